Source: an optimization exercise on an open RTL-to-GDS flow (aim: a short achievable clock period and few clock cycles). Production flows keep margins and buffers that such runs may drop. Function was checked by simulation only, so behaviour that the tests miss may differ from the original. The runs stand in the order in which they began. Some may have run side by side, so a run need not build on the results above it, and the first need not be the original design. The series may have gaps, and a smaller design here may also do less where the tests do not look. Power and IR drop assume default switching activity.

`design.v`:
```
    typedef enum bit [6:0] {
        lui_opcode   = 7'b0110111,  
        auipc_opcode = 7'b0010111,  
        jal_opcode   = 7'b1101111,  
        jalr_opcode  = 7'b1100111,  
        br_opcode    = 7'b1100011,  
        load_opcode  = 7'b0000011,  
        store_opcode = 7'b0100011,  
        imm_opcode   = 7'b0010011,  
        reg_opcode   = 7'b0110011,   
        csr_opcode   = 7'b1110011   
    } rv32i_opcode;
    typedef enum bit [2:0] {
        add_funct3  = 3'b000,  
        sll_funct3  = 3'b001,
        slt_funct3  = 3'b010,
        sltu_funct3 = 3'b011,
        axor_funct3 = 3'b100,
        sr_funct3   = 3'b101,  
        aor_funt3  = 3'b110,
        aand_funct3 = 3'b111
    } arith_funct3_t;
    typedef enum bit [2:0] {
        beq_funct3  = 3'b000,
        bne_funct3  = 3'b001,
        blt_funct3  = 3'b100,
        bge_funct3  = 3'b101,
        bltu_funct3 = 3'b110,
        bgeu_funct3 = 3'b111
    } branch_funct3_t;
    typedef enum bit [2:0] {
        lb_funct3  = 3'b000,
        lh_funct3  = 3'b001,
        lw_funct3  = 3'b010,
        lbu_funct3 = 3'b100,
        lhu_funct3 = 3'b101
    } load_funct3_t;
    typedef enum bit [2:0] {
        sb_funct3 = 3'b000,
        sh_funct3 = 3'b001,
        sw_funct3 = 3'b010
    } store_funct3_t;
    typedef enum bit [6:0] {
        base_funct7    = 7'b0000000,
        variant_funct7 = 7'b0100000
    } arith_funct7_t;
    typedef enum bit [2:0] {
        add_alu_op = 3'b000,
        sll_alu_op = 3'b001,
        sra_alu_op = 3'b010,
        sub_alu_op = 3'b011,
        xor_alu_op = 3'b100,
        srl_alu_op = 3'b101,
        or_alu_op  = 3'b110,
        and_alu_op = 3'b111
    } alu_ops_t;
    typedef enum bit [2:0] {
        beq_cmp_op  = 3'b000,
        bne_cmp_op  = 3'b001,
        blt_cmp_op  = 3'b100,
        bge_cmp_op  = 3'b101,
        bltu_cmp_op = 3'b110,
        bgeu_cmp_op = 3'b111
    } cmp_ops_t;
    typedef enum bit {
        rs1_v_alu_ex = 1'b0,
        pc_out_alu_ex = 1'b1
    } alu_m1_sel_t;
    typedef enum bit [2:0] {
        i_imm_alu_ex    = 3'b000, 
        u_imm_alu_ex   = 3'b001, 
        b_imm_alu_ex   = 3'b010,
        s_imm_alu_ex   = 3'b011,
        j_imm_alu_ex   = 3'b100,
        rs2_v_alu_ex    = 3'b101
    } alu_m2_sel_t;
    typedef enum bit {
        rs2_v_cmp_ex = 1'b0,
        i_imm_cmp_ex = 1'b1
    } cmp_m_sel_t;
    typedef enum bit [2:0] {
        lb_mem  = 3'b000,
        lh_mem  = 3'b001,
        lw_mem  = 3'b010,
        lbu_mem = 3'b100,
        lhu_mem = 3'b101
    } load_ops_t;
    typedef enum bit [2:0] {
        sb_mem = 3'b000,
        sh_mem = 3'b001,
        sw_mem = 3'b010
    } store_ops_t;
    typedef enum bit [3:0] {
        alu_out_wb   = 4'b0000
        ,br_en_wb    = 4'b0001
        ,u_imm_wb    = 4'b0010
        ,lw_wb       = 4'b0011
        ,pc_plus4_wb = 4'b0100
        ,lb_wb        = 4'b0101
        ,lbu_wb       = 4'b0110   
        ,lh_wb        = 4'b0111
        ,lhu_wb       = 4'b1000   
    } regf_m_sel_t;
    typedef enum bit[1:0] {
        rs1_s_ex_ex = 2'b00,
        rs1_s_mem_ex = 2'b01,
        rs1_s_wb_ex = 2'b10 
    } ex_rs1_forward_sel_t;
    typedef enum bit[1:0] {
        rs2_s_ex_ex = 2'b00,
        rs2_s_mem_ex = 2'b01,
        rs2_s_wb_ex = 2'b10 
    } ex_rs2_forward_sel_t;
    typedef enum bit {
        rs1_s_id_id = 1'b0,
        rs1_s_wb_id = 1'b1
    } id_rs1_forward_sel_t;
    typedef enum bit {
        rs2_s_id_id = 1'b0,
        rs2_s_wb_id = 1'b1
    } id_rs2_forward_sel_t;
    typedef struct packed {
        logic                   alu_m1_sel;
        logic [2:0]             alu_m2_sel;
        logic [2:0]             alu_ops;
        logic                   cmp_m_sel;
        logic [2:0]             cmp_ops;
    }ex_signal_t;
    typedef struct packed {
        logic               MemRead;
        logic               MemWrite;
        logic [2:0]         load_ops;
        logic [2:0]         store_ops;
    }mem_signal_t;
    typedef struct packed {
        logic [3:0]         regf_m_sel;
        logic               regf_we;
    }wb_signal_t;
    typedef struct packed {
        logic   [31:0]      pc;
        logic   [31:0]      pc_next;
        logic   [63:0]      order;
        logic               valid;
    } if_id_stage_reg_t;
    typedef struct packed {
        logic   [31:0]      inst;
        logic   [31:0]      pc;
        logic   [31:0]      pc_next;
        logic   [63:0]      order;
        logic               valid;
        ex_signal_t     ex_signal;
        mem_signal_t    mem_signal;
        wb_signal_t     wb_signal;
        logic   [31:0]      i_imm;
        logic   [31:0]      s_imm;
        logic   [31:0]      b_imm;
        logic   [31:0]      u_imm;
        logic   [31:0]      j_imm;
        logic   [31:0]      rs1_v;
        logic   [31:0]      rs2_v;
        logic   [4:0]       rs1_s;
        logic   [4:0]       rs2_s;
        logic   [4:0]       rd_s;
    } id_ex_stage_reg_t;
    typedef struct packed {
        logic   [31:0]      inst;
        logic   [31:0]      pc;
        logic   [31:0]      pc_next;
        logic   [63:0]      order;
        logic               valid;
        mem_signal_t        mem_signal;
        wb_signal_t         wb_signal;
        logic   [31:0]      alu_out;
        logic   [31:0]      br_en;
        logic   [31:0]      u_imm;
        logic   [31:0]      rs1_v;
        logic   [31:0]      rs2_v;
        logic   [4:0]       rs1_s;
        logic   [4:0]       rs2_s;
        logic   [4:0]       rd_s;
        logic   [31:0]      mem_addr;
        logic   [3:0]       mem_rmask;
        logic   [3:0]       mem_wmask;
        logic   [31:0]      mem_wdata;
    } ex_mem_stage_reg_t;
    typedef struct packed {
        logic   [31:0]      inst;
        logic   [31:0]      pc;
        logic   [31:0]      pc_next;
        logic   [63:0]      order;
        logic               valid;
        mem_signal_t        mem_signal;
        wb_signal_t         wb_signal;
        logic   [31:0]      alu_out;
        logic   [31:0]      br_en;
        logic   [31:0]      u_imm;
        logic   [31:0]      rs1_v;
        logic   [31:0]      rs2_v;
        logic   [4:0]       rs1_s;
        logic   [4:0]       rs2_s;
        logic   [4:0]       rd_s;
        logic   [31:0]      mem_addr;
        logic   [3:0]       mem_rmask;
        logic   [3:0]       mem_wmask;
        logic   [31:0]      mem_wdata;
    } mem_wb_stage_reg_t;
module alu
(
    input   logic   [2:0]   aluop,
    input   logic   [31:0]  a, b,
    output  logic   [31:0]  f
);
    logic signed   [31:0] as;
    logic signed   [31:0] bs;
    logic unsigned [31:0] au;
    logic unsigned [31:0] bu;
    assign as =   signed'(a);
    assign bs =   signed'(b);
    assign au = unsigned'(a);
    assign bu = unsigned'(b);
    always_comb begin
        unique case (aluop)
            add_alu_op: f = au +   bu;
            sll_alu_op: f = au <<  bu[4:0];
            sra_alu_op: f = unsigned'(as >>> bu[4:0]);
            sub_alu_op: f = au -   bu;
            xor_alu_op: f = au ^   bu;
            srl_alu_op: f = au >>  bu[4:0];
            or_alu_op:  f = au |   bu;
            and_alu_op: f = au &   bu;
            default: f = '0;
        endcase
    end
endmodule
module cmp
(
    input   logic   [2:0]   cmpop,
    input   logic   [31:0]  a, b,
    output  logic           br_en
);
    logic signed   [31:0] as;
    logic signed   [31:0] bs;
    logic unsigned [31:0] au;
    logic unsigned [31:0] bu;
    assign as =   signed'(a);
    assign bs =   signed'(b);
    assign au = unsigned'(a);
    assign bu = unsigned'(b);
    always_comb begin
        unique case (cmpop)
            beq_cmp_op:  br_en = (au == bu);
            bne_cmp_op:  br_en = (au != bu);
            blt_cmp_op:  br_en = (as <  bs);
            bge_cmp_op:  br_en = (as >=  bs);
            bltu_cmp_op: br_en = (au <  bu);
            bgeu_cmp_op: br_en = (au >=  bu);
            default: br_en = 1'b0;
        endcase
    end
endmodule
module regfile
(
    input   logic           clk,
    input   logic           rst,
    input   logic           regf_we,
    input   logic   [31:0]  rd_v,
    input   logic   [4:0]   rs1_s, rs2_s, rd_s,
    output  logic   [31:0]  rs1_v, rs2_v,
    input   id_rs1_forward_sel_t         id_rs1_forward_sel,
    input   id_rs2_forward_sel_t         id_rs2_forward_sel
);
    logic   [31:0]  data [32];
    always_ff @(posedge clk) begin
        if (rst) begin
            for (int i = 0; i < 32; i++) begin
                data[i] <= '0;
            end
        end else if (regf_we && (rd_s != 5'd0)) begin
            data[rd_s] <= rd_v;
        end
    end
    always_comb begin
        if (rst) begin
            rs1_v = '0;
            rs2_v = '0;
        end else begin 
            case (id_rs1_forward_sel) 
                rs1_s_id_id: rs1_v = (rs1_s != 5'd0) ? data[rs1_s] : '0;
                rs1_s_wb_id: rs1_v = (rs1_s != 5'd0) ? rd_v : '0;
            endcase
            case (id_rs2_forward_sel)
                rs2_s_id_id: rs2_v = (rs2_s != 5'd0) ? data[rs2_s] : '0;
                rs2_s_wb_id: rs2_v = (rs2_s != 5'd0) ? rd_v : '0;
            endcase
        end 
    end 
endmodule
module Forwarding
(
    input logic [4:0]                   id_rs1_s,
    input logic [4:0]                   id_rs2_s,
    input id_ex_stage_reg_t             id_ex_stage_reg,
    input ex_mem_stage_reg_t            ex_mem_stage_reg,
    input mem_wb_stage_reg_t            mem_wb_stage_reg,
    output logic                        forwarding_stall,
    output id_rs1_forward_sel_t         id_rs1_forward_sel,
    output id_rs2_forward_sel_t         id_rs2_forward_sel,
    output ex_rs1_forward_sel_t         ex_rs1_forward_sel,
    output ex_rs2_forward_sel_t         ex_rs2_forward_sel
);
    always_comb begin
        forwarding_stall = '0;
        id_rs1_forward_sel = rs1_s_id_id;
        id_rs2_forward_sel = rs2_s_id_id;
        ex_rs1_forward_sel = rs1_s_ex_ex;
        ex_rs2_forward_sel = rs2_s_ex_ex;
        if (mem_wb_stage_reg.rd_s != '0 && mem_wb_stage_reg.wb_signal.regf_we && mem_wb_stage_reg.rd_s == id_rs1_s) begin 
            id_rs1_forward_sel = rs1_s_wb_id;
        end 
        if (mem_wb_stage_reg.rd_s != '0 && mem_wb_stage_reg.wb_signal.regf_we && mem_wb_stage_reg.rd_s == id_rs2_s) begin 
            id_rs2_forward_sel = rs2_s_wb_id;
        end 
        if (id_ex_stage_reg.rd_s != '0 && id_ex_stage_reg.wb_signal.regf_we && id_ex_stage_reg.mem_signal.MemRead && 
            (id_ex_stage_reg.rd_s == id_rs1_s || id_ex_stage_reg.rd_s == id_rs2_s)) begin 
            forwarding_stall = '1;
        end 
        if (ex_mem_stage_reg.rd_s != '0 && ex_mem_stage_reg.wb_signal.regf_we && ex_mem_stage_reg.rd_s == id_ex_stage_reg.rs1_s) begin 
            ex_rs1_forward_sel = rs1_s_mem_ex;
        end
        if (ex_mem_stage_reg.rd_s != '0 && ex_mem_stage_reg.wb_signal.regf_we && ex_mem_stage_reg.rd_s == id_ex_stage_reg.rs2_s) begin 
            ex_rs2_forward_sel = rs2_s_mem_ex;
        end
        if (!(ex_mem_stage_reg.rd_s != '0 && ex_mem_stage_reg.wb_signal.regf_we && ex_mem_stage_reg.rd_s == id_ex_stage_reg.rs1_s) &&
             mem_wb_stage_reg.rd_s != '0 && mem_wb_stage_reg.wb_signal.regf_we && mem_wb_stage_reg.rd_s == id_ex_stage_reg.rs1_s) begin 
            ex_rs1_forward_sel = rs1_s_wb_ex;
        end  
        if (!(ex_mem_stage_reg.rd_s != '0 && ex_mem_stage_reg.wb_signal.regf_we && ex_mem_stage_reg.rd_s == id_ex_stage_reg.rs2_s) &&
             mem_wb_stage_reg.rd_s != '0 && mem_wb_stage_reg.wb_signal.regf_we && mem_wb_stage_reg.rd_s == id_ex_stage_reg.rs2_s) begin 
            ex_rs2_forward_sel = rs2_s_wb_ex;
        end 
    end
endmodule
module STALLFSM
(   
    input logic clk,
    input logic rst,
    input logic imem_rqst,
    input logic dmem_rqst,
    input logic imem_resp,
    input logic dmem_resp,
    output logic move_pipeline
);
    enum logic[1:0] {Start, IMEM_STALL, DMEM_STALL, IMEM_DMEM_STALL} curr_state, next_state;
    always_ff @(posedge clk) begin
        if (rst) begin
            curr_state <= Start;
        end else begin
            curr_state <= next_state;
        end
    end
    always_comb begin 
        next_state = curr_state;
        move_pipeline = '0;
        case (curr_state) 
            Start: begin 
                if (imem_rqst == '1 && dmem_rqst == '1) begin 
                    next_state = IMEM_DMEM_STALL;
                end else if (imem_rqst == '1) begin 
                    next_state = IMEM_STALL;
                end else if (dmem_rqst == '1) begin 
                    next_state = DMEM_STALL;
                end else begin 
                    next_state = Start;
                end
            end 
            IMEM_STALL: begin 
                if (imem_resp == '1) begin 
                    if (imem_rqst == '1 && dmem_rqst == '1) begin 
                        next_state = IMEM_DMEM_STALL;
                    end else if (imem_rqst == '1) begin 
                        next_state = IMEM_STALL;
                    end else if (dmem_rqst == '1) begin 
                        next_state = DMEM_STALL;
                    end else begin 
                        next_state = Start;
                    end 
                end
            end 
            DMEM_STALL: begin 
                if (dmem_resp == '1) begin 
                    if (imem_rqst == '1 && dmem_rqst == '1) begin 
                        next_state = IMEM_DMEM_STALL;
                    end else if (imem_rqst == '1) begin 
                        next_state = IMEM_STALL;
                    end else if (dmem_rqst == '1) begin 
                        next_state = DMEM_STALL;
                    end else begin 
                        next_state = Start;
                    end
                end
            end 
            IMEM_DMEM_STALL: begin 
                if (imem_resp == '1 && dmem_resp == '1) begin 
                    if (imem_rqst == '1 && dmem_rqst == '1) begin 
                        next_state = IMEM_DMEM_STALL;
                    end else if (imem_rqst == '1) begin 
                        next_state = IMEM_STALL;
                    end else if (dmem_rqst == '1) begin 
                        next_state = DMEM_STALL;
                    end else begin 
                        next_state = Start;
                    end
                end else if (imem_resp == '1) begin 
                    next_state = DMEM_STALL;
                end else if (dmem_resp == '1) begin 
                    next_state = IMEM_STALL;
                end 
            end
        endcase
        case (curr_state) 
            Start: begin
                move_pipeline = '1;
            end 
            IMEM_STALL: begin 
                if (imem_resp == '1) begin 
                    move_pipeline = '1;
                end
            end
            DMEM_STALL: begin 
                if (dmem_resp == '1) begin 
                    move_pipeline = '1;
                end
            end
            IMEM_DMEM_STALL: begin 
                if (imem_resp == '1 && dmem_resp == '1) begin 
                    move_pipeline = '1;
                end 
            end
        endcase
    end 
endmodule
module FLUSHFSM
(
    input logic clk,
    input logic rst,
    input logic branch_flush,
    input logic move_pipeline,
    output logic branch_flush_delay
);
    enum logic {Start, FLUSH_DELAY} curr_state, next_state;
    always_ff @(posedge clk) begin
        if (rst) begin
            curr_state <= Start;
        end else begin
            curr_state <= next_state;
        end
    end
    always_comb begin 
        next_state = curr_state;
        branch_flush_delay = '0;
        case (curr_state)
            Start: begin 
                if (move_pipeline == '1) begin 
                    if (branch_flush == '1) begin
                        next_state = FLUSH_DELAY;
                    end else begin
                        next_state = Start;
                    end
                end 
            end 
            FLUSH_DELAY: begin 
                if (move_pipeline == '1) begin 
                    if (branch_flush == '1) begin
                        next_state = FLUSH_DELAY;
                    end else begin
                        next_state = Start;
                    end
                end 
            end 
        endcase 
        case (curr_state)
            Start: begin 
                branch_flush_delay = '0;
            end 
            FLUSH_DELAY: begin 
                branch_flush_delay = '1;
            end 
        endcase
    end 
endmodule
module IF_Stage
(
    input   logic           clk,
    input   logic           rst,
    output  logic   [31:0]  imem_addr,
    output  logic   [3:0]   imem_rmask,
    input   logic             forwarding_stall,
    output  if_id_stage_reg_t if_id_stage_reg,
    input   logic             branch_flush,
    input   logic [31:0]      target_pc,
    input  logic move_pipeline,
    output logic imem_rqst
);      
    logic   [31:0]  pc;
    logic   [31:0]  pc_next;
    logic   [31:0]  data;
    always_ff @( posedge clk ) begin
        if (rst) begin 
            pc <= 32'h60000000;
        end else begin 
            if (~forwarding_stall) begin 
                if (move_pipeline) begin 
                    pc <= pc_next;
                end
            end
        end 
    end
    always_comb begin
        imem_addr = '0;
        imem_rmask = '0;
        imem_rqst = '0;
        if (~forwarding_stall) begin
            if (move_pipeline) begin 
                imem_addr = pc;
                imem_rmask = 4'b1111;
                imem_rqst = '1;
            end 
        end 
    end
    always_comb begin
        if (branch_flush) begin 
            pc_next = (target_pc);
        end else begin 
            pc_next = (pc + 'd4);
        end 
    end 
    always_comb begin 
        if_id_stage_reg.pc = pc;
        if_id_stage_reg.pc_next = pc_next;
        if_id_stage_reg.order = '0;
        if_id_stage_reg.valid = 1'b1;
        if (branch_flush) begin 
            if_id_stage_reg = '0;
        end
    end 
endmodule
module ID_Stage
(
    input   logic           clk,
    input   logic           rst,
    input   if_id_stage_reg_t if_id_stage_reg,
    output  id_ex_stage_reg_t id_ex_stage_reg,
    input   logic           imem_resp,
    input   logic   [31:0]  imem_rdata,
    input   logic [4:0]     wb_rd_s,
    input   logic [31:0]    wb_rd_v,
    input   logic           wb_regf_we,
    input   logic           forwarding_stall,
    input   logic           branch_flush,
    output  logic [4:0]                 id_rs1_s,
    output  logic [4:0]                 id_rs2_s,
    input   id_rs1_forward_sel_t         id_rs1_forward_sel,
    input   id_rs2_forward_sel_t         id_rs2_forward_sel,
    input logic move_pipeline,
    input logic branch_flush_delay
);  
    logic   [31:0]      inst;
    logic   [31:0]      pc;
    logic   [31:0]      pc_next;
    logic   [63:0]      order;
    logic               valid;
    ex_signal_t     ex_signal;
    mem_signal_t    mem_signal;
    wb_signal_t     wb_signal;
    logic   [31:0]      i_imm;
    logic   [31:0]      s_imm;
    logic   [31:0]      b_imm;
    logic   [31:0]      u_imm;
    logic   [31:0]      j_imm;
    logic   [31:0]      rs1_v;
    logic   [31:0]      rs2_v;
    logic   [4:0]       rd_s;
    logic   [2:0]       funct3;
    logic   [6:0]       funct7;
    logic   [6:0]       opcode;
    logic [31:0] imem_rdata_store;
    always_ff @ (posedge clk) begin 
        if (rst) begin
            imem_rdata_store <= '0;
        end else if (imem_resp) begin 
            imem_rdata_store <= imem_rdata;
        end 
    end 
    always_comb begin
        inst = '0;
        pc = '0;
        pc_next = '0;
        order = '0;
        valid = '0;
        funct3 = '0;
        funct7 = '0;
        opcode = '0;
        i_imm = '0;
        s_imm = '0;
        b_imm = '0;
        u_imm = '0;
        j_imm = '0;
        id_rs1_s = '0;
        id_rs2_s = '0;
        rd_s = '0;
        if (move_pipeline == '1 && branch_flush_delay == '0 && imem_resp == '1) begin
            inst = imem_rdata;
            pc = if_id_stage_reg.pc;
            pc_next = if_id_stage_reg.pc_next;
            order = if_id_stage_reg.order;
            valid = if_id_stage_reg.valid;
            funct3 = imem_rdata[14:12];
            funct7 = imem_rdata[31:25];
            opcode = imem_rdata[6:0];
            i_imm = {{21{imem_rdata[31]}}, imem_rdata[30:20]};
            s_imm = {{21{imem_rdata[31]}}, imem_rdata[30:25], imem_rdata[11:7]};
            b_imm = {{20{imem_rdata[31]}}, imem_rdata[7], imem_rdata[30:25], imem_rdata[11:8], 1'b0};
            u_imm = {imem_rdata[31:12], 12'h000};
            j_imm = {{12{imem_rdata[31]}}, imem_rdata[19:12], imem_rdata[20], imem_rdata[30:21], 1'b0};
            id_rs1_s = imem_rdata[19:15];
            id_rs2_s = imem_rdata[24:20];
            rd_s = imem_rdata[11:7]; 
        end else if (move_pipeline == '1 && branch_flush_delay == '0) begin 
            inst = imem_rdata_store;
            pc = if_id_stage_reg.pc;
            pc_next = if_id_stage_reg.pc_next;
            order = if_id_stage_reg.order;
            valid = if_id_stage_reg.valid;
            funct3 = imem_rdata_store[14:12];
            funct7 = imem_rdata_store[31:25];
            opcode = imem_rdata_store[6:0];
            i_imm = {{21{imem_rdata_store[31]}}, imem_rdata_store[30:20]};
            s_imm = {{21{imem_rdata_store[31]}}, imem_rdata_store[30:25], imem_rdata_store[11:7]};
            b_imm = {{20{imem_rdata_store[31]}}, imem_rdata_store[7], imem_rdata_store[30:25], imem_rdata_store[11:8], 1'b0};
            u_imm = {imem_rdata_store[31:12], 12'h000};
            j_imm = {{12{imem_rdata_store[31]}}, imem_rdata_store[19:12], imem_rdata_store[20], imem_rdata_store[30:21], 1'b0};
            id_rs1_s = imem_rdata_store[19:15];
            id_rs2_s = imem_rdata_store[24:20];
            rd_s = imem_rdata_store[11:7];
        end 
    end
    regfile regfile(
        .clk(clk),
        .rst(rst),
        .regf_we(wb_regf_we),
        .rd_s(wb_rd_s),
        .rd_v(wb_rd_v),
        .rs1_s(id_rs1_s),
        .rs2_s(id_rs2_s),
        .rs1_v(rs1_v),
        .rs2_v(rs2_v),
        .id_rs1_forward_sel(id_rs1_forward_sel),
        .id_rs2_forward_sel(id_rs2_forward_sel)
    );
    always_comb begin 
        ex_signal.alu_m1_sel = '0;
        ex_signal.alu_m2_sel = '0;
        ex_signal.alu_ops = '0;
        ex_signal.cmp_m_sel = '0;
        ex_signal.cmp_ops = '0;
        mem_signal.MemRead = '0;
        mem_signal.MemWrite = '0;
        mem_signal.load_ops = '0;
        mem_signal.store_ops = '0;
        wb_signal.regf_m_sel = '0;
        wb_signal.regf_we = '0;
        case (opcode) 
            lui_opcode: begin
                wb_signal.regf_m_sel = u_imm_wb;
                wb_signal.regf_we = '1;
            end
            auipc_opcode: begin
                ex_signal.alu_m1_sel = pc_out_alu_ex;
                ex_signal.alu_m2_sel = u_imm_alu_ex;
                ex_signal.alu_ops = add_alu_op;
                wb_signal.regf_m_sel = alu_out_wb;
                wb_signal.regf_we = '1;
            end
            imm_opcode: begin 
                wb_signal.regf_we = '1;
                case (funct3)
                    slt_funct3: begin 
                        ex_signal.cmp_m_sel = i_imm_cmp_ex;
                        ex_signal.cmp_ops = blt_cmp_op;
                        wb_signal.regf_m_sel = br_en_wb;
                    end
                    sltu_funct3: begin 
                        ex_signal.cmp_m_sel = i_imm_cmp_ex;
                        ex_signal.cmp_ops = bltu_cmp_op;
                        wb_signal.regf_m_sel = br_en_wb;
                    end 
                    sr_funct3: begin 
                        ex_signal.alu_m1_sel = rs1_v_alu_ex;
                        ex_signal.alu_m2_sel = i_imm_alu_ex;
                        if (funct7[5]) begin 
                            ex_signal.alu_ops = sra_alu_op;
                            wb_signal.regf_m_sel = alu_out_wb;
                        end else begin 
                            ex_signal.alu_ops = srl_alu_op;
                            wb_signal.regf_m_sel = alu_out_wb;
                        end 
                    end 
                    default: begin 
                        ex_signal.alu_m1_sel = rs1_v_alu_ex;
                        ex_signal.alu_m2_sel = i_imm_alu_ex;
                        ex_signal.alu_ops = funct3;
                        wb_signal.regf_m_sel = alu_out_wb;
                    end 
                endcase
            end
            reg_opcode: begin 
                wb_signal.regf_we = '1;
                case (funct3)  
                    slt_funct3: begin 
                        ex_signal.cmp_m_sel = rs2_v_cmp_ex;
                        ex_signal.cmp_ops = blt_cmp_op;
                        wb_signal.regf_m_sel = br_en_wb;
                    end 
                    sltu_funct3: begin 
                        ex_signal.cmp_m_sel = rs2_v_cmp_ex;
                        ex_signal.cmp_ops = bltu_cmp_op;
                        wb_signal.regf_m_sel = br_en_wb;
                    end
                    sr_funct3: begin 
                        ex_signal.alu_m1_sel = rs1_v_alu_ex;
                        ex_signal.alu_m2_sel = rs2_v_alu_ex;
                        if (funct7[5]) begin 
                            ex_signal.alu_ops = sra_alu_op;
                            wb_signal.regf_m_sel = alu_out_wb;
                        end else begin 
                            ex_signal.alu_ops = srl_alu_op;
                            wb_signal.regf_m_sel = alu_out_wb;
                        end 
                    end
                    add_funct3: begin 
                        ex_signal.alu_m1_sel = rs1_v_alu_ex;
                        ex_signal.alu_m2_sel = rs2_v_alu_ex;
                        if (funct7[5]) begin 
                            ex_signal.alu_ops = sub_alu_op;
                            wb_signal.regf_m_sel = alu_out_wb;
                        end else begin 
                            ex_signal.alu_ops = add_alu_op;
                            wb_signal.regf_m_sel = alu_out_wb;
                        end 
                    end 
                    default: begin 
                        ex_signal.alu_m1_sel = rs1_v_alu_ex;
                        ex_signal.alu_m2_sel = rs2_v_alu_ex;
                        ex_signal.alu_ops = funct3;
                        wb_signal.regf_m_sel = alu_out_wb;
                    end 
                endcase 
            end
            load_opcode: begin 
                ex_signal.alu_m1_sel = rs1_v_alu_ex;
                ex_signal.alu_m2_sel = i_imm_alu_ex;
                ex_signal.alu_ops = add_alu_op;
                mem_signal.MemRead = '1;
                mem_signal.load_ops = funct3;
                wb_signal.regf_we = '1;
                case (funct3)  
                    lb_funct3:  wb_signal.regf_m_sel = lb_wb;
                    lh_funct3:  wb_signal.regf_m_sel = lh_wb;
                    lw_funct3:  wb_signal.regf_m_sel = lw_wb;
                    lbu_funct3: wb_signal.regf_m_sel = lbu_wb;
                    lhu_funct3: wb_signal.regf_m_sel = lhu_wb;   
                endcase 
            end
            store_opcode: begin 
                ex_signal.alu_m1_sel = rs1_v_alu_ex;
                ex_signal.alu_m2_sel = s_imm_alu_ex;
                ex_signal.alu_ops = add_alu_op;
                mem_signal.MemWrite = '1;
                mem_signal.store_ops = funct3;
            end 
            jal_opcode: begin 
                wb_signal.regf_m_sel = pc_plus4_wb;
                wb_signal.regf_we = '1;
            end 
            jalr_opcode: begin 
                wb_signal.regf_m_sel = pc_plus4_wb;
                wb_signal.regf_we = '1;
            end 
            br_opcode: begin
                ex_signal.cmp_m_sel = rs2_v_cmp_ex;
                ex_signal.cmp_ops = funct3;
            end 
        endcase
    end 
    always_comb begin 
        id_ex_stage_reg.inst = {25'd0, inst[6:0]};
        id_ex_stage_reg.pc = pc;
        id_ex_stage_reg.pc_next = pc_next;
        id_ex_stage_reg.order = '0;
        id_ex_stage_reg.valid = valid;
        id_ex_stage_reg.ex_signal = ex_signal;
        id_ex_stage_reg.mem_signal = mem_signal;
        id_ex_stage_reg.wb_signal = wb_signal;
        id_ex_stage_reg.i_imm = i_imm;
        id_ex_stage_reg.s_imm = s_imm;
        id_ex_stage_reg.b_imm = b_imm;
        id_ex_stage_reg.u_imm = u_imm;
        id_ex_stage_reg.j_imm = j_imm;
        id_ex_stage_reg.rs1_v = rs1_v;
        id_ex_stage_reg.rs2_v = rs2_v;
        id_ex_stage_reg.rs1_s = id_rs1_s;
        id_ex_stage_reg.rs2_s = id_rs2_s;
        id_ex_stage_reg.rd_s = rd_s;
        if (forwarding_stall) begin 
            id_ex_stage_reg = '0;
        end 
        if (branch_flush) begin 
            id_ex_stage_reg = '0;
        end 
    end
endmodule
module EX_Stage
(
    input   id_ex_stage_reg_t id_ex_stage_reg,
    output  ex_mem_stage_reg_t ex_mem_stage_reg,
    input   ex_mem_stage_reg_t ex_mem_stage_reg_curr,
    input   logic[31:0]         wb_rd_v,
    input ex_rs1_forward_sel_t         ex_rs1_forward_sel,
    input ex_rs2_forward_sel_t         ex_rs2_forward_sel,
    output   logic          branch_flush,
    output   logic [31:0]   target_pc
);  
    logic   [31:0]      inst;
    logic   [31:0]      pc;
    logic   [31:0]      pc_next;
    logic   [63:0]      order;
    logic               valid;
    ex_signal_t     ex_signal;
    mem_signal_t    mem_signal;
    wb_signal_t     wb_signal;
    logic   [31:0]      i_imm;
    logic   [31:0]      s_imm;
    logic   [31:0]      b_imm;
    logic   [31:0]      u_imm;
    logic   [31:0]      j_imm;
    logic   [31:0]      rs1_v;
    logic   [31:0]      rs1_v_ex;
    logic   [31:0]      rs1_v_mem;
    logic   [31:0]      rs1_v_wb;
    logic   [31:0]      rs2_v;
    logic   [31:0]      rs2_v_ex;
    logic   [31:0]      rs2_v_mem;
    logic   [31:0]      rs2_v_wb;
    logic   [4:0]       rs1_s;
    logic   [4:0]       rs2_s;
    logic   [4:0]       rd_s;
    logic   [31:0]      mem_addr;
    logic   [3:0]       mem_rmask;
    logic   [3:0]       mem_wmask;
    logic   [31:0]       mem_wdata;
    logic   [6:0]       opcode;
    assign opcode =  inst[6:0];
    logic   [31:0]      alu_out_grab;
    logic               br_en_grab;
    always_comb begin 
        inst = id_ex_stage_reg.inst;
        pc = id_ex_stage_reg.pc;
        order = id_ex_stage_reg.order;
        valid = id_ex_stage_reg.valid;
        ex_signal = id_ex_stage_reg.ex_signal;
        mem_signal = id_ex_stage_reg.mem_signal;
        wb_signal = id_ex_stage_reg.wb_signal;
        i_imm = id_ex_stage_reg.i_imm;
        s_imm = id_ex_stage_reg.s_imm;
        b_imm = id_ex_stage_reg.b_imm;
        u_imm = id_ex_stage_reg.u_imm;
        j_imm = id_ex_stage_reg.j_imm;
        rs1_v_ex = id_ex_stage_reg.rs1_v;
        rs2_v_ex = id_ex_stage_reg.rs2_v;
        rs1_s = id_ex_stage_reg.rs1_s;
        rs2_s = id_ex_stage_reg.rs2_s;
        rd_s = id_ex_stage_reg.rd_s;
    end 
    always_comb begin 
        rs1_v_mem = '0;
        rs2_v_mem = '0;
        case(ex_mem_stage_reg_curr.wb_signal.regf_m_sel) 
            alu_out_wb: begin
                rs1_v_mem = ex_mem_stage_reg_curr.alu_out;
                rs2_v_mem = ex_mem_stage_reg_curr.alu_out;
            end 
            br_en_wb:   begin 
                rs1_v_mem = ex_mem_stage_reg_curr.br_en;
                rs2_v_mem = ex_mem_stage_reg_curr.br_en;
            end 
            u_imm_wb:   begin       
                rs1_v_mem = ex_mem_stage_reg_curr.u_imm;
                rs2_v_mem = ex_mem_stage_reg_curr.u_imm;
            end 
            pc_plus4_wb: begin 
                rs1_v_mem = ex_mem_stage_reg_curr.pc + 4;
                rs2_v_mem = ex_mem_stage_reg_curr.pc + 4;
            end 
        endcase 
    end 
    always_comb begin 
        rs1_v_wb = wb_rd_v;
        rs2_v_wb = wb_rd_v;
    end 
    always_comb begin 
        rs1_v = '0;
        rs2_v = '0;
        case (ex_rs1_forward_sel)  
            rs1_s_ex_ex: rs1_v = rs1_v_ex;
            rs1_s_mem_ex: rs1_v = rs1_v_mem;
            rs1_s_wb_ex:  rs1_v = rs1_v_wb;
        endcase 
        case (ex_rs2_forward_sel)  
            rs2_s_ex_ex: rs2_v = rs2_v_ex;
            rs2_s_mem_ex: rs2_v = rs2_v_mem;
            rs2_s_wb_ex:  rs2_v = rs2_v_wb;
        endcase
    end
    always_comb begin
        pc_next = id_ex_stage_reg.pc_next;
        branch_flush = '0;
        target_pc = '0;
        case (opcode)
            jal_opcode: begin 
                if (pc_next != ((pc + j_imm))) begin 
                    branch_flush = '1;
                    target_pc = pc + j_imm;
                    pc_next = pc + j_imm;
                end 
            end 
            jalr_opcode: begin 
                if (pc_next != ((rs1_v + i_imm) & 32'hfffffffe)) begin 
                    branch_flush = '1;
                    target_pc = (rs1_v + i_imm) & 32'hfffffffe;
                    pc_next = (rs1_v + i_imm) & 32'hfffffffe;
                end
            end 
            br_opcode: begin
                if (br_en_grab) begin 
                    if (pc_next != ((pc + b_imm))) begin 
                        branch_flush = '1;
                        target_pc = pc + b_imm;
                        pc_next = pc + b_imm;
                    end
                end
            end 
        endcase
    end 
    logic [31:0]    alu_m1_sel_grab;
    always_comb begin 
        alu_m1_sel_grab = '0;
        case (ex_signal.alu_m1_sel)
            rs1_v_alu_ex: alu_m1_sel_grab = rs1_v;
            pc_out_alu_ex: alu_m1_sel_grab = pc;
        endcase
    end 
    logic [31:0]    alu_m2_sel_grab;
    always_comb begin 
        alu_m2_sel_grab = '0;
        case (ex_signal.alu_m2_sel)
            i_imm_alu_ex: alu_m2_sel_grab = i_imm;
            u_imm_alu_ex: alu_m2_sel_grab = u_imm;  
            b_imm_alu_ex: alu_m2_sel_grab = b_imm;  
            s_imm_alu_ex: alu_m2_sel_grab = s_imm;  
            j_imm_alu_ex: alu_m2_sel_grab = j_imm;
            rs2_v_alu_ex: alu_m2_sel_grab = rs2_v;
        endcase
    end 
    logic [31:0]   cmp_m_sel_grab;
    always_comb begin
        cmp_m_sel_grab = '0;
        case (ex_signal.cmp_m_sel) 
            rs2_v_cmp_ex: cmp_m_sel_grab = rs2_v;
            i_imm_cmp_ex: cmp_m_sel_grab = i_imm;
        endcase
    end 
    alu alu(
        .aluop(ex_signal.alu_ops),
        .a(alu_m1_sel_grab),
        .b(alu_m2_sel_grab),
        .f(alu_out_grab)
    );
    cmp cmp(
        .cmpop(ex_signal.cmp_ops),
        .a(rs1_v),
        .b(cmp_m_sel_grab),
        .br_en(br_en_grab)
    );
    always_comb begin
        mem_addr = '0;
        mem_wdata = '0;
        mem_rmask = '0;
        mem_wmask = '0;
        if (mem_signal.MemRead) begin
            case (mem_signal.load_ops) 
                lb_mem, lbu_mem: begin 
                    mem_addr = alu_out_grab;
                    mem_rmask = 4'b0001 << mem_addr[1:0];
                end
                lh_mem, lhu_mem: begin 
                    mem_addr = alu_out_grab;
                    mem_rmask = 4'b0011 << mem_addr[1:0];
                end 
                lw_mem: begin
                    mem_addr = alu_out_grab;
                    mem_rmask = 4'b1111;
                end 
            endcase
        end else if (mem_signal.MemWrite) begin 
            case (mem_signal.store_ops)
                sb_mem: begin 
                    mem_addr = alu_out_grab;
                    mem_wmask = 4'b0001 << mem_addr[1:0];
                    mem_wdata[8 * mem_addr[1:0] +: 8] = rs2_v[7:0];
                end
                sh_mem: begin  
                    mem_addr = alu_out_grab;
                    mem_wmask = 4'b0011 << mem_addr[1:0];
                    mem_wdata[16 * mem_addr[1] +: 16] = rs2_v[15:0];
                end
                sw_mem: begin
                    mem_addr = alu_out_grab;
                    mem_wmask = 4'b1111;
                    mem_wdata = rs2_v;
                end
            endcase
        end
    end 
    always_comb begin
        ex_mem_stage_reg.inst = {25'd0, inst[6:0]};
        ex_mem_stage_reg.pc = pc;
        ex_mem_stage_reg.pc_next = '0;
        ex_mem_stage_reg.order = '0;
        ex_mem_stage_reg.valid = valid; 
        ex_mem_stage_reg.mem_signal = mem_signal;
        ex_mem_stage_reg.wb_signal = wb_signal;
        ex_mem_stage_reg.alu_out = alu_out_grab;
        ex_mem_stage_reg.br_en = {31'd0, br_en_grab};
        ex_mem_stage_reg.u_imm = u_imm;
        ex_mem_stage_reg.rs1_v = '0;
        ex_mem_stage_reg.rs2_v = '0;
        ex_mem_stage_reg.rs1_s = '0;
        ex_mem_stage_reg.rs2_s = '0;
        ex_mem_stage_reg.rd_s = rd_s;   
        ex_mem_stage_reg.mem_addr = mem_addr;
        ex_mem_stage_reg.mem_rmask = mem_rmask;
        ex_mem_stage_reg.mem_wmask = mem_wmask;
        ex_mem_stage_reg.mem_wdata = mem_wdata;
    end 
endmodule
module MEM_Stage
(
    output  logic   [31:0]  dmem_addr,
    output  logic   [3:0]   dmem_rmask,
    output  logic   [3:0]   dmem_wmask,
    output  logic   [31:0]  dmem_wdata,
    input   ex_mem_stage_reg_t ex_mem_stage_reg,
    output  mem_wb_stage_reg_t mem_wb_stage_reg,
    input  logic move_pipeline,
    output logic dmem_rqst  
);
    logic   [31:0]      inst;
    logic   [31:0]      pc;
    logic   [31:0]      pc_next;
    logic   [63:0]      order;
    logic               valid;
    mem_signal_t        mem_signal;
    wb_signal_t         wb_signal;
    logic   [31:0]      alu_out;
    logic   [31:0]      br_en;
    logic   [31:0]      u_imm;
    logic   [31:0]      rs1_v;
    logic   [31:0]      rs2_v;
    logic   [4:0]       rs1_s;
    logic   [4:0]       rs2_s;
    logic   [4:0]       rd_s;
    logic   [31:0]      lw;
    logic   [31:0]      lb;
    logic   [31:0]      lbu;
    logic   [31:0]      lh;
    logic   [31:0]      lhu;
    logic   [6:0]       opcode;
    assign opcode =  inst[6:0];
    always_comb begin 
        inst = ex_mem_stage_reg.inst;
        pc = ex_mem_stage_reg.pc;
        pc_next = ex_mem_stage_reg.pc_next;
        order = ex_mem_stage_reg.order;
        valid = ex_mem_stage_reg.valid;
        mem_signal = ex_mem_stage_reg.mem_signal;
        wb_signal = ex_mem_stage_reg.wb_signal;
        alu_out = ex_mem_stage_reg.alu_out;
        br_en = ex_mem_stage_reg.br_en;
        u_imm = ex_mem_stage_reg.u_imm;
        rs1_v = ex_mem_stage_reg.rs1_v;
        rs2_v = ex_mem_stage_reg.rs2_v;
        rs1_s = ex_mem_stage_reg.rs1_s;
        rs2_s = ex_mem_stage_reg.rs2_s;
        rd_s = ex_mem_stage_reg.rd_s;
        dmem_addr = '0;
        dmem_rmask = '0;
        dmem_wmask = '0;
        dmem_wdata =  '0;
        dmem_rqst = '0;
        if (move_pipeline == '1 && (opcode == load_opcode || opcode == store_opcode)) begin 
            dmem_addr = ex_mem_stage_reg.mem_addr & 32'hfffffffc;
            dmem_rmask = ex_mem_stage_reg.mem_rmask;
            dmem_wmask = ex_mem_stage_reg.mem_wmask;
            dmem_wdata =  ex_mem_stage_reg.mem_wdata;
            dmem_rqst = '1;
        end 
    end 
    always_comb begin 
        mem_wb_stage_reg.inst = inst;
        mem_wb_stage_reg.pc = pc;
        mem_wb_stage_reg.pc_next = '0;
        mem_wb_stage_reg.order = '0;
        mem_wb_stage_reg.valid = valid;
        mem_wb_stage_reg.mem_signal = mem_signal;
        mem_wb_stage_reg.wb_signal = wb_signal;
        mem_wb_stage_reg.alu_out = alu_out;
        mem_wb_stage_reg.br_en = br_en;
        mem_wb_stage_reg.u_imm = u_imm;
        mem_wb_stage_reg.rs1_v = '0;
        mem_wb_stage_reg.rs2_v = '0;
        mem_wb_stage_reg.rs1_s = '0;
        mem_wb_stage_reg.rs2_s = '0;
        mem_wb_stage_reg.rd_s = rd_s;
        mem_wb_stage_reg.mem_addr = {30'd0, ex_mem_stage_reg.mem_addr[1:0]};
        mem_wb_stage_reg.mem_rmask = '0;
        mem_wb_stage_reg.mem_wmask = '0;
        mem_wb_stage_reg.mem_wdata = '0;
    end 
endmodule
module WB_Stage
(   
    input logic clk,
    input logic rst,
    input       mem_wb_stage_reg_t mem_wb_stage_reg,
    input   logic           dmem_resp,
    input   logic   [31:0]  dmem_rdata,
    output      logic [4:0]     wb_rd_s,
    output      logic [31:0]    wb_rd_v,
    output      logic           wb_regf_we,
    input logic move_pipeline
);
    logic   [31:0]      inst;
    logic   [31:0]      pc;
    logic   [31:0]      pc_next;
    logic   [63:0]      order;
    logic               valid;
    mem_signal_t        mem_signal;
    wb_signal_t         wb_signal;
    logic   [31:0]      alu_out;
    logic   [31:0]      br_en;
    logic   [31:0]      u_imm;
    logic   [31:0]      lw;
    logic   [31:0]      lb;
    logic   [31:0]      lbu;
    logic   [31:0]      lh;
    logic   [31:0]      lhu; 
    logic   [31:0]      rs1_v;
    logic   [31:0]      rs2_v;
    logic   [4:0]       rs1_s;
    logic   [4:0]       rs2_s;
    logic   [4:0]       rd_s;
    logic   [31:0]      mem_addr;
    logic   [3:0]       mem_rmask;
    logic   [3:0]       mem_wmask;
    logic   [31:0]       mem_rdata;
    logic   [31:0]       mem_wdata;
    logic   [31:0]      wb_rd_v_grab;
    logic   [31:0]     dmem_rdata_store;
    always_ff @ (posedge clk) begin 
        if (rst) begin 
            dmem_rdata_store <= '0;
        end else if (dmem_resp) begin 
            dmem_rdata_store <= dmem_rdata;
        end 
    end 
    always_comb begin
        inst = mem_wb_stage_reg.inst;
        pc = mem_wb_stage_reg.pc;
        pc_next = mem_wb_stage_reg.pc_next;
        order = mem_wb_stage_reg.order;
        mem_signal = mem_wb_stage_reg.mem_signal;
        wb_signal = mem_wb_stage_reg.wb_signal;
        alu_out = mem_wb_stage_reg.alu_out;
        br_en = mem_wb_stage_reg.br_en;
        u_imm = mem_wb_stage_reg.u_imm;
        rd_s = mem_wb_stage_reg.rd_s;
        if (mem_signal.MemWrite) begin 
            rd_s = '0;
        end 
        if (inst[6:0] == br_opcode) begin
            rd_s = '0;
        end 
        rs1_v = mem_wb_stage_reg.rs1_v;
        rs2_v = mem_wb_stage_reg.rs2_v;
        rs1_s = mem_wb_stage_reg.rs1_s;
        rs2_s = mem_wb_stage_reg.rs2_s;
        if (mem_signal.MemRead) begin
            rs2_s = '0;
        end 
        mem_addr = mem_wb_stage_reg.mem_addr;
        mem_rmask = mem_wb_stage_reg.mem_rmask;
        mem_wmask = mem_wb_stage_reg.mem_wmask;
        mem_wdata = mem_wb_stage_reg.mem_wdata;
    end 
    always_comb begin 
        mem_rdata = '0;
        lb = '0;
        lbu = '0;
        lh = '0;
        lhu = '0;
        lw = '0;
        if (mem_signal.MemRead == '1 && move_pipeline == '1 && dmem_resp == '1) begin
            case (mem_signal.load_ops)
                lb_mem: begin 
                    lb = {{24{dmem_rdata[7 +8 * mem_addr[1:0]]}}, dmem_rdata[8 * mem_addr[1:0] +: 8 ]};
                    mem_rdata = dmem_rdata;
                end
                lbu_mem: begin 
                    lbu = {{24{1'b0}}                          , dmem_rdata[8 * mem_addr[1:0] +: 8 ]};
                    mem_rdata = dmem_rdata;
                end
                lh_mem: begin 
                    lh = {{16{dmem_rdata[15+16*mem_addr[1]  ]}}, dmem_rdata[16 * mem_addr[1]   +: 16]};
                    mem_rdata = dmem_rdata;
                end 
                lhu_mem: begin 
                    lhu = {{16{1'b0}}                          , dmem_rdata[16*mem_addr[1]   +: 16]};
                    mem_rdata = dmem_rdata;
                end
                lw_mem: begin 
                    lw = dmem_rdata;
                    mem_rdata = dmem_rdata;
                end
            endcase
        end else if (mem_signal.MemRead == '1 && move_pipeline == '1) begin 
            case (mem_signal.load_ops)
                lb_mem: begin 
                    lb = {{24{dmem_rdata_store[7 +8 * mem_addr[1:0]]}}, dmem_rdata_store[8 * mem_addr[1:0] +: 8 ]};
                    mem_rdata = dmem_rdata_store;
                end
                lbu_mem: begin 
                    lbu = {{24{1'b0}}                          , dmem_rdata_store[8 * mem_addr[1:0] +: 8 ]};
                    mem_rdata = dmem_rdata_store;
                end
                lh_mem: begin 
                    lh = {{16{dmem_rdata_store[15+16*mem_addr[1]  ]}}, dmem_rdata_store[16 * mem_addr[1]   +: 16]};
                    mem_rdata = dmem_rdata_store;
                end 
                lhu_mem: begin 
                    lhu = {{16{1'b0}}                          , dmem_rdata_store[16*mem_addr[1]   +: 16]};
                    mem_rdata = dmem_rdata_store;
                end
                lw_mem: begin 
                    lw = dmem_rdata_store;
                    mem_rdata = dmem_rdata_store;
                end
            endcase
        end 
    end
    always_comb begin 
        wb_rd_v_grab = '0;
        if (mem_wb_stage_reg.valid) begin
            case (wb_signal.regf_m_sel)
                alu_out_wb: begin
                    wb_rd_v_grab = alu_out;
                end 
                br_en_wb:   begin 
                    wb_rd_v_grab = br_en;
                end 
                u_imm_wb:   begin       
                    wb_rd_v_grab = u_imm;
                end 
                lw_wb:  begin             
                    wb_rd_v_grab = lw;
                end
                lb_wb:  begin            
                    wb_rd_v_grab = lb;
                end
                lbu_wb: begin            
                    wb_rd_v_grab = lbu;
                end
                lh_wb:  begin            
                    wb_rd_v_grab = lh;
                end
                lhu_wb: begin             
                    wb_rd_v_grab = lhu;
                end
                pc_plus4_wb:        wb_rd_v_grab = pc + 4;
            endcase
        end 
    end 
    always_comb begin
        wb_rd_s = rd_s;
        wb_rd_v = wb_rd_v_grab;
        wb_regf_we = wb_signal.regf_we;
        valid = '0;
        if (mem_wb_stage_reg.valid && move_pipeline) begin
            valid = '1;
        end
    end 
endmodule
module cpu
(
    input   logic           clk,
    input   logic           rst,
    output  logic   [31:0]  imem_addr,
    output  logic   [3:0]   imem_rmask,
    input   logic   [31:0]  imem_rdata,
    input   logic           imem_resp,
    output  logic   [31:0]  dmem_addr,
    output  logic   [3:0]   dmem_rmask,
    output  logic   [3:0]   dmem_wmask,
    input   logic   [31:0]  dmem_rdata,
    output  logic   [31:0]  dmem_wdata,
    input   logic           dmem_resp
);
    if_id_stage_reg_t   curr_if_id_stage_reg, next_if_id_stage_reg;
    id_ex_stage_reg_t   curr_id_ex_stage_reg, next_id_ex_stage_reg;
    ex_mem_stage_reg_t  curr_ex_mem_stage_reg, next_ex_mem_stage_reg;
    mem_wb_stage_reg_t  curr_mem_wb_stage_reg, next_mem_wb_stage_reg;
    logic               forwarding_stall;
    logic [4:0]         wb_rd_s;
    logic [31:0]        wb_rd_v;
    logic               wb_regf_we;
    id_rs1_forward_sel_t         id_rs1_forward_sel;
    id_rs2_forward_sel_t         id_rs2_forward_sel;
    ex_rs1_forward_sel_t         ex_rs1_forward_sel;
    ex_rs2_forward_sel_t         ex_rs2_forward_sel;
    logic  [4:0]    id_rs1_s;
    logic  [4:0]    id_rs2_s;
    logic  branch_flush;
    logic  [31:0]  target_pc;
    logic branch_flush_delay;
    logic imem_rqst;
    logic dmem_rqst;
    logic move_pipeline;
    STALLFSM stallfsm(
        .clk(clk),
        .rst(rst),
        .imem_rqst(imem_rqst),
        .dmem_rqst(dmem_rqst),
        .imem_resp(imem_resp),
        .dmem_resp(dmem_resp),
        .move_pipeline(move_pipeline)
    ); 
    FLUSHFSM flushfsm(
        .clk(clk),
        .rst(rst),
        .branch_flush(branch_flush),
        .branch_flush_delay(branch_flush_delay),
        .move_pipeline(move_pipeline)
    );
    Forwarding forwarding(
        .id_rs1_s(id_rs1_s),
        .id_rs2_s(id_rs2_s),
        .id_ex_stage_reg(curr_id_ex_stage_reg),
        .ex_mem_stage_reg(curr_ex_mem_stage_reg),
        .mem_wb_stage_reg(curr_mem_wb_stage_reg),
        .forwarding_stall(forwarding_stall),
        .id_rs1_forward_sel(id_rs1_forward_sel),
        .id_rs2_forward_sel(id_rs2_forward_sel),
        .ex_rs1_forward_sel(ex_rs1_forward_sel),
        .ex_rs2_forward_sel(ex_rs2_forward_sel)
    );
    IF_Stage if_stage(
        .clk(clk),
        .rst(rst),
        .imem_addr(imem_addr),
        .imem_rmask(imem_rmask),
        .forwarding_stall(forwarding_stall),
        .if_id_stage_reg(next_if_id_stage_reg),
        .branch_flush(branch_flush),
        .target_pc(target_pc),
        .move_pipeline(move_pipeline),
        .imem_rqst(imem_rqst)
    );
    always_ff @ (posedge clk ) begin 
        if (rst) begin 
            curr_if_id_stage_reg <= '0;
        end else if (~forwarding_stall) begin 
            if (move_pipeline) begin 
                curr_if_id_stage_reg <= next_if_id_stage_reg;
            end 
        end 
    end 
    ID_Stage id_stage(
        .clk(clk),
        .rst(rst),
        .if_id_stage_reg(curr_if_id_stage_reg),
        .id_ex_stage_reg(next_id_ex_stage_reg),
        .imem_resp(imem_resp),
        .imem_rdata(imem_rdata),
        .wb_rd_s(wb_rd_s),
        .wb_rd_v(wb_rd_v),
        .wb_regf_we(wb_regf_we),
        .forwarding_stall(forwarding_stall),
        .id_rs1_s(id_rs1_s),
        .id_rs2_s(id_rs2_s),
        .id_rs1_forward_sel(id_rs1_forward_sel),
        .id_rs2_forward_sel(id_rs2_forward_sel),
        .branch_flush(branch_flush),
        .move_pipeline(move_pipeline),
        .branch_flush_delay(branch_flush_delay)
    );
    always_ff @ (posedge clk ) begin 
        if (rst) begin 
            curr_id_ex_stage_reg <= '0;
        end else if (move_pipeline) begin 
            curr_id_ex_stage_reg <= next_id_ex_stage_reg;
        end 
    end
    EX_Stage ex_stage(
        .id_ex_stage_reg(curr_id_ex_stage_reg),
        .ex_mem_stage_reg(next_ex_mem_stage_reg),
        .ex_mem_stage_reg_curr(curr_ex_mem_stage_reg),
        .wb_rd_v(wb_rd_v),
        .ex_rs1_forward_sel(ex_rs1_forward_sel),
        .ex_rs2_forward_sel(ex_rs2_forward_sel),
        .branch_flush(branch_flush),
        .target_pc(target_pc)
    );
    always_ff @ (posedge clk ) begin 
        if (rst) begin 
            curr_ex_mem_stage_reg <= '0;
        end else if (move_pipeline) begin 
            curr_ex_mem_stage_reg <= next_ex_mem_stage_reg;
        end 
    end
    MEM_Stage mem_stage(
        .dmem_addr(dmem_addr),
        .dmem_rmask(dmem_rmask),
        .dmem_wmask(dmem_wmask),
        .dmem_wdata(dmem_wdata),
        .ex_mem_stage_reg(curr_ex_mem_stage_reg),
        .mem_wb_stage_reg(next_mem_wb_stage_reg),
        .dmem_rqst(dmem_rqst),
        .move_pipeline(move_pipeline)
    );
    always_ff @ (posedge clk ) begin 
        if (rst) begin 
            curr_mem_wb_stage_reg <= '0;
        end else if (move_pipeline) begin 
            curr_mem_wb_stage_reg <= next_mem_wb_stage_reg;
        end 
    end
    WB_Stage wb_stage(
        .clk(clk),
        .rst(rst),
        .mem_wb_stage_reg(curr_mem_wb_stage_reg),
        .dmem_resp(dmem_resp),
        .dmem_rdata(dmem_rdata),
        .wb_rd_s(wb_rd_s),
        .wb_rd_v(wb_rd_v),
        .wb_regf_we(wb_regf_we),
        .move_pipeline(move_pipeline)
    );
endmodule
```
`run.sh`:
```
#!/bin/bash
# synth_recipe.tcl (not shown) runs the flow's synth.tcl, then flattens the netlist and writes it again
# the make line also repeats each setting of config.mk as NAME=value (left out here)
make -C /OpenROAD-flow-scripts/flow DESIGN_CONFIG=/design/flow/config.mk WORK_HOME=/design/flow/orfs CLKGATE_MAP_FILE= SYNTH_SCRIPT=/design/flow/synth_recipe.tcl finish
```
`config.mk`:
```
export PLATFORM = sky130hd
export DESIGN_NAME = cpu
export DESIGN_NICKNAME = cpu
export VERILOG_FILES = /design/flow/design.v
export SDC_FILE = /design/flow/constraint.sdc
export NUM_CORES = 4
export LEC_CHECK = 0
export CAP_MARGIN = 20
export CORE_MARGIN = 2
export CORE_UTILIZATION = 40
export PLACE_DENSITY = 0.6
export SLEW_MARGIN = 20
```
`constraint.sdc`:
```
create_clock -name core_clock -period 12.0 [get_ports {clk}]
set_input_delay 2.4000 -clock core_clock [delete_from_list [all_inputs] [get_ports {clk}]]
set_output_delay 2.4000 -clock core_clock [all_outputs]
set_load 0.01 [all_outputs]
```
==> flow_summary_export.csv, run 1 <==
group,metric,value,unit
place,place_hpwl,383000,µm
timing,rsz0062_at_grt,"no",
detailed_routing,ant_nets,0,
grt,grt_pass1_vias,97500,
yosys,synth_area_leaders,"edfxtp_1 (30%), dfxtp_1 (12%), nand2_1 (8.8%), nor2_1 (5.7%), mux2i_1 (3.6%)",
yosys,synth_top_cell_by_area,"edfxtp_1",
yosys,synth-seq-cells,1659,
pwr,vdd_ir_drop_max,0.000152,V
detailed_routing,drc_errors,0,
die,die_x,510,µm
worst_setup_path,reg2reg_from,"curr_mem_wb_stage_reg[248]",
die,num_rows,185,
timing,setup-violations-final,0,
die,num_io_pins,176,
final_layout,largest_reg_flops,1024,
yosys,synth_top_cell_area_share,0.300,
grt,grt_usage,0.421,
clock_network,cts_root_buf,"clkbuf_16",
worst_setup_path,slowest_stage,"o31ai_1",
final_layout,drive_gt1_frac,0.0841,
worst_setup_path,crit_buf_inv,4,
yosys,ys_types,119,
timing,finalMaxSlewViolations,0,
yosys,synth_edf_count,1024,
worst_setup_path,cpLargestDelayFamily,"simple AND/OR/NAND/NOR gates",
detailed_routing,vias,105000,
worst_setup_path,path_class,"input port to primary output",
min_path,min_path_type,"register to register",
clock_network,cts.clk_slew.worst_paths,50,ps
worst_setup_path,cp.arrival,8080,ps
detailed_routing,drt_iter0_markers,16100,
timing,timing.setup.tns,0,ps
final_layout,final_util,0.452,
clock_network,clkLatencyLatePin,930,ps
yosys,avgSynthCellArea,8.29,µm²
final_layout,syn_to_final_growth,12.1,%
grt,grt_pass1_wl,778000,µm
clock_network,clock-sinks,1659,
die,initial_utilization,0.403,
worst_setup_path,cp-start-kind,"input port",
clock_network,cts.repair.resized,0,
final_layout,layout_common_cells,"nand2_1 (2,341), nor2_1 (1,543), edfxtp_1 (1,024), nand3_1 (719), a21oi_1 (662)",
die,core,255000,µm²
timing,worst_slew_pin_slew,1350,ps
timing,hold_viol,0,
place,gp_congestion,1.07,
worst_setup_path,cp-end-kind,"primary output",
die,die_y,510,µm
timing,timing.fmax,95.5,MHz
worst_setup_path,critPathMaxFanout,48,
detailed_routing,dr.pass1.iters,9,
timing,slew_headroom,0.0948,
yosys,synthCells,12400,
outcome,outcome,"no timing/DRC/antenna violations",
min_path,min_from,"curr_ex_mem_stage_reg[51]",
die,die_area,261000,µm²
yosys,synth.cell_area,103000,µm²
clock_network,post-cts-setup-buffers,0,
worst_setup_path,cp_data_required_time,9600,ps
timing,min_period,10480,ps
detailed_routing,drt_wl_total,568000,µm
grt,grt_max_degree,147,
clock_network,h-tree-depth,4,
clock_network,numCtsBuffers,195,
timing,post-route-period-util,0.873,
grt,grt_overflow_total,0,
yosys,ys_seq_area_frac,0.424,
pwr,p_leak,0.0409,µW
worst_setup_path,path_cells,"buf_4 -> nor2b_1 -> or3_2 -> nor2_4 -> xor2_1 -> o31ai_1 -> o2111ai_2 -> nand2_4 -> buf_4 -> inv_2 -> clkdlybuf4s50_1",
yosys,yosysWarnings,12,
worst_setup_path,cp_common_cell,"buf_4",
timing,fin_skew,95.9,ps
yosys,synthFlopType,"edfxtp_1",
final_layout,final_nets,12300,
yosys,synthArstFlopShare,0,
detailed_routing,vias_per_cell,6.75,
clock_network,cts_hold_buf,0,
clock_network,clockBufferDepth,3,
final_layout,final_common_cell,"nand2_1",
worst_setup_path,critPathMaxStageDelay,980,ps
place,port_buffers,173,
pwr,power.density,142,nW/µm²
grt,antenna_found_initial,51,
worst_setup_path,crit_start,"dmem_resp",
clock_network,cts_tree,"yes",
detailed_routing,drt-wirelength-per-cell,36.4,µm
job,drv_cap,0,
-- logic make-up (layout without fill, tap and decap cells) --
group	count (synthesis)	after routing	synth area share
simple gates	5594	5594	0.236
mux	468	468	0.0499
flops	1659	1659	0.424
buf+inv	1303	1123	0.0490
fa+ha+maj	213	213	0.0263
other cells	1	52	0.0000366
compound gates	2864	2864	0.191
xor+xnor	271	271	0.0241
-- worst min-delay path, cell delays in order (launching register included) --
cell and delay (ps):
dfxtp_1 310, nand2_1 40, o21ai_0 50
-- worst paths after layout --
path,to,slack [ps],depth (start not counted)
worst max-delay path,imem_rmask[1],1520,11
worst min-delay path,curr_ex_mem_stage_reg[51],440,2
worst max register to register,curr_id_ex_stage_reg[255],2710,21
worst min register to register,curr_ex_mem_stage_reg[51],440,2
-- Yosys cell counts (28+ instances only) --
library cell  count
buf_1            99
o21a_1           57
and3_1          249
a311oi_1        227
a32o_1           45
nand2b_1         56
mux2i_1         370
inv_1           169
o22ai_1         109
or4_1            28
o211ai_1         46
o221ai_1         77
or3_1            40
o32ai_1          35
buf_2            56
or2_2            31
o21ai_0         441
dfxtp_1         635
clkbuf_1        959
mux2_2           70
a21oi_1         664
a221o_1          29
nand3_1         719
nor4_1           54
xnor2_1         185
a221oi_1         82
nor2b_1          32
a211oi_1        259
and2_1          109
xor2_1           79
ha_1            209
nor3_1          163
nor2_1         1560
edfxtp_1       1024
o31ai_1          37
a22o_1           70
a31oi_1         227
a22oi_1         102
nand2_1        2400
a21o_1           64
nand4_1          71
-- layer usage --
layer / up-vias / global-route usage / wire length, µm
met5: - / 0 / 249
met4: 36 / 0.329 / 53800
met3: 2016 / 0.104 / 66000
met2: 8118 / 0.627 / 241000
met1: 51100 / 0.521 / 207000
li1: 44100 / - / -
-- area by class of cell --
cell class,count,area [µm²]
antenna,18,45.0
clock inverter,116,1360
inverter,172,648
sequential,1659,43500
clock buffer,249,5270
tap,3366,4210
timing repair buffer,586,5050
multi-input combinational,9444,55000
fill,24800,140000
-- stage by stage --
| step | hold slack [ps] | instance area [µm²] | cells | power (µW) | setup slack, ps |
|---|---|---|---|---|---|
| after floorplan | 414 | 103000 | 12400 | 8400 | 2430 |
| after detailed placement | 437 | 108000 | 15200 | 10000 | 885 |
| after CTS | 433 | 115000 | 15600 | 16200 | 1730 |
| after global placement | 430 | 108000 | 15200 | 10000 | 1050 |
| final | 444 | 115000 | 15600 | 16400 | 1520 |
| after global routing | 462 | 115000 | 15600 | 16700 | 1210 |
-- power by group --
part           leakage (µW)  switching [µW]  internal (µW)  total, µW
combinational        0.0220            2620            997       3610
clock               0.00323            2760           3500       6260
sequential           0.0157             216           6270       6490
total                0.0409            5590          10800      16400
Testbench counts, summed over its fixed seeds: cycles 19,009.
==> run 2: changes to the inputs <==
==> design.v (replaced) <==
module cpu
(
    input   logic           clk,
    input   logic           rst,
    output  logic   [31:0]  imem_addr,
    output  logic   [3:0]   imem_rmask,
    input   logic   [31:0]  imem_rdata,
    input   logic           imem_resp,
    output  logic   [31:0]  dmem_addr,
    output  logic   [3:0]   dmem_rmask,
    output  logic   [3:0]   dmem_wmask,
    input   logic   [31:0]  dmem_rdata,
    output  logic   [31:0]  dmem_wdata,
    input   logic           dmem_resp
);
    localparam logic [6:0] OP_LUI   = 7'b0110111;
    localparam logic [6:0] OP_AUIPC = 7'b0010111;
    localparam logic [6:0] OP_JAL   = 7'b1101111;
    localparam logic [6:0] OP_JALR  = 7'b1100111;
    localparam logic [6:0] OP_BR    = 7'b1100011;
    localparam logic [6:0] OP_LOAD  = 7'b0000011;
    localparam logic [6:0] OP_STORE = 7'b0100011;
    localparam logic [6:0] OP_IMM   = 7'b0010011;
    localparam logic [6:0] OP_REG   = 7'b0110011;
    logic [31:0] fpc;           
    logic        ipend;         
    logic        ikill;         
    logic [31:0] req_pc;        
    logic        bv0, bv1;      
    logic [31:0] bi0, bi1, bp0, bp1;
    logic        e_valid;
    logic [31:0] e_rs1v, e_rs2v, e_opb, e_imm, e_alt, e_btgt, e_pc4;
    logic        e_fm1, e_fw1, e_fm2, e_fw2, e_immb;
    logic        e_use_alt, e_sub, e_sra;
    logic [2:0]  e_f3;
    logic [4:0]  e_rd;
    logic        e_wen, e_isload, e_isstore, e_isbr, e_bpred, e_bredir, e_jalr;
    logic        m_valid;
    logic [31:0] m_res, m_wdata;
    logic [31:2] m_addr;
    logic [3:0]  m_wmask;
    logic [4:0]  m_rd;
    logic        m_wen, m_isload, m_isstore, m_alt;
    logic [2:0]  m_f3;
    logic [1:0]  m_off;
    logic        dpend;
    logic        w_valid;
    logic [31:0] w_res;
    logic [4:0]  w_rd;
    logic        w_wen, w_isload;
    logic [2:0]  w_f3;
    logic [1:0]  w_off;
    logic [31:0] rf [1:31];
    logic        w_wait, wb_we;
    logic [31:0] ld_shift, ld_val, wb_val;
    assign w_wait = w_valid & w_isload & ~dmem_resp;
    always_comb begin
        ld_shift = dmem_rdata >> {w_off, 3'b000};
        case (w_f3)
            3'b000:  ld_val = {{24{ld_shift[7]}}, ld_shift[7:0]};
            3'b001:  ld_val = {{16{ld_shift[15]}}, ld_shift[15:0]};
            3'b100:  ld_val = {24'd0, ld_shift[7:0]};
            3'b101:  ld_val = {16'd0, ld_shift[15:0]};
            default: ld_val = dmem_rdata;
        endcase
        wb_val = w_isload ? ld_val : w_res;
    end
    assign wb_we = w_valid & w_wen & ~w_wait;
    always_ff @(posedge clk) begin
        if (wb_we) rf[w_rd] <= wb_val;
    end
    logic port_free, m_mem, m_stall;
    assign port_free  = ~dpend | dmem_resp;
    assign m_mem      = m_valid & (m_isload | m_isstore);
    assign m_stall    = dpend & ~dmem_resp & (m_mem | (w_valid & w_isload));
    assign dmem_addr  = {m_addr, 2'b00};
    assign dmem_wdata = m_wdata;
    assign dmem_rmask = {4{m_valid & m_isload & port_free}};
    assign dmem_wmask = m_wmask & {4{port_free}};
    logic [31:0] opa, ops, opb, alu_res, e_res, agu, e_tgt;
    logic        eq, lt, ltu, taken, e_adv, e_redirect;
    logic [3:0]  e_wmask;
    logic [31:0] e_wdata;
    assign opa = e_fm1 ? m_res : e_fw1 ? wb_val : e_rs1v;
    assign ops = e_fm2 ? m_res : e_fw2 ? wb_val : e_rs2v;
    assign opb = e_immb ? e_opb : ops;
    logic [31:0] bra, brb, jagu;
    assign bra  = e_fm1 ? m_res : e_fw1 ? w_res : e_rs1v;
    assign brb  = e_fm2 ? m_res : e_fw2 ? w_res : e_rs2v;
    assign jagu = bra + e_imm;
    logic [63:0] sr64;
    assign sr64 = {{32{e_sra & opa[31]}}, opa} >> opb[4:0];
    always_comb begin
        case (e_f3)
            3'b000:  alu_res = e_sub ? opa - opb : opa + opb;
            3'b001:  alu_res = opa << opb[4:0];
            3'b010:  alu_res = {31'd0, (opa[31] ^ opb[31]) ? opa[31] : (opa < opb)};
            3'b011:  alu_res = {31'd0, opa < opb};
            3'b100:  alu_res = opa ^ opb;
            3'b101:  alu_res = sr64[31:0];
            3'b110:  alu_res = opa | opb;
            default: alu_res = opa & opb;
        endcase
        e_res = e_use_alt ? e_alt : alu_res;
    end
    assign agu = opa + e_imm;
    assign eq  = (bra == brb);
    assign lt  = (bra[31] ^ brb[31]) ? bra[31] : (bra < brb);
    assign ltu = bra < brb;
    always_comb begin
        case (e_f3)
            3'b000:  taken = eq;
            3'b001:  taken = ~eq;
            3'b100:  taken = lt;
            3'b101:  taken = ~lt;
            3'b110:  taken = ltu;
            default: taken = ~ltu;
        endcase
    end
    always_comb begin
        e_wmask = 4'b0000;
        if (e_isstore) begin
            case (e_f3[1:0])
                2'b00:   e_wmask = 4'b0001 << agu[1:0];
                2'b01:   e_wmask = {agu[1], agu[1], ~agu[1], ~agu[1]};
                default: e_wmask = 4'b1111;
            endcase
        end
        case (e_f3[1:0])
            2'b00:   e_wdata = {4{ops[7:0]}};
            2'b01:   e_wdata = {2{ops[15:0]}};
            default: e_wdata = ops;
        endcase
    end
    assign e_adv      = ~m_stall;
    assign e_redirect = e_valid & e_adv & (e_jalr | (e_isbr & (e_bpred ? ~taken : (e_bredir & taken))));
    assign e_tgt      = e_jalr ? {jagu[31:1], 1'b0} : e_bpred ? e_pc4 : e_btgt;
    logic        arriving, d_valid, d_adv, loaduse, issue, d_redirect;
    logic [31:0] d_inst, d_pc;
    logic [6:0]  d_op;
    logic [4:0]  d_rd, d_rs1, d_rs2;
    logic [2:0]  d_f3;
    logic        d_lui, d_auipc, d_jal, d_jalr, d_br, d_load, d_store, d_opimm, d_opreg;
    logic        d_use1, d_use2, d_wen, d_bwd;
    logic [31:0] i_imm, s_imm, b_imm, u_imm, j_imm;
    logic [31:0] rv1_in, rv2_in, rv1_buf, rv2_buf, rv1, rv2;
    logic [31:0] d_btgt, d_jtgt, d_pc4, d_alt, d_tgt;
    logic        jr_e, jr_m, jr_known;
    logic [31:0] jr_base, jr_tgt;
    assign arriving = ipend & imem_resp & ~ikill;
    assign d_valid  = bv0 | arriving;
    assign d_inst   = bv0 ? bi0 : imem_rdata;
    assign d_pc     = bv0 ? bp0 : req_pc;
    assign d_op  = d_inst[6:0];
    assign d_rd  = d_inst[11:7];
    assign d_rs1 = d_inst[19:15];
    assign d_rs2 = d_inst[24:20];
    assign d_f3  = d_inst[14:12];
    assign d_lui   = d_op == OP_LUI;
    assign d_auipc = d_op == OP_AUIPC;
    assign d_jal   = d_op == OP_JAL;
    assign d_jalr  = d_op == OP_JALR;
    assign d_br    = d_op == OP_BR;
    assign d_load  = d_op == OP_LOAD;
    assign d_store = d_op == OP_STORE;
    assign d_opimm = d_op == OP_IMM;
    assign d_opreg = d_op == OP_REG;
    assign d_use1 = d_jalr | d_br | d_load | d_store | d_opimm | d_opreg;
    assign d_use2 = d_br | d_store | d_opreg;
    assign d_wen  = (d_lui | d_auipc | d_jal | d_jalr | d_load | d_opimm | d_opreg) & (d_rd != 5'd0);
    assign d_bwd  = d_inst[31];
    assign i_imm = {{20{d_inst[31]}}, d_inst[31:20]};
    assign s_imm = {{20{d_inst[31]}}, d_inst[31:25], d_inst[11:7]};
    assign b_imm = {{19{d_inst[31]}}, d_inst[31], d_inst[7], d_inst[30:25], d_inst[11:8], 1'b0};
    assign u_imm = {d_inst[31:12], 12'd0};
    assign j_imm = {{11{d_inst[31]}}, d_inst[31], d_inst[19:12], d_inst[20], d_inst[30:21], 1'b0};
    function automatic logic [31:0] rread(input logic [4:0] s, input logic byp, input logic [31:0] bv);
        if (s == 5'd0)  rread = 32'd0;
        else if (byp)   rread = bv;
        else            rread = rf[s];
    endfunction
    wire [4:0] in_rs1  = imem_rdata[19:15];
    wire [4:0] in_rs2  = imem_rdata[24:20];
    wire [4:0] buf_rs1 = bi0[19:15];
    wire [4:0] buf_rs2 = bi0[24:20];
    wire       wbyp    = w_valid & w_wen;
    assign rv1_in  = rread(in_rs1,  wbyp & (w_rd == in_rs1),  wb_val);
    assign rv2_in  = rread(in_rs2,  wbyp & (w_rd == in_rs2),  wb_val);
    assign rv1_buf = rread(buf_rs1, wbyp & (w_rd == buf_rs1), wb_val);
    assign rv2_buf = rread(buf_rs2, wbyp & (w_rd == buf_rs2), wb_val);
    assign rv1 = bv0 ? rv1_buf : rv1_in;
    assign rv2 = bv0 ? rv2_buf : rv2_in;
    assign d_pc4  = d_pc + 32'd4;
    assign d_btgt = d_pc + b_imm;
    assign d_jtgt = d_pc + j_imm;
    assign d_alt  = d_lui ? u_imm : d_auipc ? d_pc + u_imm : d_pc4;
    assign jr_e     = e_valid & e_wen & (e_rd == d_rs1);
    assign jr_m     = m_valid & m_wen & (m_rd == d_rs1);
    assign jr_known = jr_e ? e_use_alt : (jr_m & ~m_isload);
    assign jr_tgt   = jr_e ? e_alt + i_imm : m_res + i_imm;
    logic d_ctl;
    assign d_ctl   = d_br | (d_jalr & ~jr_known);
    assign loaduse = (e_valid & e_isload & e_wen &
                      ((d_use1 & (d_rs1 == e_rd)) | (d_use2 & (d_rs2 == e_rd)))) |
                     (d_ctl & m_valid & m_isload & m_wen &
                      ((d_rs1 == m_rd) | (d_br & (d_rs2 == m_rd))));
    logic d_go;
    assign d_go    = d_valid & ~m_stall & ~loaduse;
    assign d_adv   = d_go & ~e_redirect;
    logic d_jr_fast;
    assign d_jr_fast  = d_jalr & jr_known;
    logic d_redir0;
    assign d_redir0   = d_go & (d_jal | (d_br & d_bwd) | d_jr_fast);
    assign d_redirect = d_redir0 & ~e_redirect;
    assign d_tgt      = d_jal ? d_jtgt : d_br ? d_btgt : {jr_tgt[31:1], 1'b0};
    logic redirect;
    assign redirect   = e_redirect | d_redirect;
    assign issue      = ~bv0 & (~ipend | imem_resp);
    assign imem_rmask = {4{issue}};
    assign imem_addr  = fpc;
    always_ff @(posedge clk) begin
        if (rst) begin
            fpc   <= 32'h6000_0000;
            ipend <= 1'b0;
            ikill <= 1'b0;
            bv0   <= 1'b0;
            bv1   <= 1'b0;
        end else begin
            fpc <= e_redirect ? {e_tgt[31:2], 2'b00} :
                   d_redir0   ? {d_tgt[31:2], 2'b00} :
                   issue      ? fpc + 32'd4 : fpc;
            if (issue) req_pc <= fpc;
            ipend <= issue | (ipend & ~imem_resp);
            ikill <= redirect ? (issue | (ipend & ~imem_resp)) : (~issue & ~imem_resp & ikill);
            if (redirect) begin
                bv0 <= 1'b0;
                bv1 <= 1'b0;
            end else if (bv0) begin
                if (d_adv) begin
                    if (bv1) bv1 <= arriving;
                    else     bv0 <= arriving;
                end else if (arriving) begin
                    bv1 <= 1'b1;
                end
            end else if (arriving & ~d_adv) begin
                bv0 <= 1'b1;
            end
        end
    end
    always_ff @(posedge clk) begin
        if (bv0 & d_go & bv1) begin
            bi0 <= bi1; bp0 <= bp1;
        end else if (bv0 ? d_go : ~d_go) begin
            bi0 <= imem_rdata; bp0 <= req_pc;
        end
        if (bv0 & (~bv1 | d_go)) begin
            bi1 <= imem_rdata; bp1 <= req_pc;
        end
    end
    always_ff @(posedge clk) begin
        if (rst) begin
            e_valid <= 1'b0;
            m_valid <= 1'b0;
            w_valid <= 1'b0;
            m_wmask <= 4'b0000;
            dpend   <= 1'b0;
        end else begin
            dpend <= (m_mem & port_free) | (dpend & ~dmem_resp);
            if (!w_wait) begin
                w_valid <= m_valid & ~m_stall;
                if (!m_stall) begin
                    w_res    <= m_res;
                    w_rd     <= m_rd;
                    w_wen    <= m_wen;
                    w_isload <= m_isload;
                    w_f3     <= m_f3;
                    w_off    <= m_off;
                end
            end
            if (!m_stall) begin
                m_valid   <= e_valid;
                m_res     <= e_res;
                m_addr    <= agu[31:2];
                m_off     <= agu[1:0];
                m_wmask   <= e_valid ? e_wmask : 4'b0000;
                m_wdata   <= e_wdata;
                m_rd      <= e_rd;
                m_wen     <= e_wen;
                m_isload  <= e_isload;
                m_isstore <= e_isstore;
                m_f3      <= e_f3;
            end
            if (m_stall) begin
                if (e_fw1 & ~w_wait) begin e_rs1v <= wb_val; e_fw1 <= 1'b0; end
                if (e_fw2 & ~w_wait) begin e_rs2v <= wb_val; e_fw2 <= 1'b0; end
            end else begin
                e_valid   <= d_adv;
                e_rs1v    <= rv1;
                e_rs2v    <= rv2;
                e_opb     <= i_imm;
                e_immb    <= ~d_opreg;
                e_imm     <= d_store ? s_imm : i_imm;
                e_alt     <= d_alt;
                e_btgt    <= d_btgt;
                e_pc4     <= d_pc4;
                e_fm1     <= e_valid & e_wen & (e_rd == d_rs1);
                e_fm2     <= e_valid & e_wen & (e_rd == d_rs2);
                e_fw1     <= m_valid & m_wen & (m_rd == d_rs1);
                e_fw2     <= m_valid & m_wen & (m_rd == d_rs2);
                e_use_alt <= d_lui | d_auipc | d_jal | d_jalr;
                e_sub     <= d_opreg & d_inst[30];
                e_sra     <= d_inst[30];
                e_f3      <= d_f3;
                e_rd      <= d_rd;
                e_wen     <= d_wen & d_adv;
                e_isload  <= d_load & d_adv;
                e_isstore <= d_store & d_adv;
                e_isbr    <= d_br & d_adv;
                e_bpred   <= d_bwd;
                e_bredir  <= b_imm != 32'd4;
                e_jalr    <= d_jalr & ~d_jr_fast & d_adv;
            end
        end
    end
endmodule
--- a/config.mk
+++ b/config.mk
@@ -7,2 +7,3 @@
 export LEC_CHECK = 0
+export ABC_CLOCK_PERIOD_IN_PS = 4000
 export CAP_MARGIN = 20
@@ -11,2 +12,4 @@
 export PLACE_DENSITY = 0.6
+export SETUP_SLACK_MARGIN = 5
 export SLEW_MARGIN = 20
+export TNS_END_PERCENT = 100
==> flow_summary_export.csv, run 2 <==
group,metric,value,unit
clock_network,clock-sinks,1541,
timing,finalMaxSlewViolations,0,
yosys,avgSynthCellArea,13.0,µm²
timing,slew_headroom,0.121,
grt,antenna_found_initial,18,
timing,hold_viol,0,
place,place_hpwl,288000,µm
worst_setup_path,reg2reg_from,"e_fw1",
timing,setup-violations-final,0,
detailed_routing,vias,80900,
grt,grt_usage,0.315,
final_layout,layout_common_cells,"edfxtp_1 (1,489), mux4_2 (1,153), a21oi_1 (613), nand2_1 (539), nor2_1 (532)",
worst_setup_path,critPathMaxFanout,36,
die,die_x,519,µm
yosys,synth_top_cell_area_share,0.421,
yosys,synth_edf_count,1489,
timing,timing.setup.tns,0,ps
die,core,265000,µm²
grt,grt_pass1_vias,78000,
pwr,p_comb_frac,0.308,
timing,rsz0062_at_grt,"yes",
timing,timing.hold.ws,430,ps
clock_network,clkLatencyLatePin,910,ps
yosys,synthArstFlopShare,0,
grt,grt_pass1_wl,604000,µm
detailed_routing,vias_per_cell,6.80,
place,gp_congestion,1.03,
place,port_buffers,171,
clock_network,cts_tree,"yes",
min_path,hold_depth,0,
timing,min_period,7010,ps
grt,grt_max_degree,136,
worst_setup_path,r2r_end,"fpc[31]",
clock_network,cts_root_buf,"clkbuf_16",
worst_setup_path,r2r_setup_slack,5200,ps
timing,fin_skew,126,ps
pwr,p_seq_frac,0.372,
final_layout,largest_reg_flops,992,
yosys,synth_common_cells,"edfxtp_1 (1,489), mux4_2 (1,153), a21oi_1 (635)",
min_path,holdPathEnd,"w_f3[1]",
die,die_area,269000,µm²
yosys,ys_types,109,
pwr,p_leak,0.0411,µW
worst_setup_path,cp.arrival,7730,ps
worst_setup_path,reg2reg_depth,18,
pwr,power.density,150,nW/µm²
yosys,synth.cell_area,106000,µm²
timing,worst_slew_pin_slew,1300,ps
job,drv_cap,0,
timing,timing.fmax,143,MHz
pwr,clkPwrFrac,0.320,
clock_network,cts.clk_slew.worst_paths,60,ps
yosys,synth_area_leaders,"edfxtp_1 (42%), mux4_2 (24%), mux2i_1 (4.1%), ha_1 (3.3%), a21oi_1 (3.0%)",
final_layout,final_nets,8556,
clock_network,clockBufferDepth,4,
yosys,synth-seq-cells,1541,
pwr,netSwitchingFraction,0.337,
clock_network,cts_hold_buf,0,
pwr,vdd_ir_drop_max,0.000115,V
yosys,synthCells,8172,
grt,grt_overflow_total,0,
die,initial_utilization,0.401,
yosys,ys_seq_area_frac,0.431,
final_layout,final_common_cell,"edfxtp_1",
min_path,min_from,"m_f3[1]",
detailed_routing,drt_wl_total,437000,µm
detailed_routing,drt-wirelength-per-cell,36.7,µm
pwr,internal_power,11900,µW
detailed_routing,ant_nets,0,
clock_network,h-tree-depth,4,
yosys,synth.most_common_cell,"edfxtp_1",
min_path,min_path_type,"register to register",
die,die_y,519,µm
die,num_io_pins,176,
die,num_rows,189,
final_layout,drive_gt1_frac,0.258,
outcome,outcome,"no timing/DRC/antenna violations",
worst_setup_path,cp-start-kind,"input port",
worst_setup_path,cp_data_required_time,12720,ps
timing,post-route-period-util,0.584,
detailed_routing,drc_errors,0,
final_layout,top_register,"rf",
yosys,yosysWarnings,1,
detailed_routing,dr.pass1.iters,6,
worst_setup_path,cp-end-kind,"register",
clock_network,numCtsBuffers,183,
yosys,synth_top_cell_by_area,"edfxtp_1",
pwr,p_sw,6040,µW
yosys,synthFlopType,"edfxtp_1",
detailed_routing,drt_iter0_markers,10600,
final_layout,syn_to_final_growth,12.8,%
pwr,power,17900,µW
worst_setup_path,path_class,"input port to register",
## run 2: cell count changes after synthesis, moves of 82 or more
cell and change:
a311oi_1 -206, nand3_1 -650, and3_1 -204, nor2_1 -982, nor3_1 -82, mux4_2 +1126, clkbuf_1 -549, dfxtp_1 -583
a31oi_1 -185, a211oi_1 -196, nand2_1 -1854, edfxtp_1 +465
## run 2: what timing repair did
| action | CTS | global route |
|---|---|---|
| cloned | 7 | 2 |
| pin swaps | 30 | 33 |
| gates resized for setup | 139 | 90 |
| buffers inserted | 29 | 22 |
| setup endpoints to repair | 41 | 47 |
## run 2: worst max path at each step
stage / to / from
after floorplan: m_res[23] / dmem_rdata[23]
after global placement: m_res[28] / dmem_rdata[24]
after detailed placement: m_res[28] / dmem_rdata[16]
after CTS: m_res[28] / dmem_rdata[7]
after global routing: m_res[31] / dmem_rdata[23]
final: m_res[2] / dmem_rdata[23]
## run 2: cell type report
cell class | instances | area (µm²)
clock buffers | 224 | 4840
well taps | 3533 | 4420
fillers | 23500 | 145000
clock inverters | 107 | 1150
diodes | 9 | 22.5
multi-input cells | 5785 | 58400
flip-flops and latches | 1541 | 45800
inverters | 219 | 831
repair buffers | 470 | 4240
## run 2: worst max-delay path: stages
cell	delay, ps
clkdlybuf4s50_1	510
mux2i_1	110
mux4_2	560
buf_4	170
o31ai_4	200
buf_4	420
o221a_1	860
and2_1	580
nand2_1	110
o21ai_0	110
a21oi_1	340
mux2_2	460
or2_1	220
a21oi_1	410
o21a_1	200
## run 2: power groups by stage
stage / combinational, µW / clock, µW / sequential, µW
after detailed placement: 5250 / 0 / 6770
after floorplan: 3560 / 0 / 6530
final: 5530 / 5730 / 6660
after CTS: 5360 / 5790 / 6660
after global routing: 5790 / 5980 / 6680
after global placement: 5230 / 0 / 6760
## run 2: logic make-up (layout without fill, tap and decap cells)
family / count (synthesis) / in the layout / synth area share
AO/OA/AOI/OAI: 1878 / 1881 / 0.113
multiplexers: 1720 / 1720 / 0.300
AND/OR/NAND/NOR: 1639 / 1643 / 0.0693
flip-flops: 1541 / 1541 / 0.431
buffers and inverters: 856 / 1020 / 0.0321
adder cells (fa/ha/maj): 288 / 288 / 0.0344
XOR/XNOR: 249 / 249 / 0.0206
other: 1 / 13 / 0.0000353
## run 2: through the flow
stage / cell area [µm²] / setup slack [ps] / instances / util
2_1_floorplan: 106000 / 5010 / 8175 / -
5_1_grt: 120000 / 4970 / 11900 / 0.452
4_1_cts: 119000 / 4900 / 11900 / 0.450
3_5_place_dp: 112000 / 2970 / 11500 / 0.424
3_3_place_gp: 112000 / 2850 / 11500 / 0.424
6_report: 120000 / 4990 / 11900 / 0.452
## run 2: per-layer routing
metal | global-route usage | wire, µm | vias up
met3 | 0.0792 | 48900 | 1239
met4 | 0.208 | 34500 | 14
met1 | 0.387 | 153000 | 41200
met2 | 0.494 | 200000 | 5542
li1 | - | - | 32900
met5 | 0 | 104 | -
Testbench counts for the RTL of run 2, summed over its fixed seeds: cycles 18,412.
==> run 3: changes to the inputs <==
--- a/design.v
+++ b/design.v
@@ -30,5 +30,11 @@
     logic [31:0] bi0, bi1, bp0, bp1;
+    logic        bc_ok;
+    logic [4:0]  bc_idx;
+    logic [31:0] bc_val;
     logic        e_valid;
     logic [31:0] e_rs1v, e_rs2v, e_opb, e_imm, e_alt, e_btgt, e_pc4;
-    logic        e_fm1, e_fw1, e_fm2, e_fw2, e_immb;
+    logic [31:2] e_addr;
+    logic [1:0]  e_off;
+    logic [3:0]  e_wmask;
+    logic        e_fm1, e_fm2, e_immb;
     logic        e_use_alt, e_sub, e_sra;
@@ -38,7 +44,5 @@
     logic        m_valid;
-    logic [31:0] m_res, m_wdata;
-    logic [31:2] m_addr;
-    logic [3:0]  m_wmask;
+    logic [31:0] m_res;
     logic [4:0]  m_rd;
-    logic        m_wen, m_isload, m_isstore, m_alt;
+    logic        m_wen, m_isload;
     logic [2:0]  m_f3;
@@ -46,15 +50,9 @@
     logic        dpend;
-    logic        w_valid;
-    logic [31:0] w_res;
-    logic [4:0]  w_rd;
-    logic        w_wen, w_isload;
-    logic [2:0]  w_f3;
-    logic [1:0]  w_off;
     logic [31:0] rf [1:31];
-    logic        w_wait, wb_we;
+    logic        m_wait, wb_we;
     logic [31:0] ld_shift, ld_val, wb_val;
-    assign w_wait = w_valid & w_isload & ~dmem_resp;
+    assign m_wait = m_valid & m_isload & ~dmem_resp;
     always_comb begin
-        ld_shift = dmem_rdata >> {w_off, 3'b000};
-        case (w_f3)
+        ld_shift = dmem_rdata >> {m_off, 3'b000};
+        case (m_f3)
             3'b000:  ld_val = {{24{ld_shift[7]}}, ld_shift[7:0]};
@@ -65,28 +63,14 @@
         endcase
-        wb_val = w_isload ? ld_val : w_res;
+        wb_val = m_isload ? ld_val : m_res;
     end
-    assign wb_we = w_valid & w_wen & ~w_wait;
+    assign wb_we = m_valid & m_wen & ~m_wait;
     always_ff @(posedge clk) begin
-        if (wb_we) rf[w_rd] <= wb_val;
+        if (wb_we) rf[m_rd] <= wb_val;
     end
-    logic port_free, m_mem, m_stall;
-    assign port_free  = ~dpend | dmem_resp;
-    assign m_mem      = m_valid & (m_isload | m_isstore);
-    assign m_stall    = dpend & ~dmem_resp & (m_mem | (w_valid & w_isload));
-    assign dmem_addr  = {m_addr, 2'b00};
-    assign dmem_wdata = m_wdata;
-    assign dmem_rmask = {4{m_valid & m_isload & port_free}};
-    assign dmem_wmask = m_wmask & {4{port_free}};
-    logic [31:0] opa, ops, opb, alu_res, e_res, agu, e_tgt;
-    logic        eq, lt, ltu, taken, e_adv, e_redirect;
-    logic [3:0]  e_wmask;
-    logic [31:0] e_wdata;
-    assign opa = e_fm1 ? m_res : e_fw1 ? wb_val : e_rs1v;
-    assign ops = e_fm2 ? m_res : e_fw2 ? wb_val : e_rs2v;
-    assign opb = e_immb ? e_opb : ops;
-    logic [31:0] bra, brb, jagu;
-    assign bra  = e_fm1 ? m_res : e_fw1 ? w_res : e_rs1v;
-    assign brb  = e_fm2 ? m_res : e_fw2 ? w_res : e_rs2v;
-    assign jagu = bra + e_imm;
+    logic [31:0] opa, ops, opb, alu_res, e_res, jagu, e_tgt;
     logic [63:0] sr64;
+    logic        eq, lt, ltu, taken, e_stall, e_redirect, port_free, e_req;
+    assign opa = e_fm1 ? m_res : e_rs1v;
+    assign ops = e_fm2 ? m_res : e_rs2v;
+    assign opb = e_immb ? e_opb : ops;
     assign sr64 = {{32{e_sra & opa[31]}}, opa} >> opb[4:0];
@@ -105,6 +89,6 @@
     end
-    assign agu = opa + e_imm;
-    assign eq  = (bra == brb);
-    assign lt  = (bra[31] ^ brb[31]) ? bra[31] : (bra < brb);
-    assign ltu = bra < brb;
+    assign jagu = opa + e_imm;
+    assign eq  = (opa == ops);
+    assign lt  = (opa[31] ^ ops[31]) ? opa[31] : (opa < ops);
+    assign ltu = opa < ops;
     always_comb begin
@@ -119,21 +103,18 @@
     end
+    assign port_free  = ~dpend | dmem_resp;
+    assign e_stall    = m_wait | (e_valid & (e_isload | e_isstore) & ~port_free);
+    assign e_req      = e_valid & (e_isload | e_isstore) & port_free;
+    assign dmem_addr  = {e_addr, 2'b00};
+    assign dmem_rmask = {4{e_valid & e_isload & port_free}};
+    assign dmem_wmask = e_wmask & {4{port_free}};
     always_comb begin
-        e_wmask = 4'b0000;
-        if (e_isstore) begin
-            case (e_f3[1:0])
-                2'b00:   e_wmask = 4'b0001 << agu[1:0];
-                2'b01:   e_wmask = {agu[1], agu[1], ~agu[1], ~agu[1]};
-                default: e_wmask = 4'b1111;
-            endcase
-        end
         case (e_f3[1:0])
-            2'b00:   e_wdata = {4{ops[7:0]}};
-            2'b01:   e_wdata = {2{ops[15:0]}};
-            default: e_wdata = ops;
+            2'b00:   dmem_wdata = {4{ops[7:0]}};
+            2'b01:   dmem_wdata = {2{ops[15:0]}};
+            default: dmem_wdata = ops;
         endcase
     end
-    assign e_adv      = ~m_stall;
-    assign e_redirect = e_valid & e_adv & (e_jalr | (e_isbr & (e_bpred ? ~taken : (e_bredir & taken))));
+    assign e_redirect = e_valid & ~e_stall & (e_jalr | (e_isbr & (e_bpred ? ~taken : (e_bredir & taken))));
     assign e_tgt      = e_jalr ? {jagu[31:1], 1'b0} : e_bpred ? e_pc4 : e_btgt;
-    logic        arriving, d_valid, d_adv, loaduse, issue, d_redirect;
+    logic        arriving, d_valid, d_go, d_adv, loaduse, issue, d_redir0, d_redirect;
     logic [31:0] d_inst, d_pc;
@@ -143,8 +124,10 @@
     logic        d_lui, d_auipc, d_jal, d_jalr, d_br, d_load, d_store, d_opimm, d_opreg;
-    logic        d_use1, d_use2, d_wen, d_bwd;
+    logic        d_use1, d_use2, d_wen, d_bwd, d_mem;
     logic [31:0] i_imm, s_imm, b_imm, u_imm, j_imm;
     logic [31:0] rv1_in, rv2_in, rv1_buf, rv2_buf, rv1, rv2;
-    logic [31:0] d_btgt, d_jtgt, d_pc4, d_alt, d_tgt;
-    logic        jr_e, jr_m, jr_known;
-    logic [31:0] jr_base, jr_tgt;
+    logic [31:0] d_btgt, d_jtgt, d_pc4, d_alt, d_tgt, d_addr;
+    logic [3:0]  d_wmask;
+    logic        jr_e, jr_m, jr_known, d_jr_fast;
+    logic [31:0] jr_tgt;
+    logic        bc_hit, bc_busy, mem_stall;
     assign arriving = ipend & imem_resp & ~ikill;
@@ -167,3 +150,4 @@
     assign d_opreg = d_op == OP_REG;
-    assign d_use1 = d_jalr | d_br | d_load | d_store | d_opimm | d_opreg;
+    assign d_mem   = d_load | d_store;
+    assign d_use1 = d_jalr | d_br | d_opimm | d_opreg;    
     assign d_use2 = d_br | d_store | d_opreg;
@@ -185,7 +169,7 @@
     wire [4:0] buf_rs2 = bi0[24:20];
-    wire       wbyp    = w_valid & w_wen;
-    assign rv1_in  = rread(in_rs1,  wbyp & (w_rd == in_rs1),  wb_val);
-    assign rv2_in  = rread(in_rs2,  wbyp & (w_rd == in_rs2),  wb_val);
-    assign rv1_buf = rread(buf_rs1, wbyp & (w_rd == buf_rs1), wb_val);
-    assign rv2_buf = rread(buf_rs2, wbyp & (w_rd == buf_rs2), wb_val);
+    wire       mbyp    = m_valid & m_wen;
+    assign rv1_in  = rread(in_rs1,  mbyp & (m_rd == in_rs1),  wb_val);
+    assign rv2_in  = rread(in_rs2,  mbyp & (m_rd == in_rs2),  wb_val);
+    assign rv1_buf = rread(buf_rs1, mbyp & (m_rd == buf_rs1), wb_val);
+    assign rv2_buf = rread(buf_rs2, mbyp & (m_rd == buf_rs2), wb_val);
     assign rv1 = bv0 ? rv1_buf : rv1_in;
@@ -193,5 +177,21 @@
     assign d_pc4  = d_pc + 32'd4;
-    assign d_btgt = d_pc + b_imm;
-    assign d_jtgt = d_pc + j_imm;
+    addsx #(13) u_btgt (.base(d_pc), .imm(b_imm[12:0]), .sum(d_btgt));
+    addsx #(21) u_jtgt (.base(d_pc), .imm(j_imm[20:0]), .sum(d_jtgt));
     assign d_alt  = d_lui ? u_imm : d_auipc ? d_pc + u_imm : d_pc4;
+    assign bc_hit  = bc_ok & (d_rs1 == bc_idx);
+    assign bc_busy = (e_valid & e_wen & (e_rd == bc_idx)) | (m_valid & m_wen & (m_rd == bc_idx));
+    assign mem_stall = d_mem & ~(bc_hit & ~bc_busy);
+    logic [31:0] ag_il, ag_is, ag_bl, ag_bs;
+    addsx #(12) u_ag_il (.base(bc_val), .imm(imem_rdata[31:20]), .sum(ag_il));
+    addsx #(12) u_ag_is (.base(bc_val), .imm({imem_rdata[31:25], imem_rdata[11:7]}), .sum(ag_is));
+    addsx #(12) u_ag_bl (.base(bc_val), .imm(bi0[31:20]), .sum(ag_bl));
+    addsx #(12) u_ag_bs (.base(bc_val), .imm({bi0[31:25], bi0[11:7]}), .sum(ag_bs));
+    assign d_addr = bv0 ? (d_store ? ag_bs : ag_bl) : (d_store ? ag_is : ag_il);
+    always_comb begin
+        case (d_f3[1:0])
+            2'b00:   d_wmask = 4'b0001 << d_addr[1:0];
+            2'b01:   d_wmask = {d_addr[1], d_addr[1], ~d_addr[1], ~d_addr[1]};
+            default: d_wmask = 4'b1111;
+        endcase
+    end
     assign jr_e     = e_valid & e_wen & (e_rd == d_rs1);
@@ -199,15 +199,11 @@
     assign jr_known = jr_e ? e_use_alt : (jr_m & ~m_isload);
-    assign jr_tgt   = jr_e ? e_alt + i_imm : m_res + i_imm;
-    logic d_ctl;
-    assign d_ctl   = d_br | (d_jalr & ~jr_known);
-    assign loaduse = (e_valid & e_isload & e_wen &
-                      ((d_use1 & (d_rs1 == e_rd)) | (d_use2 & (d_rs2 == e_rd)))) |
-                     (d_ctl & m_valid & m_isload & m_wen &
-                      ((d_rs1 == m_rd) | (d_br & (d_rs2 == m_rd))));
-    logic d_go;
-    assign d_go    = d_valid & ~m_stall & ~loaduse;
+    logic [31:0] jr_te, jr_tm;
+    addsx #(12) u_jr_te (.base(e_alt), .imm(i_imm[11:0]), .sum(jr_te));
+    addsx #(12) u_jr_tm (.base(m_res), .imm(i_imm[11:0]), .sum(jr_tm));
+    assign jr_tgt   = jr_e ? jr_te : jr_tm;
+    assign d_jr_fast = d_jalr & jr_known;
+    assign loaduse = e_valid & e_isload & e_wen &
+                     ((d_use1 & (d_rs1 == e_rd)) | (d_use2 & (d_rs2 == e_rd)));
+    assign d_go    = d_valid & ~e_stall & ~loaduse & ~mem_stall;
     assign d_adv   = d_go & ~e_redirect;
-    logic d_jr_fast;
-    assign d_jr_fast  = d_jalr & jr_known;
-    logic d_redir0;
     assign d_redir0   = d_go & (d_jal | (d_br & d_bwd) | d_jr_fast);
@@ -231,3 +227,2 @@
                    issue      ? fpc + 32'd4 : fpc;
-            if (issue) req_pc <= fpc;
             ipend <= issue | (ipend & ~imem_resp);
@@ -250,2 +245,3 @@
     always_ff @(posedge clk) begin
+        if (issue) req_pc <= fpc;
         if (bv0 & d_go & bv1) begin
@@ -261,36 +257,33 @@
         if (rst) begin
+            bc_ok <= 1'b0;
+        end else if (d_valid & d_mem & ~bc_hit) begin
+            bc_ok  <= 1'b1;
+            bc_idx <= d_rs1;
+            bc_val <= rv1;
+        end else if (wb_we & (m_rd == bc_idx)) begin
+            bc_val <= wb_val;
+        end
+    end
+    always_ff @(posedge clk) begin
+        if (rst) begin
             e_valid <= 1'b0;
+            e_wmask <= 4'b0000;
             m_valid <= 1'b0;
-            w_valid <= 1'b0;
-            m_wmask <= 4'b0000;
             dpend   <= 1'b0;
         end else begin
-            dpend <= (m_mem & port_free) | (dpend & ~dmem_resp);
-            if (!w_wait) begin
-                w_valid <= m_valid & ~m_stall;
-                if (!m_stall) begin
-                    w_res    <= m_res;
-                    w_rd     <= m_rd;
-                    w_wen    <= m_wen;
-                    w_isload <= m_isload;
-                    w_f3     <= m_f3;
-                    w_off    <= m_off;
+            dpend <= e_req | (dpend & ~dmem_resp);
+            if (!m_wait) begin
+                m_valid <= e_valid & ~e_stall;
+                if (!e_stall) begin
+                    m_res    <= e_res;
+                    m_rd     <= e_rd;
+                    m_wen    <= e_wen;
+                    m_isload <= e_isload;
+                    m_f3     <= e_f3;
+                    m_off    <= e_off;
                 end
             end
-            if (!m_stall) begin
-                m_valid   <= e_valid;
-                m_res     <= e_res;
-                m_addr    <= agu[31:2];
-                m_off     <= agu[1:0];
-                m_wmask   <= e_valid ? e_wmask : 4'b0000;
-                m_wdata   <= e_wdata;
-                m_rd      <= e_rd;
-                m_wen     <= e_wen;
-                m_isload  <= e_isload;
-                m_isstore <= e_isstore;
-                m_f3      <= e_f3;
-            end
-            if (m_stall) begin
-                if (e_fw1 & ~w_wait) begin e_rs1v <= wb_val; e_fw1 <= 1'b0; end
-                if (e_fw2 & ~w_wait) begin e_rs2v <= wb_val; e_fw2 <= 1'b0; end
+            if (e_stall) begin
+                if (e_fm1 & ~m_wait) begin e_rs1v <= m_res; e_fm1 <= 1'b0; end
+                if (e_fm2 & ~m_wait) begin e_rs2v <= m_res; e_fm2 <= 1'b0; end
             end else begin
@@ -301,3 +294,3 @@
                 e_immb    <= ~d_opreg;
-                e_imm     <= d_store ? s_imm : i_imm;
+                e_imm     <= i_imm;
                 e_alt     <= d_alt;
@@ -305,6 +298,7 @@
                 e_pc4     <= d_pc4;
+                e_addr    <= d_addr[31:2];
+                e_off     <= d_addr[1:0];
+                e_wmask   <= (d_adv & d_store) ? d_wmask : 4'b0000;
                 e_fm1     <= e_valid & e_wen & (e_rd == d_rs1);
                 e_fm2     <= e_valid & e_wen & (e_rd == d_rs2);
-                e_fw1     <= m_valid & m_wen & (m_rd == d_rs1);
-                e_fw2     <= m_valid & m_wen & (m_rd == d_rs2);
                 e_use_alt <= d_lui | d_auipc | d_jal | d_jalr;
@@ -325 +319,15 @@
 endmodule
+module addsx #(parameter int N = 12)
+(
+    input  logic [31:0]  base,
+    input  logic [N-1:0] imm,
+    output logic [31:0]  sum
+);
+    logic [N:0]      lo;
+    logic [31-N:0]   hi0, hip, him;
+    assign lo  = {1'b0, base[N-1:0]} + {1'b0, imm};
+    assign hi0 = base[31:N];
+    assign hip = base[31:N] + 1'b1;
+    assign him = base[31:N] - 1'b1;
+    assign sum = {(imm[N-1] == lo[N]) ? hi0 : lo[N] ? hip : him, lo[N-1:0]};
+endmodule
==> flow_summary_export.csv, run 3 <==
group,metric,value,unit
min_path,min_from,"bc_ok",
pwr,internal_power,11700,µW
final_layout,top_register,"rf",
yosys,synth-seq-cells,1496,
final_layout,syn_to_final_growth,11.5,%
detailed_routing,vias,83000,
detailed_routing,dr.pass1.iters,27,
grt,grt_overflow_total,0,
yosys,synthCells,8447,
worst_setup_path,cpLargestDelayFamily,"compound AO/OA/AOI/OAI gates",
worst_setup_path,critPathMaxFanout,18,
worst_setup_path,reg2reg_depth,15,
die,num_rows,189,
timing,rsz0062_at_grt,"yes",
timing,post-route-period-util,0.576,
detailed_routing,vias_per_cell,6.85,
yosys,synth_top_cell_area_share,0.407,
clock_network,clkLatencyLatePin,890,ps
yosys,avgSynthCellArea,12.6,µm²
worst_setup_path,reg2reg_from,"e_fm1",
grt,grt_max_degree,132,
timing,finalMaxSlewViolations,0,
pwr,p_leak,0.0412,µW
yosys,ys_types,115,
yosys,ys_seq_area_frac,0.417,
worst_setup_path,critPathMaxStageDelay,560,ps
timing,min_period,6920,ps
pwr,p_comb_frac,0.354,
die,core,265000,µm²
detailed_routing,drt_wl_total,445000,µm
worst_setup_path,crit_start,"imem_rdata[24]",
clock_network,cts.clk_slew.worst_paths,60,ps
yosys,synth_common_cells,"edfxtp_1 (1,444), mux4_2 (1,081), nor2_1 (685)",
place,place_area,113000,µm²
final_layout,nFillCells,23700,
worst_setup_path,path_class,"input port to register",
final_layout,seqCellArea,44400,µm²
final_layout,final_nets,8818,
final_layout,layout_common_cells,"edfxtp_1 (1,444), mux4_2 (1,081), nor2_1 (634), a21oi_1 (582), mux2i_1 (526)",
min_path,hold_depth,2,
yosys,synth_area_leaders,"edfxtp_1 (41%), mux4_2 (23%), mux2i_1 (5.1%), ha_1 (3.7%), a21oi_1 (2.8%)",
worst_setup_path,cp.arrival,7670,ps
clock_network,cts_hold_buf,0,
timing,timing.fmax,145,MHz
detailed_routing,drt_iter0_markers,11700,
worst_setup_path,slowest_stage,"buf_4",
grt,grt_usage,0.322,
min_path,min_path_type,"register to register",
timing,setup-violations-final,0,
final_layout,largest_reg_flops,992,
die,die_area,270000,µm²
worst_setup_path,r2r_end,"m_res[0]",
worst_setup_path,crit_buf_inv,2,
pwr,power.density,155,nW/µm²
timing,hold_viol,0,
yosys,synth_edf_count,1444,
grt,grt_pass1_vias,79900,
final_layout,multi_input_area,59300,µm²
worst_setup_path,cp-start-kind,"input port",
die,initial_utilization,0.402,
yosys,synth_top_cell_by_area,"edfxtp_1",
clock_network,numCtsBuffers,169,
yosys,synthFlopType,"edfxtp_1",
clock_network,h-tree-depth,4,
timing,timing.setup.tns,0,ps
clock_network,cts_root_buf,"clkbuf_16",
worst_setup_path,path_cells,"buf_4 -> mux2_2 -> ha_1 -> a21oi_1 -> o21ai_0 -> and2_1 -> a2111oi_4 -> or3_4 -> inv_1 -> fa_1 -> nor2b_1 -> o21ai_0 -> nand2b_1 -> a311oi_2 -> o41ai_2 -> and2_1 -> mux2i_1 -> xnor2_1 -> o21ai_0 -> a221oi_1 -> a211oi_1",
detailed_routing,ant_nets,0,
grt,grt_pass1_wl,619000,µm
pwr,p_sw,6700,µW
final_layout,drive_gt1_frac,0.234,
job,drv_cap,0,
place,gp_congestion,1.01,
outcome,outcome,"no timing/DRC/antenna violations",
grt,antenna_found_initial,27,
pwr,vdd_ir_drop_max,0.000124,V
timing,slew_headroom,0.165,
die,num_io_pins,176,
timing,fin_skew,46.3,ps
worst_setup_path,r2r_setup_slack,5180,ps
clock_network,clock-sinks,1496,
yosys,synth.most_common_cell,"edfxtp_1",
worst_setup_path,cp_common_cell,"o21ai_0",
yosys,yosysWarnings,1,
worst_setup_path,cp_data_required_time,12750,ps
clock_network,cts_tree,"yes",
final_layout,final_area,119000,µm²
place,port_buffers,171,
worst_setup_path,cp-end-kind,"register",
detailed_routing,drt-wirelength-per-cell,36.8,µm
yosys,synthArstFlopShare,0,
clock_network,clockBufferDepth,3,
pwr,clkPwrFrac,0.294,
die,die_y,520,µm
final_layout,final_common_cell,"edfxtp_1",
pwr,netSwitchingFraction,0.365,
die,die_x,520,µm
pwr,p_seq_frac,0.353,
yosys,synth.cell_area,106000,µm²
min_path,holdPathEnd,"bc_ok",
detailed_routing,drc_errors,0,
timing,worst_slew_pin_slew,1240,ps
place,place_hpwl,293000,µm
[run 3: routing by layer]
metal	vias to the layer above	global-route usage	share of wire
met4	24	0.223	0.082
met1	41800	0.395	0.35
li1	33700	-	-
met5	-	0	0.00033
met3	1445	0.0960	0.12
met2	5981	0.487	0.44
[run 3: how the worst max path moves through the flow]
stage | endpoint | cells after the start
CTS | fpc[31] | 23
global route | fpc[31] | 22
finish | fpc[31] | 21
floorplan | fpc[30] | 21
detailed placement | fpc[31] | 20
global placement | fpc[31] | 20
[run 3: area by class of cell]
type / count / share of cell area
Clock inverter: 108 / 0.00961
Timing Repair Buffer: 451 / 0.0331
Multi-Input combinational cell: 6052 / 0.499
Sequential cell: 1496 / 0.374
Timing Repair inverter: 1 / 0.0000421
Antenna cell: 15 / 0.000316
Clock buffer: 208 / 0.0381
Inverter: 249 / 0.00796
Tap cell: 3533 / 0.0372
[run 3: timing repair]
item	4_1_cts	5_1_grt
setup endpoints to repair	34	23
pin swaps	3	6
hold endpoints to repair	0	0
gates resized for setup	23	39
setup buffers	7	14
cloned	0	3
[run 3: cell families after synthesis]
group                    share of synthesized area
AND/OR/NAND/NOR                             0.0712
AO/OA/AOI/OAI                                0.113
adder cells (fa/ha/maj)                     0.0398
other                                    0.0000352
multiplexers                                 0.299
buffers and inverters                       0.0346
XOR/XNOR                                    0.0256
flip-flops                                   0.417
[run 3: through the flow]
step	util	total power, µW	hold slack (ps)	cells	setup slack (ps)
after global routing	0.448	18900	486	12100	4890
after global placement	0.425	12700	437	11800	2730
after CTS	0.447	18200	453	12100	4940
final	0.448	18400	452	12100	5080
after detailed placement	0.425	12800	445	11800	2830
after floorplan	-	10500	400	8450	5020
[run 3: power by group through the flow]
stage               Clock [µW]  Combinational (µW)  Sequential [µW]
floorplan                    0                4170             6330
global placement             0                6180             6570
detailed placement           0                6210             6570
CTS                       5440                6260             6470
global route              5640                6810             6490
finish                    5400                6500             6480
[run 3: worst register-to-register path, cell delays in order (launching register included)]
cell      delay [ps]
edfxtp_1         490
buf_4            530
mux2i_1          780
inv_1            550
fa_1             550
a21oi_1          250
o311ai_0         340
a211o_1          410
a21boi_0         300
o21ai_0          180
buf_4            200
a311oi_1         450
o31ai_1          130
a21oi_1          230
o221ai_1         340
a211oi_1         770
Testbench counts for the RTL of run 3, summed over its fixed seeds: cycles 18,359.
==> run 4: changes to the inputs <==
==> flow/run.sh (new file) <==
#!/bin/bash
set -euo pipefail
MARGIN=${MARGIN:-7}
bash standard.sh synth > log_synth.txt 2>&1
bash standard.sh SETUP_SLACK_MARGIN=$MARGIN floorplan > log_floorplan.txt 2>&1
bash standard.sh SETUP_SLACK_MARGIN=$MARGIN place > log_place.txt 2>&1
bash standard.sh SETUP_SLACK_MARGIN=$MARGIN cts > log_cts.txt 2>&1
bash standard.sh SETUP_SLACK_MARGIN=$MARGIN route > log_route.txt 2>&1
bash standard.sh SETUP_SLACK_MARGIN=$MARGIN finish > log_finish.txt 2>&1
test -f out/final.def
==> standard.sh (new file) <==
#!/bin/bash
# synth_recipe.tcl (not shown) runs the flow's synth.tcl, then flattens the netlist and writes it again
# the make line also repeats each setting of config.mk as NAME=value (left out here)
make -C /OpenROAD-flow-scripts/flow DESIGN_CONFIG=/design/flow/config.mk WORK_HOME=/design/flow/orfs CLKGATE_MAP_FILE= SYNTH_SCRIPT=/design/flow/synth_recipe.tcl "${@:-finish}"
--- a/config.mk
+++ b/config.mk
@@ -7,3 +7,2 @@
 export LEC_CHECK = 0
-export ABC_CLOCK_PERIOD_IN_PS = 4000
 export CAP_MARGIN = 20
@@ -12,3 +11,2 @@
 export PLACE_DENSITY = 0.6
-export SETUP_SLACK_MARGIN = 5
 export SLEW_MARGIN = 20
removed: run.sh
==> flow_summary_export.csv, run 4 <==
group,metric,value,unit
outcome,outcome,"no timing/DRC/antenna violations",
pwr,power.density,153,nW/µm²
timing,timing.fmax,168,MHz
yosys,synthCells,8447,
yosys,synth.most_common_cell,"edfxtp_1",
yosys,synth_edf_count,1444,
yosys,synth-xor-area-share,0.0256,
final_layout,top_register,"rf",
detailed_routing,ant_nets,0,
die,die_y,520,µm
clock_network,h-tree-depth,4,
place,place_hpwl,288000,µm
pwr,p_sw,7010,µW
yosys,synth.cell_area,106000,µm²
yosys,ys_seq_area_frac,0.417,
detailed_routing,dr.pass1.iters,27,
worst_setup_path,r2r_setup_slack,6260,ps
min_path,hold_depth,0,
place,port_buffers,171,
yosys,avgSynthCellArea,12.6,µm²
detailed_routing,drt_iter0_markers,12300,
grt,grt_usage,0.326,
detailed_routing,drt_wl_total,456000,µm
detailed_routing,drc_errors,0,
yosys,synth_top_family_by_area,"multiplexers",
final_layout,final_util,0.476,
pwr,clkPwrFrac,0.282,
yosys,synthFlopType,"edfxtp_1",
detailed_routing,vias,85200,
clock_network,numCtsBuffers,178,
die,core,265000,µm²
worst_setup_path,reg2reg_from,"bv0",
min_path,min_path_type,"register to register",
timing,worst_slew_pin_slew,1240,ps
yosys,synth_common_cells,"edfxtp_1 (1,444), mux4_2 (1,081), nor2_1 (685)",
timing,fin_skew,52.2,ps
pwr,vdd_ir_drop_max,0.000114,V
die,die_area,270000,µm²
clock_network,cts.clk_slew.worst_paths,70,ps
yosys,synth_area_leaders,"edfxtp_1 (41%), mux4_2 (23%), mux2i_1 (5.1%), ha_1 (3.7%), a21oi_1 (2.8%)",
die,num_io_pins,176,
timing,slew_headroom,0.173,
place,place_area,113000,µm²
timing,finalMaxSlewViolations,0,
final_layout,largest_reg_flops,992,
worst_setup_path,critPathMaxStageDelay,420,ps
grt,grt_pass1_vias,81900,
yosys,synth_top_cell_by_area,"edfxtp_1",
worst_setup_path,cp-start-kind,"input port",
pwr,p_leak,0.0440,µW
yosys,synth_fa_ha_area_frac,0.0398,
grt,grt_overflow_total,0,
yosys,synth-seq-cells,1496,
pwr,netSwitchingFraction,0.363,
timing,min_period,5950,ps
grt,grt_max_degree,156,
yosys,synthArstFlopShare,0,
detailed_routing,vias_per_cell,6.86,
worst_setup_path,reg2reg_depth,23,
worst_setup_path,cp.arrival,6730,ps
clock_network,cts_hold_buf,0,
clock_network,clockBufferDepth,4,
die,num_rows,189,
clock_network,clkLatencyLatePin,890,ps
die,initial_utilization,0.402,
worst_setup_path,cp_data_required_time,12780,ps
worst_setup_path,crit_start,"imem_rdata[22]",
final_layout,final_nets,9131,
final_layout,syn_to_final_growth,18.5,%
yosys,synth_compound_area_frac,0.113,
place,gp_congestion,1.04,
pwr,internal_power,12300,µW
worst_setup_path,path_cells,"buf_16 -> mux2i_4 -> inv_4 -> ha_4 -> nand2_2 -> or3_4 -> nand3_4 -> a31oi_4 -> o221ai_4 -> clkinvlp_4 -> buf_8 -> ha_4 -> or3_4 -> nor2_4 -> o31ai_4 -> a32oi_2 -> o21ai_2 -> a21o_1 -> a21oi_2 -> xor2_1 -> o211a_1 -> o31ai_2 -> a221o_1",
grt,grt_pass1_wl,629000,µm
worst_setup_path,cp-end-kind,"register",
timing,rsz0062_at_grt,"yes",
timing,setup-violations-final,0,
pwr,p_seq_frac,0.335,
final_layout,layout_common_cells,"edfxtp_1 (1,444), mux4_2 (1,081), nor2_1 (610), nand2_1 (497), mux2i_1 (493)",
detailed_routing,drt-wirelength-per-cell,36.7,µm
yosys,muxShareOfSynthArea,0.299,
grt,antenna_found_initial,24,
die,die_x,520,µm
timing,post-route-period-util,0.496,
worst_setup_path,crit_end,"fpc[29]",
worst_setup_path,critPathMaxFanout,7,
yosys,yosysWarnings,1,
job,drv_cap,0,
yosys,yosys.area_share.simple,0.0712,
clock_network,cts_root_buf,"clkbuf_16",
yosys,synth_top_cell_area_share,0.407,
pwr,p_comb_frac,0.383,
timing,hold_viol,0,
final_layout,drive_gt1_frac,0.319,
worst_setup_path,slowest_stage,"or3_4",
worst_setup_path,r2r_end,"fpc[29]",
yosys,ys_types,115,
final_layout,final_area,126000,µm²
worst_setup_path,path_class,"input port to register",
clock_network,clock-sinks,1496,
clock_network,cts_tree,"yes",
final_layout,final_common_cell,"edfxtp_1",
timing,timing.setup.tns,0,ps
==> run 4: cell families after synthesis <==
| family | count (synthesis) |
|---|---|
| other | 1 |
| flip-flops | 1496 |
| XOR/XNOR | 310 |
| adder cells (fa/ha/maj) | 330 |
| multiplexers | 1803 |
| AO/OA/AOI/OAI | 1893 |
| buffers and inverters | 904 |
| AND/OR/NAND/NOR | 1710 |
==> run 4: worst max-delay path, delay by kind of cell <==
kind	cells	cell delay, ps
compound gates	10	1890
xor+xnor	1	160
fa+ha+maj	2	460
buf+inv	4	550
mux	1	220
simple gates	5	1060
==> run 4: final cells by class <==
| cell class | count | area [µm²] |
|---|---|---|
| diodes | 19 | 47.5 |
| clock buffers | 213 | 4610 |
| clock inverters | 100 | 1020 |
| fillers | 22800 | 139000 |
| inverters | 249 | 1100 |
| multi-input cells | 6059 | 62700 |
| flip-flops and latches | 1496 | 44400 |
| well taps | 3533 | 4420 |
| repair buffers | 745 | 7740 |
| repair inverters | 4 | 37.5 |
==> run 4: timing repair <==
item | in CTS | in global routing
setup endpoints to repair | 745 | 318
setup buffers | 203 | 104
cloned | 30 | 10
pin swaps | 102 | 156
gates resized for setup | 775 | 378
==> run 4: power by group through the flow <==
stage	Sequential, µW	Clock [µW]	Combinational, µW
after floorplan	6330	0	4280
after global placement	6570	0	6210
after detailed placement	6570	0	6240
after CTS	6460	5490	6860
after global routing	6480	5690	7710
final	6470	5460	7400
==> run 4: metal layers <==
layer | GRT usage | vias to the layer above | part of all wire
met1 | 0.397 | 42800 | 0.35
met4 | 0.250 | 24 | 0.091
met5 | 0.00281 | - | 0.00054
li1 | - | 34400 | -
met3 | 0.0876 | 1651 | 0.12
met2 | 0.496 | 6372 | 0.44
==> run 4: worst min path at each step <==
stage	end	slack (ps)	from
2_1_floorplan	m_off[0]	400	e_off[0]
3_3_place_gp	m_off[0]	420	e_off[0]
3_5_place_dp	m_off[0]	410	e_off[0]
4_1_cts	m_off[1]	420	e_off[1]
5_1_grt	m_off[1]	430	e_off[1]
6_report	m_off[1]	420	e_off[1]
==> run 4: per-stage QoR <==
step	setup WS [ps]	instances	hold WS, ps	total power, µW
after floorplan	5260	8450	400	10600
after global placement	3130	11700	417	12800
after detailed placement	3340	11700	412	12800
after CTS	6110	12300	423	18800
after global routing	5930	12400	427	19900
final	6050	12400	423	19300
==> run 5: changes to the inputs <==
--- a/design.v
+++ b/design.v
@@ -16,2 +16,5 @@
     localparam logic [6:0] OP_LUI   = 7'b0110111;
+    function automatic logic [31:0] spsum(input logic [52:0] sp);
+        spsum = {sp[52] ? sp[51:32] : sp[31:12], sp[11:0]};
+    endfunction
     localparam logic [6:0] OP_AUIPC = 7'b0010111;
@@ -34,3 +37,4 @@
     logic        e_valid;
-    logic [31:0] e_rs1v, e_rs2v, e_opb, e_imm, e_alt, e_btgt, e_pc4;
+    logic [31:0] e_rs1v, e_rs2v, e_opb, e_imm, e_alt, e_pc4;
+    logic [52:0] e_bsp;
     logic [31:2] e_addr;
@@ -43,2 +47,3 @@
     logic        e_wen, e_isload, e_isstore, e_isbr, e_bpred, e_bredir, e_jalr;
+    logic        e_ldv;      
     logic        m_valid;
@@ -107,4 +112,6 @@
     assign dmem_addr  = {e_addr, 2'b00};
-    assign dmem_rmask = {4{e_valid & e_isload & port_free}};
-    assign dmem_wmask = e_wmask & {4{port_free}};
+    logic       o_r0, o_r1;
+    logic [3:0] o_w0, o_w1;
+    assign dmem_rmask = {4{o_r0 | (o_r1 & dmem_resp)}};
+    assign dmem_wmask = o_w0 | (o_w1 & {4{dmem_resp}});
     always_comb begin
@@ -117,3 +124,3 @@
     assign e_redirect = e_valid & ~e_stall & (e_jalr | (e_isbr & (e_bpred ? ~taken : (e_bredir & taken))));
-    assign e_tgt      = e_jalr ? {jagu[31:1], 1'b0} : e_bpred ? e_pc4 : e_btgt;
+    assign e_tgt      = e_jalr ? {jagu[31:1], 1'b0} : e_bpred ? e_pc4 : spsum(e_bsp);
     logic        arriving, d_valid, d_go, d_adv, loaduse, issue, d_redir0, d_redirect;
@@ -127,6 +134,7 @@
     logic [31:0] rv1_in, rv2_in, rv1_buf, rv2_buf, rv1, rv2;
-    logic [31:0] d_btgt, d_jtgt, d_pc4, d_alt, d_tgt, d_addr;
+    logic [31:0] d_pc4, d_alt, d_addr;
+    logic [52:0] d_tsp;
     logic [3:0]  d_wmask;
     logic        jr_e, jr_m, jr_known, d_jr_fast;
-    logic [31:0] jr_tgt;
+    logic [52:0] jr_sp;
     logic        bc_hit, bc_busy, mem_stall;
@@ -177,4 +185,9 @@
     assign d_pc4  = d_pc + 32'd4;
-    addsx #(13) u_btgt (.base(d_pc), .imm(b_imm[12:0]), .sum(d_btgt));
-    addsx #(21) u_jtgt (.base(d_pc), .imm(j_imm[20:0]), .sum(d_jtgt));
+    logic [52:0] bt_in, bt_buf, jt_in, jt_buf, d_bsp, d_jsp;
+    addsp #(13) u_bt_in  (.base(req_pc), .imm({imem_rdata[31], imem_rdata[7], imem_rdata[30:25], imem_rdata[11:8], 1'b0}), .sp(bt_in));
+    addsp #(13) u_bt_buf (.base(bp0),    .imm({bi0[31], bi0[7], bi0[30:25], bi0[11:8], 1'b0}), .sp(bt_buf));
+    addsp #(21) u_jt_in  (.base(req_pc), .imm({imem_rdata[31], imem_rdata[19:12], imem_rdata[20], imem_rdata[30:21], 1'b0}), .sp(jt_in));
+    addsp #(21) u_jt_buf (.base(bp0),    .imm({bi0[31], bi0[19:12], bi0[20], bi0[30:21], 1'b0}), .sp(jt_buf));
+    assign d_bsp = bv0 ? bt_buf : bt_in;
+    assign d_jsp = bv0 ? jt_buf : jt_in;
     assign d_alt  = d_lui ? u_imm : d_auipc ? d_pc + u_imm : d_pc4;
@@ -199,6 +212,8 @@
     assign jr_known = jr_e ? e_use_alt : (jr_m & ~m_isload);
-    logic [31:0] jr_te, jr_tm;
-    addsx #(12) u_jr_te (.base(e_alt), .imm(i_imm[11:0]), .sum(jr_te));
-    addsx #(12) u_jr_tm (.base(m_res), .imm(i_imm[11:0]), .sum(jr_tm));
-    assign jr_tgt   = jr_e ? jr_te : jr_tm;
+    logic [52:0] jr_te_in, jr_tm_in, jr_te_buf, jr_tm_buf;
+    addsp #(12) u_jr_te_in  (.base(e_alt), .imm(imem_rdata[31:20]), .sp(jr_te_in));
+    addsp #(12) u_jr_tm_in  (.base(m_res), .imm(imem_rdata[31:20]), .sp(jr_tm_in));
+    addsp #(12) u_jr_te_buf (.base(e_alt), .imm(bi0[31:20]), .sp(jr_te_buf));
+    addsp #(12) u_jr_tm_buf (.base(m_res), .imm(bi0[31:20]), .sp(jr_tm_buf));
+    assign jr_sp    = bv0 ? (jr_e ? jr_te_buf : jr_tm_buf) : (jr_e ? jr_te_in : jr_tm_in);
     assign d_jr_fast = d_jalr & jr_known;
@@ -210,3 +225,3 @@
     assign d_redirect = d_redir0 & ~e_redirect;
-    assign d_tgt      = d_jal ? d_jtgt : d_br ? d_btgt : {jr_tgt[31:1], 1'b0};
+    assign d_tsp      = d_jal ? d_jsp : d_br ? d_bsp : jr_sp;
     logic redirect;
@@ -214,4 +229,9 @@
     assign issue      = ~bv0 & (~ipend | imem_resp);
-    assign imem_rmask = {4{issue}};
-    assign imem_addr  = fpc;
+    logic o_i0, o_i1;
+    assign imem_rmask = {4{o_i0 | (o_i1 & imem_resp)}};
+    logic        e_redir_r, d_redir_r;
+    logic [31:0] e_tgt_r, d_tgt_r;
+    logic [52:0] d_tsp_r;
+    assign d_tgt_r    = spsum(d_tsp_r);
+    assign imem_addr  = e_redir_r ? e_tgt_r : d_redir_r ? {d_tgt_r[31:2], 2'b00} : fpc;
     always_ff @(posedge clk) begin
@@ -219,2 +239,4 @@
             fpc   <= 32'h6000_0000;
+            e_redir_r <= 1'b0;
+            d_redir_r <= 1'b0;
             ipend <= 1'b0;
@@ -223,21 +245,32 @@
             bv1   <= 1'b0;
+            o_i0  <= 1'b1;
+            o_i1  <= 1'b1;
         end else begin
-            fpc <= e_redirect ? {e_tgt[31:2], 2'b00} :
-                   d_redir0   ? {d_tgt[31:2], 2'b00} :
-                   issue      ? fpc + 32'd4 : fpc;
+            e_redir_r <= e_redirect;
+            d_redir_r <= d_redirect;
+            fpc <= issue ? imem_addr + 32'd4 : imem_addr;
             ipend <= issue | (ipend & ~imem_resp);
             ikill <= redirect ? (issue | (ipend & ~imem_resp)) : (~issue & ~imem_resp & ikill);
-            if (redirect) begin
-                bv0 <= 1'b0;
-                bv1 <= 1'b0;
-            end else if (bv0) begin
-                if (d_adv) begin
-                    if (bv1) bv1 <= arriving;
-                    else     bv0 <= arriving;
-                end else if (arriving) begin
-                    bv1 <= 1'b1;
-                end
-            end else if (arriving & ~d_adv) begin
-                bv0 <= 1'b1;
+            bv0 <= bv0_n;
+            bv1 <= bv1_n;
+            o_i0 <= ~bv0_n & ~(issue | (ipend & ~imem_resp));
+            o_i1 <= ~bv0_n;
+        end
+    end
+    logic bv0_n, bv1_n;
+    always_comb begin
+        bv0_n = bv0;
+        bv1_n = bv1;
+        if (redirect) begin
+            bv0_n = 1'b0;
+            bv1_n = 1'b0;
+        end else if (bv0) begin
+            if (d_adv) begin
+                if (bv1) bv1_n = arriving;
+                else     bv0_n = arriving;
+            end else if (arriving) begin
+                bv1_n = 1'b1;
             end
+        end else if (arriving & ~d_adv) begin
+            bv0_n = 1'b1;
         end
@@ -245,3 +278,5 @@
     always_ff @(posedge clk) begin
-        if (issue) req_pc <= fpc;
+        if (issue) req_pc <= imem_addr;
+        e_tgt_r <= {e_tgt[31:2], 2'b00};
+        d_tsp_r <= d_tsp;
         if (bv0 & d_go & bv1) begin
@@ -266,2 +301,7 @@
     end
+    logic       dpend_n, e_ldv_n;
+    logic [3:0] e_wmask_n;
+    assign dpend_n   = e_req | (dpend & ~dmem_resp);
+    assign e_ldv_n   = e_stall ? e_ldv : (d_load & d_adv);
+    assign e_wmask_n = e_stall ? e_wmask : ((d_adv & d_store) ? d_wmask : 4'b0000);
     always_ff @(posedge clk) begin
@@ -269,2 +309,3 @@
             e_valid <= 1'b0;
+            e_ldv   <= 1'b0;
             e_wmask <= 4'b0000;
@@ -272,4 +313,12 @@
             dpend   <= 1'b0;
+            o_r0    <= 1'b0;
+            o_r1    <= 1'b0;
+            o_w0    <= 4'b0000;
+            o_w1    <= 4'b0000;
         end else begin
-            dpend <= e_req | (dpend & ~dmem_resp);
+            dpend <= dpend_n;
+            o_r0  <= e_ldv_n & ~dpend_n;
+            o_r1  <= e_ldv_n;
+            o_w0  <= e_wmask_n & {4{~dpend_n}};
+            o_w1  <= e_wmask_n;
             if (!m_wait) begin
@@ -296,3 +345,3 @@
                 e_alt     <= d_alt;
-                e_btgt    <= d_btgt;
+                e_bsp     <= d_bsp;
                 e_pc4     <= d_pc4;
@@ -310,2 +359,3 @@
                 e_isload  <= d_load & d_adv;
+                e_ldv     <= d_load & d_adv;
                 e_isstore <= d_store & d_adv;
@@ -327,3 +377,12 @@
     logic [31-N:0]   hi0, hip, him;
-    assign lo  = {1'b0, base[N-1:0]} + {1'b0, imm};
+    if (N > 12) begin : g_split
+        logic [12:0]   l12;
+        logic [N-12:0] m0, m1;
+        assign l12 = {1'b0, base[11:0]} + {1'b0, imm[11:0]};
+        assign m0  = {1'b0, base[N-1:12]} + {1'b0, imm[N-1:12]};
+        assign m1  = {1'b0, base[N-1:12]} + {1'b0, imm[N-1:12]} + 1'b1;
+        assign lo  = {l12[12] ? m1 : m0, l12[11:0]};
+    end else begin : g_plain
+        assign lo  = {1'b0, base[N-1:0]} + {1'b0, imm};
+    end
     assign hi0 = base[31:N];
@@ -333 +392,25 @@
 endmodule
+module addsp #(parameter int N = 12)
+(
+    input  logic [31:0]  base,
+    input  logic [N-1:0] imm,
+    output logic [52:0]  sp
+);
+    logic [12:0] l;
+    logic [19:0] u0, u1;
+    assign l = {1'b0, base[11:0]} + {1'b0, imm[11:0]};
+    if (N > 13) begin : g_wide
+        logic [19:0] mid;
+        assign mid = {{(32-N){imm[N-1]}}, imm[N-1:12]};
+        assign u0  = base[31:12] + mid;
+        assign u1  = base[31:12] + mid + 1'b1;
+    end else begin : g_narrow
+        logic [19:0] h0, hp, hm;
+        assign h0 = base[31:12];
+        assign hp = base[31:12] + 1'b1;
+        assign hm = base[31:12] - 1'b1;
+        assign u0 = imm[N-1] ? hm : h0;
+        assign u1 = imm[N-1] ? h0 : hp;
+    end
+    assign sp = {l[12], u1, u0, l[11:0]};
+endmodule
==> flow_summary_export.csv, run 5 <==
group,metric,value,unit
timing,hold_viol,0,
detailed_routing,ant_nets,0,
worst_setup_path,cpLargestDelayFamily,"buffers and inverters",
worst_setup_path,slowest_stage,"a21o_4",
place,gp_congestion,1.02,
min_path,holdPathEnd,"e_wmask[1]",
pwr,netSwitchingFraction,0.363,
grt,grt_pass1_wl,663000,µm
yosys,synth_top_cell_area_share,0.390,
worst_setup_path,critPathMaxStageDelay,240,ps
yosys,ys_seq_area_frac,0.415,
yosys,synth_top_cell_by_area,"edfxtp_1",
worst_setup_path,reg2reg_depth,19,
final_layout,final_nets,9788,
yosys,synth.cell_area,114000,µm²
timing,timing.fmax,189,MHz
final_layout,seqCellArea,47200,µm²
timing,fin_skew,126,ps
worst_setup_path,critPathMaxFanout,6,
worst_setup_path,path_cells,"buf_12 -> a21o_4 -> buf_6",
clock_network,h-tree-depth,4,
pwr,power.density,159,nW/µm²
clock_network,clkLatencyLatePin,910,ps
pwr,internal_power,13400,µW
min_path,min_path_type,"register to register",
worst_setup_path,cp-end-kind,"primary output",
final_layout,final_common_cell,"edfxtp_1",
detailed_routing,vias,90100,
worst_setup_path,reg2reg_from,"e_fm2",
yosys,synth_common_cells,"edfxtp_1 (1,473), mux4_2 (1,153), nor2_1 (822)",
timing,rsz0062_at_grt,"yes",
pwr,vdd_ir_drop_max,0.000118,V
worst_setup_path,r2r_setup_slack,6950,ps
timing,setup-violations-final,0,
worst_setup_path,r2r_end,"m_res[11]",
timing,post-route-period-util,0.441,
pwr,p_sw,7610,µW
final_layout,top_register,"rf",
worst_setup_path,path_depth,3,
timing,worst_slew_pin_slew,1190,ps
pwr,p_leak,0.0459,µW
yosys,avgSynthCellArea,12.3,µm²
grt,grt_overflow_total,0,
die,initial_utilization,0.402,
clock_network,clock-sinks,1618,
final_layout,multi_input_area,65300,µm²
clock_network,numCtsBuffers,192,
timing,timing.setup.tns,0,ps
final_layout,drive_gt1_frac,0.281,
grt,grt_max_degree,136,
worst_setup_path,cp_data_required_time,9600,ps
final_layout,syn_to_final_growth,16.1,%
die,num_io_pins,176,
final_layout,largest_reg_flops,992,
place,place_hpwl,309000,µm
die,die_x,537,µm
yosys,synth-seq-cells,1618,
worst_setup_path,cp-start-kind,"input port",
job,drv_cap,0,
clock_network,cts_root_buf,"clkbuf_16",
timing,min_period,5300,ps
yosys,yosysWarnings,1,
detailed_routing,drt_wl_total,482000,µm
clock_network,cts_hold_buf,0,
yosys,synthArstFlopShare,0,
die,num_rows,195,
clock_network,cts.clk_slew.worst_paths,50,ps
pwr,p_comb_frac,0.365,
final_layout,nFillCells,24700,
clock_network,cts_tree,"yes",
yosys,synth_area_leaders,"edfxtp_1 (39%), mux4_2 (23%), mux2i_1 (4.8%), ha_1 (3.7%), a21oi_1 (3.2%)",
die,die_area,288000,µm²
timing,finalMaxSlewViolations,0,
grt,grt_usage,0.325,
pwr,clkPwrFrac,0.288,
worst_setup_path,path_class,"input port to primary output",
grt,grt_pass1_vias,85900,
min_path,min_from,"e_wmask[1]",
clock_network,clockBufferDepth,4,
worst_setup_path,crit_buf_inv,2,
outcome,outcome,"no timing/DRC/antenna violations",
final_layout,layout_common_cells,"edfxtp_1 (1,473), mux4_2 (1,153), nor2_1 (754), a21oi_1 (659), nand2_1 (528)",
detailed_routing,drt_iter0_markers,13000,
yosys,synth.most_common_cell,"edfxtp_1",
yosys,synthCells,9201,
die,die_y,537,µm
yosys,synth_edf_count,1473,
detailed_routing,vias_per_cell,6.79,
worst_setup_path,cp.arrival,2900,ps
grt,antenna_found_initial,24,
yosys,synthFlopType,"edfxtp_1",
detailed_routing,dr.pass1.iters,7,
timing,timing.hold.ws,501,ps
min_path,hold_depth,2,
pwr,p_seq_frac,0.347,
place,port_buffers,173,
detailed_routing,drt-wirelength-per-cell,36.3,µm
timing,slew_headroom,0.195,
detailed_routing,drc_errors,0,
yosys,ys_types,112,
die,core,282000,µm²
run 5: cell count changes after synthesis, moves of 89 or more:
| cell | previous run | this run |
|---|---|---|
| nor2_1 | 685 | 822 |
| a211oi_1 | 78 | 193 |
| clkbuf_1 | 388 | 477 |
| o211ai_1 | 137 | 48 |
| a21oi_1 | 598 | 722 |
| dfxtp_1 | 52 | 145 |
run 5: repair_timing:
| action | in CTS | in global routing |
|---|---|---|
| buffers inserted | 141 | 99 |
| pin swaps | 54 | 88 |
| resized for setup | 578 | 267 |
| gates cloned | 27 | 6 |
| setup endpoints to repair | 661 | 352 |
run 5: how the worst max path moves through the flow:
stage | startpoint | endpoint | slack (ps)
2_1_floorplan | dmem_resp | o_w0[2] | 2870
3_3_place_gp | dmem_resp | bp0[0] | 4490
3_5_place_dp | dmem_resp | bp0[30] | 4500
4_1_cts | dmem_resp | dmem_rmask[3] | 6690
5_1_grt | dmem_resp | dmem_rmask[3] | 6700
6_report | dmem_resp | dmem_rmask[3] | 6700
run 5: cell type report:
class / count / area share
antenna: 13 / 0.000247
timing repair buffer: 697 / 0.0552
tap: 3743 / 0.0355
inverter: 264 / 0.00814
clock inverter: 117 / 0.00966
multi-input combinational: 6597 / 0.495
clock buffer: 223 / 0.0382
sequential: 1618 / 0.358
timing repair inverter: 1 / 0.0000380
run 5: per-layer routing:
metal / GRT usage / vias up / share of wire
met5: 0.00345 / - / 0.00023
met4: 0.247 / 12 / 0.096
met3: 0.0840 / 1756 / 0.11
met2: 0.497 / 6605 / 0.44
met1: 0.394 / 45100 / 0.35
li1: - / 36600 / -
run 5: power groups by stage:
stage	clock, µW	combinational (µW)	sequential, µW
after global routing	6280	8020	7300
after detailed placement	0	6870	7390
final	6040	7660	7280
after floorplan	0	4800	6960
after CTS	6070	7250	7260
after global placement	0	6800	7390
run 5: worst register-to-register path: cells and delay by family, from the launching register on:
family | cells | cell delay (ps)
compound gates | 6 | 1480
buf+inv | 7 | 1170
simple gates | 2 | 520
mux | 2 | 510
flops | 1 | 440
fa+ha+maj | 1 | 340
xor+xnor | 1 | 270
run 5: kinds of logic (layout without fill, tap and decap cells):
group                      after synthesis  in the layout  share of synthesized area
AOI/OAI and AO/OA                     1902           1902                      0.103
xor gates and xnor gates               449            449                     0.0346
adders and majority gates              349            349                     0.0393
buffers and inverters                  993           1302                     0.0347
DFF                                   1618           1618                      0.415
muxes                                 1859           1859                      0.293
other                                    1             15                  0.0000330
and+or+nand+nor                       2030           2036                     0.0799
run 5: metrics by stage:
step	area, µm²	total power [µW]	util	setup slack (ps)	cells
6_report	132000	21000	0.467	6700	13300
3_3_place_gp	120000	14200	0.425	4490	12600
5_1_grt	132000	21600	0.467	6700	13300
3_5_place_dp	120000	14300	0.425	4500	12600
4_1_cts	130000	20600	0.460	6690	13200
2_1_floorplan	114000	11800	-	2870	9202
Testbench counts for the RTL of run 5, summed over its fixed seeds: cycles 18,359.
==> run 6: changes to the inputs <==
--- a/design.v
+++ b/design.v
@@ -33,2 +33,12 @@
     logic [31:0] bi0, bi1, bp0, bp1;
+    logic        req_pred, bpr0, bpr1;   
+    localparam int NB = 8;
+    logic [NB-1:0] bt_v;
+    logic [29:0]   bt_pc [NB];
+    logic [29:0]   bt_tg [NB];
+    logic [2:0]    bt_ptr;
+    logic          al_v, al_inv;       
+    logic          al_d;               
+    logic [29:0]   al_pc;
+    logic [52:0]   al_sp;
     logic        bc_ok;
@@ -37,3 +47,3 @@
     logic        e_valid;
-    logic [31:0] e_rs1v, e_rs2v, e_opb, e_imm, e_alt, e_pc4;
+    logic [31:0] e_rs1v, e_rs2v, e_opb, e_imm, e_alt, e_pc4, e_pc;
     logic [52:0] e_bsp;
@@ -144,2 +154,4 @@
     assign d_pc     = bv0 ? bp0 : req_pc;
+    logic d_pred, d_badpred;
+    assign d_pred   = bv0 ? bpr0 : req_pred;
     assign d_op  = d_inst[6:0];
@@ -223,5 +235,7 @@
     assign d_adv   = d_go & ~e_redirect;
-    assign d_redir0   = d_go & (d_jal | (d_br & d_bwd) | d_jr_fast);
+    assign d_badpred  = d_pred & ~(d_jal | d_br | d_jalr);
+    assign d_redir0   = d_go & (((d_jal | (d_br & d_bwd)) & ~d_pred) | d_jr_fast | d_badpred);
     assign d_redirect = d_redir0 & ~e_redirect;
-    assign d_tsp      = d_jal ? d_jsp : d_br ? d_bsp : jr_sp;
+    assign d_tsp      = d_jal ? d_jsp : d_br ? d_bsp : d_jalr ? jr_sp :
+                        {1'b0, 20'd0, d_pc4[31:12], d_pc4[11:0]};
     logic redirect;
@@ -250,3 +264,3 @@
             d_redir_r <= d_redirect;
-            fpc <= issue ? imem_addr + 32'd4 : imem_addr;
+            fpc <= issue ? (bt_hit ? {bt_tgt, 2'b00} : imem_addr + 32'd4) : imem_addr;
             ipend <= issue | (ipend & ~imem_resp);
@@ -259,2 +273,14 @@
     end
+    logic        bt_hit;
+    logic [29:0] bt_tgt;
+    always_comb begin
+        bt_hit = 1'b0;
+        bt_tgt = 30'd0;
+        for (int i = 0; i < NB; i++) begin
+            if (bt_v[i] && bt_pc[i] == imem_addr[31:2]) begin
+                bt_hit = 1'b1;
+                bt_tgt = bt_tgt | bt_tg[i];
+            end
+        end
+    end
     logic bv0_n, bv1_n;
@@ -278,3 +304,6 @@
     always_ff @(posedge clk) begin
-        if (issue) req_pc <= imem_addr;
+        if (issue) begin
+            req_pc   <= imem_addr;
+            req_pred <= bt_hit;
+        end
         e_tgt_r <= {e_tgt[31:2], 2'b00};
@@ -282,8 +311,38 @@
         if (bv0 & d_go & bv1) begin
-            bi0 <= bi1; bp0 <= bp1;
+            bi0 <= bi1; bp0 <= bp1; bpr0 <= bpr1;
         end else if (bv0 ? d_go : ~d_go) begin
-            bi0 <= imem_rdata; bp0 <= req_pc;
+            bi0 <= imem_rdata; bp0 <= req_pc; bpr0 <= req_pred;
         end
         if (bv0 & (~bv1 | d_go)) begin
-            bi1 <= imem_rdata; bp1 <= req_pc;
+            bi1 <= imem_rdata; bp1 <= req_pc; bpr1 <= req_pred;
+        end
+    end
+    always_ff @(posedge clk) begin
+        if (rst) begin
+            bt_v   <= '0;
+            bt_ptr <= 3'd0;
+            al_v   <= 1'b0;
+            al_d   <= 1'b0;
+        end else begin
+            al_v   <= e_redirect & e_isbr;
+            al_inv <= e_bpred;
+            al_pc  <= e_pc[31:2];
+            al_sp  <= e_bsp;
+            al_d   <= d_redirect & (d_jal | d_br) & ~d_pred;
+            if (al_d) begin
+                bt_v[bt_ptr]  <= 1'b1;
+                bt_pc[bt_ptr] <= e_pc[31:2];
+                bt_tg[bt_ptr] <= d_tgt_r[31:2];
+                bt_ptr <= bt_ptr + 3'd1;
+            end else if (al_v) begin
+                if (al_inv) begin
+                    for (int i = 0; i < NB; i++)
+                        if (bt_pc[i] == al_pc) bt_v[i] <= 1'b0;
+                end else begin
+                    bt_v[bt_ptr]  <= 1'b1;
+                    bt_pc[bt_ptr] <= al_pc;
+                    bt_tg[bt_ptr] <= spsum(al_sp) >> 2;
+                    bt_ptr <= bt_ptr + 3'd1;
+                end
+            end
         end
@@ -362,3 +421,4 @@
                 e_isbr    <= d_br & d_adv;
-                e_bpred   <= d_bwd;
+                e_bpred   <= d_bwd | d_pred;
+                e_pc      <= d_pc;
                 e_bredir  <= b_imm != 32'd4;
==> flow_summary_export.csv, run 6 <==
group,metric,value,unit
worst_setup_path,cp_data_required_time,9600,ps
min_path,min_from,"e_off[0]",
yosys,avgSynthCellArea,12.2,µm²
final_layout,final_area,168000,µm²
die,die_x,605,µm
timing,rsz0062_at_grt,"yes",
final_layout,drive_gt1_frac,0.243,
grt,grt_usage,0.379,
yosys,synth_top_cell_area_share,0.431,
place,gp_congestion,1.04,
pwr,clkPwrFrac,0.300,
min_path,hold_depth,0,
worst_setup_path,crit_buf_inv,2,
worst_setup_path,cp-start-kind,"input port",
grt,grt_overflow_total,0,
worst_setup_path,cpLargestDelayFamily,"buffers and inverters",
die,num_rows,220,
place,place_hpwl,460000,µm
worst_setup_path,critPathMaxFanout,4,
final_layout,layout_common_cells,"edfxtp_1 (2,069), mux4_2 (1,077), nor2_1 (769), a21oi_1 (752), nand2_1 (747)",
timing,worst_slew_pin_slew,1310,ps
yosys,synthArstFlopShare,0,
timing,slew_headroom,0.125,
die,num_io_pins,176,
timing,fin_skew,75.3,ps
pwr,power.density,166,nW/µm²
outcome,outcome,"no timing/DRC/antenna violations",
die,initial_utilization,0.402,
pwr,p_comb_frac,0.342,
clock_network,cts_hold_buf,0,
timing,timing.setup.tns,0,ps
final_layout,final_nets,12500,
timing,hold_viol,0,
yosys,synth_edf_count,2069,
detailed_routing,drt_iter0_markers,17900,
job,drv_cap,0,
die,die_y,605,µm
final_layout,syn_to_final_growth,16.4,%
pwr,p_sw,10300,µW
worst_setup_path,r2r_setup_slack,6950,ps
detailed_routing,ant_nets,0,
worst_setup_path,cp-end-kind,"primary output",
yosys,synth-seq-cells,2227,
place,port_buffers,173,
worst_setup_path,path_class,"input port to primary output",
detailed_routing,vias,118000,
yosys,yosysWarnings,1,
clock_network,clockBufferDepth,4,
min_path,min_path_type,"register to register",
worst_setup_path,reg2reg_depth,19,
yosys,synth_common_cells,"edfxtp_1 (2,069), mux4_2 (1,077), nor2_1 (842)",
yosys,synth.cell_area,144000,µm²
clock_network,h-tree-depth,5,
detailed_routing,vias_per_cell,6.91,
grt,grt_max_degree,141,
worst_setup_path,critPathMaxStageDelay,250,ps
worst_setup_path,cp.arrival,2900,ps
yosys,synthCells,11800,
worst_setup_path,reg2reg_from,"e_redir_r",
yosys,synth_area_leaders,"edfxtp_1 (43%), mux4_2 (17%), mux2i_1 (4.1%), xnor2_1 (3.7%), ha_1 (2.9%)",
place,place_area,152000,µm²
final_layout,top_register,"rf",
clock_network,cts.clk_slew.worst_paths,60,ps
min_path,holdPathEnd,"m_off[0]",
detailed_routing,dr.pass1.iters,8,
timing,min_period,5300,ps
grt,grt_pass1_vias,112000,
detailed_routing,drc_errors,0,
clock_network,clkLatencyLatePin,940,ps
timing,timing.fmax,189,MHz
worst_setup_path,r2r_end,"fpc[27]",
detailed_routing,drt_wl_total,712000,µm
worst_setup_path,slowest_stage,"a21o_4",
yosys,ys_seq_area_frac,0.453,
pwr,p_leak,0.0583,µW
pwr,internal_power,17700,µW
yosys,synth.most_common_cell,"edfxtp_1",
timing,post-route-period-util,0.442,
detailed_routing,drt-wirelength-per-cell,41.6,µm
clock_network,cts_root_buf,"clkbuf_16",
yosys,ys_types,101,
pwr,p_seq_frac,0.357,
final_layout,largest_reg_flops,992,
final_layout,final_common_cell,"edfxtp_1",
pwr,vdd_ir_drop_max,0.000174,V
grt,grt_pass1_wl,953000,µm
pwr,netSwitchingFraction,0.367,
timing,finalMaxSlewViolations,0,
die,die_area,366000,µm²
timing,setup-violations-final,0,
yosys,synthFlopType,"edfxtp_1",
die,core,359000,µm²
grt,antenna_found_initial,65,
clock_network,cts_tree,"yes",
yosys,synth_top_cell_by_area,"edfxtp_1",
clock_network,numCtsBuffers,265,
worst_setup_path,path_cells,"buf_12 -> a21o_4 -> buf_6",
clock_network,clock-sinks,2227,
## run 6: timing repair
item                                    4_1_cts  5_1_grt
setup buffers                               227       94
cloned                                       32       13
pin swaps                                    57       73
gates resized for setup                     780      267
endpoints found under the setup margin     1103      503
## run 6: layer usage
metal | wire [µm] | track usage
met1 | 236000 | 0.435
met4 | 82400 | 0.352
met2 | 311000 | 0.575
met5 | 327 | 0
met3 | 82300 | 0.102
## run 6: final cells by class
type	instances	area (µm²)
flip-flops and latches	2227	65400
fillers	31800	191000
repair inverters	4	25.0
multi-input cells	8384	76900
inverters	308	1330
clock inverters	146	1640
clock buffers	327	7140
well taps	4773	5970
repair buffers	930	9620
diodes	23	57.6
## run 6: how the worst max path moves through the flow
stage                     to  cells after the start          start
4_1_cts        imem_rmask[1]                      3      imem_resp
6_report       imem_rmask[1]                      3      imem_resp
3_5_place_dp        register                     11  imem_rdata[3]
2_1_floorplan        o_w0[3]                      7      dmem_resp
3_3_place_gp        register                     11  imem_rdata[3]
5_1_grt        imem_rmask[1]                      3      imem_resp
## run 6: logic make-up (layout without fill, tap and decap cells)
kind of cell	Yosys count	in the layout	synth area share
compound gates	2467	2467	0.109
xor+xnor	1025	1025	0.0622
fa+ha+maj	353	353	0.0313
buf+inv	1234	1715	0.0336
flops	2227	2227	0.453
mux	1878	1878	0.226
other cells	1	25	0.0000260
simple gates	2652	2659	0.0855
## run 6: power by group through the flow
stage / registers (µW) / logic [µW] / clock network, µW
finish: 9980 / 9560 / 8380
global route: 9980 / 9830 / 8680
CTS: 9930 / 9050 / 8390
detailed placement: 10100 / 8490 / 0
global placement: 10100 / 8430 / 0
floorplan: 9530 / 5470 / 0
## run 6: metrics by stage
step	hold slack [ps]	cells	power, µW	worst slack (ps)	util
2_1_floorplan	400	11800	15000	4810	-
3_5_place_dp	407	16300	18600	4050	0.425
6_report	423	17100	27900	6700	0.468
4_1_cts	420	17000	27400	6690	0.462
3_3_place_gp	413	16300	18500	3750	0.425
5_1_grt	439	17100	28500	6700	0.468
## run 6: worst reg2reg max path: stages, from the launching register on
cell       delay (ps)
dfxtp_4           410
buf_6             140
buf_12            140
buf_4             160
buf_16            160
o21ai_2           200
buf_12            150
buf_4             240
buf_4             360
xor2_4            470
nor3_1            100
o2111ai_1         200
nor4_2            120
buf_4             310
or3_1             490
nor3_4            370
inv_6             220
or3_1             420
a21oi_1           160
a211oi_1           80
Testbench counts for the RTL of run 6, summed over its fixed seeds: cycles 17,844.
==> run 7: changes to the inputs <==
--- a/design.v
+++ b/design.v
@@ -57,2 +57,4 @@
     logic        e_wen, e_isload, e_isstore, e_isbr, e_bpred, e_bredir, e_jalr;
+    logic        e_b8;       
+    logic        skip_pend;  
     logic        e_ldv;      
@@ -134,2 +136,4 @@
     assign e_redirect = e_valid & ~e_stall & (e_jalr | (e_isbr & (e_bpred ? ~taken : (e_bredir & taken))));
+    logic e_skip;
+    assign e_skip     = e_valid & ~e_stall & e_isbr & ~e_bpred & e_b8 & taken;
     assign e_tgt      = e_jalr ? {jagu[31:1], 1'b0} : e_bpred ? e_pc4 : spsum(e_bsp);
@@ -234,7 +238,9 @@
     assign d_go    = d_valid & ~e_stall & ~loaduse & ~mem_stall;
-    assign d_adv   = d_go & ~e_redirect;
+    logic d_drop;
+    assign d_drop  = d_valid & (e_skip | skip_pend);
+    assign d_adv   = d_go & ~e_redirect & ~d_drop;
     assign d_badpred  = d_pred & ~(d_jal | d_br | d_jalr);
-    assign d_redir0   = d_go & (((d_jal | (d_br & d_bwd)) & ~d_pred) | d_jr_fast | d_badpred);
-    assign d_redirect = d_redir0 & ~e_redirect;
-    assign d_tsp      = d_jal ? d_jsp : d_br ? d_bsp : d_jalr ? jr_sp :
+    assign d_redir0   = d_go & ((((d_jal & (j_imm != 32'd4)) | (d_br & d_bwd)) & ~d_pred) | d_jr_fast | d_badpred);
+    assign d_redirect = (d_redir0 & ~e_redirect & ~d_drop) | (d_drop & d_pred);
+    assign d_tsp      = (~d_drop & d_jal) ? d_jsp : (~d_drop & d_br) ? d_bsp : (~d_drop & d_jalr) ? jr_sp :
                         {1'b0, 20'd0, d_pc4[31:12], d_pc4[11:0]};
@@ -293,3 +299,3 @@
         end else if (bv0) begin
-            if (d_adv) begin
+            if (d_adv | d_drop) begin
                 if (bv1) bv1_n = arriving;
@@ -299,3 +305,3 @@
             end
-        end else if (arriving & ~d_adv) begin
+        end else if (arriving & ~(d_adv | d_drop)) begin
             bv0_n = 1'b1;
@@ -303,2 +309,4 @@
     end
+    logic d_gone;    
+    assign d_gone = d_go | d_drop;
     always_ff @(posedge clk) begin
@@ -310,8 +318,8 @@
         d_tsp_r <= d_tsp;
-        if (bv0 & d_go & bv1) begin
+        if (bv0 & d_gone & bv1) begin
             bi0 <= bi1; bp0 <= bp1; bpr0 <= bpr1;
-        end else if (bv0 ? d_go : ~d_go) begin
+        end else if (bv0 ? d_gone : ~d_gone) begin
             bi0 <= imem_rdata; bp0 <= req_pc; bpr0 <= req_pred;
         end
-        if (bv0 & (~bv1 | d_go)) begin
+        if (bv0 & (~bv1 | d_gone)) begin
             bi1 <= imem_rdata; bp1 <= req_pc; bpr1 <= req_pred;
@@ -368,2 +376,3 @@
             e_valid <= 1'b0;
+            skip_pend <= 1'b0;
             e_ldv   <= 1'b0;
@@ -378,2 +387,3 @@
             dpend <= dpend_n;
+            skip_pend <= (e_skip | skip_pend) & ~d_drop;
             o_r0  <= e_ldv_n & ~dpend_n;
@@ -423,3 +433,4 @@
                 e_pc      <= d_pc;
-                e_bredir  <= b_imm != 32'd4;
+                e_bredir  <= (b_imm != 32'd4) & (b_imm != 32'd8);
+                e_b8      <= b_imm == 32'd8;
                 e_jalr    <= d_jalr & ~d_jr_fast & d_adv;
==> flow_summary_export.csv, run 7 <==
group,metric,value,unit
final_layout,seqCellArea,65400,µm²
die,num_io_pins,176,
job,drv_cap,0,
place,gp_congestion,1.06,
final_layout,largest_reg_flops,992,
pwr,power.density,169,nW/µm²
grt,grt_usage,0.367,
pwr,clkPwrFrac,0.307,
timing,hold_viol,0,
worst_setup_path,reg2reg_depth,14,
worst_setup_path,crit_end,"dmem_rmask[2]",
yosys,ys_types,105,
worst_setup_path,cp.arrival,2950,ps
clock_network,cts_root_buf,"clkbuf_16",
detailed_routing,drt-wirelength-per-cell,40.3,µm
clock_network,h-tree-depth,5,
grt,grt_max_degree,153,
pwr,internal_power,17900,µW
pwr,netSwitchingFraction,0.366,
grt,antenna_found_initial,51,
die,die_y,602,µm
clock_network,numCtsBuffers,269,
final_layout,top_register,"rf",
worst_setup_path,crit_start,"dmem_resp",
timing,worst_slew_pin_slew,1360,ps
clock_network,cts_tree,"yes",
timing,post-route-period-util,0.446,
yosys,synth_top_cell_area_share,0.435,
pwr,vdd_ir_drop_max,0.000169,V
worst_setup_path,r2r_setup_slack,6790,ps
final_layout,multi_input_area,76800,µm²
detailed_routing,drt_iter0_markers,18000,
pwr,p_comb_frac,0.336,
die,die_x,602,µm
timing,finalMaxSlewViolations,0,
worst_setup_path,critPathMaxFanout,6,
worst_setup_path,cp-end-kind,"primary output",
worst_setup_path,cp_data_required_time,9600,ps
yosys,synth-seq-cells,2229,
yosys,synth-xor-area-share,0.0594,
yosys,muxShareOfSynthArea,0.221,
clock_network,cts_hold_buf,0,
worst_setup_path,cp-start-kind,"input port",
final_layout,syn_to_final_growth,17.4,%
yosys,synth_common_cells,"edfxtp_1 (2,070), mux4_2 (1,036), nor2_1 (884)",
yosys,synthArstFlopShare,0,
worst_setup_path,path_class,"input port to primary output",
place,dp_slack,4470,ps
detailed_routing,drc_errors,0,
worst_setup_path,critPathMaxStageDelay,280,ps
detailed_routing,dr.pass1.iters,19,
final_layout,layout_common_cells,"edfxtp_1 (2,070), mux4_2 (1,036), nor2_1 (801), nand2_1 (772), a21oi_1 (740)",
yosys,synth.most_common_cell,"edfxtp_1",
yosys,synth_fa_ha_area_frac,0.0316,
yosys,synth_top_family_by_area,"multiplexers",
yosys,synth_edf_count,2070,
detailed_routing,ant_nets,0,
detailed_routing,vias_per_cell,6.81,
grt,grt_pass1_vias,111000,
detailed_routing,drt_wl_total,686000,µm
yosys,synth_top_cell_by_area,"edfxtp_1",
worst_setup_path,r2r_end,"m_res[7]",
worst_setup_path,path_cells,"buf_12 -> a21o_4 -> buf_6",
die,initial_utilization,0.402,
timing,slew_headroom,0.0838,
pwr,p_sw,10300,µW
final_layout,final_common_cell,"edfxtp_1",
yosys,yosys.area_share.simple,0.0859,
place,place_hpwl,447000,µm
timing,timing.fmax,187,MHz
clock_network,clockBufferDepth,4,
timing,setup-violations-final,0,
yosys,yosysWarnings,1,
yosys,avgSynthCellArea,12.1,µm²
die,num_rows,219,
min_path,hold_depth,0,
worst_setup_path,slowest_stage,"a21o_4",
final_layout,nFillCells,31500,
yosys,synthCells,11800,
clock_network,clock-sinks,2229,
pwr,p_seq_frac,0.357,
timing,min_period,5350,ps
die,die_area,362000,µm²
yosys,synth.cell_area,143000,µm²
outcome,outcome,"no timing/DRC/antenna violations",
die,core,356000,µm²
detailed_routing,vias,116000,
place,port_buffers,173,
yosys,synth_compound_area_frac,0.112,
clock_network,cts.clk_slew.worst_paths,60,ps
final_layout,final_nets,12400,
worst_setup_path,reg2reg_from,"e_fm2",
min_path,min_path_type,"register to register",
pwr,p_leak,0.0577,µW
timing,setup_ws,6650,ps
timing,rsz0062_at_grt,"yes",
yosys,synthFlopType,"edfxtp_1",
yosys,ys_seq_area_frac,0.457,
final_layout,drive_gt1_frac,0.252,
grt,grt_pass1_wl,923000,µm
clock_network,clkLatencyLatePin,940,ps
yosys,synth_area_leaders,"edfxtp_1 (44%), mux4_2 (16%), mux2i_1 (3.9%), xnor2_1 (3.7%), a21oi_1 (3.0%)",
timing,timing.setup.tns,0,ps
timing,fin_skew,51.3,ps
grt,grt_overflow_total,0,
run 7: changes by cell type in the layout (fill, tap and decap cells not counted), moves of 41 or more:
cell / before / now
xor2_1: 422 / 372
o22ai_1: 102 / 39
a21oi_4: 12 / 62
a221oi_1: 24 / 96
buf_4: 573 / 508
o21ai_0: 438 / 499
mux4_2: 1077 / 1036
inv_1: 264 / 217
a222oi_1: 63 / 8
run 7: through the flow:
step | cell area (µm²) | std cells | utilization | hold slack [ps] | total power, µW
after floorplan | 143000 | 11800 | - | 400 | 15000
final | 168000 | 17000 | 0.471 | 425 | 28300
after CTS | 165000 | 16900 | 0.464 | 427 | 27700
after global routing | 168000 | 17000 | 0.471 | 440 | 28800
after global placement | 151000 | 16100 | 0.423 | 416 | 18500
after detailed placement | 151000 | 16100 | 0.424 | 412 | 18600
run 7: routing by layer:
layer | vias up | wire, µm | share of wire | GRT usage
met1 | 58200 | 236000 | 0.34 | 0.433
met4 | 26 | 75800 | 0.11 | 0.326
met3 | 2523 | 71600 | 0.10 | 0.0843
li1 | 46400 | - | - | -
met5 | - | 201 | 0.00029 | 0.000264
met2 | 8778 | 303000 | 0.44 | 0.563
run 7: cell families (layout without fill, tap and decap cells):
logic type | after synthesis | in the layout
adder cells (fa/ha/maj) | 353 | 353
AND/OR/NAND/NOR | 2677 | 2688
buffers and inverters | 1174 | 1629
other | 1 | 24
multiplexers | 1825 | 1825
AO/OA/AOI/OAI | 2546 | 2547
flip-flops | 2229 | 2229
XOR/XNOR | 969 | 969
run 7: how the worst min path moves through the flow:
stage / from / to / slack, ps
2_1_floorplan: e_off[0] / m_off[0] / 400
3_3_place_gp: e_off[1] / m_off[1] / 420
3_5_place_dp: e_off[1] / m_off[1] / 410
4_1_cts: e_off[1] / m_off[1] / 430
5_1_grt: e_off[1] / m_off[1] / 440
6_report: e_off[1] / m_off[1] / 420
run 7: worst max-delay path: cells and delay by family:
kind / cells / cell delay (ps)
buf+inv: 2 / 260
compound gates: 1 / 280
run 7: final cells by class:
| class | count | area share |
|---|---|---|
| Multi-Input combinational cell | 8384 | 0.458 |
| Tap cell | 4751 | 0.0355 |
| Timing Repair Buffer | 868 | 0.0543 |
| Clock inverter | 151 | 0.0104 |
| Antenna cell | 22 | 0.000328 |
| Sequential cell | 2229 | 0.390 |
| Clock buffer | 336 | 0.0445 |
| Inverter | 274 | 0.00700 |
run 7: power by group through the flow:
stage / Sequential [µW] / Clock (µW) / Combinational (µW)
after CTS: 10000 / 8700 / 8910
after detailed placement: 10200 / 0 / 8380
after global placement: 10200 / 0 / 8330
final: 10100 / 8670 / 9510
after global routing: 10100 / 8980 / 9760
after floorplan: 9550 / 0 / 5450
run 7: what timing repair did:
action                                  CTS  global route
endpoints found under the setup margin  666           478
gates cloned                             31            10
resized for setup                       940           334
buffers inserted                        194           120
endpoints found under the hold margin     0             0
pin swaps                                89           114
Testbench counts for the RTL of run 7, summed over its fixed seeds: cycles 17,722.
==> run 8: changes to the inputs <==
--- a/design.v
+++ b/design.v
@@ -34,3 +34,3 @@
     logic        req_pred, bpr0, bpr1;   
-    localparam int NB = 8;
+    localparam int NB = 4;
     logic [NB-1:0] bt_v;
@@ -38,3 +38,3 @@
     logic [29:0]   bt_tg [NB];
-    logic [2:0]    bt_ptr;
+    logic [1:0]    bt_ptr;
     logic          al_v, al_inv;       
@@ -126,3 +126,3 @@
     logic [3:0] o_w0, o_w1;
-    assign dmem_rmask = {4{o_r0 | (o_r1 & dmem_resp)}};
+    assign dmem_rmask = {3'b000, o_r0 | (o_r1 & dmem_resp)};
     assign dmem_wmask = o_w0 | (o_w1 & {4{dmem_resp}});
@@ -235,2 +235,16 @@
     assign d_jr_fast = d_jalr & jr_known;
+    function automatic logic immeq(input logic [31:0] d, input logic [11:0] imm);
+        immeq = (imm[11] ? &d[31:11] : ~|d[31:11]) & (d[10:0] == imm[10:0]);
+    endfunction
+    logic [31:0] df_ei, df_eb, df_mi, df_mb;
+    logic        jr_pc4, pc4_ei, pc4_eb, pc4_mi, pc4_mb;
+    assign df_ei  = req_pc + 32'd4 - e_alt;
+    assign df_eb  = bp0 + 32'd4 - e_alt;
+    assign df_mi  = req_pc + 32'd4 - m_res;
+    assign df_mb  = bp0 + 32'd4 - m_res;
+    assign pc4_ei = immeq(df_ei, imem_rdata[31:20]) | immeq(df_ei + 32'd1, imem_rdata[31:20]);
+    assign pc4_eb = immeq(df_eb, bi0[31:20])        | immeq(df_eb + 32'd1, bi0[31:20]);
+    assign pc4_mi = immeq(df_mi, imem_rdata[31:20]) | immeq(df_mi + 32'd1, imem_rdata[31:20]);
+    assign pc4_mb = immeq(df_mb, bi0[31:20])        | immeq(df_mb + 32'd1, bi0[31:20]);
+    assign jr_pc4 = bv0 ? (jr_e ? pc4_eb : pc4_mb) : (jr_e ? pc4_ei : pc4_mi);
     assign loaduse = e_valid & e_isload & e_wen &
@@ -242,3 +256,3 @@
     assign d_badpred  = d_pred & ~(d_jal | d_br | d_jalr);
-    assign d_redir0   = d_go & ((((d_jal & (j_imm != 32'd4)) | (d_br & d_bwd)) & ~d_pred) | d_jr_fast | d_badpred);
+    assign d_redir0   = d_go & ((((d_jal & (j_imm != 32'd4)) | (d_br & d_bwd)) & ~d_pred) | (d_jr_fast & ~jr_pc4) | d_badpred);
     assign d_redirect = (d_redir0 & ~e_redirect & ~d_drop) | (d_drop & d_pred);
@@ -250,3 +264,3 @@
     logic o_i0, o_i1;
-    assign imem_rmask = {4{o_i0 | (o_i1 & imem_resp)}};
+    assign imem_rmask = {3'b000, o_i0 | (o_i1 & imem_resp)};
     logic        e_redir_r, d_redir_r;
@@ -330,3 +344,3 @@
             bt_v   <= '0;
-            bt_ptr <= 3'd0;
+            bt_ptr <= 2'd0;
             al_v   <= 1'b0;
@@ -334,3 +348,3 @@
         end else begin
-            al_v   <= e_redirect & e_isbr;
+            al_v   <= (e_redirect & e_isbr) | e_skip;
             al_inv <= e_bpred;
@@ -343,3 +357,3 @@
                 bt_tg[bt_ptr] <= d_tgt_r[31:2];
-                bt_ptr <= bt_ptr + 3'd1;
+                bt_ptr <= bt_ptr + 2'd1;
             end else if (al_v) begin
@@ -352,3 +366,3 @@
                     bt_tg[bt_ptr] <= spsum(al_sp) >> 2;
-                    bt_ptr <= bt_ptr + 3'd1;
+                    bt_ptr <= bt_ptr + 2'd1;
                 end
==> flow_summary_export.csv, run 8 <==
group,metric,value,unit
detailed_routing,drt_wl_total,630000,µm
min_path,hold_depth,0,
yosys,ys_seq_area_frac,0.405,
worst_setup_path,reg2reg_from,"req_pc[4]",
clock_network,clockBufferDepth,4,
detailed_routing,dr.pass1.iters,9,
worst_setup_path,path_cells,"and3_4 -> nand4_1 -> buf_6 -> inv_2 -> nand4_1 -> xnor2_4 -> buf_12 -> ha_4 -> and3_4 -> o211ai_1 -> and4_1 -> a2111o_1 -> or4b_4 -> or4b_4 -> buf_12 -> nor4_4 -> xnor2_2 -> a21boi_2 -> nand4_1 -> o2111a_2 -> a211oi_4 -> a21oi_4 -> or2_4 -> or3_1",
timing,timing.fmax,156,MHz
detailed_routing,met2WireLength,267000,µm
die,initial_utilization,0.402,
clock_network,cts.clk_slew.worst_paths,70,ps
die,die_area,363000,µm²
timing,timing.setup.tns,0,ps
yosys,synth_common_cells,"edfxtp_1 (1,830), mux4_2 (1,153), nor2_1 (1,000)",
timing,post-route-period-util,0.533,
worst_setup_path,critPathMaxStageDelay,590,ps
place,port_buffers,167,
final_layout,nFillCells,31400,
outcome,outcome,"no timing/DRC/antenna violations",
timing,finalMaxSlewViolations,0,
die,die_x,603,µm
timing,rsz0062_at_grt,"yes",
worst_setup_path,critPathMaxFanout,5,
clock_network,numCtsBuffers,224,
clock_network,cts_root_buf,"clkbuf_16",
yosys,synth.most_common_cell,"edfxtp_1",
yosys,synth_edf_count,1830,
yosys,synthArstFlopShare,0,
yosys,synth_top_cell_area_share,0.384,
timing,fin_skew,140,ps
min_path,min_path_type,"register to register",
worst_setup_path,reg2reg_depth,24,
detailed_routing,vias,121000,
timing,hold_viol,0,
worst_setup_path,cp-end-kind,"register",
grt,grt_usage,0.329,
pwr,p_leak,0.0607,µW
final_layout,drive_gt1_frac,0.286,
die,core,356000,µm²
worst_setup_path,slowest_stage,"or4b_4",
place,gp_congestion,1.05,
yosys,synth_top_cell_by_area,"edfxtp_1",
final_layout,final_common_cell,"edfxtp_1",
final_layout,final_area,173000,µm²
grt,antenna_found_initial,48,
yosys,synth-seq-cells,1984,
yosys,yosysWarnings,1,
final_layout,final_nets,13600,
pwr,power.density,172,nW/µm²
detailed_routing,drt_iter0_markers,18800,
detailed_routing,drc_errors,0,
final_layout,syn_to_final_growth,20.5,%
detailed_routing,drt-wirelength-per-cell,35.0,µm
final_layout,seqCellArea,58100,µm²
detailed_routing,wl_met3,82600,µm
yosys,synth.cell_area,143000,µm²
pwr,vdd_ir_drop_max,0.000277,V
timing,slew_headroom,0.0741,
detailed_routing,highest_layer,"met5",
final_layout,top_register,"rf",
detailed_routing,ant_nets,0,
die,num_rows,219,
clock_network,cts_hold_buf,0,
final_layout,largest_reg_flops,992,
place,place_hpwl,408000,µm
final_layout,multi_input_area,87300,µm²
die,num_io_pins,176,
yosys,synth_area_leaders,"edfxtp_1 (38%), mux4_2 (18%), ha_1 (4.1%), xnor2_1 (3.7%), mux2i_1 (3.6%)",
grt,grt_max_degree,142,
grt,grt_pass1_wl,852000,µm
clock_network,cts_tree,"yes",
worst_setup_path,path_class,"register to register",
timing,worst_slew_pin_slew,1370,ps
yosys,avgSynthCellArea,11.4,µm²
min_path,min_from,"e_bsp[32]",
worst_setup_path,cp-start-kind,"register",
job,drv_cap,0,
worst_setup_path,cp.arrival,7210,ps
place,place_area,150000,µm²
die,die_y,603,µm
yosys,synthCells,12600,
detailed_routing,vias_per_cell,6.72,
clock_network,clkLatencyLatePin,1000,ps
worst_setup_path,r2r_setup_slack,5610,ps
yosys,ys_types,100,
grt,grt_pass1_vias,111000,
timing,min_period,6390,ps
min_path,holdPathEnd,"al_sp[32]",
clock_network,h-tree-depth,4,
detailed_routing,drt-met1-wl,217000,µm
final_layout,layout_common_cells,"edfxtp_1 (1,830), mux4_2 (1,153), nor2_1 (906), nand2_1 (818), a21oi_1 (784)",
worst_setup_path,cp_common_cell,"nand4_1",
clock_network,clock-sinks,1984,
grt,grt_overflow_total,0,
worst_setup_path,cp_data_required_time,12810,ps
timing,setup-violations-final,0,
worst_setup_path,r2r_end,"o_i1",
yosys,synthFlopType,"edfxtp_1",
run 8: changes by cell type in the layout (fill, tap and decap cells not counted), moves of 97 or more:
cell      delta
inv_1      +117
mux4_2     +117
buf_4      +140
ha_1       +106
edfxtp_1   -240
nor3_1      +97
mux2_2     -107
nor2_1     +105
run 8: repair_timing:
| item | 4_1_cts | 5_1_grt |
|---|---|---|
| setup endpoints to repair | 900 | 531 |
| pin swaps | 203 | 253 |
| buffers inserted | 376 | 183 |
| endpoints found under the hold margin | 0 | 0 |
| resized for setup | 1299 | 812 |
| gates cloned | 37 | 41 |
run 8: worst max-delay path: cells and delay by family (launching register included):
kind / cells / cell delay, ps
AO/OA/AOI/OAI: 6 / 1670
XOR/XNOR: 2 / 370
adder cells (fa/ha/maj): 1 / 300
buffers and inverters: 4 / 540
flip-flops: 1 / 400
AND/OR/NAND/NOR: 11 / 2990
run 8: where the power goes:
group	total, µW	internal, µW	switching, µW
Combinational	13600	5240	8350
Clock	7360	4250	3100
Sequential	8790	8220	574
Total	29700	17700	12000
run 8: logic make-up (layout without fill, tap and decap cells):
| logic type | after synthesis | count (layout) | share of synthesized area |
|---|---|---|---|
| compound gates | 2766 | 2766 | 0.120 |
| fa+ha+maj | 487 | 487 | 0.0434 |
| simple gates | 3261 | 3276 | 0.108 |
| mux | 1848 | 1848 | 0.231 |
| buf+inv | 1345 | 1940 | 0.0357 |
| flops | 1984 | 1984 | 0.405 |
| xor+xnor | 920 | 920 | 0.0564 |
| other cells | 1 | 37 | 0.0000262 |
run 8: metrics by stage:
| stage | util | hold slack, ps | total power, µW | setup slack (ps) | cells |
|---|---|---|---|---|---|
| global route | 0.484 | 388 | 30600 | 5500 | 18000 |
| floorplan | - | 400 | 16400 | 5040 | 12600 |
| CTS | 0.469 | 374 | 28600 | 5870 | 17800 |
| finish | 0.485 | 385 | 29700 | 5610 | 18000 |
| global placement | 0.422 | 428 | 20300 | 3770 | 16900 |
| detailed placement | 0.422 | 433 | 20300 | 3790 | 16900 |
run 8: metal layers:
| layer | GRT usage | vias to the layer above |
|---|---|---|
| li1 | - | 49900 |
| met1 | 0.400 | 59600 |
| met2 | 0.482 | 9172 |
| met3 | 0.104 | 2346 |
| met4 | 0.261 | 40 |
| met5 | 0 | - |
run 8: layout make-up:
class	count	share of cell area
repair buffers	1105	0.0680
well taps	4751	0.0344
multi-input cells	9305	0.506
diodes	29	0.000420
clock inverters	153	0.0104
flip-flops and latches	1984	0.337
inverters	416	0.00987
clock buffers	265	0.0344
repair inverters	1	0.0000290
run 8: worst max-delay path by stage:
stage          startpoint  endpoint  slack (ps)  depth (start not counted)
2_1_floorplan   dmem_resp   o_w0[0]        5040                          6
3_3_place_gp    req_pc[3]      o_i1        3770                         23
3_5_place_dp    req_pc[3]      o_i1        3790                         23
4_1_cts         req_pc[4]      o_i1        5870                         24
5_1_grt         req_pc[4]      o_i1        5500                         24
6_report        req_pc[4]      o_i1        5610                         24
Testbench counts for the RTL of run 8, summed over its fixed seeds: cycles 17,545.
==> run 9: changes to the inputs <==
--- a/design.v
+++ b/design.v
@@ -43,5 +43,7 @@
     logic [52:0]   al_sp;
-    logic        bc_ok;
-    logic [4:0]  bc_idx;
-    logic [31:0] bc_val;
+    localparam int NC = 4;
+    logic [NC-1:0] bc_ok;
+    logic [4:0]    bc_idx [NC];
+    logic [31:0]   bc_val [NC];
+    logic [1:0]    bc_ptr;
     logic        e_valid;
@@ -209,11 +211,19 @@
     assign d_alt  = d_lui ? u_imm : d_auipc ? d_pc + u_imm : d_pc4;
-    assign bc_hit  = bc_ok & (d_rs1 == bc_idx);
-    assign bc_busy = (e_valid & e_wen & (e_rd == bc_idx)) | (m_valid & m_wen & (m_rd == bc_idx));
+    logic [NC-1:0] bc_hitv;
+    logic [31:0]   ag_il [NC], ag_is [NC], ag_bl [NC], ag_bs [NC];
+    for (genvar k = 0; k < NC; k++) begin : g_ag
+        assign bc_hitv[k] = bc_ok[k] & (d_rs1 == bc_idx[k]);
+        addsx #(12) u_ag_il (.base(bc_val[k]), .imm(imem_rdata[31:20]), .sum(ag_il[k]));
+        addsx #(12) u_ag_is (.base(bc_val[k]), .imm({imem_rdata[31:25], imem_rdata[11:7]}), .sum(ag_is[k]));
+        addsx #(12) u_ag_bl (.base(bc_val[k]), .imm(bi0[31:20]), .sum(ag_bl[k]));
+        addsx #(12) u_ag_bs (.base(bc_val[k]), .imm({bi0[31:25], bi0[11:7]}), .sum(ag_bs[k]));
+    end
+    assign bc_hit  = |bc_hitv;
+    assign bc_busy = (e_valid & e_wen & (e_rd == d_rs1)) | (m_valid & m_wen & (m_rd == d_rs1));
     assign mem_stall = d_mem & ~(bc_hit & ~bc_busy);
-    logic [31:0] ag_il, ag_is, ag_bl, ag_bs;
-    addsx #(12) u_ag_il (.base(bc_val), .imm(imem_rdata[31:20]), .sum(ag_il));
-    addsx #(12) u_ag_is (.base(bc_val), .imm({imem_rdata[31:25], imem_rdata[11:7]}), .sum(ag_is));
-    addsx #(12) u_ag_bl (.base(bc_val), .imm(bi0[31:20]), .sum(ag_bl));
-    addsx #(12) u_ag_bs (.base(bc_val), .imm({bi0[31:25], bi0[11:7]}), .sum(ag_bs));
-    assign d_addr = bv0 ? (d_store ? ag_bs : ag_bl) : (d_store ? ag_is : ag_il);
+    always_comb begin
+        d_addr = 32'd0;
+        for (int k = 0; k < NC; k++)
+            if (bc_hitv[k]) d_addr = d_addr | (bv0 ? (d_store ? ag_bs[k] : ag_bl[k]) : (d_store ? ag_is[k] : ag_il[k]));
+    end
     always_comb begin
@@ -235,16 +245,2 @@
     assign d_jr_fast = d_jalr & jr_known;
-    function automatic logic immeq(input logic [31:0] d, input logic [11:0] imm);
-        immeq = (imm[11] ? &d[31:11] : ~|d[31:11]) & (d[10:0] == imm[10:0]);
-    endfunction
-    logic [31:0] df_ei, df_eb, df_mi, df_mb;
-    logic        jr_pc4, pc4_ei, pc4_eb, pc4_mi, pc4_mb;
-    assign df_ei  = req_pc + 32'd4 - e_alt;
-    assign df_eb  = bp0 + 32'd4 - e_alt;
-    assign df_mi  = req_pc + 32'd4 - m_res;
-    assign df_mb  = bp0 + 32'd4 - m_res;
-    assign pc4_ei = immeq(df_ei, imem_rdata[31:20]) | immeq(df_ei + 32'd1, imem_rdata[31:20]);
-    assign pc4_eb = immeq(df_eb, bi0[31:20])        | immeq(df_eb + 32'd1, bi0[31:20]);
-    assign pc4_mi = immeq(df_mi, imem_rdata[31:20]) | immeq(df_mi + 32'd1, imem_rdata[31:20]);
-    assign pc4_mb = immeq(df_mb, bi0[31:20])        | immeq(df_mb + 32'd1, bi0[31:20]);
-    assign jr_pc4 = bv0 ? (jr_e ? pc4_eb : pc4_mb) : (jr_e ? pc4_ei : pc4_mi);
     assign loaduse = e_valid & e_isload & e_wen &
@@ -256,3 +252,3 @@
     assign d_badpred  = d_pred & ~(d_jal | d_br | d_jalr);
-    assign d_redir0   = d_go & ((((d_jal & (j_imm != 32'd4)) | (d_br & d_bwd)) & ~d_pred) | (d_jr_fast & ~jr_pc4) | d_badpred);
+    assign d_redir0   = d_go & ((((d_jal & (j_imm != 32'd4)) | (d_br & d_bwd)) & ~d_pred) | d_jr_fast | d_badpred);
     assign d_redirect = (d_redir0 & ~e_redirect & ~d_drop) | (d_drop & d_pred);
@@ -373,9 +369,13 @@
         if (rst) begin
-            bc_ok <= 1'b0;
-        end else if (d_valid & d_mem & ~bc_hit) begin
-            bc_ok  <= 1'b1;
-            bc_idx <= d_rs1;
-            bc_val <= rv1;
-        end else if (wb_we & (m_rd == bc_idx)) begin
-            bc_val <= wb_val;
+            bc_ok  <= '0;
+            bc_ptr <= 2'd0;
+        end else begin
+            for (int k = 0; k < NC; k++)
+                if (wb_we & (m_rd == bc_idx[k])) bc_val[k] <= wb_val;
+            if (d_valid & d_mem & ~bc_hit) begin
+                bc_ok[bc_ptr]  <= 1'b1;
+                bc_idx[bc_ptr] <= d_rs1;
+                bc_val[bc_ptr] <= rv1;
+                bc_ptr <= bc_ptr + 2'd1;
+            end
         end
==> flow_summary_export.csv, run 9 <==
group,metric,value,unit
pwr,power.density,150,nW/µm²
detailed_routing,dr.pass1.iters,7,
grt,grt_pass1_wl,897000,µm
final_layout,nFillCells,32600,
yosys,synth_top_cell_area_share,0.396,
final_layout,fin_cells,18100,
clock_network,clockBufferDepth,4,
yosys,yosysWarnings,5,
yosys,synth_area_leaders,"edfxtp_1 (40%), mux4_2 (16%), mux2i_1 (4.6%), ha_1 (3.8%), a21oi_1 (3.2%)",
place,place_hpwl,420000,µm
final_layout,syn_to_final_growth,17.8,%
timing,finalMaxSlewViolations,0,
worst_setup_path,cp_data_required_time,9600,ps
yosys,yosys.area_share.simple,0.0914,
die,initial_utilization,0.402,
detailed_routing,ant_nets,0,
min_path,hold_depth,0,
clock_network,clkLatencyLatePin,980,ps
job,drv_cap,0,
yosys,synth.most_common_cell,"edfxtp_1",
worst_setup_path,reg2reg_from,"e_fm2",
grt,grt_usage,0.338,
timing,worst_slew_pin_slew,1200,ps
yosys,synth-seq-cells,2100,
die,die_y,611,µm
worst_setup_path,cp-end-kind,"primary output",
yosys,synth_top_family_by_area,"multiplexers",
final_layout,final_common_cell,"edfxtp_1",
place,place_area,155000,µm²
timing,min_period,5270,ps
outcome,outcome,"no timing/DRC/antenna violations",
min_path,min_path_type,"register to register",
timing,hold_viol,0,
clock_network,clock-sinks,2100,
timing,rsz0062_at_grt,"yes",
final_layout,layout_common_cells,"edfxtp_1 (1,941), mux4_2 (1,053), nor2_1 (944), a21oi_1 (872), nand2_1 (753)",
place,gp_congestion,1.02,
worst_setup_path,cp.arrival,2870,ps
timing,timing.setup.tns,0,ps
place,port_buffers,167,
min_path,holdPathEnd,"m_off[1]",
worst_setup_path,cp-start-kind,"input port",
pwr,power,26100,µW
timing,setup_ws,6730,ps
die,num_io_pins,176,
yosys,synth_fa_ha_area_frac,0.0419,
yosys,synth_common_cells,"edfxtp_1 (1,941), mux4_2 (1,053), nor2_1 (1,022)",
pwr,p_leak,0.0610,µW
worst_setup_path,critPathMaxFanout,6,
worst_setup_path,path_cells,"buf_12 -> a21o_4 -> buf_6",
place,dp_slack,4190,ps
timing,timing.fmax,190,MHz
detailed_routing,drc_errors,0,
pwr,vdd_ir_drop_max,0.000136,V
worst_setup_path,cpLargestDelayFamily,"buffers and inverters",
timing,post-route-period-util,0.439,
die,num_rows,222,
worst_setup_path,crit_buf_inv,2,
clock_network,cts.clk_slew.worst_paths,70,ps
yosys,synthCells,12800,
final_layout,drive_gt1_frac,0.250,
worst_setup_path,r2r_end,"m_res[26]",
detailed_routing,vias,123000,
yosys,synth-xor-area-share,0.0547,
detailed_routing,drt_wl_total,654000,µm
die,die_x,611,µm
yosys,synth.cell_area,147000,µm²
timing,fin_skew,97.1,ps
timing,setup-violations-final,0,
die,die_area,373000,µm²
yosys,synthFlopType,"edfxtp_1",
yosys,synth_top_cell_by_area,"edfxtp_1",
grt,grt_max_degree,142,
clock_network,h-tree-depth,4,
clock_network,numCtsBuffers,233,
yosys,synth_edf_count,1941,
min_path,min_from,"e_off[1]",
yosys,ys_seq_area_frac,0.417,
yosys,muxShareOfSynthArea,0.228,
grt,grt_pass1_vias,113000,
clock_network,cts_tree,"yes",
worst_setup_path,reg2reg_depth,24,
yosys,ys_types,116,
grt,grt_overflow_total,0,
final_layout,final_area,174000,µm²
place,placed_cells,17100,
worst_setup_path,r2r_setup_slack,6750,ps
final_layout,top_register,"rf",
final_layout,largest_reg_flops,992,
timing,slew_headroom,0.202,
detailed_routing,vias_per_cell,6.79,
yosys,synth_compound_area_frac,0.132,
clock_network,cts_root_buf,"clkbuf_16",
final_layout,final_nets,13600,
yosys,avgSynthCellArea,11.5,µm²
grt,antenna_found_initial,47,
worst_setup_path,path_class,"input port to primary output",
yosys,synthArstFlopShare,0,
die,core,366000,µm²
detailed_routing,drt_iter0_markers,19300,
worst_setup_path,slowest_stage,"a21o_4",
worst_setup_path,critPathMaxStageDelay,230,ps
detailed_routing,drt-wirelength-per-cell,36.2,µm
run 9: cell types whose count changed after synthesis, sizes merged, moves of 84 or more:
cell    delta
nor3      -84
mux2i    +171
mux4     -100
xnor2    -133
buf      +107
edfxtp   +111
inv      -103
o21ai     +93
xor2     +135
run 9: cell families after synthesis:
| kind of cell | after synthesis |
|---|---|
| buffers and inverters | 1308 |
| AOI/OAI and AO/OA | 3051 |
| other | 1 |
| adders and majority gates | 478 |
| DFF | 2100 |
| muxes | 1999 |
| xor gates and xnor gates | 920 |
| and+or+nand+nor | 2917 |
run 9: cell type report:
cell class,count,area [µm²],share of cell area
Antenna cell,26,65.1,0.000375
Clock buffer,291,6200,0.0357
Clock inverter,145,1560,0.00900
Inverter,312,1280,0.00740
Multi-Input combinational cell,9385,86000,0.495
Sequential cell,2100,61500,0.354
Tap cell,4816,6030,0.0347
Timing Repair Buffer,987,10900,0.0630
run 9: per-stage QoR:
stage                util  hold WS [ps]
floorplan               -           400
global placement    0.424           409
detailed placement  0.424           422
CTS                 0.464           439
global route        0.474           442
finish              0.474           425
run 9: where the power goes:
| part | switching, µW | internal (µW) | total, µW |
|---|---|---|---|
| Combinational | 5620 | 3710 | 9330 |
| Sequential | 692 | 8640 | 9330 |
| Clock | 3240 | 4200 | 7440 |
run 9: per-layer routing:
metal / global-route usage / wire length, µm
met5: 0 / 273
met4: 0.241 / 58700
met3: 0.0853 / 80300
met2: 0.499 / 280000
met1: 0.433 / 235000
run 9: worst max path at each step:
stage	start	to	slack [ps]	cells after the start
floorplan	dmem_resp	o_w0[0]	4700	8
global placement	imem_rdata[15]	bc_val[0][0]	4220	11
detailed placement	imem_rdata[15]	e_rs1v[0]	4190	11
CTS	d_redir_r	imem_addr[21]	6620	5
global route	e_fm2	dmem_wdata[27]	6720	11
finish	dmem_resp	dmem_rmask[0]	6730	3
run 9: repair_timing:
item,in CTS,in global routing
hold buffers,0,0
gates cloned,49,16
endpoints found under the setup margin,1003,547
setup buffers,296,137
gates resized for setup,934,483
pin swaps,124,173
Testbench counts for the RTL of run 9, summed over its fixed seeds: cycles 17,606.
==> run 10: changes to the inputs <==
--- a/design.v
+++ b/design.v
@@ -258,3 +258,3 @@
     assign redirect   = e_redirect | d_redirect;
-    assign issue      = ~bv0 & (~ipend | imem_resp);
+    assign issue      = ~ipend ? (~bv0 | ~bv1) : (imem_resp & ~bv0);
     logic o_i0, o_i1;
@@ -265,3 +265,7 @@
     assign d_tgt_r    = spsum(d_tsp_r);
-    assign imem_addr  = e_redir_r ? e_tgt_r : d_redir_r ? {d_tgt_r[31:2], 2'b00} : fpc;
+    logic        s_e, s_d1, s_d0, s_f;
+    assign imem_addr  = ({32{s_e}} & e_tgt_r) |
+                        ({32{s_d1}} & {d_tsp_r[51:32], d_tsp_r[11:2], 2'b00}) |
+                        ({32{s_d0}} & {d_tsp_r[31:12], d_tsp_r[11:2], 2'b00}) |
+                        ({32{s_f}} & fpc);
     always_ff @(posedge clk) begin
@@ -271,2 +275,6 @@
             d_redir_r <= 1'b0;
+            s_e  <= 1'b0;
+            s_d1 <= 1'b0;
+            s_d0 <= 1'b0;
+            s_f  <= 1'b1;
             ipend <= 1'b0;
@@ -280,2 +288,6 @@
             d_redir_r <= d_redirect;
+            s_e  <= e_redirect;
+            s_d1 <= d_redirect & ~e_redirect & d_tsp[52];
+            s_d0 <= d_redirect & ~e_redirect & ~d_tsp[52];
+            s_f  <= ~(e_redirect | d_redirect);
             fpc <= issue ? (bt_hit ? {bt_tgt, 2'b00} : imem_addr + 32'd4) : imem_addr;
@@ -285,3 +297,3 @@
             bv1 <= bv1_n;
-            o_i0 <= ~bv0_n & ~(issue | (ipend & ~imem_resp));
+            o_i0 <= (~bv0_n | ~bv1_n) & ~(issue | (ipend & ~imem_resp));
             o_i1 <= ~bv0_n;
==> flow_summary_export.csv, run 10 <==
group,metric,value,unit
final_layout,largest_reg_flops,992,
die,initial_utilization,0.402,
pwr,netSwitchingFraction,0.350,
yosys,synth_top_cell_by_area,"edfxtp_1",
worst_setup_path,slowest_stage,"a21o_4",
worst_setup_path,reg2reg_depth,22,
detailed_routing,drt-wirelength-per-cell,36.3,µm
grt,antenna_found_initial,57,
worst_setup_path,crit_buf_inv,2,
worst_setup_path,cp-end-kind,"primary output",
pwr,clkPwrFrac,0.303,
timing,slew_headroom,0.145,
timing,hold_viol,0,
clock_network,cts.clk_slew.worst_paths,60,ps
pwr,power.density,143,nW/µm²
place,port_buffers,167,
final_layout,top_register,"rf",
clock_network,clockBufferDepth,4,
final_layout,drive_gt1_frac,0.234,
worst_setup_path,cp.arrival,2910,ps
clock_network,clkLatencyLatePin,970,ps
worst_setup_path,cpLargestDelayFamily,"buffers and inverters",
timing,fin_skew,125,ps
timing,finalMaxSlewViolations,0,
pwr,p_comb_frac,0.322,
timing,setup-violations-final,0,
pwr,internal_power,15700,µW
final_layout,layout_common_cells,"edfxtp_1 (1,941), mux4_2 (1,050), nor2_1 (947), a21oi_1 (913), nand2_1 (693)",
die,die_x,610,µm
detailed_routing,drt_iter0_markers,20400,
yosys,ys_types,122,
pwr,p_sw,8480,µW
clock_network,cts_tree,"yes",
yosys,avgSynthCellArea,11.6,µm²
clock_network,cts_hold_buf,0,
final_layout,final_nets,13400,
timing,rsz0062_at_grt,"yes",
detailed_routing,drt_wl_total,648000,µm
detailed_routing,dr.pass1.iters,9,
grt,grt_pass1_vias,112000,
yosys,ys_seq_area_frac,0.419,
pwr,p_seq_frac,0.375,
grt,grt_pass1_wl,885000,µm
worst_setup_path,critPathMaxFanout,6,
grt,grt_usage,0.336,
worst_setup_path,critPathMaxStageDelay,250,ps
clock_network,h-tree-depth,4,
place,placed_cells,17000,
worst_setup_path,cp-start-kind,"input port",
detailed_routing,vias,122000,
place,dp_slack,4560,ps
grt,grt_max_degree,164,
outcome,outcome,"no timing/DRC/antenna violations",
min_path,hold_depth,0,
final_layout,final_common_cell,"edfxtp_1",
clock_network,cts_root_buf,"clkbuf_16",
timing,min_period,5310,ps
die,core,365000,µm²
timing,post-route-period-util,0.442,
pwr,p_leak,0.0593,µW
min_path,min_path_type,"register to register",
worst_setup_path,cp_data_required_time,9600,ps
worst_setup_path,path_class,"input port to primary output",
detailed_routing,vias_per_cell,6.82,
die,die_y,610,µm
min_path,holdPathEnd,"m_off[0]",
yosys,synthFlopType,"edfxtp_1",
detailed_routing,ant_nets,0,
clock_network,numCtsBuffers,230,
yosys,synth_area_leaders,"edfxtp_1 (40%), mux4_2 (16%), mux2i_1 (4.7%), ha_1 (3.9%), a21oi_1 (3.3%)",
yosys,synthCells,12600,
worst_setup_path,reg2reg_from,"e_fm2",
die,num_rows,222,
worst_setup_path,path_cells,"buf_12 -> a21o_4 -> buf_6",
yosys,synth.cell_area,147000,µm²
yosys,yosysWarnings,5,
grt,grt_overflow_total,0,
yosys,synthArstFlopShare,0,
final_layout,syn_to_final_growth,15.5,%
yosys,synth_edf_count,1941,
place,gp_congestion,1.07,
timing,setup_ws,6690,ps
detailed_routing,drc_errors,0,
final_layout,nFillCells,32700,
final_layout,fin_cells,17800,
die,die_area,372000,µm²
min_path,min_from,"e_off[0]",
timing,timing.fmax,188,MHz
yosys,synth_common_cells,"edfxtp_1 (1,941), mux4_2 (1,050), nor2_1 (1,019)",
worst_setup_path,r2r_setup_slack,6910,ps
yosys,synth-seq-cells,2102,
yosys,synth.most_common_cell,"edfxtp_1",
pwr,vdd_ir_drop_max,0.000130,V
yosys,synth_top_cell_area_share,0.397,
clock_network,clock-sinks,2102,
worst_setup_path,r2r_end,"m_res[25]",
die,num_io_pins,176,
timing,worst_slew_pin_slew,1280,ps
place,place_hpwl,421000,µm
job,drv_cap,0,
timing,timing.setup.tns,0,ps
## run 10: timing repair
action                                  in CTS  in global routing
pin swaps                                   81                107
cloned                                      32                 21
setup buffers                              204                113
gates resized for setup                    684                325
endpoints found under the setup margin    1503                561
## run 10: cell type report
class | count | area, µm² | area share
Antenna cell | 33 | 82.6 | 0.000487
Tap cell | 4816 | 6030 | 0.0356
Inverter | 335 | 1370 | 0.00807
Timing Repair inverter | 7 | 35.0 | 0.000207
Clock buffer | 283 | 6160 | 0.0364
Clock inverter | 133 | 1380 | 0.00812
Timing Repair Buffer | 885 | 9420 | 0.0556
Sequential cell | 2102 | 61600 | 0.363
Multi-Input combinational cell | 9249 | 83400 | 0.492
## run 10: worst register-to-register path, delay by kind of cell (launching register included)
kind | cells | cell delay (ps)
flip-flops | 1 | 430
buffers and inverters | 7 | 1140
XOR/XNOR | 1 | 170
AND/OR/NAND/NOR | 5 | 840
AO/OA/AOI/OAI | 7 | 1570
adder cells (fa/ha/maj) | 1 | 440
multiplexers | 1 | 200
## run 10: power groups by stage
stage / clock (µW) / sequential, µW / combinational [µW]
CTS: 7380 / 9040 / 7330
detailed placement: 0 / 9220 / 6930
finish: 7350 / 9070 / 7800
global route: 7650 / 9080 / 8080
floorplan: 0 / 8840 / 4680
global placement: 0 / 9220 / 6900
## run 10: worst max-delay path by stage
stage,start,end,slack [ps],cells past startpoint
3_3_place_gp,imem_rdata[15],bc_val[3][9],4590,9
5_1_grt,dmem_resp,dmem_rmask[0],6710,3
6_report,dmem_resp,dmem_rmask[0],6690,3
4_1_cts,dmem_resp,dmem_rmask[0],6680,3
2_1_floorplan,dmem_resp,o_w0[1],4510,6
3_5_place_dp,imem_rdata[15],bc_val[0][9],4560,9
## run 10: cell families (layout without fill, tap and decap cells)
kind of cell,count (synthesis),count (layout),synth area share
fa+ha+maj,479,479,0.0421
buf+inv,1313,1643,0.0358
xor+xnor,868,868,0.0519
compound gates,2980,2983,0.130
other cells,1,41,0.0000256
simple gates,2922,2928,0.0935
mux,1983,1983,0.228
flops,2102,2102,0.419
## run 10: stage by stage
stage	power, µW	instance area (µm²)	utilization	hold WS (ps)
floorplan	13500	148000	-	400
global placement	16100	154000	0.423	402
detailed placement	16200	154000	0.423	408
CTS	23700	167000	0.456	424
global route	24800	169000	0.464	421
finish	24200	169000	0.464	418
## run 10: metal layers
metal	wire [µm]	vias up	GRT usage
met5	548	-	0.00530
met4	59200	46	0.252
met3	84200	2187	0.0984
met2	275000	9429	0.487
met1	229000	60200	0.423
li1	-	49800	-
Testbench counts for the RTL of run 10, summed over its fixed seeds: cycles 17,261.
==> run 11: changes to the inputs <==
--- a/design.v
+++ b/design.v
@@ -60,2 +60,4 @@
     logic        e_b8;       
+    logic        e_isaddi;   
+    logic [31:0] e_nimm;
     logic        skip_pend;  
@@ -252,5 +254,12 @@
     assign d_badpred  = d_pred & ~(d_jal | d_br | d_jalr);
-    assign d_redir0   = d_go & ((((d_jal & (j_imm != 32'd4)) | (d_br & d_bwd)) & ~d_pred) | d_jr_fast | d_badpred);
-    assign d_redirect = (d_redir0 & ~e_redirect & ~d_drop) | (d_drop & d_pred);
-    assign d_tsp      = (~d_drop & d_jal) ? d_jsp : (~d_drop & d_br) ? d_bsp : (~d_drop & d_jalr) ? jr_sp :
+    logic e_zero, d_ebr_nt;
+    assign e_zero   = (opa == e_nimm);
+    assign d_ebr_nt = d_br & (d_f3[2:1] == 2'b00) & e_valid & e_wen & e_isaddi &
+                      (((d_rs2 == 5'd0) & (d_rs1 == e_rd)) | ((d_rs1 == 5'd0) & (d_rs2 == e_rd))) &
+                      (d_f3[0] ? e_zero : ~e_zero);
+    assign d_redir0   = d_go & ((((d_jal & (j_imm != 32'd4)) | (d_br & d_bwd & ~d_ebr_nt)) & ~d_pred) | d_jr_fast | d_badpred);
+    logic d_redir_p4;
+    assign d_redir_p4 = d_pred & (d_drop | (d_go & ~e_redirect & d_br & d_ebr_nt));
+    assign d_redirect = (d_redir0 & ~e_redirect & ~d_drop) | d_redir_p4;
+    assign d_tsp      = d_jal ? d_jsp : d_br ? d_bsp : d_jalr ? jr_sp :
                         {1'b0, 20'd0, d_pc4[31:12], d_pc4[11:0]};
@@ -265,3 +274,4 @@
     assign d_tgt_r    = spsum(d_tsp_r);
-    logic        s_e, s_d1, s_d0, s_f;
+    logic        s_e, s_d1, s_d0, s_p4, s_f;
+    logic [31:0] d_pc4_r;
     assign imem_addr  = ({32{s_e}} & e_tgt_r) |
@@ -269,2 +279,3 @@
                         ({32{s_d0}} & {d_tsp_r[31:12], d_tsp_r[11:2], 2'b00}) |
+                        ({32{s_p4}} & {d_pc4_r[31:2], 2'b00}) |
                         ({32{s_f}} & fpc);
@@ -278,2 +289,3 @@
             s_d0 <= 1'b0;
+            s_p4 <= 1'b0;
             s_f  <= 1'b1;
@@ -289,4 +301,5 @@
             s_e  <= e_redirect;
-            s_d1 <= d_redirect & ~e_redirect & d_tsp[52];
-            s_d0 <= d_redirect & ~e_redirect & ~d_tsp[52];
+            s_d1 <= d_redirect & ~e_redirect & ~d_redir_p4 & d_tsp[52];
+            s_d0 <= d_redirect & ~e_redirect & ~d_redir_p4 & ~d_tsp[52];
+            s_p4 <= d_redir_p4 & ~e_redirect;
             s_f  <= ~(e_redirect | d_redirect);
@@ -340,2 +353,3 @@
         d_tsp_r <= d_tsp;
+        d_pc4_r <= d_pc4;
         if (bv0 & d_gone & bv1) begin
@@ -457,3 +471,5 @@
                 e_isbr    <= d_br & d_adv;
-                e_bpred   <= d_bwd | d_pred;
+                e_bpred   <= (d_bwd | d_pred) & ~d_ebr_nt;
+                e_isaddi  <= d_opimm & (d_f3 == 3'b000);
+                e_nimm    <= 32'd0 - i_imm;
                 e_pc      <= d_pc;
==> flow_summary_export.csv, run 11 <==
group,metric,value,unit
place,place_hpwl,427000,µm
yosys,ys_seq_area_frac,0.423,
clock_network,cts_root_buf,"clkbuf_16",
die,die_y,612,µm
yosys,synth_common_cells,"edfxtp_1 (1,954), nor2_1 (1,063), mux4_2 (1,044)",
final_layout,final_area,172000,µm²
worst_setup_path,cp.arrival,2910,ps
detailed_routing,drc_errors,0,
final_layout,final_nets,13700,
place,place_area,155000,µm²
grt,antenna_found_initial,40,
yosys,yosysWarnings,5,
clock_network,cts_hold_buf,0,
grt,grt_max_degree,186,
grt,grt_overflow_total,0,
final_layout,largest_reg_flops,992,
timing,post-route-period-util,0.443,
job,drv_cap,0,
final_layout,layout_common_cells,"edfxtp_1 (1,954), mux4_2 (1,044), nor2_1 (1,001), a21oi_1 (898), nand2_1 (705)",
final_layout,top_register,"rf",
timing,slew_headroom,0.155,
detailed_routing,drt_wl_total,654000,µm
detailed_routing,dr.pass1.iters,8,
detailed_routing,ant_nets,0,
detailed_routing,drt_iter0_markers,19400,
timing,hold_viol,0,
yosys,synth-seq-cells,2146,
clock_network,cts.clk_slew.worst_paths,60,ps
final_layout,final_common_cell,"edfxtp_1",
yosys,synthArstFlopShare,0,
timing,rsz0062_at_grt,"yes",
worst_setup_path,cp_data_required_time,9600,ps
die,initial_utilization,0.401,
timing,min_period,5310,ps
yosys,avgSynthCellArea,11.4,µm²
grt,grt_usage,0.336,
yosys,synthFlopType,"edfxtp_1",
clock_network,clock-sinks,2146,
clock_network,h-tree-depth,4,
yosys,synth_area_leaders,"edfxtp_1 (40%), mux4_2 (16%), mux2i_1 (4.1%), ha_1 (3.9%), a21oi_1 (3.3%)",
yosys,synth.most_common_cell,"edfxtp_1",
pwr,vdd_ir_drop_max,0.000149,V
yosys,synth.cell_area,148000,µm²
timing,setup_ws,6690,ps
worst_setup_path,critPathMaxFanout,2,
timing,finalMaxSlewViolations,0,
die,core,368000,µm²
yosys,synth_top_cell_by_area,"edfxtp_1",
final_layout,syn_to_final_growth,16.8,%
place,gp_congestion,1.06,
die,num_io_pins,176,
outcome,outcome,"no timing/DRC/antenna violations",
pwr,p_leak,0.0608,µW
min_path,min_path_type,"register to register",
yosys,synthCells,12900,
worst_setup_path,cp-start-kind,"input port",
clock_network,clockBufferDepth,4,
final_layout,final_util,0.468,
grt,grt_pass1_vias,114000,
yosys,synth_top_cell_area_share,0.397,
die,num_rows,223,
detailed_routing,drt-wirelength-per-cell,36.0,µm
timing,timing.setup.tns,0,ps
yosys,synth_edf_count,1954,
timing,setup-violations-final,0,
clock_network,cts_tree,"yes",
place,dp_slack,4280,ps
yosys,ys_types,105,
die,die_x,612,µm
timing,worst_slew_pin_slew,1260,ps
clock_network,numCtsBuffers,242,
pwr,power.density,147,nW/µm²
timing,timing.hold.ws,396,ps
detailed_routing,vias_per_cell,6.75,
final_layout,drive_gt1_frac,0.244,
grt,grt_pass1_wl,892000,µm
worst_setup_path,cp-end-kind,"primary output",
worst_setup_path,path_class,"input port to primary output",
die,die_area,374000,µm²
place,port_buffers,167,
timing,timing.fmax,188,MHz
clock_network,clkLatencyLatePin,1040,ps
timing,fin_skew,134,ps
detailed_routing,vias,123000,
==> run 11: final timing paths <==
kind                            cells past startpoint      start  slack, ps       endpoint
worst max-delay path                                3  imem_resp       6690  imem_rmask[0]
worst min-delay path                                0  e_bsp[12]        400      al_sp[12]
worst max register to register                     18      e_fm2       6890      m_res[30]
worst min register to register                      0  e_bsp[12]        400      al_sp[12]
==> run 11: timing repair <==
item	in CTS	in global routing
hold endpoints to repair	0	0
pin swaps	121	171
setup buffers	252	134
setup endpoints to repair	1393	549
cloned	43	17
resized for setup	853	463
==> run 11: worst max-delay path, stage by stage <==
cell	delay, ps
buf_12	120
a21o_4	250
buf_6	140
==> run 11: area by class of cell <==
class                           instances  area, µm²
Clock inverter                        154       1590
Timing Repair Buffer                  918       9440
Antenna cell                           25       62.6
Tap cell                             4837       6050
Inverter                              361       1550
Fill cell                           33200     196000
Clock buffer                          299       6530
Multi-Input combinational cell       9430      84600
Timing Repair inverter                 19        103
Sequential cell                      2146      62600
==> run 11: metrics by stage <==
stage | total power (µW) | cells
floorplan | 13900 | 12900
global placement | 16700 | 17300
detailed placement | 16700 | 17300
global route | 26000 | 18200
finish | 25400 | 18200
CTS | 24800 | 18000
==> run 11: metal layers <==
layer | global-route usage | up-vias | part of all wire
li1 | - | 50800 | -
met1 | 0.420 | 60700 | 0.35
met2 | 0.493 | 9195 | 0.42
met3 | 0.106 | 2137 | 0.13
met4 | 0.236 | 12 | 0.087
met5 | 0.00375 | - | 0.00037
==> run 11: power breakdown <==
part / switching, µW / leakage, µW / total, µW / internal [µW]
Sequential: 531 / 0.0197 / 9280 / 8750
Combinational: 5160 / 0.0371 / 8340 / 3190
Clock: 3350 / 0.00394 / 7750 / 4410
==> run 11: cells by family after synthesis <==
group	count (synthesis)	share of synthesized area
DFF	2146	0.423
xor gates and xnor gates	865	0.0514
muxes	1896	0.219
buffers and inverters	1357	0.0357
and+or+nand+nor	3018	0.0952
AOI/OAI and AO/OA	3155	0.133
other	1	0.0000254
adders and majority gates	481	0.0420
Testbench counts for the RTL of run 11, summed over its fixed seeds: cycles 17,053.
==> run 12: changes to the inputs <==
--- a/flow/run.sh
+++ b/flow/run.sh
@@ -2,3 +2,3 @@
 set -euo pipefail
-MARGIN=${MARGIN:-7}
+MARGIN=${MARGIN:-8}
 bash standard.sh synth > log_synth.txt 2>&1
==> flow_summary_export.csv, run 12 <==
group,metric,value,unit
clock_network,h-tree-depth,4,
detailed_routing,drc_errors,0,
yosys,synth-xor-area-share,0.0514,
detailed_routing,ant_nets,0,
timing,timing.setup.tns,0,ps
timing,fin_skew,140,ps
place,dp_slack,3890,ps
worst_setup_path,path_class,"register to primary output",
timing,setup-violations-final,0,
timing,finalMaxSlewViolations,0,
yosys,synthArstFlopShare,0,
clock_network,numCtsBuffers,241,
detailed_routing,drt-wirelength-per-cell,38.3,µm
yosys,ys_types,105,
yosys,synth_top_cell_area_share,0.397,
grt,grt_overflow_total,0,
yosys,synth.cell_area,148000,µm²
clock_network,clkLatencyLatePin,1050,ps
timing,timing.hold.ws,397,ps
worst_setup_path,path_cells,"buf_12 -> buf_4 -> mux2i_4 -> nand2_1 -> a21oi_2 -> a21oi_4 -> dlygate4sd2_1",
pwr,power,26800,µW
final_layout,final_common_cell,"edfxtp_1",
outcome,outcome,"no timing/DRC/antenna violations",
worst_setup_path,critPathMaxFanout,13,
yosys,synth_top_family_by_area,"multiplexers",
grt,antenna_found_initial,42,
timing,setup_ws,6590,ps
pwr,p_leak,0.0689,µW
yosys,synth_fa_ha_area_frac,0.0420,
worst_setup_path,cpLargestDelayFamily,"buffers and inverters",
min_path,min_path_type,"register to register",
clock_network,cts_root_buf,"clkbuf_16",
grt,grt_max_degree,115,
yosys,yosysWarnings,5,
yosys,synthCells,12900,
final_layout,largest_reg_flops,992,
worst_setup_path,r2r_setup_slack,6760,ps
yosys,avgSynthCellArea,11.4,µm²
timing,slew_headroom,0.175,
detailed_routing,vias,132000,
yosys,synth-seq-cells,2146,
yosys,synth_common_cells,"edfxtp_1 (1,954), nor2_1 (1,063), mux4_2 (1,044)",
final_layout,drive_gt1_frac,0.353,
clock_network,clock-sinks,2146,
clock_network,clockBufferDepth,4,
place,place_hpwl,432000,µm
yosys,synth.most_common_cell,"edfxtp_1",
detailed_routing,drt_iter0_markers,22600,
yosys,muxShareOfSynthArea,0.219,
worst_setup_path,cp.arrival,3010,ps
die,die_y,612,µm
timing,hold_viol,0,
worst_setup_path,critPathMaxStageDelay,400,ps
die,core,368000,µm²
grt,grt_pass1_vias,121000,
timing,timing.fmax,185,MHz
timing,rsz0062_at_grt,"yes",
die,num_io_pins,176,
final_layout,final_nets,14500,
die,die_x,612,µm
job,drv_cap,0,
place,gp_congestion,1.03,
worst_setup_path,cp-start-kind,"register",
yosys,synth_area_leaders,"edfxtp_1 (40%), mux4_2 (16%), mux2i_1 (4.1%), ha_1 (3.9%), a21oi_1 (3.3%)",
worst_setup_path,cp-end-kind,"primary output",
grt,grt_pass1_wl,975000,µm
detailed_routing,dr.pass1.iters,9,
final_layout,layout_common_cells,"edfxtp_1 (1,954), mux4_2 (1,044), nor2_1 (892), buf_4 (829), a21oi_1 (724)",
worst_setup_path,slowest_stage,"edfxtp_1",
pwr,vdd_ir_drop_max,0.000128,V
clock_network,cts_tree,"yes",
yosys,yosys.area_share.simple,0.0952,
detailed_routing,vias_per_cell,6.94,
yosys,synth_edf_count,1954,
place,port_buffers,167,
yosys,synthFlopType,"edfxtp_1",
worst_setup_path,crit_buf_inv,3,
detailed_routing,drt_wl_total,730000,µm
timing,min_period,5410,ps
timing,worst_slew_pin_slew,1240,ps
final_layout,syn_to_final_growth,30.0,%
final_layout,top_register,"rf",
yosys,synth_top_cell_by_area,"edfxtp_1",
clock_network,cts.clk_slew.worst_paths,70,ps
timing,post-route-period-util,0.451,
worst_setup_path,cp_data_required_time,9600,ps
yosys,ys_seq_area_frac,0.423,
die,num_rows,223,
pwr,power.density,140,nW/µm²
grt,grt_usage,0.372,
die,initial_utilization,0.401,
yosys,synth_compound_area_frac,0.133,
die,die_area,374000,µm²
run 12: layout make-up:
type                            instances  area [µm²]
Fill cell                           30800      176000
Multi-Input combinational cell       9452       91000
Sequential cell                      2146       62600
Timing Repair Buffer                 1768       22300
Clock buffer                          299        6410
Tap cell                             4837        6050
Inverter                              361        1710
Clock inverter                        148        1630
Timing Repair inverter                 24         189
Antenna cell                           41         103
run 12: kinds of logic (layout without fill, tap and decap cells):
logic type	count (synthesis)	in the layout
compound gates	3155	3156
mux	1896	1898
xor+xnor	865	865
buf+inv	1357	2600
fa+ha+maj	481	481
other cells	1	49
flops	2146	2146
simple gates	3018	3044
run 12: worst reg2reg max path: cells and delay by family, from the launching register on:
| kind | cells | cell delay, ps |
|---|---|---|
| fa+ha+maj | 1 | 430 |
| buf+inv | 6 | 980 |
| compound gates | 11 | 2500 |
| xor+xnor | 1 | 160 |
| flops | 1 | 400 |
| mux | 2 | 410 |
run 12: through the flow:
stage / area (µm²) / util / instances
finish: 192000 / 0.521 / 19100
global route: 192000 / 0.521 / 19100
CTS: 184000 / 0.498 / 18700
detailed placement: 155000 / 0.421 / 17300
global placement: 155000 / 0.421 / 17300
floorplan: 148000 / - / 12900
run 12: final timing paths:
kind,end,from,cells after the start
hold / removal,al_sp[20],e_bsp[20],0
setup / recovery,dmem_wdata[31],e_fm2,7
hold reg to reg,al_sp[20],e_bsp[20],0
setup reg to reg,m_res[24],e_fm2,21
run 12: routing by layer:
metal | track usage | routed length (µm)
met1 | 0.453 | 247000
met3 | 0.137 | 109000
met2 | 0.530 | 301000
met4 | 0.291 | 73300
met5 | 0.000258 | 117
run 12: repair_timing:
action / 4_1_cts / 5_1_grt
pin swaps: 600 / 539
setup buffers: 763 / 319
cloned: 188 / 38
gates resized for setup: 2692 / 1154
setup endpoints to repair: 2979 / 1512
hold buffers: 0 / 0
run 12: power breakdown:
group	internal, µW	leakage [µW]	switching [µW]	total (µW)
logic	3940	0.0452	5780	9720
registers	8740	0.0197	581	9320
clock network	4400	0.00391	3370	7770

==> separate check: timing with driven ports <==
The results above use ideal ports. As a check the final layouts listed here were re-extracted and re-timed, cells and wires unchanged.
Step 1 assumes that a clkbuf_16 drives the clock port and a buf_2 every other input.
Step 2, shift: input delay + t, output delay - t, t = (earliest + latest rising clock arrival at the registers) / 2. This alone moves slack from input paths to output paths.
Three values: no drivers, after step 1, after step 2; two values: the first two.
| run | t (ns) | setup slack, ns | worst setup path at the end | latest minus earliest clock arrival (ns) | pins driven straight from the clock port |
|---|---|---|---|---|---|
| run 1 | 0.994 | 1.524 / 1.470 / 0.640 | input to register | 0.097 / 0.097 | 1 |
| run 2 | 0.939 | 4.993 / 5.053 / 4.114 | input to register | 0.132 / 0.132 | 1 |
| run 3 | 0.960 | 5.084 / 5.063 / 4.169 | input to register | 0.052 / 0.052 | 1 |
| run 4 | 0.963 | 6.048 / 5.946 / 4.984 | input to register | 0.065 / 0.065 | 1 |
| run 5 | 0.947 | 6.703 / 6.652 / 5.906 | input to register | 0.137 / 0.138 | 1 |
| run 6 | 1.008 | 6.699 / 6.653 / 5.872 | input to register | 0.076 / 0.076 | 1 |
| run 7 | 1.022 | 6.649 / 6.437 / 5.807 | input to register | 0.059 / 0.060 | 1 |
| run 8 | 1.057 | 5.605 / 5.605 / 4.769 | input to register | 0.153 / 0.153 | 1 |
| run 9 | 1.030 | 6.727 / 6.612 / 5.664 | input to register | 0.111 / 0.110 | 1 |
| run 10 | 1.028 | 6.693 / 6.554 / 5.561 | input to register | 0.125 / 0.125 | 1 |
| run 11 | 1.080 | 6.686 / 6.585 / 5.694 | input to register | 0.134 / 0.135 | 1 |
| run 12 | 1.099 | 6.593 / 6.480 / 5.763 | input to register | 0.143 / 0.143 | 1 |
After both steps setup and hold are still met in every run listed. The setup slack of run 10, which loses most, moves by -0.139 ns with the drivers and by -1.132 ns with both steps.
